Context: an optimization exercise on an open-source flow, tuned for small area. The choices shown serve that exercise and are no tape-out recipe.
Function was checked by simulation only, so behaviour that the tests miss may differ from the original.
Order is by start time. A run may have started before the one above it ended, and the first run may already hold edits.
Some runs may be left out. An edit can pass the tests and still lose a function that they never use.
Power figures rest on the tool's default switching activity, not on a simulated workload.

==> flow/design.v <==
module mux # (parameter SIZE = 8) (
	input logic [SIZE - 1 : 0] in_0, in_1, in_2, in_3, in_4, in_5, in_6, in_7, in_8, in_9,
	input logic [2:0] sel,
	output logic [SIZE - 1 : 0] out1, out2
);
	always_comb
	begin
		unique case (sel)
			0 : begin
				out1 = in_0;
				out2 = in_1;
			end
			1: begin
				out1 = in_2;
				out2 = in_3;	
			end
			2: begin
				out1 = in_4;
				out2 = in_5;
			end
			3: begin
				out1 = in_6;
				out2 = in_7;
			end
			4: begin
				out1 = in_8;
				out2 = in_9;
			end
			default: begin
				out1 = 0;
				out2 = 0;
			end
		endcase
	end
endmodule
module ADD_LOOKAHEAD # (
	parameter SIZE = 8
) (
	input wire [SIZE - 1 : 0] A,
	input wire [SIZE - 1 : 0] B,
	output logic [SIZE - 1 : 0] S
);
	wire [SIZE : 0] carries;
	logic [SIZE - 1 : 0] p_and;
	logic [SIZE - 1 : 0] p_xor;
	assign p_and = A & B;
	assign p_xor = A ^ B;
	assign carries[0] = 0;
	genvar i;
	generate
		for(i = 1; i < SIZE + 1; i++)
		begin
			assign carries[i] = p_and[i - 1] || (p_xor[i - 1] && carries[i - 1]);
		end 
	endgenerate
	assign S = p_xor ^ carries[SIZE - 1 : 0];
endmodule
module MULT_LOOKAHEAD # (
	parameter SIZE = 8
) (
	input wire [SIZE - 1 : 0] A,
	input wire [SIZE - 1 : 0] B,
	output logic [SIZE * 2 - 1 : 0] S,
	input wire clk,
	input wire resetn
);
	logic [SIZE - 1 : 0] register [SIZE : 0];
	logic [SIZE - 1 : 0] register_pipe [SIZE * 2: SIZE];
	logic [SIZE - 1 : 0] S_pipe;
	logic [SIZE - 1 : 0] A_pipe;
	logic B_pipe;
	assign register[0] = {SIZE {1'b0}};
	always @(posedge clk, negedge resetn)
	begin
		if(~resetn)
		begin
			register_pipe[SIZE] <= 0;
			A_pipe <= 0;
			B_pipe <= 0;
			S[SIZE - 1 : 0] <= 0;
		end
		else
		begin
			register_pipe[SIZE] <= register[SIZE];
			S[SIZE - 1 : 0] <= S_pipe[SIZE - 1 : 0];
			A_pipe <= A;
			B_pipe <= B[SIZE - 1];
		end
	end
	genvar i;
	generate
		for(i = 0; i < SIZE; i++)
		begin
			ADD_LOOKAHEAD # (.SIZE(SIZE + 1)) adder (
				.A({A[SIZE - 1], A[SIZE - 1 : 0]} & (B[i] ? {SIZE + 1 {1'b1}} : {SIZE{1'b0}})),
				.B({register[i][SIZE - 1], register[i][SIZE - 1 : 0]}),
				.S({register[i + 1][SIZE - 1 : 0], S_pipe[i]})
			);
		end		
		for(i = SIZE; i < SIZE * 2; i++)
		begin
			ADD_LOOKAHEAD # (.SIZE(SIZE + 1)) adder (
				.A({A_pipe[SIZE - 1], A_pipe[SIZE - 1 : 0]} & (B_pipe ? {SIZE + 1 {1'b1}} : {SIZE{1'b0}})),
				.B({register_pipe[i][SIZE - 1], register_pipe[i][SIZE - 1 : 0]}),
				.S({register_pipe[i + 1][SIZE - 1 : 0], S[i]})
			);
		end
	endgenerate
endmodule
module fsm (
  input  logic       clk,                
  input  logic       resetn,              
  output logic signed [1:0] cosine_out,        
  output logic signed [1:0] sine_out
);
logic [2:0] counter;
typedef enum  {
  INIT, ONE, TWO, THREE, FOUR
   } fsm_t;
  fsm_t current_state, next_state;
always_ff @(posedge clk, negedge resetn)
begin
     if(~resetn) begin
	current_state <= INIT;
	counter <= 0;
     end
     else if (counter==4) begin
	current_state <= next_state;
	counter <= 0;
	end
     else
	counter <= counter + 1;
end
always_comb
	begin
	     unique case(current_state)
		INIT:
		     begin
			sine_out = 0;
			cosine_out = 1;
			next_state = ONE;
			end
		ONE:
		     begin
			cosine_out = 0;
			sine_out = 1;
			next_state = TWO;
			end
		TWO:
		     begin
			cosine_out = -1;
			sine_out = 0;
			next_state = THREE;
		     end
		THREE:
		     begin
			cosine_out = 0;
			sine_out = -1;
			next_state = FOUR;
		     end
		FOUR:
		     begin
			cosine_out = 1;
			sine_out = 0;
			next_state = ONE;
		     end
		default :
			begin
			sine_out = 0;
			cosine_out = 1;
			next_state = INIT;
			end
		endcase
	end
endmodule
module shift_register_20 (
  input  logic                       clk,            
  input  logic                       reset,          
  input  logic                [4:0] data_in,        
  input  logic                       data_shift_en,  
  output  logic                 [2:0] cpt_shift,  
  output logic                 [4:0] data_out0, data_out1,  data_out2,  data_out3,  data_out4,  data_out5,  data_out6,  data_out7,  data_out8,  data_out9, data_out10, data_out11,  data_out12,  data_out13,  data_out14,  data_out15,  data_out16,  data_out17,  data_out18,  data_out19         
);
always_ff @(posedge clk, negedge reset) begin  
  if      (~reset)         begin  
                            data_out19<=10'b0;
			    data_out18<=10'b0;
                            data_out17<=10'b0;
			    data_out16<=10'b0;
                            data_out15<=10'b0;
			    data_out14<=10'b0;
                            data_out13<=10'b0;
			    data_out12<=10'b0;
                            data_out11<=10'b0;
			    data_out10<=10'b0;
                            data_out9<=10'b0;
			    data_out8<=10'b0;
                            data_out7<=10'b0;
			    data_out6<=10'b0;
                            data_out5<=10'b0;
			    data_out4<=10'b0;
                            data_out3<=10'b0;
			    data_out2<=10'b0;
                            data_out1<=10'b0;
			    data_out0<=10'b0;
			    cpt_shift<=3'b0;
			  end  
  else if ((data_shift_en) && ((cpt_shift == 3'b100))) begin  
		       data_out19<=data_out18;
		       data_out18<=data_out17;
		       data_out17<=data_out16;
		       data_out16<=data_out15;
		       data_out15<=data_out14;
		       data_out14<=data_out13;
		       data_out13<=data_out12;
	   	       data_out12<=data_out11;
		       data_out11<=data_out10;
		       data_out10<=data_out9;
		       data_out9<=data_out8;
		       data_out8<=data_out7;
		       data_out7<=data_out6;
		       data_out6<=data_out5;
		       data_out5<=data_out4;
		       data_out4<=data_out3;
		       data_out3<=data_out2;
	   	       data_out2<=data_out1;
		       data_out1<=data_out0;
		       data_out0<=data_in;
		       cpt_shift<=3'b0;
		         	     		    end 
 else cpt_shift<=cpt_shift+1;			   
end  
endmodule
module enable
	(input logic clk,
	input logic resetn,
	input logic ADC_rdy,
	output logic demod_rdy);
typedef enum {IDLE,S_ENABLE,WAIT}fsm_valid;
fsm_valid next_state_valid, current_state_valid;
always_ff @(posedge clk, negedge resetn)
	begin
		if(~resetn) begin
			current_state_valid <= IDLE;
		end
		else
		begin
			current_state_valid <= next_state_valid;
		end
	end  
always_comb
	begin
	unique case(current_state_valid)
		IDLE: 
			begin
				if (~ADC_rdy)
					next_state_valid <= IDLE;
				else 
					next_state_valid <= S_ENABLE;
			end
		S_ENABLE: 
		     	begin
				next_state_valid <= WAIT; 
			end
		WAIT: 
		     	begin
				if (ADC_rdy)
 					next_state_valid <= WAIT; 
				else
					next_state_valid <= IDLE; 
			end
		default:
			begin
				next_state_valid <= IDLE;
			end
		endcase
	end  
	assign demod_rdy = (current_state_valid == S_ENABLE) ? 1 : 0;
endmodule
module filter_20 (
	input logic clk,
	input logic resetn,
	input bit in_valid,
	input logic signed [4:0] data_in,
	output logic signed [4:0] data_out,
	output bit out_valid
);
logic signed [4:0] data_1_1, data_2_1, data_1_2, data_2_2;
logic signed [4:0] data_1_1_req, data_2_1_req, data_1_2_req, data_2_2_req;
logic signed [8:0] out_factor1, out_factor2;
logic signed [8:0] out_factor1_req, out_factor2_req;
logic signed [17:0] mult1,mult2;
logic signed [15:0] tot;
logic signed [17:0] temp, n_temp;
logic signed [5:0] sum1, sum2;
logic [2:0] sel;
logic signed [4:0] shift_reg0, shift_reg1, shift_reg2, shift_reg3, shift_reg4, shift_reg5, shift_reg6, shift_reg7, shift_reg8, shift_reg9,shift_reg10, shift_reg11, shift_reg12, shift_reg13, shift_reg14, shift_reg15, shift_reg16, shift_reg17, shift_reg18, shift_reg19;
logic [2:0] shift_count;
always @(posedge clk, negedge resetn)
begin
	if(~resetn)
	begin
		data_1_1 <= 0;
		data_2_1 <= 0;
		data_1_2 <= 0;
		data_2_2 <= 0;
		out_factor1 <= 0;
		out_factor2 <= 0;
	end
	else
	begin
		data_1_1 <= data_1_1_req;
		data_2_1 <= data_2_1_req;
		data_1_2 <= data_1_2_req;
		data_2_2 <= data_2_2_req;
		out_factor1 <= out_factor1_req;
		out_factor2 <= out_factor2_req;
	end
end
mux # (.SIZE(5)) data_reg1 (.in_0(shift_reg0),
	    .in_1(shift_reg1),
	    .in_2(shift_reg2),
	    .in_3(shift_reg3),
	    .in_4(shift_reg4),
	    .in_5(shift_reg5),
	    .in_6(shift_reg6),
	    .in_7(shift_reg7),
	    .in_8(shift_reg8),
	    .in_9(shift_reg9),
	    .sel(sel),
	    .out1(data_1_1_req),
	    .out2(data_2_1_req)
);
mux # (.SIZE(5)) data_reg2 (.in_0(shift_reg19),
	    .in_1(shift_reg18),
	    .in_2(shift_reg17),
	    .in_3(shift_reg16),
	    .in_4(shift_reg15),
	    .in_5(shift_reg14),
	    .in_6(shift_reg13),
	    .in_7(shift_reg12),
	    .in_8(shift_reg11),
	    .in_9(shift_reg10),
	    .sel(sel),
	    .out1(data_1_2_req),
	    .out2(data_2_2_req)
);
mux # (.SIZE(9)) factor (
	    .in_0(9'h001),
	    .in_1(9'h1F7),
	    .in_2(9'h1FE),
	    .in_3(9'h00D),
	    .in_4(9'h00E),
	    .in_5(9'h1F2),
	    .in_6(9'h1D9),
	    .in_7(9'h1FD),
	    .in_8(9'h063),
	    .in_9(9'h0C1),
	    .sel(sel),
	    .out1(out_factor1_req),
	    .out2(out_factor2_req)
);
shift_register_20 shift_r (.clk(clk),
			.reset(resetn),
			.data_in(data_in),
			.data_shift_en(in_valid),
			.data_out0(shift_reg0),
			.data_out1(shift_reg1),
			.data_out2(shift_reg2),
			.data_out3(shift_reg3),
			.data_out4(shift_reg4),
			.data_out5(shift_reg5),
			.data_out6(shift_reg6),
			.data_out7(shift_reg7),
			.data_out8(shift_reg8),
			.data_out9(shift_reg9),
			.data_out10(shift_reg10),
			.data_out11(shift_reg11),
			.data_out12(shift_reg12),
			.data_out13(shift_reg13),
			.data_out14(shift_reg14),
			.data_out15(shift_reg15),
			.data_out16(shift_reg16),
			.data_out17(shift_reg17),
			.data_out18(shift_reg18),
			.data_out19(shift_reg19),
			.cpt_shift(shift_count)
);
typedef enum  {
  INIT, ZERO, ONE, TWO, THREE, FOUR
   } fsm_t;
fsm_t current_state, next_state;
 always_ff @(posedge clk, negedge resetn)
	begin
	     if(~resetn) begin
		current_state <= INIT;
		out_valid <= 0;
		data_out <= 'b0;
		temp <= 'b0;
	     end
	     else 
		begin
			if (shift_count == 3'b010) begin 
				data_out <= temp[13:9];
				temp <= tot;
				out_valid <= 1'b1;
			end
			else begin
				temp <= n_temp;
				out_valid <= 1'b0;
			end
		current_state <= next_state;
		end
	end 
ADD_LOOKAHEAD #(.SIZE(18)) temp_adder (
		.A(temp),
		.B({tot[15] ? 2'b11 : 2'b00, tot}),
		.S(n_temp)
	);
always_comb
	begin
	     case(current_state)
		INIT:
		    begin
			sel = 3'b000;
			next_state = ZERO;
		    end
		ZERO:
		     begin
			sel = 3'b000;
			next_state = ONE;
			end
		ONE:
		     begin
			sel = 3'b001;
			next_state = TWO;			
			end
		TWO:
		     begin
			sel = 3'b010;
			next_state = THREE;		
			end
		THREE:
		     begin
			sel = 3'b011;
			next_state = FOUR;
			end
		FOUR:
		     begin
			sel = 3'b100;
			next_state = ZERO;
			end
		default:
			begin
			sel = 3'b100;
			next_state = ZERO;
			end
		endcase
	end
	ADD_LOOKAHEAD #(.SIZE(6)) sum1_adder (
		.A({data_1_1[4], data_1_1}),
		.B({data_2_1[4], data_2_1}),
		.S(sum1[5:0])
	);
	ADD_LOOKAHEAD #(.SIZE(6)) sum2_adder (
		.A({data_1_2[4], data_1_2}),
		.B({data_2_2[4], data_2_2}),
		.S(sum2[5:0])
	);
	MULT_LOOKAHEAD #(.SIZE(9)) mult1_multiplier (
		.A(out_factor1),
		.B({sum1[5] ? 3'b111 : 3'b000, sum1}),
		.S(mult1[17:0]),
		.clk(clk),
		.resetn(resetn)
	);
	MULT_LOOKAHEAD #(.SIZE(9)) mult2_multiplier (
		.A(out_factor2),
		.B({sum2[5] ? 3'b111 : 3'b000, sum2}),
		.S(mult2[17:0]),
		.clk(clk),
		.resetn(resetn)
	);
	ADD_LOOKAHEAD #(.SIZE(16)) tot_adder (
		.A({mult1[14], mult1[14:0]}),
		.B({mult2[14], mult2[14:0]}),
		.S(tot[15:0])
	);
endmodule
module demodulation(
	input logic clk,
	input logic resetn,
	input bit ADC_rdy,
	input logic signed [4:0] I_IF,
	input logic signed [4:0] Q_IF,
	input logic signed [1:0] sine_in,
	input logic signed [1:0] cosine_in,
	output logic signed [4:0] I_BB, 
	output logic signed [4:0] Q_BB,
	output bit demod_rdy
);
	logic signed [6:0] I_BB_f;
	logic signed [6:0] Q_BB_f;
	logic signed [6:0] IS;
	logic signed [6:0] IC;
	logic signed [6:0] QS;
	logic signed [6:0] QC;
	enable validation(	.clk(clk),
				.resetn(resetn),
				.ADC_rdy(ADC_rdy),
				.demod_rdy(demod_rdy)
	);
	always_comb
	begin
		unique case (sine_in)
			-2:
			begin
				IS <= 0;
				QS <= 0;
			end
			-1:
			begin
				IS <= -I_IF;
				QS <= -Q_IF;
			end
			0:
			begin
				IS <= 0;
				QS <= 0;
			end
			1:
			begin
				IS <= I_IF;
				QS <= Q_IF;
			end
			default:
			begin
				IS <= 0;
				QS <= 0;
			end
		endcase
		unique case (cosine_in)
			-2:
			begin
				IC <= 0;
				QC <= 0;
			end
			-1:
			begin
				IC <= -I_IF;
				QC <= -Q_IF;
			end
			0:
			begin
				IC <= 0;
				QC <= 0;
			end
			1:
			begin
				IC <= I_IF;
				QC <= Q_IF;
			end
			default:
			begin
				IC <= 0;
				QC <= 0;
			end
		endcase
	end  
	assign I_BB_f = (IC + QS) * -1;
	assign Q_BB_f = (QC - IS) * -1;
	assign I_BB[4:0] = I_BB_f[4:0];  
	assign Q_BB[4:0] = Q_BB_f[4:0];
endmodule
module top_iq_demod(
	input logic clk,
	input logic resetn,
	input bit ADC_rdy_i,  
	input logic signed [4:0] I_IF,
	input logic signed [4:0] Q_IF,
	output bit demod_iq_valid,  
	output logic signed [4:0] I_BB,
	output logic signed [4:0] Q_BB
);
logic signed [4:0] I_BB_IN, Q_BB_IN;
logic signed [1:0] sine_IN, cosine_IN; 
bit  filter_en, valid_out_I, valid_out_Q;  
demodulation demod(
	.clk(clk),
	.resetn(resetn),
	.ADC_rdy(ADC_rdy_i),
	.I_IF(I_IF),
	.Q_IF(Q_IF),
	.sine_in(sine_IN),
	.cosine_in(cosine_IN),
	.I_BB(I_BB_IN),
	.Q_BB(Q_BB_IN),
	.demod_rdy(filter_en)
);
filter_20 filtre_I (
	.clk(clk),
	.resetn(resetn),
	.in_valid(filter_en),
	.data_in(I_BB_IN),
	.data_out(I_BB),
	.out_valid(valid_out_I)
);
filter_20 filtre_Q (
	.clk(clk),
	.resetn(resetn),
	.in_valid(filter_en),
	.data_in(Q_BB_IN),
	.data_out(Q_BB),
	.out_valid(valid_out_Q)
);
fsm gen_sin(
	.clk(clk),                
  	.resetn(resetn),              
	.cosine_out(cosine_IN),        
  	.sine_out(sine_IN)
	);
always_comb
begin
	if (valid_out_I && valid_out_Q) begin
	for (integer i = 0; i < 100; i++)begin  
	demod_iq_valid = 1;
	end
	end 
	else demod_iq_valid = 0;
end
endmodule
==> flow/run.sh <==
#!/bin/bash
# synth_recipe.tcl (not shown) runs the flow's synth.tcl, then flattens the netlist and writes it again
# the make line also repeats each setting of config.mk as NAME=value (left out here)
make -C /OpenROAD-flow-scripts/flow DESIGN_CONFIG=/design/flow/config.mk WORK_HOME=/design/flow/orfs CLKGATE_MAP_FILE= SYNTH_SCRIPT=/design/flow/synth_recipe.tcl finish
==> flow/config.mk <==
export PLATFORM = sky130hd
export DESIGN_NAME = top_iq_demod
export DESIGN_NICKNAME = top_iq_demod
export VERILOG_FILES = /design/flow/design.v
export SDC_FILE = /design/flow/constraint.sdc
export NUM_CORES = 4
export LEC_CHECK = 0
export ABC_AREA = 1
export CAP_MARGIN = 20
export CORE_MARGIN = 2
export CORE_UTILIZATION = 40
export SLEW_MARGIN = 20
==> flow/constraint.sdc <==
create_clock -name core_clock -period 13.0 [get_ports {clk}]
set_input_delay 2.6000 -clock core_clock [delete_from_list [all_inputs] [get_ports {clk}]]
set_output_delay 2.6000 -clock core_clock [all_outputs]
set_load 0.01 [all_outputs]
==> results_dict.tcl, run 1 <==
set metrics [dict create \
    core_area_sq_um 61710 \
    dieArea_sq_um 64550 \
    numCtsBuffers 44 \
    maxSlewHeadroom_pct 37.96 \
    slew_violations 0 \
    die_x_um 254.1 \
    hold_end "filtre_I.shift_r.cpt_shift[0]$_DFF_PN0_" \
    nNetsFinal 2994 \
    clkLatencyLatePin_ns 0.59 \
    cp.arrival_ns 10.52 \
    multi_input_area_sq_um 12350 \
    grt_pass1_wl_um 79120 \
    r2r_setup_slack_ns 2.96 \
    path_max_fanout 6 \
    syn-num-nets 2981 \
    status "timing/DRC/antenna clean" \
    htreeDepth 2 \
    die_h_um 254.1 \
    syn_inst 2583 \
    initial_utilization_pct 40.53 \
    synth_seq_cells 402 \
    final_cell_mix "inv_1, nand2_1, dfrtp_1" \
    postCtsHoldBufs 0 \
    irDropWorstVdd_uv 86.55 \
    area_growth_pct 10.78 \
    avgSynthCellArea_sq_um 9.684 \
    endpoint_kind "flop" \
    r2r_end "filtre_I.mult2_multiplier.register_pipe[9][4]$_DFF_PN0_" \
    reg2regPathDepth 35 \
    yosysWarnings 11 \
    syn-cell-area_sq_um 25010 \
    clock.fmax_mhz 99.58 \
    fillers 5856 \
    report.final.hold_viol_count 0 \
    synth_area_leaders "dfrtp_1, fa_1, inv_1, nand2_1, o21ai_0" \
    cts_setup_buffers 0 \
    ant_nets 0 \
    min_path_cells 1 \
    gp_congestion 0.8052 \
    clock_sinks 402 \
    synthArstFlopShare_pct 100.0 \
    required_ns 13.48 \
    power_density_nw_per_um2 149.8 \
    cap_violations 0 \
    worstHoldStart "filtre_I.shift_r.cpt_shift[0]$_DFF_PN0_" \
    crit_top_cell "fa_1" \
    final-seq-area_sq_um 10060 \
    final_common_cell "inv_1" \
    p_leak_nw 13.25 \
    cp_slowest_cell "fa_1" \
    clk_pin_slew_ns 0.06 \
    yosysTopAreaCell "dfrtp_1" \
    wl_um 44730 \
    ctsRootBufferMaster "clkbuf_16" \
    worst_pin_slew_ns 0.9305 \
    synth_cell_types 33 \
    via_count 16010 \
    first_pass_iters 6 \
    timing.final.crit_share_pct 77.25 \
    startpoint_type "flop" \
    synth-edff-count 0 \
    finalSetupTns_ns 0 \
    min_period_ns 10.04 \
    io_pins 24 \
    clock_path_buffers 3 \
    place_ws_ns 2.917 \
    drt_iter0_markers 1032 \
    viasPerCell 4.617 \
    grt_usage_pct 14.91 \
    drive_above_1_share_pct 4.105 \
    post-route-drc-count 0 \
    rsz0062_at_grt "no" \
    r2r_start "filtre_I.data_2_2[0]$_DFF_PN0_" \
    num_rows 91 \
    synth_top_area_share_pct 40.22 \
    fin_skew_ns 0.02944 \
    ys_seq_area_share_pct 40.22 \
    antenna_cells 0 \
    grt_start_max_net_pins 137 \
    ctsResizeCount 0 \
    hpwl_um 32610 \
    wl_per_cell_um 12.90 \
    first_global_vias 16800 \
    portBuffers 23 \
    finalWorstSetupSlack_ns 2.958 \
    cts_tree "done" \
    critPathKind "flop to flop" \
    overflow 0 \
    hold_path.class "flop to flop" \
    finalSetupViolCount 0 \
    ys_dominant_reg_cell "dfrtp_1" \
    antenna_found_initial 0 \
    critical_path.max_stage_delay_ns 0.59 \
]
[sequential cells by signal, summed over array words and instances (netlist names), 6 cells and up]
| signal | cells |
|---|---|
| filtre_I.out_factor1 | 6 |
| filtre_Q.mult2_multiplier.S | 9 |
| filtre_I.temp | 14 |
| filtre_Q.mult1_multiplier.S | 9 |
| filtre_Q.out_factor2 | 6 |
| filtre_I.out_factor2 | 6 |
| filtre_I.mult2_multiplier.S | 9 |
| filtre_Q.out_factor1 | 6 |
| filtre_I.mult1_multiplier.S | 9 |
| filtre_Q.temp | 14 |
[synth_stat cells (7+ instances only)]
cell type	instances
nand2_1	598
fa_1	308
o22ai_1	43
buf_2	25
o221ai_1	14
a21oi_1	40
a221oi_1	7
mux2i_1	22
xor2_1	21
clkbuf_1	36
inv_1	615
nor2_1	59
o21ai_0	195
nand3_1	55
dfrtp_1	402
xnor2_1	22
ha_1	77
[kinds of logic after synthesis]
kind of cell,count (synthesis),synth area share (%)
simple gates,733,11.56
buf+inv,689,10.54
flops,402,40.22
compound gates,309,6.793
mux,22,0.8804
fa+ha+maj,385,28.50
xor+xnor,43,1.506
[through the flow]
stage | util [%] | cell area [sq um] | cells | hold WS (ns) | power, mW
global route | 44.90 | 27710 | 3468 | 0.4939 | 4.515
floorplan | - | 25010 | 2583 | 0.3721 | 2.549
CTS | 44.84 | 27670 | 3467 | 0.4619 | 4.239
finish | 44.90 | 27710 | 3468 | 0.4634 | 4.150
global placement | 42.30 | 26110 | 3386 | 0.4432 | 2.821
detailed placement | 42.30 | 26110 | 3386 | 0.4536 | 2.893
[where the power goes]
group | total (mW) | internal (mW) | switching (mW)
clock network | 1.32 | 0.796 | 0.523
logic | 1.28 | 0.521 | 0.756
registers | 1.55 | 1.46 | 0.0932
total | 4.15 | 2.78 | 1.37
[critical path, delay by kind of cell (launching register included)]
family / cells / cell delay, ns
XOR/XNOR: 3 / 0.55
adder cells (fa/ha/maj): 21 / 8.26
buffers and inverters: 10 / 0.63
flip-flops: 1 / 0.36
AND/OR/NAND/NOR: 1 / 0.11
[worst max-delay path by stage]
stage                                              start                                                      end  slack, ns  cells after the start
after floorplan           filtre_Q.data_2_1[0]$_DFF_PN0_  filtre_Q.mult1_multiplier.register_pipe[9][4]$_DFF_PN0_       3.32                     35
after global placement    filtre_I.data_2_2[0]$_DFF_PN0_  filtre_I.mult2_multiplier.register_pipe[9][4]$_DFF_PN0_       3.05                     33
after detailed placement  filtre_I.data_2_2[0]$_DFF_PN0_  filtre_I.mult2_multiplier.register_pipe[9][4]$_DFF_PN0_       2.92                     35
after CTS                 filtre_I.data_2_2[0]$_DFF_PN0_  filtre_I.mult2_multiplier.register_pipe[9][4]$_DFF_PN0_       2.88                     35
after global routing      filtre_I.data_2_2[0]$_DFF_PN0_  filtre_I.mult2_multiplier.register_pipe[9][4]$_DFF_PN0_       2.41                     35
final                     filtre_I.data_2_2[0]$_DFF_PN0_  filtre_I.mult2_multiplier.register_pipe[9][4]$_DFF_PN0_       2.96                     35
[per-layer routing]
layer / GRT usage, % / vias up / wire length (um) / part of all wire, %
met5: 0 / - / 0 / 0
met4: 3.832 / 0 / 892 / 2.0
met3: 2.499 / 68 / 1788 / 4.0
met2: 25.25 / 246 / 21880 / 49
met1: 19.95 / 7953 / 20170 / 45
li1: - / 7744 / - / -
[cell type report]
cell class,instances,area share (%)
timing repair buffer,34,1.278
clock buffer,60,4.624
tap,837,3.779
inverter,622,8.426
clock inverter,21,1.030
multi-input combinational,1492,44.56
sequential,402,36.30
==> run 2, diff against run 1 <==
==> flow/design.v (replaced) <==
module fa_cell (input logic a, b, ci, output logic s, co);
	assign s = a ^ b ^ ci;
	assign co = (a & b) | (a & ci) | (b & ci);
endmodule
module ha_cell (input logic a, b, output logic s, co);
	assign s = a ^ b;
	assign co = a & b;
endmodule
module fir_mac (
	input logic [4:0] sel,
	input logic [4:0] a, b, c, d,
	input logic start,
	input logic [13:0] acc,
	output logic [13:0] nacc
);
	wire hs1, hc1;
	ha_cell u1 (.a(a[0]), .b(b[0]), .s(hs1), .co(hc1));
	wire fs2, fc2;
	fa_cell u2 (.a(a[1]), .b(b[1]), .ci(hc1), .s(fs2), .co(fc2));
	wire fs3, fc3;
	fa_cell u3 (.a(a[2]), .b(b[2]), .ci(fc2), .s(fs3), .co(fc3));
	wire fs4, fc4;
	fa_cell u4 (.a(a[3]), .b(b[3]), .ci(fc3), .s(fs4), .co(fc4));
	wire fs5, fc5;
	fa_cell u5 (.a(a[4]), .b(b[4]), .ci(fc4), .s(fs5), .co(fc5));
	wire t6 = a[4] ^ b[4] ^ fc5;
	wire hs7, hc7;
	ha_cell u7 (.a(c[0]), .b(d[0]), .s(hs7), .co(hc7));
	wire fs8, fc8;
	fa_cell u8 (.a(c[1]), .b(d[1]), .ci(hc7), .s(fs8), .co(fc8));
	wire fs9, fc9;
	fa_cell u9 (.a(c[2]), .b(d[2]), .ci(fc8), .s(fs9), .co(fc9));
	wire fs10, fc10;
	fa_cell u10 (.a(c[3]), .b(d[3]), .ci(fc9), .s(fs10), .co(fc10));
	wire fs11, fc11;
	fa_cell u11 (.a(c[4]), .b(d[4]), .ci(fc10), .s(fs11), .co(fc11));
	wire t12 = c[4] ^ d[4] ^ fc11;
	wire hs13, hc13;
	ha_cell u13 (.a(hs1), .b(hs7), .s(hs13), .co(hc13));
	wire fs14, fc14;
	fa_cell u14 (.a(fs2), .b(fs8), .ci(hc13), .s(fs14), .co(fc14));
	wire fs15, fc15;
	fa_cell u15 (.a(fs3), .b(fs9), .ci(fc14), .s(fs15), .co(fc15));
	wire fs16, fc16;
	fa_cell u16 (.a(fs4), .b(fs10), .ci(fc15), .s(fs16), .co(fc16));
	wire fs17, fc17;
	fa_cell u17 (.a(fs5), .b(fs11), .ci(fc16), .s(fs17), .co(fc17));
	wire fs18, fc18;
	fa_cell u18 (.a(t6), .b(t12), .ci(fc17), .s(fs18), .co(fc18));
	wire t19 = t6 ^ t12 ^ fc18;
	wire hs20, hc20;
	ha_cell u20 (.a(hs13), .b(hs7), .s(hs20), .co(hc20));
	wire fs21, fc21;
	fa_cell u21 (.a(fs14), .b(fs8), .ci(hc20), .s(fs21), .co(fc21));
	wire fs22, fc22;
	fa_cell u22 (.a(fs15), .b(fs9), .ci(fc21), .s(fs22), .co(fc22));
	wire fs23, fc23;
	fa_cell u23 (.a(fs16), .b(fs10), .ci(fc22), .s(fs23), .co(fc23));
	wire fs24, fc24;
	fa_cell u24 (.a(fs17), .b(fs11), .ci(fc23), .s(fs24), .co(fc24));
	wire fs25, fc25;
	fa_cell u25 (.a(fs18), .b(t12), .ci(fc24), .s(fs25), .co(fc25));
	wire fs26, fc26;
	fa_cell u26 (.a(t19), .b(t12), .ci(fc25), .s(fs26), .co(fc26));
	wire t27 = t19 ^ t12 ^ fc26;
	wire [5:0] S1 = {t6, fs5, fs4, fs3, fs2, hs1};
	wire [5:0] S2 = {t12, fs11, fs10, fs9, fs8, hs7};
	wire [6:0] T = {t19, fs18, fs17, fs16, fs15, fs14, hs13};
	wire [7:0] E = {t27, fs26, fs25, fs24, fs23, fs22, fs21, hs20};
	wire t28 = (~S2[0] & (sel[0])) | (~T[1] & (sel[1])) | (~S1[0] & (sel[2])) | (T[1] & (sel[3] | sel[4]));
	wire t29 = (~S2[1] & (sel[0])) | (~T[2] & (sel[1])) | (~S1[1] & (sel[2])) | (T[2] & (sel[3] | sel[4]));
	wire t30 = (~S2[2] & (sel[0])) | (~T[3] & (sel[1])) | (~S1[2] & (sel[2])) | (T[3] & (sel[3] | sel[4]));
	wire t31 = (~S2[3] & (sel[0])) | (~T[4] & (sel[1])) | (~S1[3] & (sel[2])) | (T[4] & (sel[3] | sel[4]));
	wire t32 = (~S2[4] & (sel[0])) | (~T[5] & (sel[1])) | (~S1[4] & (sel[2])) | (T[5] & (sel[3] | sel[4]));
	wire t33 = (S2[5] & (sel[0])) | (T[6] & (sel[1])) | (S1[5] & (sel[2])) | (~T[6] & (sel[3] | sel[4]));
	wire t34 = (~T[0] & (sel[1])) | (T[0] & (sel[3] | sel[4]));
	wire t35 = (~S2[0] & (sel[0])) | (~T[0] & (sel[3]));
	wire t36 = (~S2[1] & (sel[0])) | (S2[0] & (sel[1])) | (S1[0] & (sel[2])) | (~T[1] & (sel[3]));
	wire t37 = (~S2[2] & (sel[0])) | (S2[1] & (sel[1])) | (S1[1] & (sel[2])) | (~T[2] & (sel[3]));
	wire t38 = (~S2[3] & (sel[0])) | (S2[2] & (sel[1])) | (S1[2] & (sel[2])) | (~T[3] & (sel[3]));
	wire t39 = (~S2[4] & (sel[0])) | (S2[3] & (sel[1])) | (S1[3] & (sel[2])) | (~T[4] & (sel[3])) | (E[0] & (sel[4]));
	wire t40 = (S2[5] & (sel[0])) | (S2[4] & (sel[1])) | (S1[4] & (sel[2])) | (~T[5] & (sel[3])) | (E[1] & (sel[4]));
	wire t41 = (~S2[5] & (sel[1])) | (~S1[5] & (sel[2])) | (T[6] & (sel[3])) | (E[2] & (sel[4]));
	wire t42 = (E[3] & (sel[4]));
	wire t43 = (E[4] & (sel[4]));
	wire t44 = (E[5] & (sel[4]));
	wire t45 = (E[6] & (sel[4]));
	wire t46 = (T[0] & (sel[0])) | (~E[0] & (sel[1]));
	wire t47 = (T[1] & (sel[0])) | (~E[1] & (sel[1])) | (S2[0] & (sel[2])) | (S1[0] & (sel[4]));
	wire t48 = (T[2] & (sel[0])) | (~E[2] & (sel[1])) | (S2[1] & (sel[2])) | (S2[0] & (sel[3])) | (S1[1] & (sel[4]));
	wire t49 = (T[3] & (sel[0])) | (~E[3] & (sel[1])) | (S2[2] & (sel[2])) | (S2[1] & (sel[3])) | (S1[2] & (sel[4]));
	wire t50 = (T[4] & (sel[0])) | (~E[4] & (sel[1])) | (S2[3] & (sel[2])) | (S2[2] & (sel[3])) | (S1[3] & (sel[4]));
	wire t51 = (T[5] & (sel[0])) | (~E[5] & (sel[1])) | (S2[4] & (sel[2])) | (S2[3] & (sel[3])) | (S1[4] & (sel[4]));
	wire t52 = (~T[6] & (sel[0])) | (~E[6] & (sel[1])) | (~S2[5] & (sel[2])) | (S2[4] & (sel[3])) | (~S1[5] & (sel[4]));
	wire t53 = (E[7] & (sel[1])) | (~S2[5] & (sel[3]));
	wire t54 = (~S2[0] & (sel[2]));
	wire t55 = (~S2[1] & (sel[2])) | (~S1[0] & (sel[3])) | (~E[0] & (sel[4]));
	wire t56 = (~S2[2] & (sel[2])) | (~S1[1] & (sel[3])) | (~E[1] & (sel[4]));
	wire t57 = (~S2[3] & (sel[2])) | (~S1[2] & (sel[3])) | (~E[2] & (sel[4]));
	wire t58 = (~S2[4] & (sel[2])) | (~S1[3] & (sel[3])) | (~E[3] & (sel[4]));
	wire t59 = (S2[5] & (sel[2])) | (~S1[4] & (sel[3])) | (~E[4] & (sel[4]));
	wire t60 = (S1[5] & (sel[3])) | (~E[5] & (sel[4]));
	wire t61 = (~E[6] & (sel[4]));
	wire t62 = (E[7] & (sel[4]));
	wire t63 = sel[0] | sel[1] | sel[2];
	wire t64 = sel[0] | sel[3];
	wire t65 = sel[2];
	wire t66 = sel[3] | sel[4];
	wire t67 = sel[1] | sel[3];
	wire t68 = sel[0] | sel[2] | sel[4];
	wire t69 = sel[1] | sel[2] | sel[3] | sel[4];
	wire t70 = sel[0] | sel[2] | sel[4];
	wire t71 = sel[0] | sel[1] | sel[4];
	wire t72 = sel[0] | sel[1] | sel[2] | sel[3];
	wire t73 = acc[0] & ~start;
	wire t74 = acc[1] & ~start;
	wire t75 = acc[2] & ~start;
	wire t76 = acc[3] & ~start;
	wire t77 = acc[4] & ~start;
	wire t78 = acc[5] & ~start;
	wire t79 = acc[6] & ~start;
	wire t80 = acc[7] & ~start;
	wire t81 = acc[8] & ~start;
	wire t82 = acc[9] & ~start;
	wire t83 = acc[10] & ~start;
	wire t84 = acc[11] & ~start;
	wire t85 = acc[12] & ~start;
	wire t86 = acc[13] & ~start;
	wire hs87, hc87;
	wire fs88, fc88;
	wire hs89, hc89;
	wire fs90, fc90;
	wire fs91, fc91;
	wire fs92, fc92;
	wire fs93, fc93;
	wire fs94, fc94;
	wire hs95, hc95;
	wire fs96, fc96;
	wire hs97, hc97;
	wire hs98, hc98;
	wire t99 = ~t84;
	wire hs100, hc100;
	wire hs101, hc101;
	wire hs102, hc102;
	wire fs103, fc103;
	wire fs104, fc104;
	wire fs105, fc105;
	wire fs106, fc106;
	wire fs107, fc107;
	wire fs108, fc108;
	wire fs109, fc109;
	wire fs110, fc110;
	wire fs111, fc111;
	wire fs112, fc112;
	wire t113 = ~(t86 ^ hc100);
	wire t114 = t86 | hc100;
	wire hs115, hc115;
	wire fs116, fc116;
	wire fs117, fc117;
	wire fs118, fc118;
	wire fs119, fc119;
	wire fs120, fc120;
	wire fs121, fc121;
	wire fs122, fc122;
	wire fs123, fc123;
	wire fs124, fc124;
	wire fs125, fc125;
	wire fs126, fc126;
	wire fs127, fc127;
	wire fs128, fc128;
	wire hs129, hc129;
	wire fs130, fc130;
	wire fs131, fc131;
	wire fs132, fc132;
	wire fs133, fc133;
	wire fs134, fc134;
	wire fs135, fc135;
	wire fs136, fc136;
	wire fs137, fc137;
	wire fs138, fc138;
	wire fs139, fc139;
	wire fs140, fc140;
	wire fs141, fc141;
	wire fs142, fc142;
	ha_cell u87 (.a(t76), .b(t64), .s(hs87), .co(hc87));
	fa_cell u88 (.a(t77), .b(t65), .ci(t54), .s(fs88), .co(fc88));
	ha_cell u89 (.a(t50), .b(t36), .s(hs89), .co(hc89));
	fa_cell u90 (.a(t78), .b(t66), .ci(t55), .s(fs90), .co(fc90));
	fa_cell u91 (.a(t51), .b(t37), .ci(t32), .s(fs91), .co(fc91));
	fa_cell u92 (.a(t79), .b(t67), .ci(t56), .s(fs92), .co(fc92));
	fa_cell u93 (.a(t52), .b(t38), .ci(t33), .s(fs93), .co(fc93));
	fa_cell u94 (.a(t80), .b(t68), .ci(t57), .s(fs94), .co(fc94));
	ha_cell u95 (.a(t53), .b(t39), .s(hs95), .co(hc95));
	fa_cell u96 (.a(t81), .b(t69), .ci(t58), .s(fs96), .co(fc96));
	ha_cell u97 (.a(t82), .b(t70), .s(hs97), .co(hc97));
	ha_cell u98 (.a(t83), .b(t71), .s(hs98), .co(hc98));
	ha_cell u100 (.a(t85), .b(t72), .s(hs100), .co(hc100));
	ha_cell u101 (.a(t74), .b(t63), .s(hs101), .co(hc101));
	ha_cell u102 (.a(t75), .b(t48), .s(hs102), .co(hc102));
	fa_cell u103 (.a(hs87), .b(t49), .ci(t35), .s(fs103), .co(fc103));
	fa_cell u104 (.a(hc87), .b(hs89), .ci(fs88), .s(fs104), .co(fc104));
	fa_cell u105 (.a(hc89), .b(fc88), .ci(fs91), .s(fs105), .co(fc105));
	fa_cell u106 (.a(fc91), .b(fc90), .ci(fs93), .s(fs106), .co(fc106));
	fa_cell u107 (.a(fc93), .b(fc92), .ci(hs95), .s(fs107), .co(fc107));
	fa_cell u108 (.a(hc95), .b(fc94), .ci(fs96), .s(fs108), .co(fc108));
	fa_cell u109 (.a(fc96), .b(hs97), .ci(t59), .s(fs109), .co(fc109));
	fa_cell u110 (.a(hc97), .b(hs98), .ci(t60), .s(fs110), .co(fc110));
	fa_cell u111 (.a(hc98), .b(t99), .ci(t61), .s(fs111), .co(fc111));
	fa_cell u112 (.a(t84), .b(hs100), .ci(t62), .s(fs112), .co(fc112));
	ha_cell u115 (.a(t73), .b(t46), .s(hs115), .co(hc115));
	fa_cell u116 (.a(hs101), .b(t47), .ci(t28), .s(fs116), .co(fc116));
	fa_cell u117 (.a(hc101), .b(hs102), .ci(t29), .s(fs117), .co(fc117));
	fa_cell u118 (.a(hc102), .b(fs103), .ci(t30), .s(fs118), .co(fc118));
	fa_cell u119 (.a(fc103), .b(fs104), .ci(t31), .s(fs119), .co(fc119));
	fa_cell u120 (.a(fc104), .b(fs105), .ci(fs90), .s(fs120), .co(fc120));
	fa_cell u121 (.a(fc105), .b(fs106), .ci(fs92), .s(fs121), .co(fc121));
	fa_cell u122 (.a(fc106), .b(fs107), .ci(fs94), .s(fs122), .co(fc122));
	fa_cell u123 (.a(fc107), .b(fs108), .ci(t40), .s(fs123), .co(fc123));
	fa_cell u124 (.a(fc108), .b(fs109), .ci(t41), .s(fs124), .co(fc124));
	fa_cell u125 (.a(fc109), .b(fs110), .ci(t42), .s(fs125), .co(fc125));
	fa_cell u126 (.a(fc110), .b(fs111), .ci(t43), .s(fs126), .co(fc126));
	fa_cell u127 (.a(fc111), .b(fs112), .ci(t44), .s(fs127), .co(fc127));
	fa_cell u128 (.a(fc112), .b(t113), .ci(t45), .s(fs128), .co(fc128));
	ha_cell u129 (.a(t34), .b(hs115), .s(hs129), .co(hc129));
	fa_cell u130 (.a(fs116), .b(hc115), .ci(hc129), .s(fs130), .co(fc130));
	fa_cell u131 (.a(fs117), .b(fc116), .ci(fc130), .s(fs131), .co(fc131));
	fa_cell u132 (.a(fs118), .b(fc117), .ci(fc131), .s(fs132), .co(fc132));
	fa_cell u133 (.a(fs119), .b(fc118), .ci(fc132), .s(fs133), .co(fc133));
	fa_cell u134 (.a(fs120), .b(fc119), .ci(fc133), .s(fs134), .co(fc134));
	fa_cell u135 (.a(fs121), .b(fc120), .ci(fc134), .s(fs135), .co(fc135));
	fa_cell u136 (.a(fs122), .b(fc121), .ci(fc135), .s(fs136), .co(fc136));
	fa_cell u137 (.a(fs123), .b(fc122), .ci(fc136), .s(fs137), .co(fc137));
	fa_cell u138 (.a(fs124), .b(fc123), .ci(fc137), .s(fs138), .co(fc138));
	fa_cell u139 (.a(fs125), .b(fc124), .ci(fc138), .s(fs139), .co(fc139));
	fa_cell u140 (.a(fs126), .b(fc125), .ci(fc139), .s(fs140), .co(fc140));
	fa_cell u141 (.a(fs127), .b(fc126), .ci(fc140), .s(fs141), .co(fc141));
	fa_cell u142 (.a(fs128), .b(fc127), .ci(fc141), .s(fs142), .co(fc142));
	assign nacc = {fs142, fs141, fs140, fs139, fs138, fs137, fs136, fs135, fs134, fs133, fs132, fs131, fs130, hs129};
endmodule
module top_iq_demod(
	input logic clk,
	input logic resetn,
	input bit ADC_rdy_i,
	input logic signed [4:0] I_IF,
	input logic signed [4:0] Q_IF,
	output bit demod_iq_valid,
	output logic signed [4:0] I_BB,
	output logic signed [4:0] Q_BB
);
logic [2:0] cnt;
logic [1:0] ph;
logic [2:0] cpt;
logic e, w;
logic [4:0] n;
wire shift = e & (cpt == 3'd4);
always_ff @(posedge clk, negedge resetn)
	if (~resetn) begin
		cnt <= 0; ph <= 0; cpt <= 0; e <= 0; w <= 0; n <= 0;
	end else begin
		cnt <= (cnt == 3'd4) ? 3'd0 : cnt + 3'd1;
		if (cnt == 3'd4) ph <= ph + 2'd1;
		cpt <= shift ? 3'd0 : cpt + 3'd1;
		e <= ~e & ~w & ADC_rdy_i;
		w <= e | (w & ADC_rdy_i);
		if (shift && n != 5'd20) n <= n + 5'd1;
	end
wire [4:0] sel = {cnt == 3'd0, cnt == 3'd4, cnt == 3'd3, cnt == 3'd2, cnt == 3'd1};
wire [4:0] xi = ph[0] ? Q_IF : I_IF;
wire [4:0] xq = ph[0] ? I_IF : Q_IF;
wire [4:0] in_i = ph[1] ? xi : -xi;
wire [4:0] in_q = (ph[0] ^ ph[1]) ? xq : -xq;
logic [4:0] sr_i [0:19];
logic [4:0] sr_q [0:19];
always_ff @(posedge clk)
	if (shift) begin
		sr_i[0] <= in_i; sr_q[0] <= in_q;
		for (int k = 1; k < 20; k++) begin sr_i[k] <= sr_i[k-1]; sr_q[k] <= sr_q[k-1]; end
	end
logic [4:0] ga, gb, gc, gd;
always_comb
	for (int s = 0; s < 5; s++) begin
		ga[s] = sel[s] & (n > 2*s);
		gb[s] = sel[s] & (n > 2*s+1);
		gc[s] = sel[s] & (n > 18-2*s);
		gd[s] = sel[s] & (n > 19-2*s);
	end
logic [4:0] ai, bi, ci, di, aq, bq, cq, dq;
always_comb begin
	ai = 0; bi = 0; ci = 0; di = 0; aq = 0; bq = 0; cq = 0; dq = 0;
	for (int s = 0; s < 5; s++) begin
		ai = ai | ({5{ga[s]}} & sr_i[2*s]);
		bi = bi | ({5{gb[s]}} & sr_i[2*s+1]);
		ci = ci | ({5{gc[s]}} & sr_i[18-2*s]);
		di = di | ({5{gd[s]}} & sr_i[19-2*s]);
		aq = aq | ({5{ga[s]}} & sr_q[2*s]);
		bq = bq | ({5{gb[s]}} & sr_q[2*s+1]);
		cq = cq | ({5{gc[s]}} & sr_q[18-2*s]);
		dq = dq | ({5{gd[s]}} & sr_q[19-2*s]);
	end
end
logic [13:9] acc_i_h, acc_q_h;
logic [8:0] acc_i_l, acc_q_l;
logic [4:0] h_i, h_q;
wire start = (cpt == 3'd0);
wire [13:0] acc_i = {acc_i_h, acc_i_l};
wire [13:0] acc_q = {acc_q_h, acc_q_l};
wire [13:0] nacc_i, nacc_q;
fir_mac mac_i (.sel(sel), .a(ai), .b(bi), .c(ci), .d(di), .start(start), .acc(acc_i), .nacc(nacc_i));
fir_mac mac_q (.sel(sel), .a(aq), .b(bq), .c(cq), .d(dq), .start(start), .acc(acc_q), .nacc(nacc_q));
always_ff @(posedge clk, negedge resetn)
	if (~resetn) begin
		acc_i_h <= 0; acc_q_h <= 0; I_BB <= 0; Q_BB <= 0;
	end else begin
		acc_i_h <= nacc_i[13:9];
		acc_q_h <= nacc_q[13:9];
		if (cpt == 3'd2) begin I_BB <= h_i; Q_BB <= h_q; end
	end
always_ff @(posedge clk) begin
	acc_i_l <= nacc_i[8:0];
	acc_q_l <= nacc_q[8:0];
	if (start) begin h_i <= acc_i[13:9]; h_q <= acc_q[13:9]; end
end
assign demod_iq_valid = (cpt == 3'd3);
endmodule
==> results_dict.tcl, run 2 <==
set metrics [dict create \
    r2r_setup_slack_ns 1.65 \
    startpoint_type "flop" \
    synth_seq_cells 263 \
    final_cell_mix "nand2_1, inv_1, edfxtp_1" \
    intPower_mw 2.247 \
    drive_above_1_share_pct 7.342 \
    clock.fmax_mhz 88.12 \
    largestRegisters "sr_i (100), sr_q (100)" \
    worstHoldStart "w$_DFF_PN0_" \
    r2r_start "cnt[0]$_DFF_PN0_" \
    area_growth_pct 11.96 \
    final_common_cell "nand2_1" \
    numCtsBuffers 30 \
    place_ws_ns 1.686 \
    antenna_cells 0 \
    clkLatencyLatePin_ns 0.59 \
    core_area_sq_um 37490 \
    synth_area_leaders "edfxtp_1, fa_1, nand2_1, inv_1, dfrtp_1" \
    syn-num-nets 1594 \
    ys_seq_area_share_pct 49.67 \
    postCtsHoldBufs 0 \
    num_rows 71 \
    slew_violations 0 \
    first_global_vias 10410 \
    finalSetupViolCount 0 \
    power_density_nw_per_um2 208.4 \
    switching_share_pct 36.60 \
    report.final.hold_viol_count 0 \
    crit_top_cell "fa_1" \
    yosysWarnings 3 \
    power.share.sequential_pct 32.8 \
    post-synth-top-count-cell "nand2_1" \
    gp_congestion 0.8877 \
    reg2regPathDepth 38 \
    antenna_found_initial 0 \
    endpoint_kind "flop" \
    drt_iter0_markers 941 \
    critPathLaunch "cnt[0]$_DFF_PN0_" \
    yosysTopAreaCell "edfxtp_1" \
    status "timing/DRC/antenna clean" \
    synth_top_area_share_pct 41.53 \
    ant_nets 0 \
    required_ns 13.44 \
    htreeDepth 1 \
    min_period_ns 11.35 \
    hold_end "e$_DFF_PN0_" \
    min_path_cells 1 \
    irDropWorstVdd_uv 157.0 \
    worst_pin_slew_ns 1.143 \
    rsz0062_at_grt "no" \
    clk_pin_slew_ns 0.07 \
    ys_dominant_reg_cell "edfxtp_1" \
    overflow 0 \
    wl_per_cell_um 18.04 \
    cp.arrival_ns 11.79 \
    cts_setup_buffers 0 \
    synthArstFlopShare_pct 13.31 \
    finalWorstSetupSlack_ns 1.652 \
    finalSetupTns_ns 0 \
    clock_sinks 263 \
    critPathKind "flop to flop" \
    post-route-drc-count 0 \
    combinationalPowerShare_pct 43.3 \
    hold_path.class "flop to flop" \
    synth_cell_types 50 \
    initial_utilization_pct 40.51 \
    critical_path.max_stage_delay_ns 0.68 \
    avgSynthCellArea_sq_um 10.73 \
    p_leak_nw 6.987 \
    cp_slowest_cell "ha_1" \
    grt_usage_pct 18.80 \
    r2r_end "acc_i_h[12]$_DFF_PN0_" \
    grt_pass1_wl_um 57620 \
    die_h_um 198.8 \
    portBuffers 23 \
    grt_start_max_net_pins 202 \
    synth-edff-count 210 \
    io_pins 24 \
    viasPerCell 5.198 \
    ctsRootBufferMaster "clkbuf_16" \
    total_power_mw 3.544 \
    syn_inst 1415 \
    maxSlewHeadroom_pct 23.82 \
    power_switching_mw 1.297 \
    path_max_fanout 16 \
    wl_um 35750 \
    syn-cell-area_sq_um 15190 \
    die_x_um 198.8 \
    ctsResizeCount 0 \
    ys_top_cells_by_count "nand2_1, inv_1, edfxtp_1" \
    cts_tree "done" \
    timing.final.crit_share_pct 87.29 \
    clock_path_buffers 3 \
    fin_skew_ns 0.02874 \
    via_count 10300 \
    power.share.clock_pct 23.9 \
    dieArea_sq_um 39540 \
    cap_violations 0 \
    hpwl_um 24980 \
    first_pass_iters 7 \
    nNetsFinal 1626 \
]
run 2: cell types whose count changed in the layout (fill, tap and decap cells not counted), sizes merged, moves of 18 or more:
cell	delta
o22ai	-23
dfrtp	-367
edfxtp	+210
fa	-208
mux2i	-22
clkbuf	-23
o21ai	-142
dfxtp	+18
nand3	+28
nand2	-327
inv	-357
run 2: cell type report:
type	count	area, sq um
inverters	268	1008
clock buffers	37	777.0
clock inverters	19	221.5
repair buffers	30	290.3
multi-input cells	854	6524
flip-flops and latches	263	7542
fillers	3575	20490
well taps	511	639.4
run 2: worst max path at each step:
stage	end	slack, ns	cells after the start
6_report	acc_i_h[12]$_DFF_PN0_	1.65	38
5_1_grt	acc_i_h[12]$_DFF_PN0_	1.11	39
4_1_cts	acc_i_h[12]$_DFF_PN0_	1.68	38
3_5_place_dp	acc_i_h[12]$_DFF_PN0_	1.69	38
3_3_place_gp	acc_i_h[12]$_DFF_PN0_	2.02	38
2_1_floorplan	n[3]$_DFFE_PN0P_	2.61	7
run 2: layer usage:
metal | wire (um) | up-vias | global-route usage (%)
met5 | 0 | - | 0
met4 | 991 | 0 | 5.694
met2 | 16610 | 334 | 30.46
li1 | - | 4789 | -
met1 | 16150 | 5109 | 26.52
met3 | 1995 | 71 | 2.323
run 2: power by group through the flow:
stage / Sequential, mW / Clock [mW] / Combinational [mW]
final: 1.16 / 0.847 / 1.53
after global routing: 1.18 / 0.896 / 1.82
after CTS: 1.16 / 0.866 / 1.59
after detailed placement: 1.18 / 0 / 1.57
after global placement: 1.17 / 0 / 1.52
after floorplan: 1.17 / 0 / 1.15
run 2: cells by family (layout without fill, tap and decap cells):
family,Yosys count,after routing,share of synthesized area [%]
AND/OR/NAND/NOR,442,442,12.46
buffers and inverters,298,354,7.498
flip-flops,263,263,49.67
AO/OA/AOI/OAI,203,203,9.113
adder cells (fa/ha/maj),166,166,18.62
XOR/XNOR,33,33,1.903
multiplexers,10,10,0.7415
run 2: critical path, delay by kind of cell, from the launching register on:
kind	cells	cell delay [ns]
DFF	1	0.42
AOI/OAI and AO/OA	6	1.46
buffers and inverters	7	1.10
adders and majority gates	18	7.31
and+or+nand+nor	7	0.90
run 2: stage by stage:
stage / area (sq um) / hold WS, ns / std cells / util [%]
floorplan: 15190 / 0.4000 / 1415 / -
global placement: 16000 / 0.4053 / 1926 / 42.69
detailed placement: 16000 / 0.4231 / 1926 / 42.69
CTS: 17000 / 0.4296 / 1982 / 45.35
global route: 17000 / 0.4520 / 1982 / 45.35
finish: 17000 / 0.4293 / 1982 / 45.35
==> run 3, diff against run 2 <==
--- a/flow/config.mk
+++ b/flow/config.mk
@@ -9,4 +9,5 @@
 export CAP_MARGIN = 20
 export CORE_MARGIN = 2
-export CORE_UTILIZATION = 40
+export CORE_UTILIZATION = 60
+export CTS_BUF_LIST = sky130_fd_sc_hd__clkbuf_4
 export SLEW_MARGIN = 20
==> results_dict.tcl, run 3 <==
set metrics [dict create \
    clk_pin_slew_ns 0.06 \
    cts_tree "done" \
    first_pass_iters 7 \
    synth-edff-count 210 \
    synth_top_area_share_pct 41.53 \
    endpoint "acc_i_h[12]$_DFF_PN0_" \
    die_h_um 163.1 \
    syn-num-nets 1594 \
    status "timing/DRC/antenna clean" \
    clkLatencyLatePin_ns 0.67 \
    ys_dominant_reg_cell "edfxtp_1" \
    syn-cell-area_sq_um 15190 \
    finalSetupViolCount 0 \
    grt_pass1_wl_um 58110 \
    cp_slowest_cell "fa_1" \
    cp.buffers_inverters 10 \
    reg2regPathDepth 41 \
    min_period_ns 10.86 \
    synth_area_leaders "edfxtp_1, fa_1, nand2_1, inv_1, dfrtp_1" \
    slew_violations 0 \
    startpoint_type "flop" \
    maxSlewHeadroom_pct 20.98 \
    r2r_setup_slack_ns 2.14 \
    first_global_vias 10640 \
    fin_skew_ns 0.07085 \
    ys_top_cells_by_count "nand2_1, inv_1, edfxtp_1" \
    via_count 10490 \
    io_pins 24 \
    die_x_um 163.1 \
    finalSetupTns_ns 0 \
    postCtsHoldBufs 0 \
    yosysWarnings 3 \
    hold_path.class "flop to flop" \
    largestRegisters "sr_i (100), sr_q (100)" \
    required_ns 13.51 \
    post-synth-top-count-cell "nand2_1" \
    ant_nets 0 \
    rsz0062_at_grt "no" \
    num_rows 58 \
    area_growth_pct 9.500 \
    cts_setup_buffers 0 \
    path_max_fanout 13 \
    avgSynthCellArea_sq_um 10.73 \
    critPathKind "flop to flop" \
    r2r_start "cnt[0]$_DFF_PN0_" \
    wl_per_cell_um 19.35 \
    cp.arrival_ns 11.37 \
    ctsRootBufferMaster "clkbuf_4" \
    syn_inst 1415 \
    critical_path.max_stage_delay_ns 0.68 \
    synthArstFlopShare_pct 13.31 \
    nNetsFinal 1668 \
    wl_um 36060 \
    whs_ns 0.4081 \
    synth_cell_types 50 \
    crit_cells 41 \
    clock_sinks 263 \
    timing.final.crit_share_pct 83.52 \
    critPathLaunch "cnt[0]$_DFF_PN0_" \
    synth_seq_cells 263 \
    gp_congestion 0.9389 \
    irDropWorstVdd_uv 196.1 \
    worstHoldStart "sr_i[14][3]$_DFFE_PP_" \
    dieArea_sq_um 26600 \
    crit_top_cell "fa_1" \
    antenna_found_initial 1 \
    r2r_end "acc_i_h[12]$_DFF_PN0_" \
    report.final.hold_viol_count 0 \
    core_area_sq_um 25040 \
    hpwl_um 25310 \
    power_density_nw_per_um2 207.6 \
    final_cell_mix "nand2_1, inv_1, edfxtp_1" \
    p_leak_nw 7.017 \
    drt_iter0_markers 1085 \
    post-route-drc-count 0 \
    ctsResizeCount 0 \
    endpoint_kind "flop" \
    numCtsBuffers 70 \
    grt_usage_pct 28.79 \
    clock.fmax_mhz 92.10 \
    ys_seq_area_share_pct 49.67 \
    drive_above_1_share_pct 11.09 \
    htreeDepth 3 \
    grt_start_max_net_pins 204 \
    worst_pin_slew_ns 1.185 \
    final_common_cell "nand2_1" \
    yosysTopAreaCell "edfxtp_1" \
    cap_violations 0 \
    clock_path_buffers 3 \
    initial_utilization_pct 60.65 \
    overflow 0 \
    portBuffers 23 \
    critPathTopFamily "adder cells" \
    viasPerCell 5.628 \
]
run 3: changes by cell type in the layout (fill, tap and decap cells not counted), sizes merged:
cell      before  now
diode          0    1
buf            8   10
inv          263  265
clkbuf        37  100
bufinv         3    0
clkinvlp       4    2
run 3: cell type report:
type	count	area, sq um
Sequential cell	263	7542
Multi-Input combinational cell	854	6519
Clock buffer	100	750.7
Inverter	268	1008
Tap cell	330	412.9
Timing Repair Buffer	32	305.3
Fill cell	2000	8408
Clock inverter	16	87.58
Antenna cell	1	2.502
run 3: worst min path at each step:
stage	to	slack [ns]	depth (start not counted)
final	sr_i[15][3]$_DFFE_PP_	0.41	0
after global routing	sr_q[8][3]$_DFFE_PP_	0.42	0
after CTS	sr_i[17][4]$_DFFE_PP_	0.40	0
after detailed placement	e$_DFF_PN0_	0.41	1
after global placement	e$_DFF_PN0_	0.41	1
after floorplan	e$_DFF_PN0_	0.40	1
run 3: cells by family (layout without fill, tap and decap cells):
kind of cell             count (synthesis)  after routing  share of synthesized area (%)
AO/OA/AOI/OAI                          203            203                          9.113
XOR/XNOR                                33             33                          1.903
adder cells (fa/ha/maj)                166            166                          18.62
buffers and inverters                  298            416                          7.498
flip-flops                             263            263                          49.67
multiplexers                            10             10                         0.7415
other                                    0              1                              0
AND/OR/NAND/NOR                        442            442                          12.46
run 3: stage by stage:
stage | setup WS (ns) | area (sq um) | power, mW | cells | utilization [%]
finish | 2.143 | 16630 | 3.452 | 1864 | 66.42
global route | 1.551 | 16630 | 3.787 | 1864 | 66.42
CTS | 2.131 | 16630 | 3.519 | 1863 | 66.41
detailed placement | 2.143 | 15790 | 2.778 | 1747 | 63.06
global placement | 2.420 | 15790 | 2.721 | 1747 | 63.06
floorplan | 2.609 | 15190 | 2.322 | 1415 | -
run 3: layer usage:
layer / vias to the layer above / wire length (um) / GRT usage (%)
met4: 0 / 882 / 9.895
met3: 70 / 3047 / 6.247
li1: 4922 / - / -
met5: - / 0 / 0
met1: 5019 / 15940 / 41.88
met2: 479 / 16200 / 43.43
run 3: power breakdown:
group	total (mW)	internal, mW	switching (mW)
sequential	1.16	1.10	0.0648
clock	0.695	0.356	0.339
combinational	1.60	0.681	0.915
==> run 4, diff against run 3 <==
--- a/flow/design.v
+++ b/flow/design.v
@@ -252,16 +252,15 @@
 logic [2:0] cpt;
 logic e, w;
-logic [4:0] n;
+logic first;
 wire shift = e & (cpt == 3'd4);
 always_ff @(posedge clk, negedge resetn)
 	if (~resetn) begin
-		cnt <= 0; ph <= 0; cpt <= 0; e <= 0; w <= 0; n <= 0;
+		cnt <= 0; ph <= 0; cpt <= 0; e <= 0; w <= 0; first <= 1;
 	end else begin
 		cnt <= (cnt == 3'd4) ? 3'd0 : cnt + 3'd1;
-		if (cnt == 3'd4) ph <= ph + 2'd1;
+		if (cnt == 3'd4) begin ph <= ph + 2'd1; first <= 0; end
 		cpt <= shift ? 3'd0 : cpt + 3'd1;
 		e <= ~e & ~w & ADC_rdy_i;
 		w <= e | (w & ADC_rdy_i);
-		if (shift && n != 5'd20) n <= n + 5'd1;
 	end
 wire [4:0] sel = {cnt == 3'd0, cnt == 3'd4, cnt == 3'd3, cnt == 3'd2, cnt == 3'd1};
@@ -270,33 +269,37 @@
 wire [4:0] in_i = ph[1] ? xi : -xi;
 wire [4:0] in_q = (ph[0] ^ ph[1]) ? xq : -xq;
-logic [4:0] sr_i [0:19];
-logic [4:0] sr_q [0:19];
-always_ff @(posedge clk)
-	if (shift) begin
-		sr_i[0] <= in_i; sr_q[0] <= in_q;
-		for (int k = 1; k < 20; k++) begin sr_i[k] <= sr_i[k-1]; sr_q[k] <= sr_q[k-1]; end
-	end
-logic [4:0] ga, gb, gc, gd;
+wire [4:0] z = {sel[0], sel[1], sel[2], sel[3], sel[4]};
+wire [4:0] f = {sel[4], sel[0], sel[1], sel[2], sel[3]};
+logic [4:0] ra_i [0:4], rb_i [0:4], rc_i [0:4], rd_i [0:4];
+logic [4:0] ra_q [0:4], rb_q [0:4], rc_q [0:4], rd_q [0:4];
+logic [4:0] pa_i [0:4], pb_i [0:4], pc_i [0:4], pd_i [0:4];
+logic [4:0] pa_q [0:4], pb_q [0:4], pc_q [0:4], pd_q [0:4];
 always_comb
-	for (int s = 0; s < 5; s++) begin
-		ga[s] = sel[s] & (n > 2*s);
-		gb[s] = sel[s] & (n > 2*s+1);
-		gc[s] = sel[s] & (n > 18-2*s);
-		gd[s] = sel[s] & (n > 19-2*s);
+	for (int j = 0; j < 5; j++) begin
+		pa_i[j] = ra_i[j]; pb_i[j] = rb_i[j]; pc_i[j] = rc_i[j]; pd_i[j] = rd_i[j];
+		pa_q[j] = ra_q[j]; pb_q[j] = rb_q[j]; pc_q[j] = rc_q[j]; pd_q[j] = rd_q[j];
+		if (j == 0 && first) begin
+			pa_i[j] = 0; pb_i[j] = 0; pc_i[j] = 0; pd_i[j] = 0;
+			pa_q[j] = 0; pb_q[j] = 0; pc_q[j] = 0; pd_q[j] = 0;
+		end
 	end
-logic [4:0] ai, bi, ci, di, aq, bq, cq, dq;
-always_comb begin
-	ai = 0; bi = 0; ci = 0; di = 0; aq = 0; bq = 0; cq = 0; dq = 0;
-	for (int s = 0; s < 5; s++) begin
-		ai = ai | ({5{ga[s]}} & sr_i[2*s]);
-		bi = bi | ({5{gb[s]}} & sr_i[2*s+1]);
-		ci = ci | ({5{gc[s]}} & sr_i[18-2*s]);
-		di = di | ({5{gd[s]}} & sr_i[19-2*s]);
-		aq = aq | ({5{ga[s]}} & sr_q[2*s]);
-		bq = bq | ({5{gb[s]}} & sr_q[2*s+1]);
-		cq = cq | ({5{gc[s]}} & sr_q[18-2*s]);
-		dq = dq | ({5{gd[s]}} & sr_q[19-2*s]);
+always_ff @(posedge clk)
+	for (int j = 0; j < 5; j++) begin
+		if (shift) begin
+			ra_i[j] <= z[j] ? in_i : pb_i[j];
+			rb_i[j] <= pa_i[(j+1)%5];
+			rc_i[j] <= f[j] ? pb_i[(j+1)%5] : pd_i[(j+2)%5];
+			rd_i[j] <= pc_i[(j+1)%5];
+			ra_q[j] <= z[j] ? in_q : pb_q[j];
+			rb_q[j] <= pa_q[(j+1)%5];
+			rc_q[j] <= f[j] ? pb_q[(j+1)%5] : pd_q[(j+2)%5];
+			rd_q[j] <= pc_q[(j+1)%5];
+		end else begin
+			ra_i[j] <= pa_i[(j+1)%5]; rb_i[j] <= pb_i[(j+1)%5];
+			rc_i[j] <= pc_i[(j+1)%5]; rd_i[j] <= pd_i[(j+1)%5];
+			ra_q[j] <= pa_q[(j+1)%5]; rb_q[j] <= pb_q[(j+1)%5];
+			rc_q[j] <= pc_q[(j+1)%5]; rd_q[j] <= pd_q[(j+1)%5];
+		end
 	end
-end
 logic [13:9] acc_i_h, acc_q_h;
 logic [8:0] acc_i_l, acc_q_l;
@@ -306,6 +309,6 @@
 wire [13:0] acc_q = {acc_q_h, acc_q_l};
 wire [13:0] nacc_i, nacc_q;
-fir_mac mac_i (.sel(sel), .a(ai), .b(bi), .c(ci), .d(di), .start(start), .acc(acc_i), .nacc(nacc_i));
-fir_mac mac_q (.sel(sel), .a(aq), .b(bq), .c(cq), .d(dq), .start(start), .acc(acc_q), .nacc(nacc_q));
+fir_mac mac_i (.sel(sel), .a(pa_i[0]), .b(pb_i[0]), .c(pc_i[0]), .d(pd_i[0]), .start(start), .acc(acc_i), .nacc(nacc_i));
+fir_mac mac_q (.sel(sel), .a(pa_q[0]), .b(pb_q[0]), .c(pc_q[0]), .d(pd_q[0]), .start(start), .acc(acc_q), .nacc(nacc_q));
 always_ff @(posedge clk, negedge resetn)
 	if (~resetn) begin
--- a/flow/config.mk
+++ b/flow/config.mk
@@ -10,4 +10,6 @@
 export CORE_MARGIN = 2
 export CORE_UTILIZATION = 60
-export CTS_BUF_LIST = sky130_fd_sc_hd__clkbuf_4
+export CTS_BUF_LIST = sky130_fd_sc_hd__clkbuf_8
+export CTS_CLUSTER_DIAMETER = 50
+export CTS_CLUSTER_SIZE = 20
 export SLEW_MARGIN = 20
==> results_dict.tcl, run 4 <==
set metrics [dict create \
    core_area_sq_um 24250 \
    cp.arrival_ns 9.94 \
    finalNonFillerCells 2145 \
    portBuffers 23 \
    overflow 0 \
    final_cell_area_sq_um 15810 \
    worst_pin_slew_ns 1.057 \
    crit_top_cell "fa_1" \
    synth-edff-count 10 \
    place_inst 2093 \
    wl_um 34840 \
    yosysTopAreaCell "dfxtp_1" \
    ys_seq_area_share_pct 36.80 \
    first_global_vias 11330 \
    rsz0062_at_grt "no" \
    clock.fmax_mhz 105.6 \
    maxSlewHeadroom_pct 29.55 \
    endpoint_kind "flop" \
    wl_per_cell_um 16.24 \
    htreeDepth 1 \
    ctsRootBufferMaster "clkbuf_8" \
    io_pins 24 \
    area_growth_pct 6.947 \
    multi_input_area_sq_um 7805 \
    startpoint_type "flop" \
    slew_violations 0 \
    postCtsHoldBufs 0 \
    antenna_cells 0 \
    final_cell_mix "nand2_1, inv_1, o21ai_0" \
    clock_sinks 259 \
    grt_pass1_wl_um 57290 \
    grt_start_max_net_pins 210 \
    synth_area_leaders "dfxtp_1, fa_1, nand2_1, o21ai_0, inv_1" \
    finalSetupViolCount 0 \
    gp_congestion 0.9035 \
    syn_inst 1832 \
    die_h_um 161.0 \
    synthArstFlopShare_pct 11.97 \
    die_x_um 161.0 \
    clock_path_buffers 3 \
    yosys.area_share.simple_pct 15.28 \
    hold_path.class "flop to flop" \
    min_period_ns 9.469 \
    timing.final.crit_share_pct 72.84 \
    numCtsBuffers 28 \
    antenna_found_initial 0 \
    cts_tree "done" \
    synth_top_area_share_pct 29.51 \
    whs_ns 0.4260 \
    report.final.hold_viol_count 0 \
    clkLatencyLatePin_ns 0.61 \
    via_count 11620 \
    synth_mux_area_share_pct 0.9477 \
    num_rows 57 \
    post-route-drc-count 0 \
    fin_skew_ns 0.03054 \
    drive_above_1_share_pct 7.798 \
    status "timing/DRC/antenna clean" \
    dieArea_sq_um 25920 \
    ys_dominant_reg_cell "dfxtp_1" \
    cts_setup_buffers 0 \
    fillers 2104 \
    final-seq-area_sq_um 5441 \
    hpwl_um 23150 \
    viasPerCell 5.415 \
    first_pass_iters 5 \
    final_common_cell "nand2_1" \
    cap_violations 0 \
    ys_top_cells_by_count "nand2_1, inv_1, o21ai_0" \
    synth_adder_area_share_pct 18.53 \
    syn-cell-area_sq_um 14790 \
    required_ns 13.47 \
    nNetsFinal 1971 \
    initial_utilization_pct 60.98 \
    synth_compound_area_share_pct 15.96 \
    synth_cell_types 45 \
    ant_nets 0 \
    grt_usage_pct 27.43 \
    synth_xor_xnor_area_share_pct 1.929 \
    ctsResizeCount 0 \
    synth_top_family_by_area "adder cells" \
    critical_path.max_stage_delay_ns 0.66 \
    synth_seq_cells 259 \
    clk_pin_slew_ns 0.10 \
    path_max_fanout 55 \
    place_area_sq_um 15130 \
    cp_slowest_cell "inv_2" \
    yosysWarnings 33 \
    post-synth-top-count-cell "nand2_1" \
    syn-num-nets 2004 \
    finalSetupTns_ns 0 \
    drt_iter0_markers 834 \
    avgSynthCellArea_sq_um 8.071 \
    critPathKind "flop to flop" \
]
[run 4: changes by cell type after synthesis, moves of 36 or more]
cell	previous run	this run
inv_1	246	295
nand3_1	80	44
nand2_1	269	352
clkbuf_1	22	68
nor2_1	61	104
o21ai_0	53	238
edfxtp_1	210	10
dfxtp_1	18	218
[run 4: critical path: cells and delay by family, from the launching register on]
family	cells	cell delay [ns]
AO/OA/AOI/OAI	4	0.65
flip-flops	1	0.38
adder cells (fa/ha/maj)	18	6.54
AND/OR/NAND/NOR	4	0.51
buffers and inverters	8	1.26
[run 4: stage by stage]
stage          worst slack [ns]  utilization (%)
2_1_floorplan             4.357                -
3_3_place_gp              3.744            62.40
3_5_place_dp              3.568            62.40
4_1_cts                   3.537            65.22
5_1_grt                   2.943            65.22
6_report                  3.531            65.22
[run 4: cell families after synthesis]
| kind of cell | Yosys count |
|---|---|
| buffers and inverters | 404 |
| XOR/XNOR | 30 |
| flip-flops | 259 |
| AO/OA/AOI/OAI | 424 |
| AND/OR/NAND/NOR | 544 |
| adder cells (fa/ha/maj) | 159 |
| multiplexers | 12 |
[run 4: layout make-up]
class | count | share of cell area, %
multi-input cells | 1169 | 49.36
flip-flops and latches | 259 | 34.41
inverters | 306 | 7.279
well taps | 324 | 2.563
clock buffers | 29 | 2.524
repair buffers | 35 | 2.073
clock inverters | 23 | 1.796
[run 4: path summary, 6_finish.rpt]
| kind | start | end | slack [ns] | depth (start not counted) |
|---|---|---|---|---|
| max | first$_DFFE_PN1P_ | acc_i_h[12]$_DFF_PN0_ | 3.53 | 34 |
| min | w$_DFF_PN0_ | e$_DFF_PN0_ | 0.43 | 1 |
| max reg2reg | first$_DFFE_PN1P_ | acc_i_h[12]$_DFF_PN0_ | 3.53 | 34 |
| min reg2reg | w$_DFF_PN0_ | e$_DFF_PN0_ | 0.43 | 1 |
| max in group asynchronous | resetn | acc_i_h[12]$_DFF_PN0_ | 10.30 | 1 |
| min in group asynchronous | resetn | ph[1]$_DFFE_PN0P_ | 2.09 | 1 |
[run 4: per-layer routing]
layer | wire (um) | vias up | GRT usage (%)
li1 | - | 5751 | -
met1 | 15520 | 5505 | 36.79
met2 | 16780 | 295 | 47.23
met3 | 1689 | 65 | 3.775
met4 | 852 | 0 | 7.021
met5 | 0 | - | 0
Power of run 4 is left out: the tool's default activity adds up to more than one toggle a clock period on the data nets, which glitch-free logic cannot reach.
==> run 5, diff against run 4 <==
--- a/flow/config.mk
+++ b/flow/config.mk
@@ -10,6 +10,6 @@
 export CORE_MARGIN = 2
 export CORE_UTILIZATION = 60
-export CTS_BUF_LIST = sky130_fd_sc_hd__clkbuf_8
-export CTS_CLUSTER_DIAMETER = 50
-export CTS_CLUSTER_SIZE = 20
+export CTS_BUF_LIST = sky130_fd_sc_hd__clkbuf_8 sky130_fd_sc_hd__clkbuf_16
+export CTS_CLUSTER_DIAMETER = 60
+export CTS_CLUSTER_SIZE = 25
 export SLEW_MARGIN = 20
==> results_dict.tcl, run 5 <==
set metrics [dict create \
    nNetsFinal 1965 \
    ctsResizeCount 0 \
    initial_utilization_pct 60.98 \
    finalSetupViolCount 0 \
    antenna_found_initial 0 \
    first_global_vias 11380 \
    syn-cell-area_sq_um 14790 \
    min_period_ns 9.480 \
    cp_slowest_cell "inv_2" \
    ys_dominant_reg_cell "dfxtp_1" \
    syn-num-nets 2004 \
    fin_skew_ns 0.03094 \
    path_max_fanout 55 \
    drive_above_1_share_pct 7.186 \
    critPathKind "flop to flop" \
    ant_nets 0 \
    hpwl_um 23150 \
    wl_per_cell_um 16.34 \
    postCtsHoldBufs 0 \
    first_pass_iters 8 \
    endpoint_kind "flop" \
    synth_mux_area_share_pct 0.9477 \
    clock.fmax_mhz 105.5 \
    clock_path_buffers 3 \
    critical_path.max_stage_delay_ns 0.66 \
    ys_top_cells_by_count "nand2_1, inv_1, o21ai_0" \
    yosysTopAreaCell "dfxtp_1" \
    grt_usage_pct 27.52 \
    synth_area_leaders "dfxtp_1, fa_1, nand2_1, o21ai_0, inv_1" \
    synthArstFlopShare_pct 11.97 \
    viasPerCell 5.449 \
    synth_compound_area_share_pct 15.96 \
    report.final.hold_viol_count 0 \
    synth_top_family_by_area "adder cells" \
    num_rows 57 \
    synth_xor_xnor_area_share_pct 1.929 \
    die_x_um 161.0 \
    drt_iter0_markers 932 \
    cap_violations 0 \
    post-route-drc-count 0 \
    numCtsBuffers 22 \
    gr-usage-met3_pct 4.006 \
    worst_pin_slew_ns 1.060 \
    finalSetupTns_ns 0 \
    synth_cell_types 45 \
    grtUsageMet2_pct 47.44 \
    grt_pass1_wl_um 57440 \
    ys_seq_area_share_pct 36.80 \
    die_h_um 161.0 \
    status "timing/DRC/antenna clean" \
    post-synth-top-count-cell "nand2_1" \
    ctsRootBufferMaster "clkbuf_16" \
    synth_adder_area_share_pct 18.53 \
    startpoint_type "flop" \
    hold_path.class "flop to flop" \
    clkLatencyLatePin_ns 0.54 \
    core_area_sq_um 24250 \
    rsz0062_at_grt "no" \
    via_count 11620 \
    syn_inst 1832 \
    cp.arrival_ns 9.88 \
    overflow 0 \
    cts_tree "done" \
    crit_top_cell "fa_1" \
    synth_seq_cells 259 \
    avgSynthCellArea_sq_um 8.071 \
    fillers 2068 \
    portBuffers 23 \
    yosysWarnings 33 \
    antenna_cells 0 \
    cts_setup_buffers 0 \
    synth-edff-count 10 \
    slew_violations 0 \
    clk_pin_slew_ns 0.08 \
    synth_top_area_share_pct 29.51 \
    required_ns 13.40 \
    timing.final.crit_share_pct 72.93 \
    top_usage_layer "met2" \
    dieArea_sq_um 25920 \
    wl_um 34850 \
    final_cell_mix "nand2_1, inv_1, o21ai_0" \
    use_met1_pct 36.83 \
    area_growth_pct 7.717 \
    gp_congestion 0.9035 \
    final_common_cell "nand2_1" \
    clock_sinks 259 \
    io_pins 24 \
    grt_start_max_net_pins 210 \
    htreeDepth 1 \
    maxSlewHeadroom_pct 29.33 \
    yosys.area_share.simple_pct 15.28 \
]
## run 5: cell counts after synthesis
No cell type changed its count.
## run 5: layer usage
metal  up-vias  share of wire, %
li1       5749                 -
met1      5509                44
met2       308                49
met3        56               5.5
met4         0               2.1
met5         -                 0
## run 5: critical path, delay by kind of cell (launching register included)
family | cells | cell delay (ns)
AND/OR/NAND/NOR | 4 | 0.50
AO/OA/AOI/OAI | 4 | 0.66
adder cells (fa/ha/maj) | 18 | 6.51
buffers and inverters | 8 | 1.28
flip-flops | 1 | 0.37
## run 5: path summary, 6_finish.rpt
path / slack, ns / start / cells past startpoint / end
max in group asynchronous: 10.22 / resetn / 1 / cnt[2]$_DFF_PN0_
worst max-delay path: 3.52 / first$_DFFE_PN1P_ / 34 / acc_i_h[12]$_DFF_PN0_
worst min-delay path: 0.42 / w$_DFF_PN0_ / 1 / e$_DFF_PN0_
min in group asynchronous: 2.17 / resetn / 1 / ph[1]$_DFFE_PN0P_
worst max register to register: 3.52 / first$_DFFE_PN1P_ / 34 / acc_i_h[12]$_DFF_PN0_
worst min register to register: 0.42 / w$_DFF_PN0_ / 1 / e$_DFF_PN0_
## run 5: kinds of logic after synthesis
| logic type | after synthesis |
|---|---|
| mux | 12 |
| simple gates | 544 |
| buf+inv | 404 |
| fa+ha+maj | 159 |
| flops | 259 |
| xor+xnor | 30 |
| compound gates | 424 |
## run 5: layout make-up
type	count	area, sq um	share of cell area (%)
Clock buffer	24	589.3	3.700
Clock inverter	16	207.7	1.304
Inverter	306	1151	7.227
Multi-Input combinational cell	1169	7805	49.00
Sequential cell	259	5441	34.16
Tap cell	324	405.4	2.545
Timing Repair Buffer	35	327.8	2.058
## run 5: stage by stage
step                area, sq um  util, %  worst slack [ns]  hold WS (ns)  std cells
global placement          15130    62.40             3.744        0.4040       2093
global route              15930    65.69             2.954        0.4462       2133
floorplan                 14790        -             4.357        0.4005       1832
finish                    15930    65.69             3.520        0.4230       2133
detailed placement        15130    62.40             3.568        0.4188       2093
CTS                       15930    65.69             3.533        0.4289       2133
Power of run 5 is left out for the same reason.
==> run 6, diff against run 5 <==
--- a/flow/config.mk
+++ b/flow/config.mk
@@ -10,6 +10,6 @@
 export CORE_MARGIN = 2
 export CORE_UTILIZATION = 60
-export CTS_BUF_LIST = sky130_fd_sc_hd__clkbuf_8 sky130_fd_sc_hd__clkbuf_16
-export CTS_CLUSTER_DIAMETER = 60
-export CTS_CLUSTER_SIZE = 25
+export CTS_BUF_LIST = sky130_fd_sc_hd__clkbuf_16
+export CTS_CLUSTER_DIAMETER = 80
+export CTS_CLUSTER_SIZE = 35
 export SLEW_MARGIN = 20
==> results_dict.tcl, run 6 <==
set metrics [dict create \
    core_area_sq_um 24250 \
    ant_nets 0 \
    place_inst 2093 \
    crit_top_cell "fa_1" \
    fillers 2091 \
    avgSynthCellArea_sq_um 8.071 \
    finalSetupTns_ns 0 \
    required_ns 13.40 \
    syn-cell-area_sq_um 14790 \
    critPathKind "flop to flop" \
    final_common_cell "nand2_1" \
    finalSetupViolCount 0 \
    die_x_um 161.0 \
    path_max_fanout 55 \
    ys_top_cells_by_count "nand2_1, inv_1, o21ai_0" \
    synthArstFlopShare_pct 11.97 \
    post-synth-top-count-cell "nand2_1" \
    report.final.hold_viol_count 0 \
    clkLatencyLatePin_ns 0.53 \
    startpoint_type "flop" \
    final_cell_area_sq_um 15690 \
    ctsResizeCount 0 \
    post-route-drc-count 0 \
    place_area_sq_um 15130 \
    first_pass_iters 5 \
    die_h_um 161.0 \
    yosysTopAreaCell "dfxtp_1" \
    hpwl_um 23150 \
    fin_skew_ns 0.03180 \
    multi_input_area_sq_um 7805 \
    syn-num-nets 2004 \
    numCtsBuffers 15 \
    grt_start_max_net_pins 210 \
    clock_sinks 259 \
    io_pins 24 \
    area_growth_pct 6.092 \
    grt_pass1_wl_um 57100 \
    r2r_setup_slack_ns 3.52 \
    drt_iter0_markers 814 \
    cap_violations 0 \
    slew_violations 0 \
    critPathTopFamily "adder cells" \
    first_global_vias 11280 \
    clk_pin_slew_ns 0.11 \
    synth_area_leaders "dfxtp_1, fa_1, nand2_1, o21ai_0, inv_1" \
    maxSlewHeadroom_pct 29.13 \
    synth_seq_cells 259 \
    dieArea_sq_um 25920 \
    via_count 11550 \
    initial_utilization_pct 60.98 \
    hold_path.class "flop to flop" \
    grt_usage_pct 27.35 \
    rsz0062_at_grt "no" \
    clock.fmax_mhz 105.5 \
    ys_dominant_reg_cell "dfxtp_1" \
    drive_above_1_share_pct 6.518 \
    synth-edff-count 10 \
    htreeDepth 1 \
    ys_seq_area_share_pct 36.80 \
    cp.buffers_inverters 8 \
    worst_pin_slew_ns 1.063 \
    endpoint_kind "flop" \
    clock_path_buffers 3 \
    yosysWarnings 33 \
    wl_um 34600 \
    critical_path.max_stage_delay_ns 0.66 \
    synth_cell_types 45 \
    antenna_found_initial 0 \
    cts_tree "done" \
    timing.final.crit_share_pct 72.93 \
    wl_per_cell_um 16.33 \
    postCtsHoldBufs 0 \
    nNetsFinal 1958 \
    antenna_cells 0 \
    portBuffers 23 \
    cp.arrival_ns 9.88 \
    finalNonFillerCells 2119 \
    cts_setup_buffers 0 \
    synth_top_area_share_pct 29.51 \
    overflow 0 \
    min_period_ns 9.481 \
    gp_congestion 0.9035 \
    final-seq-area_sq_um 5441 \
    ctsRootBufferMaster "clkbuf_16" \
    syn_inst 1832 \
    status "timing/DRC/antenna clean" \
    viasPerCell 5.450 \
    final_cell_mix "nand2_1, inv_1, o21ai_0" \
    cp_slowest_cell "inv_2" \
    num_rows 57 \
]
run 6: final cells by class:
type,count,share of cell area (%)
clock buffer,15,2.393
clock inverter,11,1.156
inverter,306,7.338
multi-input combinational,1169,49.75
sequential,259,34.69
tap,324,2.584
timing repair buffer,35,2.090
run 6: per-stage QoR:
| step | setup WS, ns | util [%] | hold slack, ns |
|---|---|---|---|
| finish | 3.519 | 64.70 | 0.3988 |
| global route | 2.945 | 64.70 | 0.4187 |
| CTS | 3.543 | 64.70 | 0.4057 |
| detailed placement | 3.568 | 62.40 | 0.4188 |
| global placement | 3.744 | 62.40 | 0.4040 |
| floorplan | 4.357 | - | 0.4005 |
run 6: cell families (layout without fill, tap and decap cells):
| logic type | count (synthesis) | in the layout | share of synthesized area, % |
|---|---|---|---|
| simple gates | 544 | 544 | 15.28 |
| compound gates | 424 | 424 | 15.96 |
| buf+inv | 404 | 367 | 10.55 |
| flops | 259 | 259 | 36.80 |
| fa+ha+maj | 159 | 159 | 18.53 |
| xor+xnor | 30 | 30 | 1.929 |
| mux | 12 | 12 | 0.9477 |
run 6: metal layers:
metal	wire length (um)	share of wire, %	global-route usage (%)	vias up
met3	1726	5.0	3.287	64
met2	16780	48	47.05	293
li1	-	-	-	5723
met1	15170	44	36.80	5468
met5	0	0	0	-
met4	929	2.7	7.508	0
run 6: worst paths after layout:
check | start | cells after the start | endpoint
worst max-delay path | first$_DFFE_PN1P_ | 34 | acc_i_h[12]$_DFF_PN0_
worst min-delay path | w$_DFF_PN0_ | 1 | e$_DFF_PN0_
worst max register to register | first$_DFFE_PN1P_ | 34 | acc_i_h[12]$_DFF_PN0_
worst min register to register | w$_DFF_PN0_ | 1 | e$_DFF_PN0_
max in group asynchronous | resetn | 1 | w$_DFF_PN0_
min in group asynchronous | resetn | 1 | ph[0]$_DFFE_PN0P_
Power of run 6 is left out for the same reason.
==> run 7, diff against run 6 <==
==> flow/flow/run.sh (new file) <==
#!/bin/bash
# Layout flow: the standard ORFS flow (standard.sh) with two changes in how the
# layout is made:
#  - synthesis maps the combinational logic with an area-oriented ABC script
#    (abc_area.script in this folder) instead of ORFS's default one; registers are
#    mapped by the unchanged standard synthesis (ABC never touches them);
#  - the port buffers are the smallest buffer, sky130_fd_sc_hd__buf_1.
# Every tool's full output goes to the ORFS logs (orfs/logs/...) and to flow.log here.
set -euo pipefail
here=$(pwd)
rm -rf "$here/scripts"
cp -r "$FLOW_HOME/scripts" "$here/scripts"
cp "$here/flow/abc_area.script" "$here/scripts/abc_area.script"
bash standard.sh "SCRIPTS_DIR=$here/scripts" "BUFFER_PORTS_ARGS=-buffer_cell sky130_fd_sc_hd__buf_1" finish > "$here/flow.log" 2>&1
==> flow/flow/abc_area.script (new file) <==
strash
dc2
dch
amap -F 3 -A 8
topo
==> flow/standard.sh (new file) <==
#!/bin/bash
# synth_recipe.tcl (not shown) runs the flow's synth.tcl, then flattens the netlist and writes it again
# the make line also repeats each setting of config.mk as NAME=value (left out here)
make -C /OpenROAD-flow-scripts/flow DESIGN_CONFIG=/design/flow/config.mk WORK_HOME=/design/flow/orfs CLKGATE_MAP_FILE= SYNTH_SCRIPT=/design/flow/synth_recipe.tcl "${@:-finish}"
--- a/flow/config.mk
+++ b/flow/config.mk
@@ -10,6 +10,6 @@
 export CORE_MARGIN = 2
 export CORE_UTILIZATION = 60
-export CTS_BUF_LIST = sky130_fd_sc_hd__clkbuf_16
-export CTS_CLUSTER_DIAMETER = 80
-export CTS_CLUSTER_SIZE = 35
+export CTS_BUF_LIST = sky130_fd_sc_hd__clkbuf_8
+export CTS_CLUSTER_DIAMETER = 50
+export CTS_CLUSTER_SIZE = 20
 export SLEW_MARGIN = 20
removed: flow/run.sh
==> results_dict.tcl, run 7 <==
set metrics [dict create \
    overflow 0 \
    syn-num-nets 1594 \
    fin_skew_ns 0.02708 \
    crit_top_cell "fa_1" \
    cp_slowest_cell "o21ai_0" \
    syn_inst 1422 \
    numCtsBuffers 30 \
    finalSetupViolCount 0 \
    cp.arrival_ns 9.96 \
    finalWorstSetupSlack_ns 3.511 \
    startpoint_type "flop" \
    synth_mux_area_share_pct 0 \
    critPathTopFamily "adder cells" \
    fillers 1829 \
    final_common_cell "dfxtp_1" \
    rsz0062_at_grt "no" \
    grt_pass1_wl_um 53130 \
    ant_nets 0 \
    clock_path_buffers 3 \
    wl_per_cell_um 18.10 \
    final_cell_mix "dfxtp_1, clkinv_1, nor2_1" \
    synth_top_area_share_pct 32.71 \
    synth_xor_xnor_area_share_pct 0 \
    yosys.area_share.simple_pct 8.937 \
    required_ns 13.48 \
    synth-edff-count 10 \
    slew_violations 0 \
    finalSetupTns_ns 0 \
    num_rows 54 \
    die_x_um 153.1 \
    synth_adder_area_share_pct 20.54 \
    place_ws_ns 3.584 \
    syn-cell-area_sq_um 13340 \
    yosysTopAreaCell "dfxtp_1" \
    grt_start_max_net_pins 204 \
    synth_seq_cells 259 \
    core_area_sq_um 21820 \
    ys_dominant_reg_cell "dfxtp_1" \
    critPathKind "flop to flop" \
    synth_compound_area_share_pct 23.58 \
    whs_ns 0.4202 \
    hold_path.class "flop to flop" \
    htreeDepth 1 \
    viasPerCell 5.973 \
    die_h_um 153.1 \
    ys_seq_area_share_pct 40.78 \
    maxSlewHeadroom_pct 37.28 \
    cts_tree "done" \
    area_growth_pct 10.12 \
    first_global_vias 10300 \
    grt_usage_pct 27.96 \
    post-route-drc-count 0 \
    yosysWarnings 33 \
    synth_top_family_by_area "compound AO/OA/AOI/OAI gates" \
    timing.final.crit_share_pct 73.00 \
    cp.buffers_inverters 6 \
    first_pass_iters 5 \
    worst_pin_slew_ns 0.9408 \
    via_count 10720 \
    min_period_ns 9.489 \
    initial_utilization_pct 61.14 \
    portBuffers 23 \
    gp_congestion 0.8639 \
    drt_iter0_markers 1052 \
    critical_path.max_stage_delay_ns 0.55 \
    hpwl_um 21220 \
    synth_cell_types 30 \
    clk_pin_slew_ns 0.10 \
    status "timing/DRC/antenna clean" \
    ctsResizeCount 0 \
    cap_violations 0 \
    endpoint_kind "flop" \
    ctsRootBufferMaster "clkbuf_8" \
    clkLatencyLatePin_ns 0.62 \
    nNetsFinal 1662 \
    drive_above_1_share_pct 5.218 \
    antenna_found_initial 0 \
    dieArea_sq_um 23450 \
    report.final.hold_viol_count 0 \
    io_pins 24 \
    postCtsHoldBufs 0 \
    synthArstFlopShare_pct 11.97 \
    wl_um 32470 \
    antenna_cells 0 \
    avgSynthCellArea_sq_um 9.383 \
    path_max_fanout 20 \
    cts_setup_buffers 0 \
    ys_top_cells_by_count "clkinv_1, dfxtp_1, nor2_1" \
    clock.fmax_mhz 105.4 \
    clock_sinks 259 \
    synth_area_leaders "dfxtp_1, fa_1, clkinv_1, dfrtp_1, ha_1" \
]
-- run 7: cell count changes after synthesis, sizes merged, moves of 61 or more --
cell | previous run | this run
clkbuf | 68 | 0
nand2 | 386 | 107
clkinv | 1 | 218
o21ai | 257 | 115
o221ai | 6 | 67
inv | 305 | 0
-- run 7: stage by stage --
stage | instance area, sq um | utilization (%) | std cells
final | 14690 | 67.33 | 1794
after CTS | 14690 | 67.31 | 1794
after global placement | 13920 | 63.78 | 1738
after global routing | 14690 | 67.33 | 1794
after floorplan | 13340 | - | 1422
after detailed placement | 13920 | 63.78 | 1738
-- run 7: kinds of logic after synthesis --
kind of cell	count (synthesis)
AOI/OAI and AO/OA	489
and+or+nand+nor	296
DFF	259
buffers and inverters	219
adders and majority gates	159
-- run 7: area by class of cell --
class	instances	area, sq um	share of cell area (%)
clock buffer	32	440.4	2.998
clock inverter	24	329.1	2.240
inverter	218	825.8	5.620
multi-input combinational	944	7109	48.39
sequential	259	5441	37.03
tap	280	350.3	2.384
timing repair buffer	37	196.4	1.337
-- run 7: path summary, 6_finish.rpt --
check / to / startpoint / slack (ns) / cells after the start
min in group asynchronous: ph[0]$_DFFE_PN0P_ / resetn / 2.11 / 1
max: acc_q_h[12]$_DFF_PN0_ / first$_DFFE_PN1P_ / 3.51 / 29
min: rb_i[0][3]$_DFF_P_ / ra_i[1][3]$_DFF_P_ / 0.42 / 2
max in group asynchronous: cnt[1]$_DFF_PN0_ / resetn / 10.31 / 1
max reg2reg: acc_q_h[12]$_DFF_PN0_ / first$_DFFE_PN1P_ / 3.51 / 29
min reg2reg: rb_i[0][3]$_DFF_P_ / ra_i[1][3]$_DFF_P_ / 0.42 / 2
-- run 7: worst min-delay path, cell delays in order (launching register included) --
cell and delay (ns):
dfxtp_1 0.31, clkinv_1 0.04, a21oi_1 0.05
-- run 7: per-layer routing --
layer  vias up  wire [um]  GRT usage, %
met5         -          0             0
met4         0        764         7.892
met3        57       2215         3.799
met2       381      14130         43.60
met1      5065      15360         41.13
li1       5212          -             -
Power of run 7 is left out for the same reason.
==> run 8, diff against run 7 <==
==> flow/flow/run.sh (replaced) <==
#!/bin/bash
# Layout flow: the standard ORFS flow (standard.sh) with these changes in how the
# layout is made:
#  - synthesis maps the combinational logic with an area-oriented ABC script
#    (abc_area.script in this folder) instead of ORFS's default one; registers are
#    mapped by the unchanged standard synthesis (ABC never touches them);
#  - the port buffers are the smallest buffer, sky130_fd_sc_hd__buf_1;
#  - clock tree synthesis inserts no dummy loads.
# Every tool's full output goes to the ORFS logs (orfs/logs/...) and to flow.log here.
set -euo pipefail
here=$(pwd)
rm -rf "$here/scripts"
cp -r "$FLOW_HOME/scripts" "$here/scripts"
cp "$here/flow/abc_area.script" "$here/scripts/abc_area.script"
bash standard.sh "SCRIPTS_DIR=$here/scripts" \
	"BUFFER_PORTS_ARGS=-buffer_cell sky130_fd_sc_hd__buf_1" \
	"CTS_ARGS=-sink_clustering_enable -repair_clock_nets -buf_list sky130_fd_sc_hd__clkbuf_8 -sink_clustering_size 20 -sink_clustering_max_diameter 50 -dont_use_dummy_load" \
	finish > "$here/flow.log" 2>&1
==> flow/flow/abc_area.script (replaced) <==
strash
dc2
&get -n
&deepsyn -T 60 -S 7
&put
dch
amap -F 3 -A 8
topo
==> results_dict.tcl, run 8 <==
set metrics [dict create \
    synth_cell_types 30 \
    yosysTopAreaCell "dfxtp_1" \
    maxSlewHeadroom_pct 23.04 \
    syn-cell-area_sq_um 13200 \
    synth_seq_cells 259 \
    post-synth-top-count-cell "clkinv_1" \
    ctsResizeCount 0 \
    drt_iter0_markers 1270 \
    wl_um 32780 \
    grt_start_max_net_pins 114 \
    viasPerCell 6.114 \
    worstHoldStart "rc_i[1][4]$_DFF_P_" \
    ys_dominant_reg_cell "dfxtp_1" \
    syn-num-nets 1530 \
    grt_usage_pct 28.42 \
    grt_pass1_wl_um 53740 \
    cp.buffers_inverters 7 \
    portBuffers 23 \
    final_cell_mix "clkinv_1, dfxtp_1, nand2_1" \
    timing.final.crit_share_pct 78.39 \
    clock.fmax_mhz 98.13 \
    wl_per_cell_um 19.19 \
    yosysWarnings 33 \
    area_growth_pct 7.486 \
    ys_seq_area_share_pct 41.21 \
    hold_end "rc_i[0][4]$_DFF_P_" \
    dieArea_sq_um 23210 \
    report.final.hold_viol_count 0 \
    clkLatencyLatePin_ns 0.59 \
    synth_area_leaders "dfxtp_1, fa_1, clkinv_1, a222oi_1, dfrtp_1" \
    cp_slowest_cell "fa_1" \
    avgSynthCellArea_sq_um 9.723 \
    overflow 0 \
    slew_violations 0 \
    worst_pin_slew_ns 1.153 \
    synthArstFlopShare_pct 11.97 \
    clk_pin_slew_ns 0.10 \
    path_max_fanout 46 \
    drive_above_1_share_pct 4.135 \
    ant_nets 0 \
    nNetsFinal 1601 \
    first_global_vias 10230 \
    ctsRootBufferMaster "clkbuf_8" \
    critPathKind "flop to flop" \
    io_pins 24 \
    numCtsBuffers 25 \
    r2r_end "acc_q_h[13]$_DFF_PN0_" \
    num_rows 54 \
    critical_path.max_stage_delay_ns 0.54 \
    synth_top_area_share_pct 33.05 \
    ys_top_cells_by_count "clkinv_1, dfxtp_1, nand2_1" \
    die_h_um 152.3 \
    min_period_ns 10.19 \
    crit_top_cell "fa_1" \
    cp.arrival_ns 10.64 \
    cts_tree "done" \
    postCtsHoldBufs 0 \
    post-route-drc-count 0 \
    startpoint_type "flop" \
    finalSetupTns_ns 0 \
    min_path_cells 2 \
    via_count 10440 \
    reg2regPathDepth 35 \
    syn_inst 1358 \
    hpwl_um 22060 \
    die_x_um 152.3 \
    clock_path_buffers 3 \
    r2r_setup_slack_ns 2.81 \
    gp_congestion 0.9022 \
    critPathTopFamily "adder cells" \
    clock_sinks 259 \
    synth-edff-count 10 \
    first_pass_iters 6 \
    status "timing/DRC/antenna clean" \
    finalSetupViolCount 0 \
    antenna_found_initial 1 \
    cts_setup_buffers 0 \
    final_common_cell "clkinv_1" \
    initial_utilization_pct 60.88 \
    hold_path.class "flop to flop" \
    htreeDepth 1 \
    fin_skew_ns 0.09568 \
    core_area_sq_um 21690 \
    endpoint_kind "flop" \
    cap_violations 0 \
    required_ns 13.45 \
    r2r_start "first$_DFFE_PN1P_" \
    rsz0062_at_grt "no" \
]
run 8: cell count changes in the layout (fill, tap and decap cells not counted), moves of 8 or more:
cell / change
a21oi_1: -73
a222oi_1: +84
a22oi_1: +11
a31oi_1: -11
a32oi_1: +8
buf_4: +8
clkinv_1: +77
nor2_1: -81
o21ai_0: -12
o221ai_1: -60
o22a_1: -15
run 8: through the flow:
stage	setup WS (ns)	util, %	instance area, sq um	cells	hold WS [ns]
finish	2.810	65.44	14190	1708	0.3812
global route	2.119	65.43	14190	1707	0.4071
CTS	2.927	65.39	14180	1707	0.4069
detailed placement	3.030	63.80	13840	1682	0.4249
global placement	3.321	63.80	13840	1682	0.4209
floorplan	3.683	-	13200	1358	0.4171
run 8: final cells by class:
cell class	count	area [sq um]
well taps	280	350.3
multi-input cells	803	6689
inverters	295	1109
fillers	1848	7496
clock buffers	25	344.1
diodes	1	2.502
flip-flops and latches	259	5441
repair buffers	45	256.5
run 8: worst max-delay path by stage:
stage | startpoint | endpoint | slack (ns) | depth (start not counted)
floorplan | first$_DFFE_PN1P_ | acc_q_h[13]$_DFF_PN0_ | 3.68 | 39
global placement | first$_DFFE_PN1P_ | acc_q_h[13]$_DFF_PN0_ | 3.32 | 34
detailed placement | first$_DFFE_PN1P_ | acc_q_h[13]$_DFF_PN0_ | 3.03 | 35
CTS | first$_DFFE_PN1P_ | acc_q_h[13]$_DFF_PN0_ | 2.93 | 35
global route | first$_DFFE_PN1P_ | acc_q_h[13]$_DFF_PN0_ | 2.12 | 40
finish | first$_DFFE_PN1P_ | acc_q_h[13]$_DFF_PN0_ | 2.81 | 35
run 8: worst register-to-register path, delay by kind of cell (launching register included):
family,cells,cell delay [ns]
xor gates and xnor gates,1,0.20
adders and majority gates,19,7.00
buffers and inverters,7,0.83
AOI/OAI and AO/OA,5,1.34
and+or+nand+nor,3,0.30
DFF,1,0.40
run 8: kinds of logic (layout without fill, tap and decap cells):
group | Yosys count | count (layout) | share of synthesized area [%]
adder cells (fa/ha/maj) | 159 | 159 | 20.75
AO/OA/AOI/OAI | 417 | 417 | 22.46
other | 0 | 1 | 0
buffers and inverters | 296 | 365 | 8.415
XOR/XNOR | 2 | 2 | 0.1327
AND/OR/NAND/NOR | 225 | 225 | 7.031
flip-flops | 259 | 259 | 41.21
run 8: routing by layer:
metal | vias up | wire length [um] | global-route usage, %
met5 | - | 0 | 0
met3 | 65 | 2678 | 4.778
met1 | 4939 | 14820 | 41.29
met4 | 0 | 889 | 8.144
li1 | 4977 | - | -
met2 | 462 | 14390 | 44.32
Power of run 8 is left out for the same reason.
==> run 9, diff against run 8 <==
--- a/flow/flow/run.sh
+++ b/flow/flow/run.sh
@@ -15,4 +15,4 @@
 bash standard.sh "SCRIPTS_DIR=$here/scripts" \
 	"BUFFER_PORTS_ARGS=-buffer_cell sky130_fd_sc_hd__buf_1" \
-	"CTS_ARGS=-sink_clustering_enable -repair_clock_nets -buf_list sky130_fd_sc_hd__clkbuf_8 -sink_clustering_size 20 -sink_clustering_max_diameter 50 -dont_use_dummy_load" \
+	"CTS_ARGS=-sink_clustering_enable -repair_clock_nets -buf_list sky130_fd_sc_hd__clkbuf_16 -sink_clustering_size 30 -sink_clustering_max_diameter 80 -dont_use_dummy_load" \
 	finish > "$here/flow.log" 2>&1
==> flow/config.mk (replaced) <==
export PLATFORM = sky130hd
export DESIGN_NAME = top_iq_demod
export DESIGN_NICKNAME = top_iq_demod
export VERILOG_FILES = /design/flow/design.v
export SDC_FILE = /design/flow/constraint.sdc
export NUM_CORES = 4
export LEC_CHECK = 0
export ABC_AREA = 1
export CAP_MARGIN = 0
export CORE_MARGIN = 2
export CORE_UTILIZATION = 60
export SLEW_MARGIN = 0
==> results_dict.tcl, run 9 <==
set metrics [dict create \
    status "timing/DRC/antenna clean" \
    report.final.hold_viol_count 0 \
    crit_top_cell "fa_1" \
    drive_above_1_share_pct 3.458 \
    clock_sinks 259 \
    avgSynthCellArea_sq_um 9.723 \
    final_cell_mix "clkinv_1, dfxtp_1, nand2_1" \
    drt_iter0_markers 1253 \
    clkLatencyLatePin_ns 0.50 \
    numCtsBuffers 15 \
    maxSlewHeadroom_pct 22.94 \
    initial_utilization_pct 60.88 \
    ys_top_cells_by_count "clkinv_1, dfxtp_1, nand2_1" \
    via_count 10400 \
    cp.buffers_inverters 7 \
    first_pass_iters 10 \
    slew_violations 0 \
    hold_path.class "flop to flop" \
    die_x_um 152.3 \
    crit_cells 35 \
    die_h_um 152.3 \
    endpoint_kind "flop" \
    yosysWarnings 33 \
    r2r_end "acc_q_h[13]$_DFF_PN0_" \
    core_area_sq_um 21690 \
    reg2regPathDepth 35 \
    yosysTopAreaCell "dfxtp_1" \
    post-route-drc-count 0 \
    overflow 0 \
    ant_nets 0 \
    cts_tree "done" \
    htreeDepth 1 \
    first_global_vias 10140 \
    rsz0062_at_grt "no" \
    synth-edff-count 10 \
    clk_pin_slew_ns 0.11 \
    area_growth_pct 7.638 \
    gp_congestion 0.9022 \
    required_ns 13.40 \
    grt_usage_pct 28.36 \
    postCtsHoldBufs 0 \
    io_pins 24 \
    dieArea_sq_um 23210 \
    grt_start_max_net_pins 114 \
    grt_pass1_wl_um 53680 \
    synth_area_leaders "dfxtp_1, fa_1, clkinv_1, a222oi_1, dfrtp_1" \
    worst_pin_slew_ns 1.155 \
    cp_slowest_cell "fa_1" \
    syn-cell-area_sq_um 13200 \
    worstHoldStart "rd_q[4][1]$_DFF_P_" \
    synth_seq_cells 259 \
    startpoint_type "flop" \
    portBuffers 23 \
    finalSetupTns_ns 0 \
    ys_seq_area_share_pct 41.21 \
    multi_input_area_sq_um 6684 \
    synth_cell_types 30 \
    ctsRootBufferMaster "clkbuf_16" \
    path_max_fanout 46 \
    timing.final.crit_share_pct 78.36 \
    min_path_cells 2 \
    cp.arrival_ns 10.59 \
    finalWorstSetupSlack_ns 2.814 \
    clock_path_buffers 3 \
    syn-num-nets 1530 \
    antenna_found_initial 0 \
    post-synth-top-count-cell "clkinv_1" \
    critPathTopFamily "adder cells" \
    nNetsFinal 1591 \
    r2r_start "first$_DFFE_PN1P_" \
    place_inst 1682 \
    num_rows 54 \
    synth_top_area_share_pct 33.05 \
    fillers 1834 \
    place_ws_ns 3.030 \
    cap_violations 0 \
    cts_setup_buffers 0 \
    hpwl_um 22060 \
    finalSetupViolCount 0 \
    hold_end "rc_q[2][1]$_DFF_P_" \
    wl_per_cell_um 19.23 \
    synthArstFlopShare_pct 11.97 \
    fin_skew_ns 0.05574 \
    ys_dominant_reg_cell "dfxtp_1" \
    r2r_setup_slack_ns 2.81 \
    syn_inst 1358 \
    clock.fmax_mhz 98.17 \
    wl_um 32640 \
    viasPerCell 6.130 \
    finalNonFillerCells 1697 \
    critical_path.max_stage_delay_ns 0.54 \
    final_common_cell "clkinv_1" \
    min_period_ns 10.19 \
    ctsResizeCount 0 \
    final-seq-area_sq_um 5441 \
    antenna_cells 0 \
    critPathKind "flop to flop" \
]
-- run 9: cell counts after synthesis --
Identical to the previous run, type by type.
-- run 9: routing by layer --
| metal | track usage [%] | up-vias | part of all wire, % |
|---|---|---|---|
| li1 | - | 4969 | - |
| met5 | 0 | - | 0 |
| met2 | 44.72 | 400 | 45 |
| met1 | 41.86 | 4975 | 45 |
| met4 | 7.833 | 0 | 2.4 |
| met3 | 3.299 | 58 | 7.5 |
-- run 9: layout make-up --
| cell class | count | share of cell area [%] |
|---|---|---|
| sequential | 259 | 38.29 |
| multi-input combinational | 803 | 47.03 |
| tap | 280 | 2.465 |
| inverter | 295 | 7.800 |
| timing repair buffer | 45 | 1.778 |
| clock buffer | 15 | 2.641 |
-- run 9: cells by family (layout without fill, tap and decap cells) --
logic type      Yosys count  count (layout)  share of synthesized area, %
xor+xnor                  2               2                        0.1327
buf+inv                 296             355                         8.415
simple gates            225             225                         7.031
compound gates          417             417                         22.46
flops                   259             259                         41.21
fa+ha+maj               159             159                         20.75
-- run 9: worst max-delay path by stage --
| stage | from | end | slack [ns] |
|---|---|---|---|
| 2_1_floorplan | first$_DFFE_PN1P_ | acc_q_h[13]$_DFF_PN0_ | 3.68 |
| 3_3_place_gp | first$_DFFE_PN1P_ | acc_q_h[13]$_DFF_PN0_ | 3.32 |
| 3_5_place_dp | first$_DFFE_PN1P_ | acc_q_h[13]$_DFF_PN0_ | 3.03 |
| 4_1_cts | first$_DFFE_PN1P_ | acc_q_h[13]$_DFF_PN0_ | 2.94 |
| 5_1_grt | first$_DFFE_PN1P_ | acc_q_h[13]$_DFF_PN0_ | 2.13 |
| 6_report | first$_DFFE_PN1P_ | acc_q_h[13]$_DFF_PN0_ | 2.81 |
-- run 9: worst min-delay path, stage by stage (launching register included) --
cell	delay, ns
dfxtp_1	0.31
clkinv_1	0.05
a222oi_1	0.06
-- run 9: metrics by stage --
stage | utilization, % | area [sq um] | hold WS, ns
floorplan | - | 13200 | 0.4171
global placement | 63.80 | 13840 | 0.4209
detailed placement | 63.80 | 13840 | 0.4249
CTS | 65.53 | 14210 | 0.4221
global route | 65.53 | 14210 | 0.4365
finish | 65.53 | 14210 | 0.4241
Power of run 9 is left out for the same reason.
==> run 10, diff against run 9 <==
==> flow/design.v (replaced) <==
module fir_mac (
	input logic [4:0] sel,
	input logic [4:0] a, b, c, d,
	input logic start,
	input logic [13:0] acc,
	output logic [13:0] nacc
);
	wire t1 = a[0] ^ b[0];
	wire t2 = a[0] & b[0];
	wire t3 = a[1] ^ b[1] ^ t2;
	wire t4 = (a[1] & b[1]) | (a[1] & t2) | (b[1] & t2);
	wire t5 = a[2] ^ b[2] ^ t4;
	wire t6 = (a[2] & b[2]) | (a[2] & t4) | (b[2] & t4);
	wire t7 = a[3] ^ b[3] ^ t6;
	wire t8 = (a[3] & b[3]) | (a[3] & t6) | (b[3] & t6);
	wire t9 = a[4] ^ b[4] ^ t8;
	wire t10 = (a[4] & b[4]) | (a[4] & t8) | (b[4] & t8);
	wire t11 = a[4] ^ b[4] ^ t10;
	wire t12 = c[0] ^ d[0];
	wire t13 = c[0] & d[0];
	wire t14 = c[1] ^ d[1] ^ t13;
	wire t15 = (c[1] & d[1]) | (c[1] & t13) | (d[1] & t13);
	wire t16 = c[2] ^ d[2] ^ t15;
	wire t17 = (c[2] & d[2]) | (c[2] & t15) | (d[2] & t15);
	wire t18 = c[3] ^ d[3] ^ t17;
	wire t19 = (c[3] & d[3]) | (c[3] & t17) | (d[3] & t17);
	wire t20 = c[4] ^ d[4] ^ t19;
	wire t21 = (c[4] & d[4]) | (c[4] & t19) | (d[4] & t19);
	wire t22 = c[4] ^ d[4] ^ t21;
	wire t23 = t1 ^ t12;
	wire t24 = t1 & t12;
	wire t25 = t3 ^ t14 ^ t24;
	wire t26 = (t3 & t14) | (t3 & t24) | (t14 & t24);
	wire t27 = t5 ^ t16 ^ t26;
	wire t28 = (t5 & t16) | (t5 & t26) | (t16 & t26);
	wire t29 = t7 ^ t18 ^ t28;
	wire t30 = (t7 & t18) | (t7 & t28) | (t18 & t28);
	wire t31 = t9 ^ t20 ^ t30;
	wire t32 = (t9 & t20) | (t9 & t30) | (t20 & t30);
	wire t33 = t11 ^ t22 ^ t32;
	wire t34 = (t11 & t22) | (t11 & t32) | (t22 & t32);
	wire t35 = t11 ^ t22 ^ t34;
	wire t36 = t23 ^ t12;
	wire t37 = t23 & t12;
	wire t38 = t25 ^ t14 ^ t37;
	wire t39 = (t25 & t14) | (t25 & t37) | (t14 & t37);
	wire t40 = t27 ^ t16 ^ t39;
	wire t41 = (t27 & t16) | (t27 & t39) | (t16 & t39);
	wire t42 = t29 ^ t18 ^ t41;
	wire t43 = (t29 & t18) | (t29 & t41) | (t18 & t41);
	wire t44 = t31 ^ t20 ^ t43;
	wire t45 = (t31 & t20) | (t31 & t43) | (t20 & t43);
	wire t46 = t33 ^ t22 ^ t45;
	wire t47 = (t33 & t22) | (t33 & t45) | (t22 & t45);
	wire t48 = t35 ^ t22 ^ t47;
	wire t49 = (t35 & t22) | (t35 & t47) | (t22 & t47);
	wire t50 = t35 ^ t22 ^ t49;
	wire [5:0] S1 = {t11, t9, t7, t5, t3, t1};
	wire [5:0] S2 = {t22, t20, t18, t16, t14, t12};
	wire [6:0] T = {t35, t33, t31, t29, t27, t25, t23};
	wire [7:0] E = {t50, t48, t46, t44, t42, t40, t38, t36};
	wire t51 = (~S2[0] & (sel[0])) | (~S2[1] & (sel[1])) | (S2[0] & (sel[2])) | (T[1] & (sel[3] | sel[4]));
	wire t52 = (~S2[1] & (sel[0])) | (~S2[2] & (sel[1])) | (S2[1] & (sel[2])) | (T[2] & (sel[3] | sel[4]));
	wire t53 = (~S2[2] & (sel[0])) | (~S2[3] & (sel[1])) | (S2[2] & (sel[2])) | (T[3] & (sel[3] | sel[4]));
	wire t54 = (~S2[3] & (sel[0])) | (~S2[4] & (sel[1])) | (S2[3] & (sel[2])) | (T[4] & (sel[3] | sel[4]));
	wire t55 = (~S2[4] & (sel[0])) | (S2[5] & (sel[1])) | (S2[4] & (sel[2])) | (T[5] & (sel[3] | sel[4]));
	wire t56 = (S2[5] & (sel[0])) | (~S2[5] & (sel[2])) | (~T[6] & (sel[3] | sel[4])) | (sel[1]);
	wire t57 = (~S2[0] & (sel[1])) | (T[0] & (sel[3] | sel[4]));
	wire t58 = (~S2[0] & (sel[0])) | (~S1[2] & (sel[2])) | (~T[0] & (sel[3])) | (S1[2] & (sel[4]));
	wire t59 = (~S2[1] & (sel[0])) | (S2[0] & (sel[1])) | (~S1[3] & (sel[2])) | (~T[1] & (sel[3])) | (S1[3] & (sel[4]));
	wire t60 = (~S2[2] & (sel[0])) | (S2[1] & (sel[1])) | (~S1[4] & (sel[2])) | (~T[2] & (sel[3])) | (S1[4] & (sel[4]));
	wire t61 = (~S2[3] & (sel[0])) | (S2[2] & (sel[1])) | (S1[5] & (sel[2])) | (~T[3] & (sel[3])) | (~S1[5] & (sel[4]));
	wire t62 = (~S2[4] & (sel[0])) | (S2[3] & (sel[1])) | (~T[4] & (sel[3])) | (sel[2] | sel[4]);
	wire t63 = (S2[5] & (sel[0])) | (S2[4] & (sel[1])) | (~T[5] & (sel[3])) | (sel[2] | sel[4]);
	wire t64 = (~S2[5] & (sel[1])) | (T[6] & (sel[3])) | (sel[0] | sel[2] | sel[4]);
	wire t65 = (~S1[0] & (sel[2])) | (S1[0] & (sel[4])) | (sel[0] | sel[1]);
	wire t66 = (~S1[1] & (sel[2])) | (S1[1] & (sel[4]));
	wire t67 = (T[0] & (sel[0])) | (sel[1]);
	wire t68 = (T[1] & (sel[0])) | (~T[0] & (sel[1])) | (sel[2]);
	wire t69 = (T[2] & (sel[0])) | (~T[1] & (sel[1])) | (S2[0] & (sel[3]));
	wire t70 = (T[3] & (sel[0])) | (~T[2] & (sel[1])) | (S2[1] & (sel[3]));
	wire t71 = (T[4] & (sel[0])) | (~T[3] & (sel[1])) | (T[0] & (sel[2])) | (S2[2] & (sel[3]));
	wire t72 = (T[5] & (sel[0])) | (~T[4] & (sel[1])) | (T[1] & (sel[2])) | (S2[3] & (sel[3])) | (E[0] & (sel[4]));
	wire t73 = (~T[6] & (sel[0])) | (~T[5] & (sel[1])) | (T[2] & (sel[2])) | (S2[4] & (sel[3])) | (E[1] & (sel[4]));
	wire t74 = (T[6] & (sel[1])) | (T[3] & (sel[2])) | (~S2[5] & (sel[3])) | (E[2] & (sel[4])) | (sel[0]);
	wire t75 = (T[4] & (sel[2])) | (E[3] & (sel[4])) | (sel[1] | sel[3]);
	wire t76 = (T[5] & (sel[2])) | (E[4] & (sel[4]));
	wire t77 = (~T[6] & (sel[2])) | (E[5] & (sel[4])) | (sel[0] | sel[1]);
	wire t78 = (E[6] & (sel[4])) | (sel[0] | sel[1] | sel[3]);
	wire t79 = (~E[7] & (sel[4])) | (sel[0] | sel[1] | sel[2] | sel[3]);
	wire t80 = (~S2[0] & (sel[2])) | (~S1[0] & (sel[3])) | (sel[1]);
	wire t81 = (~S2[1] & (sel[2])) | (~S1[1] & (sel[3])) | (E[0] & (sel[4]));
	wire t82 = (~S2[2] & (sel[2])) | (~S1[2] & (sel[3])) | (E[1] & (sel[4]));
	wire t83 = (~S2[3] & (sel[2])) | (~S1[3] & (sel[3])) | (E[2] & (sel[4]));
	wire t84 = (~S2[4] & (sel[2])) | (~S1[4] & (sel[3])) | (E[3] & (sel[4]));
	wire t85 = (S2[5] & (sel[2])) | (S1[5] & (sel[3])) | (E[4] & (sel[4]));
	wire t86 = (E[5] & (sel[4]));
	wire t87 = (E[6] & (sel[4]));
	wire t88 = (~E[7] & (sel[4])) | (sel[0] | sel[1] | sel[2] | sel[3]);
	wire t89 = sel[0] | sel[3];
	wire t90 = sel[2] | sel[3];
	wire t91 = sel[3];
	wire t92 = sel[2] | sel[4];
	wire t93 = sel[4];
	wire t94 = acc[0] & ~start;
	wire t95 = acc[1] & ~start;
	wire t96 = acc[2] & ~start;
	wire t97 = acc[3] & ~start;
	wire t98 = acc[4] & ~start;
	wire t99 = acc[5] & ~start;
	wire t100 = acc[6] & ~start;
	wire t101 = acc[7] & ~start;
	wire t102 = acc[8] & ~start;
	wire t103 = acc[9] & ~start;
	wire t104 = acc[10] & ~start;
	wire t105 = acc[11] & ~start;
	wire t106 = acc[12] & ~start;
	wire t107 = acc[13] & ~start;
	wire t108 = t97 ^ t89;
	wire t109 = t97 & t89;
	wire t110 = t98 ^ t71;
	wire t111 = t98 & t71;
	wire t112 = t99 ^ t90 ^ t80;
	wire t113 = (t99 & t90) | (t99 & t80) | (t90 & t80);
	wire t114 = t72 ^ t60;
	wire t115 = t72 & t60;
	wire t116 = t100 ^ t91 ^ t81;
	wire t117 = (t100 & t91) | (t100 & t81) | (t91 & t81);
	wire t118 = t73 ^ t61 ^ t56;
	wire t119 = (t73 & t61) | (t73 & t56) | (t61 & t56);
	wire t120 = t101 ^ t82 ^ t74;
	wire t121 = (t101 & t82) | (t101 & t74) | (t82 & t74);
	wire t122 = t102 ^ t83;
	wire t123 = t102 & t83;
	wire t124 = t103 ^ t84;
	wire t125 = t103 & t84;
	wire t126 = t104 ^ t92;
	wire t127 = t104 & t92;
	wire t128 = t105 ^ t93;
	wire t129 = t105 & t93;
	wire t130 = t95 ^ t68;
	wire t131 = t95 & t68;
	wire t132 = t96 ^ t69 ^ t66;
	wire t133 = (t96 & t69) | (t96 & t66) | (t69 & t66);
	wire t134 = t108 ^ t70 ^ t58;
	wire t135 = (t108 & t70) | (t108 & t58) | (t70 & t58);
	wire t136 = t109 ^ t110 ^ t59;
	wire t137 = (t109 & t110) | (t109 & t59) | (t110 & t59);
	wire t138 = t111 ^ t114 ^ t112;
	wire t139 = (t111 & t114) | (t111 & t112) | (t114 & t112);
	wire t140 = t115 ^ t113 ^ t118;
	wire t141 = (t115 & t113) | (t115 & t118) | (t113 & t118);
	wire t142 = t119 ^ t117 ^ t120;
	wire t143 = (t119 & t117) | (t119 & t120) | (t117 & t120);
	wire t144 = t121 ^ t122 ^ t75;
	wire t145 = (t121 & t122) | (t121 & t75) | (t122 & t75);
	wire t146 = t123 ^ t124 ^ t76;
	wire t147 = (t123 & t124) | (t123 & t76) | (t124 & t76);
	wire t148 = t125 ^ t126 ^ t85;
	wire t149 = (t125 & t126) | (t125 & t85) | (t126 & t85);
	wire t150 = t127 ^ t128 ^ t86;
	wire t151 = (t127 & t128) | (t127 & t86) | (t128 & t86);
	wire t152 = t129 ^ t106 ^ t87;
	wire t153 = (t129 & t106) | (t129 & t87) | (t106 & t87);
	wire t154 = t94 ^ t67;
	wire t155 = t94 & t67;
	wire t156 = t130 ^ t65 ^ t51;
	wire t157 = (t130 & t65) | (t130 & t51) | (t65 & t51);
	wire t158 = t131 ^ t132 ^ t52;
	wire t159 = (t131 & t132) | (t131 & t52) | (t132 & t52);
	wire t160 = t133 ^ t134 ^ t53;
	wire t161 = (t133 & t134) | (t133 & t53) | (t134 & t53);
	wire t162 = t135 ^ t136 ^ t54;
	wire t163 = (t135 & t136) | (t135 & t54) | (t136 & t54);
	wire t164 = t137 ^ t138 ^ t55;
	wire t165 = (t137 & t138) | (t137 & t55) | (t138 & t55);
	wire t166 = t139 ^ t140 ^ t116;
	wire t167 = (t139 & t140) | (t139 & t116) | (t140 & t116);
	wire t168 = t141 ^ t142 ^ t62;
	wire t169 = (t141 & t142) | (t141 & t62) | (t142 & t62);
	wire t170 = t143 ^ t144 ^ t63;
	wire t171 = (t143 & t144) | (t143 & t63) | (t144 & t63);
	wire t172 = t145 ^ t146 ^ t64;
	wire t173 = (t145 & t146) | (t145 & t64) | (t146 & t64);
	wire t174 = t147 ^ t148 ^ t77;
	wire t175 = (t147 & t148) | (t147 & t77) | (t148 & t77);
	wire t176 = t149 ^ t150 ^ t78;
	wire t177 = (t149 & t150) | (t149 & t78) | (t150 & t78);
	wire t178 = t151 ^ t152 ^ t79;
	wire t179 = (t151 & t152) | (t151 & t79) | (t152 & t79);
	wire t180 = t153 ^ t107 ^ t88;
	wire t181 = (t153 & t107) | (t153 & t88) | (t107 & t88);
	wire t182 = t57 ^ t154;
	wire t183 = t57 & t154;
	wire t184 = t156 ^ t155 ^ t183;
	wire t185 = (t156 & t155) | (t156 & t183) | (t155 & t183);
	wire t186 = t158 ^ t157 ^ t185;
	wire t187 = (t158 & t157) | (t158 & t185) | (t157 & t185);
	wire t188 = t160 ^ t159 ^ t187;
	wire t189 = (t160 & t159) | (t160 & t187) | (t159 & t187);
	wire t190 = t162 ^ t161 ^ t189;
	wire t191 = (t162 & t161) | (t162 & t189) | (t161 & t189);
	wire t192 = t164 ^ t163 ^ t191;
	wire t193 = (t164 & t163) | (t164 & t191) | (t163 & t191);
	wire t194 = t166 ^ t165 ^ t193;
	wire t195 = (t166 & t165) | (t166 & t193) | (t165 & t193);
	wire t196 = t168 ^ t167 ^ t195;
	wire t197 = (t168 & t167) | (t168 & t195) | (t167 & t195);
	wire t198 = t170 ^ t169 ^ t197;
	wire t199 = (t170 & t169) | (t170 & t197) | (t169 & t197);
	wire t200 = t172 ^ t171 ^ t199;
	wire t201 = (t172 & t171) | (t172 & t199) | (t171 & t199);
	wire t202 = t174 ^ t173 ^ t201;
	wire t203 = (t174 & t173) | (t174 & t201) | (t173 & t201);
	wire t204 = t176 ^ t175 ^ t203;
	wire t205 = (t176 & t175) | (t176 & t203) | (t175 & t203);
	wire t206 = t178 ^ t177 ^ t205;
	wire t207 = (t178 & t177) | (t178 & t205) | (t177 & t205);
	wire t208 = t180 ^ t179 ^ t207;
	wire t209 = (t180 & t179) | (t180 & t207) | (t179 & t207);
	assign nacc = {t208, t206, t204, t202, t200, t198, t196, t194, t192, t190, t188, t186, t184, t182};
endmodule
module top_iq_demod(
	input logic clk,
	input logic resetn,
	input bit ADC_rdy_i,
	input logic signed [4:0] I_IF,
	input logic signed [4:0] Q_IF,
	output bit demod_iq_valid,
	output logic signed [4:0] I_BB,
	output logic signed [4:0] Q_BB
);
logic [2:0] cnt;
logic [1:0] ph;
logic [2:0] cpt;
logic e, w;
logic first;
wire shift = e & (cpt == 3'd4);
always_ff @(posedge clk, negedge resetn)
	if (~resetn) begin
		cnt <= 0; ph <= 0; cpt <= 0; e <= 0; w <= 0; first <= 1;
	end else begin
		cnt <= (cnt == 3'd4) ? 3'd0 : cnt + 3'd1;
		if (cnt == 3'd4) begin ph <= ph + 2'd1; first <= 0; end
		cpt <= shift ? 3'd0 : cpt + 3'd1;
		e <= ~e & ~w & ADC_rdy_i;
		w <= e | (w & ADC_rdy_i);
	end
wire [4:0] sel = {cnt == 3'd0, cnt == 3'd4, cnt == 3'd3, cnt == 3'd2, cnt == 3'd1};
wire [4:0] xi = ph[0] ? Q_IF : I_IF;
wire [4:0] xq = ph[0] ? I_IF : Q_IF;
wire [4:0] in_i = ph[1] ? xi : -xi;
wire [4:0] in_q = (ph[0] ^ ph[1]) ? xq : -xq;
wire [4:0] z = {sel[0], sel[1], sel[2], sel[3], sel[4]};
wire [4:0] f = {sel[4], sel[0], sel[1], sel[2], sel[3]};
logic [4:0] ra_i [0:4], rb_i [0:4], rc_i [0:4], rd_i [0:4];
logic [4:0] ra_q [0:4], rb_q [0:4], rc_q [0:4], rd_q [0:4];
logic [4:0] pa_i [0:4], pb_i [0:4], pc_i [0:4], pd_i [0:4];
logic [4:0] pa_q [0:4], pb_q [0:4], pc_q [0:4], pd_q [0:4];
always_comb
	for (int j = 0; j < 5; j++) begin
		pa_i[j] = ra_i[j]; pb_i[j] = rb_i[j]; pc_i[j] = rc_i[j]; pd_i[j] = rd_i[j];
		pa_q[j] = ra_q[j]; pb_q[j] = rb_q[j]; pc_q[j] = rc_q[j]; pd_q[j] = rd_q[j];
		if (j == 0 && first) begin
			pa_i[j] = 0; pb_i[j] = 0; pc_i[j] = 0; pd_i[j] = 0;
			pa_q[j] = 0; pb_q[j] = 0; pc_q[j] = 0; pd_q[j] = 0;
		end
	end
always_ff @(posedge clk)
	for (int j = 0; j < 5; j++) begin
		if (shift) begin
			ra_i[j] <= z[j] ? in_i : pb_i[j];
			rb_i[j] <= pa_i[(j+1)%5];
			rc_i[j] <= f[j] ? pb_i[(j+1)%5] : pd_i[(j+2)%5];
			rd_i[j] <= pc_i[(j+1)%5];
			ra_q[j] <= z[j] ? in_q : pb_q[j];
			rb_q[j] <= pa_q[(j+1)%5];
			rc_q[j] <= f[j] ? pb_q[(j+1)%5] : pd_q[(j+2)%5];
			rd_q[j] <= pc_q[(j+1)%5];
		end else begin
			ra_i[j] <= pa_i[(j+1)%5]; rb_i[j] <= pb_i[(j+1)%5];
			rc_i[j] <= pc_i[(j+1)%5]; rd_i[j] <= pd_i[(j+1)%5];
			ra_q[j] <= pa_q[(j+1)%5]; rb_q[j] <= pb_q[(j+1)%5];
			rc_q[j] <= pc_q[(j+1)%5]; rd_q[j] <= pd_q[(j+1)%5];
		end
	end
logic [13:9] acc_i_h, acc_q_h;
logic [8:0] acc_i_l, acc_q_l;
logic [4:0] h_i, h_q;
wire start = (cpt == 3'd0);
wire [13:0] acc_i = {acc_i_h, acc_i_l};
wire [13:0] acc_q = {acc_q_h, acc_q_l};
wire [13:0] nacc_i, nacc_q;
fir_mac mac_i (.sel(sel), .a(pa_i[0]), .b(pb_i[0]), .c(pc_i[0]), .d(pd_i[0]), .start(start), .acc(acc_i), .nacc(nacc_i));
fir_mac mac_q (.sel(sel), .a(pa_q[0]), .b(pb_q[0]), .c(pc_q[0]), .d(pd_q[0]), .start(start), .acc(acc_q), .nacc(nacc_q));
always_ff @(posedge clk, negedge resetn)
	if (~resetn) begin
		acc_i_h <= 0; acc_q_h <= 0; I_BB <= 0; Q_BB <= 0;
	end else begin
		acc_i_h <= nacc_i[13:9];
		acc_q_h <= nacc_q[13:9];
		if (cpt == 3'd2) begin I_BB <= h_i; Q_BB <= h_q; end
	end
always_ff @(posedge clk) begin
	acc_i_l <= nacc_i[8:0];
	acc_q_l <= nacc_q[8:0];
	if (start) begin h_i <= acc_i[13:9]; h_q <= acc_q[13:9]; end
end
assign demod_iq_valid = (cpt == 3'd3);
endmodule
--- a/flow/flow/run.sh
+++ b/flow/flow/run.sh
@@ -15,4 +15,4 @@
 bash standard.sh "SCRIPTS_DIR=$here/scripts" \
 	"BUFFER_PORTS_ARGS=-buffer_cell sky130_fd_sc_hd__buf_1" \
-	"CTS_ARGS=-sink_clustering_enable -repair_clock_nets -buf_list sky130_fd_sc_hd__clkbuf_16 -sink_clustering_size 30 -sink_clustering_max_diameter 80 -dont_use_dummy_load" \
+	"CTS_ARGS=-sink_clustering_enable -repair_clock_nets -buf_list {sky130_fd_sc_hd__clkbuf_4 sky130_fd_sc_hd__clkbuf_8} -sink_clustering_size 12 -sink_clustering_max_diameter 40 -dont_use_dummy_load" \
 	finish > "$here/flow.log" 2>&1
--- a/flow/config.mk
+++ b/flow/config.mk
@@ -7,6 +7,9 @@
 export LEC_CHECK = 0
 export ABC_AREA = 1
-export CAP_MARGIN = 0
+export CAP_MARGIN = 20
 export CORE_MARGIN = 2
 export CORE_UTILIZATION = 60
-export SLEW_MARGIN = 0
+export CTS_BUF_LIST = sky130_fd_sc_hd__clkbuf_8
+export CTS_CLUSTER_DIAMETER = 50
+export CTS_CLUSTER_SIZE = 20
+export SLEW_MARGIN = 20
==> results_dict.tcl, run 10 <==
set metrics [dict create \
    status "timing/DRC/antenna clean" \
    dieArea_sq_um 22720 \
    r2r_setup_slack_ns 3.91 \
    wl_um 32230 \
    clk_pin_slew_ns 0.08 \
    r2r_start "first$_DFFE_PN1P_" \
    gp_congestion 0.9599 \
    min_path_cells 2 \
    ys_seq_area_share_pct 42.13 \
    ys_top_cells_by_count "clkinv_1, dfxtp_1, o22ai_1" \
    hpwl_um 22240 \
    grt_pass1_wl_um 52190 \
    synth_seq_cells 259 \
    report.final.hold_viol_count 0 \
    postCtsHoldBufs 0 \
    endpoint "acc_q_h[13]$_DFF_PN0_" \
    startpoint_type "flop" \
    cts_setup_buffers 0 \
    antenna_found_initial 0 \
    ys_dominant_reg_cell "dfxtp_1" \
    multi_input_area_sq_um 6310 \
    numCtsBuffers 35 \
    finalSetupTns_ns 0 \
    avgSynthCellArea_sq_um 10.05 \
    num_rows 53 \
    r2r_end "acc_q_h[13]$_DFF_PN0_" \
    synth_cell_types 28 \
    htreeDepth 2 \
    cap_violations 0 \
    post-route-drc-count 0 \
    crit_top_cell "fa_1" \
    final-seq-area_sq_um 5441 \
    drt_iter0_markers 1408 \
    overflow 0 \
    ctsResizeCount 0 \
    path_max_fanout 30 \
    post-synth-top-count-cell "clkinv_1" \
    synth_area_leaders "dfxtp_1, fa_1, clkinv_1, a222oi_1, dfrtp_1" \
    cts_tree "done" \
    finalSetupViolCount 0 \
    viasPerCell 6.158 \
    die_x_um 150.7 \
    timing.final.crit_share_pct 69.95 \
    ctsRootBufferMaster "clkbuf_8" \
    via_count 10100 \
    syn-num-nets 1453 \
    synth_top_area_share_pct 33.79 \
    grt_usage_pct 29.58 \
    core_area_sq_um 21090 \
    worst_pin_slew_ns 1.092 \
    portBuffers 23 \
    drive_above_1_share_pct 4.908 \
    io_pins 24 \
    endpoint_kind "flop" \
    min_period_ns 9.093 \
    clock_path_buffers 3 \
    final_common_cell "clkinv_1" \
    syn_inst 1285 \
    die_h_um 150.7 \
    slew_violations 0 \
    area_growth_pct 8.651 \
    grt_start_max_net_pins 87 \
    yosysTopAreaCell "dfxtp_1" \
    final_cell_mix "clkinv_1, dfxtp_1, o22ai_1" \
    cp.arrival_ns 9.47 \
    critPathLaunch "first$_DFFE_PN1P_" \
    critPathKind "flop to flop" \
    hold_path.class "flop to flop" \
    required_ns 13.38 \
    reg2regPathDepth 30 \
    ant_nets 0 \
    initial_utilization_pct 61.24 \
    clock_sinks 259 \
    whs_ns 0.4114 \
    yosysWarnings 33 \
    synth-edff-count 10 \
    synthArstFlopShare_pct 11.97 \
    cp_slowest_cell "dfstp_2" \
    wl_per_cell_um 19.65 \
    nNetsFinal 1535 \
    first_pass_iters 9 \
    antenna_cells 0 \
    fillers 1707 \
    clock.fmax_mhz 110.0 \
    first_global_vias 9742 \
    fin_skew_ns 0.06419 \
    syn-cell-area_sq_um 12910 \
    rsz0062_at_grt "no" \
    critical_path.max_stage_delay_ns 0.55 \
    clkLatencyLatePin_ns 0.54 \
    maxSlewHeadroom_pct 27.13 \
]
run 10: cells by family after synthesis:
| family | share of synthesized area (%) |
|---|---|
| simple gates | 5.551 |
| buf+inv | 9.301 |
| compound gates | 21.72 |
| flops | 42.13 |
| fa+ha+maj | 21.29 |
run 10: worst min-delay path by stage:
stage                                    end                   from
after floorplan             h_i[0]$_DFFE_PP_   acc_i_h[9]$_DFF_PN0_
after global placement      h_i[2]$_DFFE_PP_  acc_i_h[11]$_DFF_PN0_
after detailed placement    h_i[3]$_DFFE_PP_  acc_i_h[12]$_DFF_PN0_
after CTS                 ra_i[1][3]$_DFF_P_     ra_i[2][3]$_DFF_P_
after global routing      rb_i[2][0]$_DFF_P_     ra_i[3][0]$_DFF_P_
final                     ra_i[1][3]$_DFF_P_     ra_i[2][3]$_DFF_P_
run 10: through the flow:
step | instances | setup WS, ns | utilization [%] | area [sq um]
after floorplan | 1285 | 4.210 | - | 12910
after global placement | 1605 | 4.140 | 64.21 | 13540
after detailed placement | 1605 | 3.966 | 64.26 | 13550
after CTS | 1640 | 3.940 | 66.54 | 14030
after global routing | 1640 | 3.321 | 66.54 | 14030
final | 1640 | 3.907 | 66.54 | 14030
run 10: layer usage:
layer	vias to the layer above	share of wire [%]	global-route usage, %
met4	0	2.3	8.458
met5	-	0	0
met3	57	8.4	5.970
met1	4827	44	42.86
met2	467	45	45.27
li1	4748	-	-
run 10: cell type report:
type / count / share of cell area [%]
multi-input combinational: 706 / 44.97
sequential: 259 / 38.78
inverter: 320 / 8.569
clock buffer: 35 / 3.433
tap: 275 / 2.452
timing repair buffer: 45 / 1.801
run 10: worst max-delay path, delay by kind of cell (launching register included):
kind	cells	cell delay (ns)
AND/OR/NAND/NOR	2	0.19
AO/OA/AOI/OAI	4	1.08
buffers and inverters	7	1.12
adder cells (fa/ha/maj)	17	6.00
flip-flops	1	0.55
Power of run 10 is left out for the same reason.
==> run 11, diff against run 10 <==
--- a/flow/flow/run.sh
+++ b/flow/flow/run.sh
@@ -15,4 +15,4 @@
 bash standard.sh "SCRIPTS_DIR=$here/scripts" \
 	"BUFFER_PORTS_ARGS=-buffer_cell sky130_fd_sc_hd__buf_1" \
-	"CTS_ARGS=-sink_clustering_enable -repair_clock_nets -buf_list {sky130_fd_sc_hd__clkbuf_4 sky130_fd_sc_hd__clkbuf_8} -sink_clustering_size 12 -sink_clustering_max_diameter 40 -dont_use_dummy_load" \
+	"CTS_ARGS=-sink_clustering_enable -repair_clock_nets -buf_list sky130_fd_sc_hd__clkbuf_8 -sink_clustering_size 20 -sink_clustering_max_diameter 50 -dont_use_dummy_load" \
 	finish > "$here/flow.log" 2>&1
==> results_dict.tcl, run 11 <==
set metrics [dict create \
    hpwl_um 22240 \
    ys_top_cells_by_count "clkinv_1, dfxtp_1, o22ai_1" \
    path_max_fanout 30 \
    clock_sinks 259 \
    critPathKind "flop to flop" \
    final_cell_area_sq_um 13890 \
    initial_utilization_pct 61.24 \
    syn-num-nets 1453 \
    dieArea_sq_um 22720 \
    gp_congestion 0.9599 \
    fillers 1717 \
    status "timing/DRC/antenna clean" \
    report.final.hold_viol_count 0 \
    slew_violations 0 \
    nNetsFinal 1525 \
    min_period_ns 9.098 \
    ctsResizeCount 0 \
    finalSetupTns_ns 0 \
    clock_path_buffers 3 \
    synth-edff-count 10 \
    yosysWarnings 33 \
    post-route-drc-count 0 \
    portBuffers 23 \
    ctsRootBufferMaster "clkbuf_8" \
    antenna_found_initial 0 \
    synth_area_leaders "dfxtp_1, fa_1, clkinv_1, a222oi_1, dfrtp_1" \
    wl_per_cell_um 19.60 \
    yosysTopAreaCell "dfxtp_1" \
    clk_pin_slew_ns 0.09 \
    ys_seq_area_share_pct 42.13 \
    r2r_end "acc_q_h[13]$_DFF_PN0_" \
    top_usage_layer "met2" \
    place_area_sq_um 13550 \
    cp.arrival_ns 9.53 \
    clkLatencyLatePin_ns 0.60 \
    maxSlewHeadroom_pct 28.92 \
    cp_slowest_cell "dfstp_2" \
    core_area_sq_um 21090 \
    htreeDepth 1 \
    gr-usage-met3_pct 4.606 \
    io_pins 24 \
    startpoint_type "flop" \
    fin_skew_ns 0.08639 \
    whs_ns 0.4137 \
    critPathTopFamily "adder cells" \
    overflow 0 \
    cts_tree "done" \
    antenna_cells 0 \
    ant_nets 0 \
    viasPerCell 6.169 \
    synthArstFlopShare_pct 11.97 \
    num_rows 53 \
    min_path_cells 2 \
    syn_inst 1285 \
    reg2regPathDepth 30 \
    clock.fmax_mhz 109.9 \
    drive_above_1_share_pct 4.207 \
    worstHoldStart "rc_i[3][4]$_DFF_P_" \
    numCtsBuffers 25 \
    area_growth_pct 7.586 \
    grt_start_max_net_pins 87 \
    postCtsHoldBufs 0 \
    cts_setup_buffers 0 \
    endpoint_kind "flop" \
    crit_top_cell "fa_1" \
    final_cell_mix "clkinv_1, dfxtp_1, o22ai_1" \
    required_ns 13.43 \
    use_met1_pct 42.36 \
    r2r_start "first$_DFFE_PN1P_" \
    via_count 10060 \
    avgSynthCellArea_sq_um 10.05 \
    wl_um 31950 \
    first_global_vias 9641 \
    grt_pass1_wl_um 51740 \
    timing.final.crit_share_pct 69.99 \
    drt_iter0_markers 1465 \
    rsz0062_at_grt "no" \
    synth_seq_cells 259 \
    r2r_setup_slack_ns 3.90 \
    cp.buffers_inverters 7 \
    worst_pin_slew_ns 1.065 \
    hold_end "rc_i[2][4]$_DFF_P_" \
    first_pass_iters 10 \
    finalSetupViolCount 0 \
    syn-cell-area_sq_um 12910 \
    critical_path.max_stage_delay_ns 0.56 \
    cap_violations 0 \
    grtUsageMet2_pct 46.14 \
    place_ws_ns 3.966 \
    final_common_cell "clkinv_1" \
    die_h_um 150.7 \
    hold_path.class "flop to flop" \
    post-synth-top-count-cell "clkinv_1" \
    die_x_um 150.7 \
    grt_usage_pct 29.19 \
    ys_dominant_reg_cell "dfxtp_1" \
    finalWorstSetupSlack_ns 3.902 \
    synth_cell_types 28 \
    synth_top_area_share_pct 33.79 \
]
==> run 11: how the worst max path moves through the flow <==
| stage | depth (start not counted) | end | from | slack (ns) |
|---|---|---|---|---|
| floorplan | 31 | acc_i_h[13]$_DFF_PN0_ | first$_DFFE_PN1P_ | 4.21 |
| global placement | 30 | acc_i_h[13]$_DFF_PN0_ | first$_DFFE_PN1P_ | 4.14 |
| detailed placement | 30 | acc_q_h[13]$_DFF_PN0_ | first$_DFFE_PN1P_ | 3.97 |
| CTS | 30 | acc_q_h[13]$_DFF_PN0_ | first$_DFFE_PN1P_ | 3.95 |
| global route | 33 | acc_i_h[13]$_DFF_PN0_ | first$_DFFE_PN1P_ | 3.34 |
| finish | 30 | acc_q_h[13]$_DFF_PN0_ | first$_DFFE_PN1P_ | 3.90 |
==> run 11: kinds of logic after synthesis <==
logic type      Yosys count  share of synthesized area, %
flops                   259                         42.13
buf+inv                 320                         9.301
compound gates          380                         21.72
simple gates            171                         5.551
fa+ha+maj               155                         21.29
==> run 11: final cells by class <==
| cell class | count | area [sq um] | area share (%) |
|---|---|---|---|
| multi-input cells | 706 | 6310 | 45.41 |
| inverters | 320 | 1202 | 8.654 |
| clock buffers | 25 | 344.1 | 2.476 |
| repair buffers | 45 | 252.7 | 1.819 |
| flip-flops and latches | 259 | 5441 | 39.16 |
| well taps | 275 | 344.1 | 2.476 |
==> run 11: through the flow <==
stage / util, % / cells
final: 65.89 / 1630
after global placement: 64.21 / 1605
after floorplan: - / 1285
after global routing: 65.89 / 1630
after detailed placement: 64.26 / 1605
after CTS: 65.89 / 1630
==> run 11: worst reg2reg max path: cells and delay by family, from the launching register on <==
family	cells	cell delay, ns
AND/OR/NAND/NOR	2	0.20
adder cells (fa/ha/maj)	17	6.01
flip-flops	1	0.56
buffers and inverters	7	1.12
AO/OA/AOI/OAI	4	1.08
==> run 11: layer usage <==
| layer | routed length (um) | vias up |
|---|---|---|
| met4 | 642 | 0 |
| met2 | 14690 | 456 |
| li1 | - | 4729 |
| met5 | 0 | - |
| met3 | 2459 | 41 |
| met1 | 14150 | 4829 |
Power of run 11 is left out for the same reason.
==> run 12, diff against run 11 <==
--- a/flow/flow/run.sh
+++ b/flow/flow/run.sh
@@ -2,7 +2,9 @@
 # Layout flow: the standard ORFS flow (standard.sh) with these changes in how the
 # layout is made:
-#  - synthesis maps the combinational logic with an area-oriented ABC script
-#    (abc_area.script in this folder) instead of ORFS's default one; registers are
-#    mapped by the unchanged standard synthesis (ABC never touches them);
+#  - synthesis: Yosys's coarse "synth -run fine:" step runs without its quick ABC pass
+#    (-noabc), so that the full adders the RTL spells out are extracted as written, and
+#    the final ABC mapping of the combinational logic uses an area-oriented script
+#    (abc_area.script in this folder) instead of ORFS's default one. Registers are
+#    mapped by the unchanged standard synthesis steps (ABC never touches them);
 #  - the port buffers are the smallest buffer, sky130_fd_sc_hd__buf_1;
 #  - clock tree synthesis inserts no dummy loads.
@@ -13,4 +15,6 @@
 cp -r "$FLOW_HOME/scripts" "$here/scripts"
 cp "$here/flow/abc_area.script" "$here/scripts/abc_area.script"
+sed -i 's/^  synth -top $::env(DESIGN_NAME) -run fine: {\*}$synth_full_args$/  synth -top $::env(DESIGN_NAME) -run fine: -noabc {*}$synth_full_args/' "$here/scripts/synth.tcl"
+grep -q -- '-run fine: -noabc' "$here/scripts/synth.tcl"
 bash standard.sh "SCRIPTS_DIR=$here/scripts" \
 	"BUFFER_PORTS_ARGS=-buffer_cell sky130_fd_sc_hd__buf_1" \
==> results_dict.tcl, run 12 <==
set metrics [dict create \
    status "timing/DRC/antenna clean" \
    final_cell_mix "dfxtp_1, clkinv_1, fa_1" \
    postCtsHoldBufs 0 \
    io_pins 24 \
    clock.fmax_mhz 88.00 \
    fin_skew_ns 0.08480 \
    clk_pin_slew_ns 0.07 \
    drive_above_1_share_pct 4.327 \
    clock_sinks 259 \
    overflow 0 \
    timing.final.crit_share_pct 87.41 \
    crit_top_cell "fa_1" \
    endpoint_kind "flop" \
    place_area_sq_um 13340 \
    cts_tree "done" \
    clock_path_buffers 3 \
    r2r_setup_slack_ns 1.64 \
    fillers 1723 \
    r2r_end "acc_q_h[13]$_DFF_PN0_" \
    final_cell_area_sq_um 13690 \
    min_period_ns 11.36 \
    required_ns 13.44 \
    grt_pass1_wl_um 50770 \
    die_h_um 149.7 \
    synthArstFlopShare_pct 11.97 \
    final_common_cell "dfxtp_1" \
    synth_cell_types 26 \
    ctsResizeCount 0 \
    ys_seq_area_share_pct 42.70 \
    nNetsFinal 1443 \
    cp.arrival_ns 11.80 \
    yosysWarnings 33 \
    antenna_found_initial 0 \
    hold_path.class "flop to flop" \
    critPathLaunch "first$_DFFE_PN1N_" \
    ys_dominant_reg_cell "dfxtp_1" \
    viasPerCell 6.173 \
    synth_top_area_share_pct 34.25 \
    cp_slowest_cell "dfstp_2" \
    place_ws_ns 1.625 \
    drt_iter0_markers 1290 \
    synth-edff-count 10 \
    ctsRootBufferMaster "clkbuf_8" \
    startpoint_type "flop" \
    post-route-drc-count 0 \
    area_growth_pct 7.414 \
    clkLatencyLatePin_ns 0.59 \
    portBuffers 23 \
    htreeDepth 1 \
    critical_path.max_stage_delay_ns 0.73 \
    synth_seq_cells 259 \
    post-synth-top-count-cell "dfxtp_1" \
    report.final.hold_viol_count 0 \
    reg2regPathDepth 35 \
    rsz0062_at_grt "no" \
    dieArea_sq_um 22420 \
    hpwl_um 22210 \
    cap_violations 0 \
    synth_area_leaders "dfxtp_1, fa_1, a222oi_1, clkinv_1, dfrtp_1" \
    endpoint "acc_q_h[13]$_DFF_PN0_" \
    avgSynthCellArea_sq_um 10.57 \
    syn_inst 1205 \
    finalWorstSetupSlack_ns 1.637 \
    grt_usage_pct 29.11 \
    wl_per_cell_um 20.39 \
    antenna_cells 0 \
    path_max_fanout 17 \
    ys_top_cells_by_count "dfxtp_1, clkinv_1, fa_1" \
    finalSetupViolCount 0 \
    gp_congestion 0.9356 \
    first_global_vias 9369 \
    maxSlewHeadroom_pct 23.15 \
    core_area_sq_um 20960 \
    slew_violations 0 \
    via_count 9544 \
    grt_start_max_net_pins 97 \
    first_pass_iters 9 \
    yosysTopAreaCell "dfxtp_1" \
    die_x_um 149.7 \
    worst_pin_slew_ns 1.141 \
    ant_nets 0 \
    r2r_start "first$_DFFE_PN1N_" \
    syn-num-nets 1375 \
    syn-cell-area_sq_um 12740 \
    critPathKind "flop to flop" \
    initial_utilization_pct 60.81 \
    cts_setup_buffers 0 \
    wl_um 31530 \
    finalSetupTns_ns 0 \
    numCtsBuffers 25 \
    num_rows 53 \
]
==> run 12: cell types whose count changed in the layout (fill, tap and decap cells not counted), moves of 15 or more <==
cell,delta
nor2b_1,+25
o21ai_0,+29
o22ai_1,-73
a22o_1,+34
a222oi_1,-15
clkinv_1,-104
a221oi_1,-16
a22oi_1,+21
==> run 12: critical path: cells and delay by family (launching register included) <==
kind,cells,cell delay [ns]
adders and majority gates,18,7.81
buffers and inverters,7,1.38
AOI/OAI and AO/OA,6,1.00
DFF,1,0.73
and+or+nand+nor,4,0.31
==> run 12: layout make-up <==
cell class,instances,area (sq um),share of cell area (%)
multi-input cells,730,6523,47.66
flip-flops and latches,259,5441,39.76
inverters,216,812.0,5.933
clock buffers,25,344.1,2.514
well taps,275,344.1,2.514
repair buffers,41,222.7,1.627
==> run 12: cell families (layout without fill, tap and decap cells) <==
family          Yosys count  after routing  synth area share, %
compound gates          374            374                21.88
fa+ha+maj               157            157                22.25
simple gates            199            199                6.805
flops                   259            259                42.70
buf+inv                 216            282                6.363
==> run 12: metrics by stage <==
stage	hold slack, ns	std cells	utilization (%)
after floorplan	0.4171	1205	-
after global placement	0.4232	1521	63.67
after detailed placement	0.4234	1521	63.67
after CTS	0.4117	1546	65.32
after global routing	0.4196	1546	65.32
final	0.4188	1546	65.32
==> run 12: routing by layer <==
| metal | part of all wire, % | track usage [%] |
|---|---|---|
| met1 | 45 | 43.32 |
| met2 | 45 | 44.01 |
| met3 | 6.8 | 4.268 |
| met4 | 3.3 | 9.670 |
| met5 | 0 | 0 |
==> run 12: worst min path at each step <==
stage,start,endpoint,slack [ns],cells past startpoint
floorplan,acc_i_h[9]$_DFF_PN0_,h_i[0]$_DFFE_PN_,0.42,0
global placement,acc_i_h[10]$_DFF_PN0_,h_i[1]$_DFFE_PN_,0.42,0
detailed placement,acc_i_h[10]$_DFF_PN0_,h_i[1]$_DFFE_PN_,0.42,0
CTS,rd_q[3][4]$_DFF_P_,rc_q[1][4]$_DFF_P_,0.41,2
global route,rc_q[4][4]$_DFF_P_,rc_q[3][4]$_DFF_P_,0.42,2
finish,rc_q[4][4]$_DFF_P_,rc_q[3][4]$_DFF_P_,0.42,2
Power of run 12 is left out for the same reason.
==> run 13, diff against run 12 <==
--- a/flow/flow/run.sh
+++ b/flow/flow/run.sh
@@ -19,4 +19,4 @@
 bash standard.sh "SCRIPTS_DIR=$here/scripts" \
 	"BUFFER_PORTS_ARGS=-buffer_cell sky130_fd_sc_hd__buf_1" \
-	"CTS_ARGS=-sink_clustering_enable -repair_clock_nets -buf_list sky130_fd_sc_hd__clkbuf_8 -sink_clustering_size 20 -sink_clustering_max_diameter 50 -dont_use_dummy_load" \
+	"CTS_ARGS=-sink_clustering_enable -repair_clock_nets -buf_list sky130_fd_sc_hd__clkbuf_8 -sink_clustering_size 20 -sink_clustering_max_diameter 70 -dont_use_dummy_load" \
 	finish > "$here/flow.log" 2>&1
==> results_dict.tcl, run 13 <==
set metrics [dict create \
    status "timing/DRC/antenna clean" \
    clock_sinks 259 \
    synth_compound_area_share_pct 21.88 \
    place_ws_ns 1.625 \
    ys_dominant_reg_cell "dfxtp_1" \
    overflow 0 \
    worst_pin_slew_ns 1.099 \
    cp_slowest_cell "dfstp_2" \
    cts_setup_buffers 0 \
    required_ns 13.42 \
    post-synth-top-count-cell "dfxtp_1" \
    ctsRootBufferMaster "clkbuf_8" \
    cp.arrival_ns 11.83 \
    avgSynthCellArea_sq_um 10.57 \
    synth_xor_xnor_area_share_pct 0 \
    report.final.hold_viol_count 0 \
    final_common_cell "dfxtp_1" \
    drt_iter0_markers 1301 \
    place_inst 1521 \
    min_period_ns 11.41 \
    synth_top_family_by_area "adder cells" \
    clk_pin_slew_ns 0.12 \
    wl_um 31580 \
    viasPerCell 6.251 \
    crit_top_cell "fa_1" \
    die_x_um 149.7 \
    synth_seq_cells 259 \
    syn_inst 1205 \
    rsz0062_at_grt "no" \
    yosysWarnings 33 \
    core_area_sq_um 20960 \
    maxSlewHeadroom_pct 26.68 \
    wl_met2_um 14140 \
    wl_met1_um 14270 \
    nNetsFinal 1436 \
    num_rows 53 \
    io_pins 24 \
    grt_usage_pct 29.08 \
    synthArstFlopShare_pct 11.97 \
    gp_congestion 0.9356 \
    final_cell_mix "dfxtp_1, clkinv_1, fa_1" \
    htreeDepth 1 \
    antenna_found_initial 0 \
    finalSetupViolCount 0 \
    ant_nets 0 \
    syn-cell-area_sq_um 12740 \
    numCtsBuffers 18 \
    finalWorstSetupSlack_ns 1.593 \
    first_global_vias 9342 \
    cap_violations 0 \
    drive_above_1_share_pct 3.797 \
    synth-edff-count 10 \
    critPathKind "flop to flop" \
    die_h_um 149.7 \
    post-route-drc-count 0 \
    synth_cell_types 26 \
    ys_top_cells_by_count "dfxtp_1, clkinv_1, fa_1" \
    clock_path_buffers 3 \
    dieArea_sq_um 22420 \
    initial_utilization_pct 60.81 \
    cts_tree "done" \
    postCtsHoldBufs 0 \
    wl_per_cell_um 20.52 \
    clkLatencyLatePin_ns 0.57 \
    timing.final.crit_share_pct 87.75 \
    slew_violations 0 \
    first_pass_iters 8 \
    fin_util_pct 64.86 \
    area_growth_pct 6.657 \
    hold_path.class "flop to flop" \
    syn-num-nets 1375 \
    critical_path.max_stage_delay_ns 0.75 \
    ctsResizeCount 0 \
    ys_seq_area_share_pct 42.70 \
    synth_area_leaders "dfxtp_1, fa_1, a222oi_1, clkinv_1, dfrtp_1" \
    synth_top_area_share_pct 34.25 \
    endpoint_kind "flop" \
    fin_skew_ns 0.1132 \
    via_count 9621 \
    startpoint_type "flop" \
    finalSetupTns_ns 0 \
    grt_start_max_net_pins 97 \
    portBuffers 23 \
    yosys.area_share.simple_pct 6.805 \
    grt_pass1_wl_um 50830 \
    dr_wl_met3_um 2346 \
    antenna_cells 0 \
    clock.fmax_mhz 87.66 \
    synth_mux_area_share_pct 0 \
    highest_layer "met4" \
    hpwl_um 22210 \
    finalNonFillerCells 1539 \
    synth_adder_area_share_pct 22.25 \
    yosysTopAreaCell "dfxtp_1" \
    path_max_fanout 17 \
]
-- run 13: cell counts after synthesis --
No cell type changed its count.
-- run 13: kinds of logic (layout without fill, tap and decap cells) --
| group | Yosys count | after routing |
|---|---|---|
| and+or+nand+nor | 199 | 199 |
| DFF | 259 | 259 |
| adders and majority gates | 157 | 157 |
| AOI/OAI and AO/OA | 374 | 374 |
| buffers and inverters | 216 | 275 |
-- run 13: final cells by class --
type / count / area [sq um]
Fill cell: 1731 / 7365
Tap cell: 275 / 344.1
Multi-Input combinational cell: 730 / 6523
Clock buffer: 18 / 247.7
Timing Repair Buffer: 41 / 222.7
Sequential cell: 259 / 5441
Inverter: 216 / 812.0
-- run 13: stage by stage --
stage	hold slack, ns	area (sq um)
2_1_floorplan	0.4171	12740
3_3_place_gp	0.4232	13340
3_5_place_dp	0.4234	13340
4_1_cts	0.3813	13590
5_1_grt	0.3960	13590
6_report	0.3811	13590
-- run 13: worst paths after layout --
path	startpoint	endpoint	slack, ns	cells after the start
min in group asynchronous	resetn	cnt[1]$_DFF_PN0_	2.15	1
max reg2reg	first$_DFFE_PN1N_	acc_q_h[13]$_DFF_PN0_	1.59	35
max in group asynchronous	resetn	Q_BB[0]$_DFFE_PN0N_	10.21	1
min	rd_q[2][4]$_DFF_P_	rd_q[1][4]$_DFF_P_	0.38	1
min reg2reg	rd_q[2][4]$_DFF_P_	rd_q[1][4]$_DFF_P_	0.38	1
max	first$_DFFE_PN1N_	acc_q_h[13]$_DFF_PN0_	1.59	35
-- run 13: worst max-delay path: cells and delay by family (launching register included) --
family | cells | cell delay (ns)
AO/OA/AOI/OAI | 6 | 1.00
AND/OR/NAND/NOR | 4 | 0.31
adder cells (fa/ha/maj) | 18 | 7.81
buffers and inverters | 7 | 1.40
flip-flops | 1 | 0.75
-- run 13: routing by layer --
metal	GRT usage, %	up-vias
li1	-	4471
met1	43.62	4678
met2	44.40	405
met3	3.780	67
met4	8.679	0
met5	0	-
Power of run 13 is left out for the same reason.
==> run 14, diff against run 13 <==
==> flow/design.v (replaced) <==
module fir_mac (
	input logic [4:0] sel,
	input logic [4:0] a, b, c, d,
	input logic start,
	input logic [13:0] acc,
	output logic [13:0] nacc
);
	wire t1 = a[0] ^ b[0];
	wire t2 = a[0] & b[0];
	wire t3 = a[1] ^ b[1] ^ t2;
	wire t4 = (a[1] & b[1]) | (a[1] & t2) | (b[1] & t2);
	wire t5 = a[2] ^ b[2] ^ t4;
	wire t6 = (a[2] & b[2]) | (a[2] & t4) | (b[2] & t4);
	wire t7 = a[3] ^ b[3] ^ t6;
	wire t8 = (a[3] & b[3]) | (a[3] & t6) | (b[3] & t6);
	wire t9 = a[4] ^ b[4] ^ t8;
	wire t10 = (a[4] & b[4]) | (a[4] & t8) | (b[4] & t8);
	wire t11 = a[4] ^ b[4] ^ t10;
	wire t12 = c[0] ^ d[0];
	wire t13 = c[0] & d[0];
	wire t14 = c[1] ^ d[1] ^ t13;
	wire t15 = (c[1] & d[1]) | (c[1] & t13) | (d[1] & t13);
	wire t16 = c[2] ^ d[2] ^ t15;
	wire t17 = (c[2] & d[2]) | (c[2] & t15) | (d[2] & t15);
	wire t18 = c[3] ^ d[3] ^ t17;
	wire t19 = (c[3] & d[3]) | (c[3] & t17) | (d[3] & t17);
	wire t20 = c[4] ^ d[4] ^ t19;
	wire t21 = (c[4] & d[4]) | (c[4] & t19) | (d[4] & t19);
	wire t22 = c[4] ^ d[4] ^ t21;
	wire t23 = t1 ^ t12;
	wire t24 = t1 & t12;
	wire t25 = t3 ^ t14 ^ t24;
	wire t26 = (t3 & t14) | (t3 & t24) | (t14 & t24);
	wire t27 = t5 ^ t16 ^ t26;
	wire t28 = (t5 & t16) | (t5 & t26) | (t16 & t26);
	wire t29 = t7 ^ t18 ^ t28;
	wire t30 = (t7 & t18) | (t7 & t28) | (t18 & t28);
	wire t31 = t9 ^ t20 ^ t30;
	wire t32 = (t9 & t20) | (t9 & t30) | (t20 & t30);
	wire t33 = t11 ^ t22 ^ t32;
	wire t34 = (t11 & t22) | (t11 & t32) | (t22 & t32);
	wire t35 = t11 ^ t22 ^ t34;
	wire t36 = t3 ^ t12;
	wire t37 = t3 & t12;
	wire t38 = t5 ^ t14 ^ t37;
	wire t39 = (t5 & t14) | (t5 & t37) | (t14 & t37);
	wire t40 = t7 ^ t16 ^ t39;
	wire t41 = (t7 & t16) | (t7 & t39) | (t16 & t39);
	wire t42 = t9 ^ t18 ^ t41;
	wire t43 = (t9 & t18) | (t9 & t41) | (t18 & t41);
	wire t44 = t11 ^ t20 ^ t43;
	wire t45 = (t11 & t20) | (t11 & t43) | (t20 & t43);
	wire t46 = t11 ^ t22 ^ t45;
	wire t47 = (t11 & t22) | (t11 & t45) | (t22 & t45);
	wire t48 = t11 ^ t22 ^ t47;
	wire [5:0] S1 = {t11, t9, t7, t5, t3, t1};
	wire [5:0] S2 = {t22, t20, t18, t16, t14, t12};
	wire [6:0] T = {t35, t33, t31, t29, t27, t25, t23};
	wire [7:0] E = {t48, t46, t44, t42, t40, t38, t36, t1};
	wire t49 = (~S2[0] & (sel[0])) | (~S2[1] & (sel[1])) | (S2[0] & (sel[2])) | (T[1] & (sel[3] | sel[4]));
	wire t50 = (~S2[1] & (sel[0])) | (~S2[2] & (sel[1])) | (S2[1] & (sel[2])) | (T[2] & (sel[3] | sel[4]));
	wire t51 = (~S2[2] & (sel[0])) | (~S2[3] & (sel[1])) | (S2[2] & (sel[2])) | (T[3] & (sel[3] | sel[4]));
	wire t52 = (~S2[3] & (sel[0])) | (~S2[4] & (sel[1])) | (S2[3] & (sel[2])) | (T[4] & (sel[3] | sel[4]));
	wire t53 = (~S2[4] & (sel[0])) | (S2[5] & (sel[1])) | (S2[4] & (sel[2])) | (T[5] & (sel[3] | sel[4]));
	wire t54 = (S2[5] & (sel[0])) | (~S2[5] & (sel[2])) | (~T[6] & (sel[3] | sel[4])) | (sel[1]);
	wire t55 = (~S2[0] & (sel[1])) | (T[0] & (sel[3] | sel[4]));
	wire t56 = (~S2[0] & (sel[0])) | (~S1[2] & (sel[2])) | (~T[0] & (sel[3])) | (S1[2] & (sel[4]));
	wire t57 = (~S2[1] & (sel[0])) | (S2[0] & (sel[1])) | (~S1[3] & (sel[2])) | (~T[1] & (sel[3])) | (S1[3] & (sel[4]));
	wire t58 = (~S2[2] & (sel[0])) | (S2[1] & (sel[1])) | (~S1[4] & (sel[2])) | (~T[2] & (sel[3])) | (S1[4] & (sel[4]));
	wire t59 = (~S2[3] & (sel[0])) | (S2[2] & (sel[1])) | (S1[5] & (sel[2])) | (~T[3] & (sel[3])) | (~S1[5] & (sel[4]));
	wire t60 = (~S2[4] & (sel[0])) | (S2[3] & (sel[1])) | (~T[4] & (sel[3])) | (sel[2] | sel[4]);
	wire t61 = (S2[5] & (sel[0])) | (S2[4] & (sel[1])) | (~T[5] & (sel[3])) | (sel[2] | sel[4]);
	wire t62 = (~S2[5] & (sel[1])) | (T[6] & (sel[3])) | (sel[0] | sel[2] | sel[4]);
	wire t63 = (~S1[0] & (sel[2])) | (S1[0] & (sel[4])) | (sel[0] | sel[1]);
	wire t64 = (~S1[1] & (sel[2])) | (S1[1] & (sel[4]));
	wire t65 = (T[0] & (sel[0])) | (sel[1]);
	wire t66 = (T[1] & (sel[0])) | (~T[0] & (sel[1])) | (sel[2]);
	wire t67 = (T[2] & (sel[0])) | (~T[1] & (sel[1])) | (S2[0] & (sel[3]));
	wire t68 = (T[3] & (sel[0])) | (~T[2] & (sel[1])) | (S2[1] & (sel[3]));
	wire t69 = (T[4] & (sel[0])) | (~T[3] & (sel[1])) | (T[0] & (sel[2])) | (S2[2] & (sel[3]));
	wire t70 = (T[5] & (sel[0])) | (~T[4] & (sel[1])) | (T[1] & (sel[2])) | (S2[3] & (sel[3])) | (E[0] & (sel[4]));
	wire t71 = (~T[6] & (sel[0])) | (~T[5] & (sel[1])) | (T[2] & (sel[2])) | (S2[4] & (sel[3])) | (E[1] & (sel[4]));
	wire t72 = (T[6] & (sel[1])) | (T[3] & (sel[2])) | (~S2[5] & (sel[3])) | (E[2] & (sel[4])) | (sel[0]);
	wire t73 = (T[4] & (sel[2])) | (E[3] & (sel[4])) | (sel[1] | sel[3]);
	wire t74 = (T[5] & (sel[2])) | (E[4] & (sel[4]));
	wire t75 = (~T[6] & (sel[2])) | (E[5] & (sel[4])) | (sel[0] | sel[1]);
	wire t76 = (E[6] & (sel[4])) | (sel[0] | sel[1] | sel[3]);
	wire t77 = (~E[7] & (sel[4])) | (sel[0] | sel[1] | sel[2] | sel[3]);
	wire t78 = (~S2[0] & (sel[2])) | (~S1[0] & (sel[3])) | (sel[1]);
	wire t79 = (~S2[1] & (sel[2])) | (~S1[1] & (sel[3])) | (E[0] & (sel[4]));
	wire t80 = (~S2[2] & (sel[2])) | (~S1[2] & (sel[3])) | (E[1] & (sel[4]));
	wire t81 = (~S2[3] & (sel[2])) | (~S1[3] & (sel[3])) | (E[2] & (sel[4]));
	wire t82 = (~S2[4] & (sel[2])) | (~S1[4] & (sel[3])) | (E[3] & (sel[4]));
	wire t83 = (S2[5] & (sel[2])) | (S1[5] & (sel[3])) | (E[4] & (sel[4]));
	wire t84 = (E[5] & (sel[4]));
	wire t85 = (E[6] & (sel[4]));
	wire t86 = (~E[7] & (sel[4])) | (sel[0] | sel[1] | sel[2] | sel[3]);
	wire t87 = sel[0] | sel[3];
	wire t88 = sel[2] | sel[3];
	wire t89 = sel[3];
	wire t90 = sel[2] | sel[4];
	wire t91 = sel[4];
	wire t92 = acc[0] & ~start;
	wire t93 = acc[1] & ~start;
	wire t94 = acc[2] & ~start;
	wire t95 = acc[3] & ~start;
	wire t96 = acc[4] & ~start;
	wire t97 = acc[5] & ~start;
	wire t98 = acc[6] & ~start;
	wire t99 = acc[7] & ~start;
	wire t100 = acc[8] & ~start;
	wire t101 = acc[9] & ~start;
	wire t102 = acc[10] & ~start;
	wire t103 = acc[11] & ~start;
	wire t104 = acc[12] & ~start;
	wire t105 = acc[13] & ~start;
	wire t106 = t95 ^ t87;
	wire t107 = t95 & t87;
	wire t108 = t96 ^ t69;
	wire t109 = t96 & t69;
	wire t110 = t97 ^ t88 ^ t78;
	wire t111 = (t97 & t88) | (t97 & t78) | (t88 & t78);
	wire t112 = t70 ^ t58;
	wire t113 = t70 & t58;
	wire t114 = t98 ^ t89 ^ t79;
	wire t115 = (t98 & t89) | (t98 & t79) | (t89 & t79);
	wire t116 = t71 ^ t59 ^ t54;
	wire t117 = (t71 & t59) | (t71 & t54) | (t59 & t54);
	wire t118 = t99 ^ t80 ^ t72;
	wire t119 = (t99 & t80) | (t99 & t72) | (t80 & t72);
	wire t120 = t100 ^ t81;
	wire t121 = t100 & t81;
	wire t122 = t101 ^ t82;
	wire t123 = t101 & t82;
	wire t124 = t102 ^ t90;
	wire t125 = t102 & t90;
	wire t126 = t103 ^ t91;
	wire t127 = t103 & t91;
	wire t128 = t93 ^ t66;
	wire t129 = t93 & t66;
	wire t130 = t94 ^ t67 ^ t64;
	wire t131 = (t94 & t67) | (t94 & t64) | (t67 & t64);
	wire t132 = t106 ^ t68 ^ t56;
	wire t133 = (t106 & t68) | (t106 & t56) | (t68 & t56);
	wire t134 = t107 ^ t108 ^ t57;
	wire t135 = (t107 & t108) | (t107 & t57) | (t108 & t57);
	wire t136 = t109 ^ t112 ^ t110;
	wire t137 = (t109 & t112) | (t109 & t110) | (t112 & t110);
	wire t138 = t113 ^ t111 ^ t116;
	wire t139 = (t113 & t111) | (t113 & t116) | (t111 & t116);
	wire t140 = t117 ^ t115 ^ t118;
	wire t141 = (t117 & t115) | (t117 & t118) | (t115 & t118);
	wire t142 = t119 ^ t120 ^ t73;
	wire t143 = (t119 & t120) | (t119 & t73) | (t120 & t73);
	wire t144 = t121 ^ t122 ^ t74;
	wire t145 = (t121 & t122) | (t121 & t74) | (t122 & t74);
	wire t146 = t123 ^ t124 ^ t83;
	wire t147 = (t123 & t124) | (t123 & t83) | (t124 & t83);
	wire t148 = t125 ^ t126 ^ t84;
	wire t149 = (t125 & t126) | (t125 & t84) | (t126 & t84);
	wire t150 = t127 ^ t104 ^ t85;
	wire t151 = (t127 & t104) | (t127 & t85) | (t104 & t85);
	wire t152 = t92 ^ t65;
	wire t153 = t92 & t65;
	wire t154 = t128 ^ t63 ^ t49;
	wire t155 = (t128 & t63) | (t128 & t49) | (t63 & t49);
	wire t156 = t129 ^ t130 ^ t50;
	wire t157 = (t129 & t130) | (t129 & t50) | (t130 & t50);
	wire t158 = t131 ^ t132 ^ t51;
	wire t159 = (t131 & t132) | (t131 & t51) | (t132 & t51);
	wire t160 = t133 ^ t134 ^ t52;
	wire t161 = (t133 & t134) | (t133 & t52) | (t134 & t52);
	wire t162 = t135 ^ t136 ^ t53;
	wire t163 = (t135 & t136) | (t135 & t53) | (t136 & t53);
	wire t164 = t137 ^ t138 ^ t114;
	wire t165 = (t137 & t138) | (t137 & t114) | (t138 & t114);
	wire t166 = t139 ^ t140 ^ t60;
	wire t167 = (t139 & t140) | (t139 & t60) | (t140 & t60);
	wire t168 = t141 ^ t142 ^ t61;
	wire t169 = (t141 & t142) | (t141 & t61) | (t142 & t61);
	wire t170 = t143 ^ t144 ^ t62;
	wire t171 = (t143 & t144) | (t143 & t62) | (t144 & t62);
	wire t172 = t145 ^ t146 ^ t75;
	wire t173 = (t145 & t146) | (t145 & t75) | (t146 & t75);
	wire t174 = t147 ^ t148 ^ t76;
	wire t175 = (t147 & t148) | (t147 & t76) | (t148 & t76);
	wire t176 = t149 ^ t150 ^ t77;
	wire t177 = (t149 & t150) | (t149 & t77) | (t150 & t77);
	wire t178 = t151 ^ t105 ^ t86;
	wire t179 = (t151 & t105) | (t151 & t86) | (t105 & t86);
	wire t180 = t55 ^ t152;
	wire t181 = t55 & t152;
	wire t182 = t154 ^ t153 ^ t181;
	wire t183 = (t154 & t153) | (t154 & t181) | (t153 & t181);
	wire t184 = t156 ^ t155 ^ t183;
	wire t185 = (t156 & t155) | (t156 & t183) | (t155 & t183);
	wire t186 = t158 ^ t157 ^ t185;
	wire t187 = (t158 & t157) | (t158 & t185) | (t157 & t185);
	wire t188 = t160 ^ t159 ^ t187;
	wire t189 = (t160 & t159) | (t160 & t187) | (t159 & t187);
	wire t190 = t162 ^ t161 ^ t189;
	wire t191 = (t162 & t161) | (t162 & t189) | (t161 & t189);
	wire t192 = t164 ^ t163 ^ t191;
	wire t193 = (t164 & t163) | (t164 & t191) | (t163 & t191);
	wire t194 = t166 ^ t165 ^ t193;
	wire t195 = (t166 & t165) | (t166 & t193) | (t165 & t193);
	wire t196 = t168 ^ t167 ^ t195;
	wire t197 = (t168 & t167) | (t168 & t195) | (t167 & t195);
	wire t198 = t170 ^ t169 ^ t197;
	wire t199 = (t170 & t169) | (t170 & t197) | (t169 & t197);
	wire t200 = t172 ^ t171 ^ t199;
	wire t201 = (t172 & t171) | (t172 & t199) | (t171 & t199);
	wire t202 = t174 ^ t173 ^ t201;
	wire t203 = (t174 & t173) | (t174 & t201) | (t173 & t201);
	wire t204 = t176 ^ t175 ^ t203;
	wire t205 = (t176 & t175) | (t176 & t203) | (t175 & t203);
	wire t206 = t178 ^ t177 ^ t205;
	wire t207 = (t178 & t177) | (t178 & t205) | (t177 & t205);
	assign nacc = {t206, t204, t202, t200, t198, t196, t194, t192, t190, t188, t186, t184, t182, t180};
endmodule
module top_iq_demod(
	input logic clk,
	input logic resetn,
	input bit ADC_rdy_i,
	input logic signed [4:0] I_IF,
	input logic signed [4:0] Q_IF,
	output bit demod_iq_valid,
	output logic signed [4:0] I_BB,
	output logic signed [4:0] Q_BB
);
logic [2:0] cnt;
logic [1:0] ph;
logic [2:0] cpt;
logic e, w;
logic first;
wire shift = e & (cpt == 3'd4);
always_ff @(posedge clk, negedge resetn)
	if (~resetn) begin
		cnt <= 0; ph <= 0; cpt <= 0; e <= 0; w <= 0; first <= 1;
	end else begin
		cnt <= (cnt == 3'd4) ? 3'd0 : cnt + 3'd1;
		if (cnt == 3'd4) begin ph <= ph + 2'd1; first <= 0; end
		cpt <= shift ? 3'd0 : cpt + 3'd1;
		e <= ~e & ~w & ADC_rdy_i;
		w <= e | (w & ADC_rdy_i);
	end
wire [4:0] sel = {cnt == 3'd0, cnt == 3'd4, cnt == 3'd3, cnt == 3'd2, cnt == 3'd1};
wire [4:0] xi = ph[0] ? Q_IF : I_IF;
wire [4:0] xq = ph[0] ? I_IF : Q_IF;
wire [4:0] in_i = ph[1] ? xi : -xi;
wire [4:0] in_q = (ph[0] ^ ph[1]) ? xq : -xq;
wire [4:0] z = {sel[0], sel[1], sel[2], sel[3], sel[4]};
wire [4:0] f = {sel[4], sel[0], sel[1], sel[2], sel[3]};
logic [4:0] ra_i [0:4], rb_i [0:4], rc_i [0:4], rd_i [0:4];
logic [4:0] ra_q [0:4], rb_q [0:4], rc_q [0:4], rd_q [0:4];
logic [4:0] pa_i [0:4], pb_i [0:4], pc_i [0:4], pd_i [0:4];
logic [4:0] pa_q [0:4], pb_q [0:4], pc_q [0:4], pd_q [0:4];
always_comb
	for (int j = 0; j < 5; j++) begin
		pa_i[j] = ra_i[j]; pb_i[j] = rb_i[j]; pc_i[j] = rc_i[j]; pd_i[j] = rd_i[j];
		pa_q[j] = ra_q[j]; pb_q[j] = rb_q[j]; pc_q[j] = rc_q[j]; pd_q[j] = rd_q[j];
		if (j == 0 && first) begin
			pa_i[j] = 0; pb_i[j] = 0; pc_i[j] = 0; pd_i[j] = 0;
			pa_q[j] = 0; pb_q[j] = 0; pc_q[j] = 0; pd_q[j] = 0;
		end
	end
always_ff @(posedge clk)
	for (int j = 0; j < 5; j++) begin
		if (shift) begin
			ra_i[j] <= z[j] ? in_i : pb_i[j];
			rb_i[j] <= pa_i[(j+1)%5];
			rc_i[j] <= f[j] ? pb_i[(j+1)%5] : pd_i[(j+2)%5];
			rd_i[j] <= pc_i[(j+1)%5];
			ra_q[j] <= z[j] ? in_q : pb_q[j];
			rb_q[j] <= pa_q[(j+1)%5];
			rc_q[j] <= f[j] ? pb_q[(j+1)%5] : pd_q[(j+2)%5];
			rd_q[j] <= pc_q[(j+1)%5];
		end else begin
			ra_i[j] <= pa_i[(j+1)%5]; rb_i[j] <= pb_i[(j+1)%5];
			rc_i[j] <= pc_i[(j+1)%5]; rd_i[j] <= pd_i[(j+1)%5];
			ra_q[j] <= pa_q[(j+1)%5]; rb_q[j] <= pb_q[(j+1)%5];
			rc_q[j] <= pc_q[(j+1)%5]; rd_q[j] <= pd_q[(j+1)%5];
		end
	end
logic [13:9] acc_i_h, acc_q_h;
logic [8:0] acc_i_l, acc_q_l;
logic [4:0] h_i, h_q;
wire start = (cpt == 3'd0);
wire [13:0] acc_i = {acc_i_h, acc_i_l};
wire [13:0] acc_q = {acc_q_h, acc_q_l};
wire [13:0] nacc_i, nacc_q;
fir_mac mac_i (.sel(sel), .a(pa_i[0]), .b(pb_i[0]), .c(pc_i[0]), .d(pd_i[0]), .start(start), .acc(acc_i), .nacc(nacc_i));
fir_mac mac_q (.sel(sel), .a(pa_q[0]), .b(pb_q[0]), .c(pc_q[0]), .d(pd_q[0]), .start(start), .acc(acc_q), .nacc(nacc_q));
always_ff @(posedge clk, negedge resetn)
	if (~resetn) begin
		acc_i_h <= 0; acc_q_h <= 0; I_BB <= 0; Q_BB <= 0;
	end else begin
		acc_i_h <= nacc_i[13:9];
		acc_q_h <= nacc_q[13:9];
		if (cpt == 3'd2) begin I_BB <= h_i; Q_BB <= h_q; end
	end
always_ff @(posedge clk) begin
	acc_i_l <= nacc_i[8:0];
	acc_q_l <= nacc_q[8:0];
	if (start) begin h_i <= acc_i[13:9]; h_q <= acc_q[13:9]; end
end
assign demod_iq_valid = (cpt == 3'd3);
endmodule
--- a/flow/flow/run.sh
+++ b/flow/flow/run.sh
@@ -19,4 +19,4 @@
 bash standard.sh "SCRIPTS_DIR=$here/scripts" \
 	"BUFFER_PORTS_ARGS=-buffer_cell sky130_fd_sc_hd__buf_1" \
-	"CTS_ARGS=-sink_clustering_enable -repair_clock_nets -buf_list sky130_fd_sc_hd__clkbuf_8 -sink_clustering_size 20 -sink_clustering_max_diameter 70 -dont_use_dummy_load" \
+	"CTS_ARGS=-sink_clustering_enable -repair_clock_nets -buf_list sky130_fd_sc_hd__clkbuf_8 -sink_clustering_size 20 -sink_clustering_max_diameter 50 -dont_use_dummy_load" \
 	finish > "$here/flow.log" 2>&1
==> results_dict.tcl, run 14 <==
set metrics [dict create \
    initial_utilization_pct 60.74 \
    synth_top_area_share_pct 34.40 \
    die_h_um 149.4 \
    required_ns 13.50 \
    cts_tree "done" \
    antenna_cells 0 \
    synth_area_leaders "dfxtp_1, fa_1, a222oi_1, clkinv_1, dfrtp_1" \
    syn-num-nets 1384 \
    post-synth-top-count-cell "clkinv_1" \
    finalWorstSetupSlack_ns 1.366 \
    nNetsFinal 1453 \
    path_max_fanout 24 \
    ys_seq_area_share_pct 42.89 \
    place_area_sq_um 13290 \
    cp_slowest_cell "clkinv_1" \
    synth-edff-count 10 \
    place_ws_ns 1.467 \
    dieArea_sq_um 22330 \
    io_pins 24 \
    slew_violations 0 \
    finalSetupTns_ns 0 \
    status "timing/DRC/antenna clean" \
    wl_um 31710 \
    fillers 1746 \
    final_common_cell "clkinv_1" \
    wl_per_cell_um 20.33 \
    yosysTopAreaCell "dfxtp_1" \
    antenna_found_initial 0 \
    startpoint_type "flop" \
    via_count 9628 \
    numCtsBuffers 25 \
    synth_seq_cells 259 \
    ant_nets 0 \
    core_area_sq_um 20890 \
    critPathKind "flop to flop" \
    endpoint_kind "flop" \
    overflow 0 \
    drt_iter0_markers 1256 \
    cp.arrival_ns 12.13 \
    clkLatencyLatePin_ns 0.57 \
    first_pass_iters 6 \
    hold_path.class "flop to flop" \
    synthArstFlopShare_pct 11.97 \
    postCtsHoldBufs 0 \
    crit_top_cell "fa_1" \
    yosysWarnings 33 \
    num_rows 53 \
    clock_path_buffers 3 \
    clk_pin_slew_ns 0.09 \
    min_period_ns 11.63 \
    final_cell_area_sq_um 13630 \
    ys_dominant_reg_cell "dfxtp_1" \
    critPathTopFamily "adder cells" \
    grt_usage_pct 28.78 \
    area_growth_pct 7.415 \
    rsz0062_at_grt "no" \
    avgSynthCellArea_sq_um 10.42 \
    timing.final.crit_share_pct 89.49 \
    finalSetupViolCount 0 \
    maxSlewHeadroom_pct 25.88 \
    ctsRootBufferMaster "clkbuf_8" \
    final_cell_mix "clkinv_1, dfxtp_1, fa_1" \
    synth_cell_types 33 \
    cts_setup_buffers 0 \
    htreeDepth 1 \
    report.final.hold_viol_count 0 \
    final-seq-area_sq_um 5441 \
    clock_sinks 259 \
    grt_pass1_wl_um 50130 \
    grt_start_max_net_pins 83 \
    worst_pin_slew_ns 1.111 \
    post-route-drc-count 0 \
    first_global_vias 9167 \
    viasPerCell 6.172 \
    hpwl_um 21810 \
    gp_congestion 0.8903 \
    syn-cell-area_sq_um 12690 \
    die_x_um 149.4 \
    critical_path.max_stage_delay_ns 0.81 \
    ctsResizeCount 0 \
    multi_input_area_sq_um 6331 \
    clock.fmax_mhz 85.96 \
    cp.buffers_inverters 2 \
    fin_skew_ns 0.05638 \
    cap_violations 0 \
    portBuffers 23 \
    drive_above_1_share_pct 4.047 \
    ys_top_cells_by_count "clkinv_1, dfxtp_1, fa_1" \
    syn_inst 1218 \
]
==> run 14: cell count changes in the layout (fill, tap and decap cells not counted), moves of 13 or more <==
cell and change:
a22o_1 -33, a22oi_1 -13, clkinv_1 +34, o21ai_0 -23
o22ai_1 +36
==> run 14: cell families after synthesis <==
kind of cell | share of synthesized area [%]
xor+xnor | 0.1381
flops | 42.89
compound gates | 20.89
fa+ha+maj | 21.83
simple gates | 6.863
buf+inv | 7.396
==> run 14: worst paths after layout <==
| check | slack, ns | endpoint | startpoint | cells after the start |
|---|---|---|---|---|
| setup / recovery | 1.37 | acc_i_h[13]$_DFF_PN0_ | first$_DFFE_PN1N_ | 27 |
| hold / removal | 0.41 | h_i[3]$_DFFE_PN_ | acc_i_h[12]$_DFF_PN0_ | 0 |
| setup reg to reg | 1.37 | acc_i_h[13]$_DFF_PN0_ | first$_DFFE_PN1N_ | 27 |
| hold reg to reg | 0.41 | h_i[3]$_DFFE_PN_ | acc_i_h[12]$_DFF_PN0_ | 0 |
| max in group asynchronous | 10.27 | acc_i_h[10]$_DFF_PN0_ | resetn | 1 |
| min in group asynchronous | 2.14 | Q_BB[4]$_DFFE_PN0N_ | resetn | 1 |
==> run 14: final cells by class <==
| cell class | count | share of cell area, % |
|---|---|---|
| Clock buffer | 25 | 2.525 |
| Inverter | 250 | 6.885 |
| Multi-Input combinational cell | 709 | 46.45 |
| Sequential cell | 259 | 39.92 |
| Tap cell | 275 | 2.525 |
| Timing Repair Buffer | 42 | 1.689 |
==> run 14: worst reg2reg max path: stages, from the launching register on <==
cell,delay [ns]
dfstp_2,0.79
clkinv_1,0.82
nand2_1,0.37
clkinv_1,0.11
ha_1,0.22
fa_1,0.45
fa_1,0.47
fa_1,0.64
fa_1,0.49
fa_1,0.58
a222oi_1,0.38
o21ai_0,0.18
ha_1,0.32
fa_1,0.52
fa_1,0.52
fa_1,0.45
fa_1,0.47
fa_1,0.47
fa_1,0.47
fa_1,0.46
fa_1,0.47
fa_1,0.47
fa_1,0.46
fa_1,0.44
o21ai_0,0.20
xnor2_1,0.16
nor2_1,0.06
a21oi_1,0.13
==> run 14: routing by layer <==
layer  up-vias  global-route usage (%)  routed length, um
met5         -                       0                  0
met4         0                   7.000                589
met3        50                   3.720               2410
met2       413                   44.11              14090
met1      4643                   43.69              14630
li1       4522                       -                  -
==> run 14: metrics by stage <==
stage | util [%] | instances | hold WS (ns)
6_report | 65.25 | 1560 | 0.4054
5_1_grt | 65.25 | 1560 | 0.4057
4_1_cts | 65.25 | 1560 | 0.4049
3_5_place_dp | 63.60 | 1535 | 0.4250
3_3_place_gp | 63.60 | 1535 | 0.4227
2_1_floorplan | - | 1218 | 0.4171
Power of run 14 is left out for the same reason.
==> run 15, diff against run 14 <==
--- a/flow/flow/run.sh
+++ b/flow/flow/run.sh
@@ -19,4 +19,4 @@
 bash standard.sh "SCRIPTS_DIR=$here/scripts" \
 	"BUFFER_PORTS_ARGS=-buffer_cell sky130_fd_sc_hd__buf_1" \
-	"CTS_ARGS=-sink_clustering_enable -repair_clock_nets -buf_list sky130_fd_sc_hd__clkbuf_8 -sink_clustering_size 20 -sink_clustering_max_diameter 50 -dont_use_dummy_load" \
+	"CTS_ARGS=-sink_clustering_enable -repair_clock_nets -buf_list sky130_fd_sc_hd__clkbuf_8 -sink_clustering_size 20 -sink_clustering_max_diameter 60 -dont_use_dummy_load" \
 	finish > "$here/flow.log" 2>&1
==> results_dict.tcl, run 15 <==
set metrics [dict create \
    min_path_cells 2 \
    die_h_um 149.4 \
    synth_compound_area_share_pct 20.89 \
    post-synth-top-count-cell "clkinv_1" \
    critPathTopFamily "adder cells" \
    crit_cells 27 \
    clkLatencyLatePin_ns 0.60 \
    hpwl_um 21810 \
    r2r_setup_slack_ns 1.51 \
    antenna_found_initial 0 \
    cts_tree "done" \
    grt_start_max_net_pins 83 \
    grt_usage_pct 28.85 \
    drt_iter0_markers 1333 \
    synth-edff-count 10 \
    ys_dominant_reg_cell "dfxtp_1" \
    yosysWarnings 33 \
    via_count 9624 \
    num_rows 53 \
    area_growth_pct 7.199 \
    htreeDepth 1 \
    first_global_vias 9095 \
    yosys.area_share.simple_pct 6.863 \
    wl_per_cell_um 20.32 \
    gp_congestion 0.8903 \
    antenna_cells 0 \
    synth_top_area_share_pct 34.40 \
    synth_seq_cells 259 \
    viasPerCell 6.177 \
    finalSetupTns_ns 0 \
    ys_seq_area_share_pct 42.89 \
    startpoint_type "flop" \
    drive_above_1_share_pct 3.897 \
    clock.fmax_mhz 87.04 \
    postCtsHoldBufs 0 \
    avgSynthCellArea_sq_um 10.42 \
    required_ns 13.47 \
    synth_area_leaders "dfxtp_1, fa_1, a222oi_1, clkinv_1, dfrtp_1" \
    ys_top_cells_by_count "clkinv_1, dfxtp_1, fa_1" \
    wl_um 31660 \
    report.final.hold_viol_count 0 \
    critPathKind "flop to flop" \
    clock_sinks 259 \
    grt_pass1_wl_um 50280 \
    portBuffers 23 \
    cp_slowest_cell "dfstp_2" \
    min_period_ns 11.49 \
    whs_ns 0.3580 \
    endpoint_kind "flop" \
    finalSetupViolCount 0 \
    first_pass_iters 8 \
    final_cell_mix "clkinv_1, dfxtp_1, fa_1" \
    rsz0062_at_grt "no" \
    clk_pin_slew_ns 0.12 \
    synth_cell_types 33 \
    final_common_cell "clkinv_1" \
    status "timing/DRC/antenna clean" \
    reg2regPathDepth 27 \
    fin_skew_ns 0.1095 \
    ctsRootBufferMaster "clkbuf_8" \
    cp.buffers_inverters 2 \
    fillers 1735 \
    io_pins 24 \
    cap_violations 0 \
    dieArea_sq_um 22330 \
    slew_violations 0 \
    timing.final.crit_share_pct 88.38 \
    clock_path_buffers 3 \
    syn-cell-area_sq_um 12690 \
    synth_adder_area_share_pct 21.83 \
    multi_input_area_sq_um 6331 \
    critical_path.max_stage_delay_ns 0.78 \
    die_x_um 149.4 \
    numCtsBuffers 23 \
    crit_top_cell "fa_1" \
    synthArstFlopShare_pct 11.97 \
    synth_top_family_by_area "adder cells" \
    syn-num-nets 1384 \
    syn_inst 1218 \
    maxSlewHeadroom_pct 25.62 \
    nNetsFinal 1451 \
    cts_setup_buffers 0 \
    synth_xor_xnor_area_share_pct 0.1381 \
    path_max_fanout 24 \
    worst_pin_slew_ns 1.115 \
    core_area_sq_um 20890 \
    synth_mux_area_share_pct 0 \
    post-route-drc-count 0 \
    yosysTopAreaCell "dfxtp_1" \
    final-seq-area_sq_um 5441 \
    cp.arrival_ns 11.96 \
    initial_utilization_pct 60.74 \
    ctsResizeCount 0 \
    overflow 0 \
    ant_nets 0 \
    hold_path.class "flop to flop" \
]
run 15: cell count changes in the layout (fill, tap and decap cells not counted), sizes merged:
cell    change
clkbuf      -2
run 15: worst paths after layout:
check,to,from
worst min register to register,rd_q[2][4]$_DFF_P_,rd_q[3][4]$_DFF_P_
worst max register to register,acc_i_h[13]$_DFF_PN0_,first$_DFFE_PN1N_
worst max-delay path,acc_i_h[13]$_DFF_PN0_,first$_DFFE_PN1N_
max in group asynchronous,w$_DFF_PN0_,resetn
worst min-delay path,rd_q[2][4]$_DFF_P_,rd_q[3][4]$_DFF_P_
min in group asynchronous,ph[1]$_DFFE_PN0N_,resetn
run 15: cell type report:
type | count | area share (%)
Clock buffer | 23 | 2.327
Inverter | 250 | 6.899
Multi-Input combinational cell | 709 | 46.55
Sequential cell | 259 | 40.01
Tap cell | 275 | 2.530
Timing Repair Buffer | 42 | 1.693
run 15: logic make-up after synthesis:
kind of cell	after synthesis
fa+ha+maj	153
simple gates	197
flops	259
compound gates	357
buf+inv	250
xor+xnor	2
run 15: worst reg2reg max path, cell delays in order, from the launching register on:
cell      delay [ns]
dfstp_2         0.78
clkinv_1        0.77
nand2_1         0.37
clkinv_1        0.11
ha_1            0.22
fa_1            0.45
fa_1            0.47
fa_1            0.65
fa_1            0.49
fa_1            0.58
a222oi_1        0.33
o21ai_0         0.17
ha_1            0.32
fa_1            0.52
fa_1            0.52
fa_1            0.45
fa_1            0.47
fa_1            0.47
fa_1            0.47
fa_1            0.46
fa_1            0.47
fa_1            0.47
fa_1            0.46
fa_1            0.44
o21ai_0         0.20
xnor2_1         0.16
nor2_1          0.06
a21oi_1         0.13
run 15: layer usage:
layer | wire length, um | track usage (%) | share of wire, %
met5 | 0 | 0 | 0
met4 | 805 | 7.429 | 2.5
met3 | 2526 | 3.720 | 8.0
met2 | 13880 | 44.11 | 44
met1 | 14450 | 43.71 | 46
run 15: stage by stage:
step | utilization (%) | instances | instance area (sq um) | setup slack [ns]
after floorplan | - | 1218 | 12690 | 2.555
after global placement | 63.60 | 1535 | 13290 | 1.720
final | 65.12 | 1558 | 13600 | 1.511
after CTS | 65.12 | 1558 | 13600 | 1.445
after detailed placement | 63.60 | 1535 | 13290 | 1.467
after global routing | 65.12 | 1558 | 13600 | 0.8925
Power of run 15 is left out for the same reason.
==> run 16, diff against run 15 <==
--- a/flow/design.v
+++ b/flow/design.v
@@ -258,6 +258,6 @@
 always_comb
 	for (int j = 0; j < 5; j++) begin
-		pa_i[j] = ra_i[j]; pb_i[j] = rb_i[j]; pc_i[j] = rc_i[j]; pd_i[j] = rd_i[j];
-		pa_q[j] = ra_q[j]; pb_q[j] = rb_q[j]; pc_q[j] = rc_q[j]; pd_q[j] = rd_q[j];
+		pa_i[j] = ~ra_i[j]; pb_i[j] = rb_i[j]; pc_i[j] = ~rc_i[j]; pd_i[j] = rd_i[j];
+		pa_q[j] = ~ra_q[j]; pb_q[j] = rb_q[j]; pc_q[j] = ~rc_q[j]; pd_q[j] = rd_q[j];
 		if (j == 0 && first) begin
 			pa_i[j] = 0; pb_i[j] = 0; pc_i[j] = 0; pd_i[j] = 0;
@@ -268,17 +268,17 @@
 	for (int j = 0; j < 5; j++) begin
 		if (shift) begin
-			ra_i[j] <= z[j] ? in_i : pb_i[j];
+			ra_i[j] <= ~(z[j] ? in_i : pb_i[j]);
 			rb_i[j] <= pa_i[(j+1)%5];
-			rc_i[j] <= f[j] ? pb_i[(j+1)%5] : pd_i[(j+2)%5];
+			rc_i[j] <= ~(f[j] ? pb_i[(j+1)%5] : pd_i[(j+2)%5]);
 			rd_i[j] <= pc_i[(j+1)%5];
-			ra_q[j] <= z[j] ? in_q : pb_q[j];
+			ra_q[j] <= ~(z[j] ? in_q : pb_q[j]);
 			rb_q[j] <= pa_q[(j+1)%5];
-			rc_q[j] <= f[j] ? pb_q[(j+1)%5] : pd_q[(j+2)%5];
+			rc_q[j] <= ~(f[j] ? pb_q[(j+1)%5] : pd_q[(j+2)%5]);
 			rd_q[j] <= pc_q[(j+1)%5];
 		end else begin
-			ra_i[j] <= pa_i[(j+1)%5]; rb_i[j] <= pb_i[(j+1)%5];
-			rc_i[j] <= pc_i[(j+1)%5]; rd_i[j] <= pd_i[(j+1)%5];
-			ra_q[j] <= pa_q[(j+1)%5]; rb_q[j] <= pb_q[(j+1)%5];
-			rc_q[j] <= pc_q[(j+1)%5]; rd_q[j] <= pd_q[(j+1)%5];
+			ra_i[j] <= ~(pa_i[(j+1)%5]); rb_i[j] <= pb_i[(j+1)%5];
+			rc_i[j] <= ~(pc_i[(j+1)%5]); rd_i[j] <= pd_i[(j+1)%5];
+			ra_q[j] <= ~(pa_q[(j+1)%5]); rb_q[j] <= pb_q[(j+1)%5];
+			rc_q[j] <= ~(pc_q[(j+1)%5]); rd_q[j] <= pd_q[(j+1)%5];
 		end
 	end
--- a/flow/flow/run.sh
+++ b/flow/flow/run.sh
@@ -19,4 +19,4 @@
 bash standard.sh "SCRIPTS_DIR=$here/scripts" \
 	"BUFFER_PORTS_ARGS=-buffer_cell sky130_fd_sc_hd__buf_1" \
-	"CTS_ARGS=-sink_clustering_enable -repair_clock_nets -buf_list sky130_fd_sc_hd__clkbuf_8 -sink_clustering_size 20 -sink_clustering_max_diameter 60 -dont_use_dummy_load" \
+	"CTS_ARGS=-sink_clustering_enable -repair_clock_nets -buf_list sky130_fd_sc_hd__clkbuf_8 -sink_clustering_size 20 -sink_clustering_max_diameter 50 -dont_use_dummy_load" \
 	finish > "$here/flow.log" 2>&1
==> results_dict.tcl, run 16 <==
set metrics [dict create \
    status "timing/DRC/antenna clean" \
    fin_skew_ns 0.08805 \
    slew_violations 0 \
    synth_compound_area_share_pct 21.38 \
    timing.final.crit_share_pct 86.00 \
    hold_path.class "flop to flop" \
    synth_adder_area_share_pct 22.02 \
    fillers 1661 \
    path_max_fanout 21 \
    gp_congestion 0.9264 \
    worstHoldStart "acc_i_h[13]$_DFF_PN0_" \
    ys_top_cells_by_count "clkinv_1, dfxtp_1, fa_1" \
    portBuffers 23 \
    required_ns 13.40 \
    critical_path.max_stage_delay_ns 0.84 \
    syn-cell-area_sq_um 12580 \
    synth_xor_xnor_area_share_pct 0.1393 \
    antenna_cells 0 \
    clkLatencyLatePin_ns 0.60 \
    dieArea_sq_um 22140 \
    reg2regPathDepth 31 \
    place_inst 1507 \
    syn_inst 1194 \
    rsz0062_at_grt "no" \
    die_x_um 148.8 \
    ant_nets 0 \
    r2r_setup_slack_ns 1.82 \
    avgSynthCellArea_sq_um 10.53 \
    wl_per_cell_um 20.30 \
    min_path_cells 0 \
    cts_tree "done" \
    cap_violations 0 \
    syn-num-nets 1360 \
    synth-edff-count 10 \
    ys_dominant_reg_cell "dfxtp_1" \
    crit_top_cell "fa_1" \
    maxSlewHeadroom_pct 38.92 \
    drt_iter0_markers 1454 \
    finalWorstSetupSlack_ns 1.821 \
    critPathKind "flop to flop" \
    synth_top_area_share_pct 34.70 \
    place_ws_ns 1.926 \
    clock_path_buffers 3 \
    clk_pin_slew_ns 0.11 \
    ctsResizeCount 0 \
    yosysTopAreaCell "dfxtp_1" \
    hpwl_um 21660 \
    startpoint_type "flop" \
    die_h_um 148.8 \
    clock_sinks 259 \
    endpoint_kind "flop" \
    clock.fmax_mhz 89.45 \
    grt_start_max_net_pins 91 \
    cp_slowest_cell "dfstp_2" \
    synth_mux_area_share_pct 0 \
    area_growth_pct 7.610 \
    initial_utilization_pct 61.57 \
    r2r_start "first$_DFFE_PN1N_" \
    antenna_found_initial 0 \
    finalSetupViolCount 0 \
    nNetsFinal 1430 \
    synthArstFlopShare_pct 11.97 \
    post-route-drc-count 0 \
    wl_um 31110 \
    first_global_vias 9260 \
    finalNonFillerCells 1532 \
    grt_usage_pct 29.22 \
    yosys.area_share.simple_pct 6.128 \
    overflow 0 \
    postCtsHoldBufs 0 \
    htreeDepth 1 \
    synth_cell_types 27 \
    worst_pin_slew_ns 0.9128 \
    synth_top_family_by_area "adder cells" \
    synth_seq_cells 259 \
    ys_seq_area_share_pct 43.26 \
    core_area_sq_um 20430 \
    final_cell_mix "clkinv_1, dfxtp_1, fa_1" \
    io_pins 24 \
    report.final.hold_viol_count 0 \
    r2r_end "acc_q_h[13]$_DFF_PN0_" \
    num_rows 52 \
    numCtsBuffers 25 \
    final_common_cell "clkinv_1" \
    grt_pass1_wl_um 50580 \
    first_pass_iters 10 \
    drive_above_1_share_pct 4.358 \
    min_period_ns 11.18 \
    post-synth-top-count-cell "clkinv_1" \
    ctsRootBufferMaster "clkbuf_8" \
    viasPerCell 6.271 \
    finalSetupTns_ns 0 \
    yosysWarnings 33 \
    cp.arrival_ns 11.58 \
    hold_end "h_i[4]$_DFFE_PN_" \
    via_count 9607 \
    cts_setup_buffers 0 \
    synth_area_leaders "dfxtp_1, fa_1, a222oi_1, clkinv_1, dfrtp_1" \
]
run 16: logic make-up (layout without fill, tap and decap cells):
logic type | after synthesis | in the layout
and+or+nand+nor | 182 | 182
buffers and inverters | 237 | 305
DFF | 259 | 259
AOI/OAI and AO/OA | 361 | 361
xor gates and xnor gates | 2 | 2
adders and majority gates | 153 | 153
run 16: cell type report:
cell class	count	area, sq um	area share, %
well taps	270	337.8	2.496
flip-flops and latches	259	5441	40.20
inverters	237	890.9	6.582
multi-input cells	698	6280	46.39
repair buffers	43	241.5	1.784
clock buffers	25	344.1	2.542
run 16: per-stage QoR:
step	hold slack, ns	utilization [%]	area [sq um]
2_1_floorplan	0.4171	-	12580
3_3_place_gp	0.4219	64.49	13180
3_5_place_dp	0.4276	64.57	13190
4_1_cts	0.4253	66.25	13540
5_1_grt	0.4376	66.25	13540
6_report	0.4305	66.25	13540
run 16: per-layer routing:
| metal | vias up | part of all wire [%] | GRT usage [%] |
|---|---|---|---|
| li1 | 4458 | - | - |
| met1 | 4679 | 43 | 43.76 |
| met2 | 410 | 46 | 44.88 |
| met3 | 60 | 8.6 | 4.404 |
| met4 | 0 | 2.5 | 7.762 |
| met5 | - | 0 | 0 |
run 16: worst max-delay path by stage:
stage               depth (start not counted)                     to              start  slack, ns
floorplan                                  30  acc_q_h[13]$_DFF_PN0_  first$_DFFE_PN1N_       2.63
global placement                           31  acc_q_h[13]$_DFF_PN0_  first$_DFFE_PN1N_       2.12
detailed placement                         31  acc_q_h[13]$_DFF_PN0_  first$_DFFE_PN1N_       1.93
CTS                                        32  acc_q_h[13]$_DFF_PN0_  first$_DFFE_PN1N_       1.84
global route                               31  acc_q_h[13]$_DFF_PN0_  first$_DFFE_PN1N_       1.30
finish                                     31  acc_q_h[13]$_DFF_PN0_  first$_DFFE_PN1N_       1.82
run 16: critical path: cells and delay by family (launching register included):
kind	cells	cell delay, ns
buffers and inverters	7	1.13
AO/OA/AOI/OAI	4	0.89
flip-flops	1	0.84
AND/OR/NAND/NOR	1	0.14
adder cells (fa/ha/maj)	18	7.82
XOR/XNOR	1	0.16
Power of run 16 is left out for the same reason.
==> run 17, diff against run 16 <==
==> flow/design.v (replaced) <==
module fir_mac (
	input logic [4:0] sel,
	input logic [4:0] a, b, c, d,
	input logic start,
	input logic [13:0] acc,
	output logic [13:0] nacc
);
	wire t1 = a[0] ^ b[0];
	wire t2 = a[0] & b[0];
	wire t3 = a[1] ^ b[1] ^ t2;
	wire t4 = (a[1] & b[1]) | (a[1] & t2) | (b[1] & t2);
	wire t5 = a[2] ^ b[2] ^ t4;
	wire t6 = (a[2] & b[2]) | (a[2] & t4) | (b[2] & t4);
	wire t7 = a[3] ^ b[3] ^ t6;
	wire t8 = (a[3] & b[3]) | (a[3] & t6) | (b[3] & t6);
	wire t9 = a[4] ^ b[4] ^ t8;
	wire t10 = (a[4] & b[4]) | (a[4] & t8) | (b[4] & t8);
	wire t11 = a[4] ^ b[4] ^ t10;
	wire t12 = c[0] ^ d[0];
	wire t13 = c[0] & d[0];
	wire t14 = c[1] ^ d[1] ^ t13;
	wire t15 = (c[1] & d[1]) | (c[1] & t13) | (d[1] & t13);
	wire t16 = c[2] ^ d[2] ^ t15;
	wire t17 = (c[2] & d[2]) | (c[2] & t15) | (d[2] & t15);
	wire t18 = c[3] ^ d[3] ^ t17;
	wire t19 = (c[3] & d[3]) | (c[3] & t17) | (d[3] & t17);
	wire t20 = c[4] ^ d[4] ^ t19;
	wire t21 = (c[4] & d[4]) | (c[4] & t19) | (d[4] & t19);
	wire t22 = c[4] ^ d[4] ^ t21;
	wire t23 = t1 ^ t12;
	wire t24 = t1 & t12;
	wire t25 = t3 ^ t14 ^ t24;
	wire t26 = (t3 & t14) | (t3 & t24) | (t14 & t24);
	wire t27 = t5 ^ t16 ^ t26;
	wire t28 = (t5 & t16) | (t5 & t26) | (t16 & t26);
	wire t29 = t7 ^ t18 ^ t28;
	wire t30 = (t7 & t18) | (t7 & t28) | (t18 & t28);
	wire t31 = t9 ^ t20 ^ t30;
	wire t32 = (t9 & t20) | (t9 & t30) | (t20 & t30);
	wire t33 = t11 ^ t22 ^ t32;
	wire t34 = (t11 & t22) | (t11 & t32) | (t22 & t32);
	wire t35 = t11 ^ t22 ^ t34;
	wire t36 = t3 ^ t12;
	wire t37 = t3 & t12;
	wire t38 = t5 ^ t14 ^ t37;
	wire t39 = (t5 & t14) | (t5 & t37) | (t14 & t37);
	wire t40 = t7 ^ t16 ^ t39;
	wire t41 = (t7 & t16) | (t7 & t39) | (t16 & t39);
	wire t42 = t9 ^ t18 ^ t41;
	wire t43 = (t9 & t18) | (t9 & t41) | (t18 & t41);
	wire t44 = t11 ^ t20 ^ t43;
	wire t45 = (t11 & t20) | (t11 & t43) | (t20 & t43);
	wire t46 = t11 ^ t22 ^ t45;
	wire t47 = (t11 & t22) | (t11 & t45) | (t22 & t45);
	wire t48 = t11 ^ t22 ^ t47;
	wire [5:0] S1 = {t11, t9, t7, t5, t3, t1};
	wire [5:0] S2 = {t22, t20, t18, t16, t14, t12};
	wire [6:0] T = {t35, t33, t31, t29, t27, t25, t23};
	wire [7:0] E = {t48, t46, t44, t42, t40, t38, t36, t1};
	wire t49 = (~S2[0] & (sel[0])) | (sel[1] | sel[2]);
	wire t50 = (~S2[1] & (sel[0])) | (S2[0] & (sel[3])) | (sel[2]);
	wire t51 = (~S2[2] & (sel[0])) | (S2[1] & (sel[3])) | (sel[2]);
	wire t52 = (~S2[3] & (sel[0])) | (S1[0] & (sel[2])) | (S2[2] & (sel[3]));
	wire t53 = (~S2[4] & (sel[0])) | (S1[1] & (sel[2])) | (S2[3] & (sel[3])) | (E[0] & (sel[4])) | (sel[1]);
	wire t54 = (S2[5] & (sel[0])) | (S1[2] & (sel[2])) | (S2[4] & (sel[3])) | (E[1] & (sel[4])) | (sel[1]);
	wire t55 = (S1[3] & (sel[2])) | (~S2[5] & (sel[3])) | (E[2] & (sel[4])) | (sel[0] | sel[1]);
	wire t56 = (S1[4] & (sel[2])) | (E[3] & (sel[4])) | (sel[3]);
	wire t57 = (~S1[5] & (sel[2])) | (E[4] & (sel[4])) | (sel[0]);
	wire t58 = (E[5] & (sel[4])) | (sel[0] | sel[1] | sel[2]);
	wire t59 = (E[6] & (sel[4])) | (sel[0] | sel[1] | sel[2] | sel[3]);
	wire t60 = (~E[7] & (sel[4])) | (sel[0] | sel[1] | sel[2] | sel[3]);
	wire t61 = (~S2[0] & (sel[0])) | (~E[2] & (sel[1])) | (~S2[1] & (sel[2])) | (S1[2] & (sel[4])) | (sel[3]);
	wire t62 = (~S2[1] & (sel[0])) | (~E[3] & (sel[1])) | (~S2[2] & (sel[2])) | (S1[3] & (sel[4]));
	wire t63 = (~S2[2] & (sel[0])) | (~E[4] & (sel[1])) | (~S2[3] & (sel[2])) | (~S1[0] & (sel[3])) | (S1[4] & (sel[4]));
	wire t64 = (~S2[3] & (sel[0])) | (~E[5] & (sel[1])) | (~S2[4] & (sel[2])) | (~S1[1] & (sel[3])) | (~S1[5] & (sel[4]));
	wire t65 = (~S2[4] & (sel[0])) | (~E[6] & (sel[1])) | (S2[5] & (sel[2])) | (~S1[2] & (sel[3])) | (sel[4]);
	wire t66 = (S2[5] & (sel[0])) | (E[7] & (sel[1])) | (~S1[3] & (sel[3])) | (sel[4]);
	wire t67 = (~E[0] & (sel[1])) | (S1[0] & (sel[4])) | (sel[0]);
	wire t68 = (~E[1] & (sel[1])) | (~S2[0] & (sel[2])) | (S1[1] & (sel[4]));
	wire t69 = (~S1[4] & (sel[3])) | (sel[4]);
	wire t70 = (S1[5] & (sel[3])) | (sel[4]);
	wire t71 = (T[0] & (sel[0] | sel[3] | sel[4])) | (S2[0] & (sel[1]));
	wire t72 = (T[1] & (sel[0] | sel[3] | sel[4])) | (S2[1] & (sel[1])) | (~T[0] & (sel[2]));
	wire t73 = (T[2] & (sel[0] | sel[3] | sel[4])) | (S2[2] & (sel[1])) | (~T[1] & (sel[2]));
	wire t74 = (T[3] & (sel[0] | sel[3] | sel[4])) | (S2[3] & (sel[1])) | (~T[2] & (sel[2]));
	wire t75 = (T[4] & (sel[0] | sel[3] | sel[4])) | (S2[4] & (sel[1])) | (~T[3] & (sel[2]));
	wire t76 = (T[5] & (sel[0] | sel[3] | sel[4])) | (~S2[5] & (sel[1])) | (~T[4] & (sel[2]));
	wire t77 = (~T[6] & (sel[0] | sel[3] | sel[4])) | (~T[5] & (sel[2]));
	wire t78 = (T[6] & (sel[2]));
	wire t79 = (S2[0] & (sel[1])) | (~S2[1] & (sel[2])) | (~T[1] & (sel[3]));
	wire t80 = (S2[1] & (sel[1])) | (~S2[2] & (sel[2])) | (~T[2] & (sel[3]));
	wire t81 = (S2[2] & (sel[1])) | (~S2[3] & (sel[2])) | (~T[3] & (sel[3])) | (E[0] & (sel[4]));
	wire t82 = (S2[3] & (sel[1])) | (~S2[4] & (sel[2])) | (~T[4] & (sel[3])) | (E[1] & (sel[4]));
	wire t83 = (S2[4] & (sel[1])) | (S2[5] & (sel[2])) | (~T[5] & (sel[3])) | (E[2] & (sel[4]));
	wire t84 = (~S2[5] & (sel[1])) | (T[6] & (sel[3])) | (E[3] & (sel[4]));
	wire t85 = (~S2[0] & (sel[2])) | (~T[0] & (sel[3])) | (sel[0]);
	wire t86 = (E[4] & (sel[4]));
	wire t87 = (E[5] & (sel[4]));
	wire t88 = (E[6] & (sel[4]));
	wire t89 = (~E[7] & (sel[4])) | (sel[0] | sel[1] | sel[2] | sel[3]);
	wire t90 = sel[3];
	wire t91 = sel[3];
	wire t92 = sel[4];
	wire t93 = acc[0] & ~start;
	wire t94 = acc[1] & ~start;
	wire t95 = acc[2] & ~start;
	wire t96 = acc[3] & ~start;
	wire t97 = acc[4] & ~start;
	wire t98 = acc[5] & ~start;
	wire t99 = acc[6] & ~start;
	wire t100 = acc[7] & ~start;
	wire t101 = acc[8] & ~start;
	wire t102 = acc[9] & ~start;
	wire t103 = acc[10] & ~start;
	wire t104 = acc[11] & ~start;
	wire t105 = acc[12] & ~start;
	wire t106 = acc[13] & ~start;
	wire t107 = t96 ^ t85;
	wire t108 = t96 & t85;
	wire t109 = t97 ^ t79 ^ t75;
	wire t110 = (t97 & t79) | (t97 & t75) | (t79 & t75);
	wire t111 = t98 ^ t90 ^ t80;
	wire t112 = (t98 & t90) | (t98 & t80) | (t90 & t80);
	wire t113 = t76 ^ t63;
	wire t114 = t76 & t63;
	wire t115 = t99 ^ t91 ^ t81;
	wire t116 = (t99 & t91) | (t99 & t81) | (t91 & t81);
	wire t117 = t77 ^ t64 ^ t54;
	wire t118 = (t77 & t64) | (t77 & t54) | (t64 & t54);
	wire t119 = t100 ^ t82 ^ t78;
	wire t120 = (t100 & t82) | (t100 & t78) | (t82 & t78);
	wire t121 = t65 ^ t55;
	wire t122 = t65 & t55;
	wire t123 = t101 ^ t83 ^ t66;
	wire t124 = (t101 & t83) | (t101 & t66) | (t83 & t66);
	wire t125 = t102 ^ t84;
	wire t126 = t102 & t84;
	wire t127 = t103 ^ t86;
	wire t128 = t103 & t86;
	wire t129 = t104 ^ t92;
	wire t130 = t104 & t92;
	wire t131 = t94 ^ t72;
	wire t132 = t94 & t72;
	wire t133 = t95 ^ t73 ^ t68;
	wire t134 = (t95 & t73) | (t95 & t68) | (t73 & t68);
	wire t135 = t107 ^ t74 ^ t61;
	wire t136 = (t107 & t74) | (t107 & t61) | (t74 & t61);
	wire t137 = t108 ^ t109 ^ t62;
	wire t138 = (t108 & t109) | (t108 & t62) | (t109 & t62);
	wire t139 = t110 ^ t113 ^ t111;
	wire t140 = (t110 & t113) | (t110 & t111) | (t113 & t111);
	wire t141 = t114 ^ t112 ^ t117;
	wire t142 = (t114 & t112) | (t114 & t117) | (t112 & t117);
	wire t143 = t118 ^ t116 ^ t121;
	wire t144 = (t118 & t116) | (t118 & t121) | (t116 & t121);
	wire t145 = t122 ^ t120 ^ t123;
	wire t146 = (t122 & t120) | (t122 & t123) | (t120 & t123);
	wire t147 = t124 ^ t125 ^ t69;
	wire t148 = (t124 & t125) | (t124 & t69) | (t125 & t69);
	wire t149 = t126 ^ t127 ^ t70;
	wire t150 = (t126 & t127) | (t126 & t70) | (t127 & t70);
	wire t151 = t128 ^ t129 ^ t87;
	wire t152 = (t128 & t129) | (t128 & t87) | (t129 & t87);
	wire t153 = t130 ^ t105 ^ t88;
	wire t154 = (t130 & t105) | (t130 & t88) | (t105 & t88);
	wire t155 = t131 ^ t67;
	wire t156 = t131 & t67;
	wire t157 = t132 ^ t133 ^ t50;
	wire t158 = (t132 & t133) | (t132 & t50) | (t133 & t50);
	wire t159 = t134 ^ t135 ^ t51;
	wire t160 = (t134 & t135) | (t134 & t51) | (t135 & t51);
	wire t161 = t136 ^ t137 ^ t52;
	wire t162 = (t136 & t137) | (t136 & t52) | (t137 & t52);
	wire t163 = t138 ^ t139 ^ t53;
	wire t164 = (t138 & t139) | (t138 & t53) | (t139 & t53);
	wire t165 = t140 ^ t141 ^ t115;
	wire t166 = (t140 & t141) | (t140 & t115) | (t141 & t115);
	wire t167 = t142 ^ t143 ^ t119;
	wire t168 = (t142 & t143) | (t142 & t119) | (t143 & t119);
	wire t169 = t144 ^ t145 ^ t56;
	wire t170 = (t144 & t145) | (t144 & t56) | (t145 & t56);
	wire t171 = t146 ^ t147 ^ t57;
	wire t172 = (t146 & t147) | (t146 & t57) | (t147 & t57);
	wire t173 = t148 ^ t149 ^ t58;
	wire t174 = (t148 & t149) | (t148 & t58) | (t149 & t58);
	wire t175 = t150 ^ t151 ^ t59;
	wire t176 = (t150 & t151) | (t150 & t59) | (t151 & t59);
	wire t177 = t152 ^ t153 ^ t60;
	wire t178 = (t152 & t153) | (t152 & t60) | (t153 & t60);
	wire t179 = t154 ^ t106 ^ t89;
	wire t180 = (t154 & t106) | (t154 & t89) | (t106 & t89);
	wire t181 = t71 ^ t93;
	wire t182 = t71 & t93;
	wire t183 = t49 ^ t155 ^ t182;
	wire t184 = (t49 & t155) | (t49 & t182) | (t155 & t182);
	wire t185 = t157 ^ t156 ^ t184;
	wire t186 = (t157 & t156) | (t157 & t184) | (t156 & t184);
	wire t187 = t159 ^ t158 ^ t186;
	wire t188 = (t159 & t158) | (t159 & t186) | (t158 & t186);
	wire t189 = t161 ^ t160 ^ t188;
	wire t190 = (t161 & t160) | (t161 & t188) | (t160 & t188);
	wire t191 = t163 ^ t162 ^ t190;
	wire t192 = (t163 & t162) | (t163 & t190) | (t162 & t190);
	wire t193 = t165 ^ t164 ^ t192;
	wire t194 = (t165 & t164) | (t165 & t192) | (t164 & t192);
	wire t195 = t167 ^ t166 ^ t194;
	wire t196 = (t167 & t166) | (t167 & t194) | (t166 & t194);
	wire t197 = t169 ^ t168 ^ t196;
	wire t198 = (t169 & t168) | (t169 & t196) | (t168 & t196);
	wire t199 = t171 ^ t170 ^ t198;
	wire t200 = (t171 & t170) | (t171 & t198) | (t170 & t198);
	wire t201 = t173 ^ t172 ^ t200;
	wire t202 = (t173 & t172) | (t173 & t200) | (t172 & t200);
	wire t203 = t175 ^ t174 ^ t202;
	wire t204 = (t175 & t174) | (t175 & t202) | (t174 & t202);
	wire t205 = t177 ^ t176 ^ t204;
	wire t206 = (t177 & t176) | (t177 & t204) | (t176 & t204);
	wire t207 = t179 ^ t178 ^ t206;
	wire t208 = (t179 & t178) | (t179 & t206) | (t178 & t206);
	assign nacc = {t207, t205, t203, t201, t199, t197, t195, t193, t191, t189, t187, t185, t183, t181};
endmodule
module top_iq_demod(
	input logic clk,
	input logic resetn,
	input bit ADC_rdy_i,
	input logic signed [4:0] I_IF,
	input logic signed [4:0] Q_IF,
	output bit demod_iq_valid,
	output logic signed [4:0] I_BB,
	output logic signed [4:0] Q_BB
);
logic [2:0] cnt;
logic [1:0] ph;
logic [2:0] cpt;
logic e, w;
logic first;
wire shift = e & (cpt == 3'd4);
always_ff @(posedge clk, negedge resetn)
	if (~resetn) begin
		cnt <= 0; ph <= 0; cpt <= 0; e <= 0; w <= 0; first <= 1;
	end else begin
		cnt <= (cnt == 3'd4) ? 3'd0 : cnt + 3'd1;
		if (cnt == 3'd4) begin ph <= ph + 2'd1; first <= 0; end
		cpt <= shift ? 3'd0 : cpt + 3'd1;
		e <= ~e & ~w & ADC_rdy_i;
		w <= e | (w & ADC_rdy_i);
	end
wire [4:0] sel = {cnt == 3'd0, cnt == 3'd4, cnt == 3'd3, cnt == 3'd2, cnt == 3'd1};
wire [4:0] xi = ph[0] ? Q_IF : I_IF;
wire [4:0] xq = ph[0] ? I_IF : Q_IF;
wire [4:0] in_i = ph[1] ? xi : -xi;
wire [4:0] in_q = (ph[0] ^ ph[1]) ? xq : -xq;
wire [4:0] z = {sel[0], sel[1], sel[2], sel[3], sel[4]};
wire [4:0] f = {sel[4], sel[0], sel[1], sel[2], sel[3]};
logic [4:0] ra_i [0:4], rb_i [0:4], rc_i [0:4], rd_i [0:4];
logic [4:0] ra_q [0:4], rb_q [0:4], rc_q [0:4], rd_q [0:4];
logic [4:0] pa_i [0:4], pb_i [0:4], pc_i [0:4], pd_i [0:4];
logic [4:0] pa_q [0:4], pb_q [0:4], pc_q [0:4], pd_q [0:4];
always_comb
	for (int j = 0; j < 5; j++) begin
		pa_i[j] = ~ra_i[j]; pb_i[j] = rb_i[j]; pc_i[j] = ~rc_i[j]; pd_i[j] = rd_i[j];
		pa_q[j] = ~ra_q[j]; pb_q[j] = rb_q[j]; pc_q[j] = ~rc_q[j]; pd_q[j] = rd_q[j];
		if (j == 0 && first) begin
			pa_i[j] = 0; pb_i[j] = 0; pc_i[j] = 0; pd_i[j] = 0;
			pa_q[j] = 0; pb_q[j] = 0; pc_q[j] = 0; pd_q[j] = 0;
		end
	end
always_ff @(posedge clk)
	for (int j = 0; j < 5; j++) begin
		if (shift) begin
			ra_i[j] <= ~(z[j] ? in_i : pb_i[j]);
			rb_i[j] <= pa_i[(j+1)%5];
			rc_i[j] <= ~(f[j] ? pb_i[(j+1)%5] : pd_i[(j+2)%5]);
			rd_i[j] <= pc_i[(j+1)%5];
			ra_q[j] <= ~(z[j] ? in_q : pb_q[j]);
			rb_q[j] <= pa_q[(j+1)%5];
			rc_q[j] <= ~(f[j] ? pb_q[(j+1)%5] : pd_q[(j+2)%5]);
			rd_q[j] <= pc_q[(j+1)%5];
		end else begin
			ra_i[j] <= ~(pa_i[(j+1)%5]); rb_i[j] <= pb_i[(j+1)%5];
			rc_i[j] <= ~(pc_i[(j+1)%5]); rd_i[j] <= pd_i[(j+1)%5];
			ra_q[j] <= ~(pa_q[(j+1)%5]); rb_q[j] <= pb_q[(j+1)%5];
			rc_q[j] <= ~(pc_q[(j+1)%5]); rd_q[j] <= pd_q[(j+1)%5];
		end
	end
logic [13:9] acc_i_h, acc_q_h;
logic [8:0] acc_i_l, acc_q_l;
logic [4:0] h_i, h_q;
wire start = (cpt == 3'd0);
wire [13:0] acc_i = {acc_i_h, acc_i_l};
wire [13:0] acc_q = {acc_q_h, acc_q_l};
wire [13:0] nacc_i, nacc_q;
fir_mac mac_i (.sel(sel), .a(pa_i[0]), .b(pb_i[0]), .c(pc_i[0]), .d(pd_i[0]), .start(start), .acc(acc_i), .nacc(nacc_i));
fir_mac mac_q (.sel(sel), .a(pa_q[0]), .b(pb_q[0]), .c(pc_q[0]), .d(pd_q[0]), .start(start), .acc(acc_q), .nacc(nacc_q));
always_ff @(posedge clk, negedge resetn)
	if (~resetn) begin
		acc_i_h <= 0; acc_q_h <= 0; I_BB <= 0; Q_BB <= 0;
	end else begin
		acc_i_h <= nacc_i[13:9];
		acc_q_h <= nacc_q[13:9];
		if (cpt == 3'd2) begin I_BB <= h_i; Q_BB <= h_q; end
	end
always_ff @(posedge clk) begin
	acc_i_l <= nacc_i[8:0];
	acc_q_l <= nacc_q[8:0];
	if (start) begin h_i <= acc_i[13:9]; h_q <= acc_q[13:9]; end
end
assign demod_iq_valid = (cpt == 3'd3);
endmodule
==> results_dict.tcl, run 17 <==
set metrics [dict create \
    avgSynthCellArea_sq_um 10.66 \
    grtUsageMet2_pct 43.47 \
    min_period_ns 10.92 \
    final_cell_mix "dfxtp_1, nor2_1, o21ai_0, fa_1, nand2_1" \
    cap_violations 0 \
    synthArstFlopShare_pct 11.97 \
    ctsRootBufferMaster "clkbuf_8" \
    syn-num-nets 1327 \
    cts_setup_buffers 0 \
    grt_start_max_net_pins 89 \
    cp.arrival_ns 11.34 \
    fin_skew_ns 0.09966 \
    synth_area_leaders "dfxtp_1, fa_1, dfrtp_1, a221oi_1, o21ai_0" \
    first_global_vias 9038 \
    post-route-drc-count 0 \
    die_x_um 147.6 \
    yosysTopAreaCell "dfxtp_1" \
    grt_usage_pct 28.05 \
    io_pins 24 \
    reg2regPathDepth 26 \
    hpwl_um 21140 \
    startpoint_type "flop" \
    worstHoldStart "acc_i_h[12]$_DFF_PN0_" \
    critPathTopFamily "adder cells" \
    worst_pin_slew_ns 1.116 \
    hold_end "h_i[3]$_DFFE_PN_" \
    hold_path.class "flop to flop" \
    synth_top_area_share_pct 35.28 \
    maxSlewHeadroom_pct 25.55 \
    gr-usage-met3_pct 3.827 \
    critPathLaunch "first$_DFFE_PN1N_" \
    ys_top_cells_by_count "dfxtp_1, nor2_1, fa_1, o21ai_0, nand2_1" \
    drt_iter0_markers 972 \
    slew_violations 0 \
    nNetsFinal 1393 \
    crit_top_cell "fa_1" \
    critical_path.max_stage_delay_ns 1.04 \
    antenna_cells 0 \
    ys_dominant_reg_cell "dfxtp_1" \
    rsz0062_at_grt "no" \
    postCtsHoldBufs 0 \
    clock.fmax_mhz 91.57 \
    die_h_um 147.6 \
    portBuffers 23 \
    num_rows 52 \
    clock_path_buffers 3 \
    grt_pass1_wl_um 48360 \
    area_growth_pct 7.717 \
    ant_nets 0 \
    via_count 9294 \
    status "timing/DRC/antenna clean" \
    clock_sinks 259 \
    gp_congestion 0.9530 \
    final_common_cell "dfxtp_1" \
    core_area_sq_um 20230 \
    top_usage_layer "met2" \
    synth-edff-count 10 \
    dieArea_sq_um 21780 \
    ys_seq_area_share_pct 43.99 \
    wl_per_cell_um 19.98 \
    synth_cell_types 33 \
    wl_um 29880 \
    initial_utilization_pct 61.14 \
    synth_seq_cells 259 \
    syn_inst 1161 \
    use_met1_pct 41.42 \
    endpoint_kind "flop" \
    cp.buffers_inverters 1 \
    clkLatencyLatePin_ns 0.60 \
    critPathKind "flop to flop" \
    report.final.hold_viol_count 0 \
    htreeDepth 1 \
    min_path_cells 0 \
    viasPerCell 6.217 \
    post-synth-top-count-cell "dfxtp_1" \
    ctsResizeCount 0 \
    numCtsBuffers 26 \
    cp_slowest_cell "dfstp_2" \
    overflow 0 \
    r2r_start "first$_DFFE_PN1N_" \
    clk_pin_slew_ns 0.08 \
    required_ns 13.42 \
    antenna_found_initial 0 \
    first_pass_iters 8 \
    r2r_end "acc_i_h[13]$_DFF_PN0_" \
    yosysWarnings 33 \
    finalSetupViolCount 0 \
    syn-cell-area_sq_um 12370 \
    finalSetupTns_ns 0 \
    r2r_setup_slack_ns 2.08 \
    path_max_fanout 41 \
    cts_tree "done" \
    drive_above_1_share_pct 4.571 \
    timing.final.crit_share_pct 84.00 \
]
==> run 17: worst reg2reg max path: cells and delay by family, from the launching register on <==
kind | cells | cell delay (ns)
AO/OA/AOI/OAI | 4 | 0.67
buffers and inverters | 1 | 0.09
flip-flops | 1 | 1.04
adder cells (fa/ha/maj) | 18 | 8.59
XOR/XNOR | 1 | 0.14
AND/OR/NAND/NOR | 2 | 0.28
==> run 17: kinds of logic after synthesis <==
group | Yosys count | synth area share (%)
compound gates | 347 | 20.02
simple gates | 312 | 10.67
flops | 259 | 43.99
fa+ha+maj | 153 | 22.51
buf+inv | 88 | 2.670
xor+xnor | 2 | 0.1416
==> run 17: final cells by class <==
| class | instances | area (sq um) |
|---|---|---|
| flip-flops and latches | 259 | 5441 |
| multi-input cells | 814 | 6649 |
| clock buffers | 26 | 357.8 |
| well taps | 270 | 337.8 |
| repair buffers | 38 | 207.7 |
| inverters | 88 | 331.6 |
| fillers | 1654 | 6909 |
==> run 17: worst max path at each step <==
| stage | to | depth (start not counted) |
|---|---|---|
| after floorplan | acc_q_h[13]$_DFF_PN0_ | 26 |
| after global placement | acc_i_h[13]$_DFF_PN0_ | 28 |
| after detailed placement | acc_i_h[13]$_DFF_PN0_ | 26 |
| after CTS | acc_i_h[13]$_DFF_PN0_ | 26 |
| after global routing | acc_q_h[13]$_DFF_PN0_ | 26 |
| final | acc_i_h[13]$_DFF_PN0_ | 26 |
==> run 17: metal layers <==
metal | vias up | part of all wire [%]
li1 | 4336 | -
met1 | 4488 | 45
met2 | 392 | 44
met3 | 78 | 7.2
met4 | 0 | 3.1
met5 | - | 0
==> run 17: stage by stage <==
step           util [%]  instance area, sq um  std cells  worst slack (ns)  hold slack (ns)
6_report          65.85                 13330       1495             2.080           0.3700
5_1_grt           65.85                 13330       1495             1.552           0.3886
4_1_cts           65.81                 13320       1495             2.015           0.3771
3_5_place_dp      64.04                 12960       1469             2.019           0.4234
3_3_place_gp      63.96                 12940       1468             2.234           0.4220
2_1_floorplan         -                 12370       1161             2.782           0.4171
Power of run 17 is left out for the same reason.
==> run 18, diff against run 17 <==
--- a/flow/flow/run.sh
+++ b/flow/flow/run.sh
@@ -19,4 +19,4 @@
 bash standard.sh "SCRIPTS_DIR=$here/scripts" \
 	"BUFFER_PORTS_ARGS=-buffer_cell sky130_fd_sc_hd__buf_1" \
-	"CTS_ARGS=-sink_clustering_enable -repair_clock_nets -buf_list sky130_fd_sc_hd__clkbuf_8 -sink_clustering_size 20 -sink_clustering_max_diameter 50 -dont_use_dummy_load" \
+	"CTS_ARGS=-sink_clustering_enable -repair_clock_nets -buf_list sky130_fd_sc_hd__clkbuf_16 -sink_clustering_size 28 -sink_clustering_max_diameter 60 -dont_use_dummy_load" \
 	finish > "$here/flow.log" 2>&1
==> results_dict.tcl, run 18 <==
set metrics [dict create \
    status "timing/DRC/antenna clean" \
    final_cell_mix "dfxtp_1, nor2_1, o21ai_0, fa_1, nand2_1" \
    die_h_um 147.6 \
    antenna_cells 0 \
    post-synth-top-count-cell "dfxtp_1" \
    initial_utilization_pct 61.14 \
    postCtsHoldBufs 0 \
    drive_above_1_share_pct 4.102 \
    clk_pin_slew_ns 0.10 \
    required_ns 13.34 \
    wl_um 29880 \
    endpoint_kind "flop" \
    hpwl_um 21140 \
    startpoint_type "flop" \
    synth_top_area_share_pct 35.28 \
    critical_path.max_stage_delay_ns 1.06 \
    cts_tree "done" \
    numCtsBuffers 20 \
    die_x_um 147.6 \
    r2r_setup_slack_ns 2.00 \
    first_pass_iters 7 \
    cts_setup_buffers 0 \
    fin_util_pct 66.56 \
    wl_per_cell_um 20.07 \
    ant_nets 0 \
    reg2regPathDepth 26 \
    grt_usage_pct 28.12 \
    core_area_sq_um 20230 \
    yosysWarnings 33 \
    dieArea_sq_um 21780 \
    overflow 0 \
    min_path_cells 1 \
    num_rows 52 \
    finalNonFillerCells 1489 \
    ys_seq_area_share_pct 43.99 \
    first_global_vias 9063 \
    post-route-drc-count 0 \
    clock_path_buffers 3 \
    worst_pin_slew_ns 1.108 \
    synthArstFlopShare_pct 11.97 \
    via_count 9251 \
    io_pins 24 \
    portBuffers 23 \
    grt_pass1_wl_um 48380 \
    syn-cell-area_sq_um 12370 \
    final_common_cell "dfxtp_1" \
    timing.final.crit_share_pct 84.60 \
    hold_path.class "flop to flop" \
    synth_seq_cells 259 \
    finalSetupTns_ns 0 \
    synth_area_leaders "dfxtp_1, fa_1, dfrtp_1, a221oi_1, o21ai_0" \
    clock_sinks 259 \
    cap_violations 0 \
    r2r_start "first$_DFFE_PN1N_" \
    area_growth_pct 8.870 \
    clkLatencyLatePin_ns 0.53 \
    ys_dominant_reg_cell "dfxtp_1" \
    yosysTopAreaCell "dfxtp_1" \
    report.final.hold_viol_count 0 \
    use_met1_pct 41.64 \
    rsz0062_at_grt "no" \
    finalSetupViolCount 0 \
    path_max_fanout 41 \
    min_period_ns 11.00 \
    maxSlewHeadroom_pct 26.07 \
    r2r_end "acc_i_h[13]$_DFF_PN0_" \
    ctsResizeCount 0 \
    synth-edff-count 10 \
    antenna_found_initial 0 \
    hold_end "rc_i[0][2]$_DFF_P_" \
    ctsRootBufferMaster "clkbuf_16" \
    gr-usage-met3_pct 3.827 \
    syn_inst 1161 \
    nNetsFinal 1387 \
    grtUsageMet2_pct 43.26 \
    viasPerCell 6.213 \
    clock.fmax_mhz 90.93 \
    crit_top_cell "fa_1" \
    slew_violations 0 \
    htreeDepth 1 \
    gp_congestion 0.9530 \
    grt_start_max_net_pins 89 \
    synth_cell_types 33 \
    drt_iter0_markers 912 \
    ys_top_cells_by_count "dfxtp_1, nor2_1, fa_1, o21ai_0, nand2_1" \
    place_inst 1469 \
    worstHoldStart "rd_i[2][2]$_DFF_P_" \
    top_usage_layer "met2" \
    fin_skew_ns 0.05664 \
    cp.arrival_ns 11.34 \
    avgSynthCellArea_sq_um 10.66 \
    syn-num-nets 1327 \
    critPathKind "flop to flop" \
    cp_slowest_cell "dfstp_2" \
]
==> run 18: final cells by class <==
type | count | area (sq um)
multi-input cells | 814 | 6649
clock buffers | 20 | 500.5
inverters | 88 | 331.6
well taps | 270 | 337.8
flip-flops and latches | 259 | 5441
repair buffers | 38 | 207.7
fillers | 1647 | 6766
==> run 18: through the flow <==
stage               instance area (sq um)  setup slack (ns)  hold WS, ns
detailed placement                  12960             2.019       0.4234
global route                        13470             1.502       0.4162
CTS                                 13460             1.960       0.4012
global placement                    12940             2.234       0.4220
floorplan                           12370             2.782       0.4171
finish                              13470             2.002       0.3992
==> run 18: worst max-delay path by stage <==
stage | slack (ns) | cells after the start | startpoint | endpoint
floorplan | 2.78 | 26 | first$_DFFE_PN1N_ | acc_q_h[13]$_DFF_PN0_
global placement | 2.23 | 28 | first$_DFFE_PN1N_ | acc_i_h[13]$_DFF_PN0_
detailed placement | 2.02 | 26 | first$_DFFE_PN1N_ | acc_i_h[13]$_DFF_PN0_
CTS | 1.96 | 26 | first$_DFFE_PN1N_ | acc_i_h[13]$_DFF_PN0_
global route | 1.50 | 28 | first$_DFFE_PN1N_ | acc_i_h[13]$_DFF_PN0_
finish | 2.00 | 26 | first$_DFFE_PN1N_ | acc_i_h[13]$_DFF_PN0_
==> run 18: worst max-delay path, delay by kind of cell (launching register included) <==
| family | cells | cell delay [ns] |
|---|---|---|
| AO/OA/AOI/OAI | 4 | 0.68 |
| XOR/XNOR | 1 | 0.14 |
| adder cells (fa/ha/maj) | 18 | 8.60 |
| buffers and inverters | 1 | 0.09 |
| flip-flops | 1 | 1.06 |
| AND/OR/NAND/NOR | 2 | 0.26 |
==> run 18: layer usage <==
| layer | part of all wire [%] | wire (um) |
|---|---|---|
| met1 | 46 | 13700 |
| met2 | 44 | 13250 |
| met3 | 6.8 | 2044 |
| met4 | 3.0 | 885 |
| met5 | 0 | 0 |
==> run 18: kinds of logic after synthesis <==
| logic type | after synthesis | synth area share (%) |
|---|---|---|
| AOI/OAI and AO/OA | 347 | 20.02 |
| xor gates and xnor gates | 2 | 0.1416 |
| adders and majority gates | 153 | 22.51 |
| buffers and inverters | 88 | 2.670 |
| DFF | 259 | 43.99 |
| and+or+nand+nor | 312 | 10.67 |
Power of run 18 is left out for the same reason.
==> run 19, diff against run 18 <==
--- a/flow/flow/run.sh
+++ b/flow/flow/run.sh
@@ -19,4 +19,4 @@
 bash standard.sh "SCRIPTS_DIR=$here/scripts" \
 	"BUFFER_PORTS_ARGS=-buffer_cell sky130_fd_sc_hd__buf_1" \
-	"CTS_ARGS=-sink_clustering_enable -repair_clock_nets -buf_list sky130_fd_sc_hd__clkbuf_16 -sink_clustering_size 28 -sink_clustering_max_diameter 60 -dont_use_dummy_load" \
+	"CTS_ARGS=-sink_clustering_enable -repair_clock_nets -buf_list {sky130_fd_sc_hd__clkbuf_8 sky130_fd_sc_hd__clkbuf_16} -sink_clustering_size 24 -sink_clustering_max_diameter 60 -dont_use_dummy_load" \
 	finish > "$here/flow.log" 2>&1
==> results_dict.tcl, run 19 <==
set metrics [dict create \
    drt_iter0_markers 1081 \
    finalNonFillerCells 1490 \
    hold_end "rc_i[2][1]$_DFF_P_" \
    num_rows 52 \
    grt_start_max_net_pins 89 \
    wl_um 30040 \
    critical_path.max_stage_delay_ns 1.06 \
    cap_violations 0 \
    synth_cell_types 33 \
    place_inst 1469 \
    syn-cell-area_sq_um 12370 \
    wl_per_cell_um 20.16 \
    synth-edff-count 10 \
    endpoint_kind "flop" \
    drive_above_1_share_pct 4.180 \
    r2r_start "first$_DFFE_PN1N_" \
    cts_tree "done" \
    crit_top_cell "fa_1" \
    fin_skew_ns 0.04513 \
    clk_pin_slew_ns 0.09 \
    first_global_vias 9092 \
    initial_utilization_pct 61.14 \
    worst_pin_slew_ns 1.122 \
    cts_setup_buffers 0 \
    portBuffers 23 \
    io_pins 24 \
    first_pass_iters 6 \
    hold_path.class "flop to flop" \
    dieArea_sq_um 21780 \
    antenna_cells 0 \
    synth_top_area_share_pct 35.28 \
    ys_top_cells_by_count "dfxtp_1, nor2_1, fa_1, o21ai_0, nand2_1" \
    status "timing/DRC/antenna clean" \
    grt_pass1_wl_um 48620 \
    min_period_ns 10.99 \
    worstHoldStart "rd_i[4][1]$_DFF_P_" \
    ctsResizeCount 0 \
    syn-num-nets 1327 \
    synthArstFlopShare_pct 11.97 \
    post-synth-top-count-cell "dfxtp_1" \
    area_growth_pct 9.072 \
    clock_sinks 259 \
    avgSynthCellArea_sq_um 10.66 \
    min_path_cells 1 \
    numCtsBuffers 21 \
    synth_seq_cells 259 \
    r2r_setup_slack_ns 2.01 \
    critPathKind "flop to flop" \
    die_x_um 147.6 \
    final_cell_mix "dfxtp_1, nor2_1, o21ai_0, fa_1, nand2_1" \
    finalSetupTns_ns 0 \
    finalWorstSetupSlack_ns 2.013 \
    clock_path_buffers 3 \
    ant_nets 0 \
    grt_usage_pct 28.30 \
    clkLatencyLatePin_ns 0.52 \
    report.final.hold_viol_count 0 \
    required_ns 13.35 \
    via_count 9301 \
    slew_violations 0 \
    postCtsHoldBufs 0 \
    syn_inst 1161 \
    ctsRootBufferMaster "clkbuf_16" \
    nNetsFinal 1388 \
    timing.final.crit_share_pct 84.52 \
    finalSetupViolCount 0 \
    rsz0062_at_grt "no" \
    ys_seq_area_share_pct 43.99 \
    yosysWarnings 33 \
    synth_area_leaders "dfxtp_1, fa_1, dfrtp_1, a221oi_1, o21ai_0" \
    clock.fmax_mhz 91.01 \
    ys_dominant_reg_cell "dfxtp_1" \
    r2r_end "acc_i_h[13]$_DFF_PN0_" \
    maxSlewHeadroom_pct 25.12 \
    path_max_fanout 41 \
    gp_congestion 0.9530 \
    hpwl_um 21140 \
    cp.arrival_ns 11.33 \
    critPathTopFamily "adder cells" \
    yosysTopAreaCell "dfxtp_1" \
    antenna_found_initial 0 \
    core_area_sq_um 20230 \
    startpoint_type "flop" \
    reg2regPathDepth 26 \
    htreeDepth 1 \
    place_ws_ns 2.019 \
    overflow 0 \
    cp.buffers_inverters 1 \
    post-route-drc-count 0 \
    cp_slowest_cell "dfstp_2" \
    die_h_um 147.6 \
    final_common_cell "dfxtp_1" \
    viasPerCell 6.242 \
]
-- run 19: stage by stage --
step | util, % | hold slack [ns] | area [sq um]
after detailed placement | 64.04 | 0.4234 | 12960
after floorplan | - | 0.4171 | 12370
after global placement | 63.96 | 0.4220 | 12940
after CTS | 66.63 | 0.4141 | 13480
final | 66.68 | 0.4105 | 13490
after global routing | 66.68 | 0.4229 | 13490
-- run 19: worst reg2reg max path: stages, from the launching register on --
cell	delay, ns
dfstp_2	1.06
nor2b_1	0.20
ha_1	0.29
fa_1	0.46
fa_1	0.64
fa_1	0.48
fa_1	0.47
fa_1	0.59
clkinv_1	0.09
o221ai_1	0.26
fa_1	0.49
fa_1	0.53
fa_1	0.51
fa_1	0.43
fa_1	0.46
fa_1	0.46
fa_1	0.48
fa_1	0.46
fa_1	0.46
fa_1	0.47
fa_1	0.47
fa_1	0.45
a21oi_1	0.20
nand2_1	0.07
o21ai_0	0.09
o21ai_0	0.13
xnor2_1	0.14
-- run 19: per-layer routing --
metal | GRT usage (%) | routed length [um]
met1 | 42.19 | 13660
met2 | 43.44 | 13380
met3 | 3.580 | 2133
met4 | 9.087 | 864
met5 | 0 | 0
-- run 19: final cells by class --
cell class,count,area [sq um]
Fill cell,1640,6741
Multi-Input combinational cell,814,6649
Sequential cell,259,5441
Clock buffer,21,525.5
Tap cell,270,337.8
Inverter,88,331.6
Timing Repair Buffer,38,207.7
-- run 19: worst max-delay path by stage --
| stage | depth (start not counted) | endpoint | slack (ns) | from |
|---|---|---|---|---|
| after global routing | 28 | acc_i_h[13]$_DFF_PN0_ | 1.50 | first$_DFFE_PN1N_ |
| after floorplan | 26 | acc_q_h[13]$_DFF_PN0_ | 2.78 | first$_DFFE_PN1N_ |
| after global placement | 28 | acc_i_h[13]$_DFF_PN0_ | 2.23 | first$_DFFE_PN1N_ |
| after detailed placement | 26 | acc_i_h[13]$_DFF_PN0_ | 2.02 | first$_DFFE_PN1N_ |
| after CTS | 26 | acc_i_h[13]$_DFF_PN0_ | 1.96 | first$_DFFE_PN1N_ |
| final | 26 | acc_i_h[13]$_DFF_PN0_ | 2.01 | first$_DFFE_PN1N_ |
-- run 19: cell families (layout without fill, tap and decap cells) --
logic type                 Yosys count  count (layout)  synth area share [%]
xor gates and xnor gates             2               2                0.1416
adders and majority gates          153             153                 22.51
DFF                                259             259                 43.99
and+or+nand+nor                    312             312                 10.67
buffers and inverters               88             147                 2.670
AOI/OAI and AO/OA                  347             347                 20.02
Power of run 19 is left out for the same reason.
==> run 20, diff against run 19 <==
--- a/flow/flow/run.sh
+++ b/flow/flow/run.sh
@@ -19,4 +19,4 @@
 bash standard.sh "SCRIPTS_DIR=$here/scripts" \
 	"BUFFER_PORTS_ARGS=-buffer_cell sky130_fd_sc_hd__buf_1" \
-	"CTS_ARGS=-sink_clustering_enable -repair_clock_nets -buf_list {sky130_fd_sc_hd__clkbuf_8 sky130_fd_sc_hd__clkbuf_16} -sink_clustering_size 24 -sink_clustering_max_diameter 60 -dont_use_dummy_load" \
+	"CTS_ARGS=-sink_clustering_enable -repair_clock_nets -buf_list sky130_fd_sc_hd__clkbuf_8 -sink_clustering_size 20 -sink_clustering_max_diameter 50 -dont_use_dummy_load" \
 	finish > "$here/flow.log" 2>&1
--- a/flow/config.mk
+++ b/flow/config.mk
@@ -9,5 +9,5 @@
 export CAP_MARGIN = 20
 export CORE_MARGIN = 2
-export CORE_UTILIZATION = 60
+export CORE_UTILIZATION = 50
 export CTS_BUF_LIST = sky130_fd_sc_hd__clkbuf_8
 export CTS_CLUSTER_DIAMETER = 50
==> results_dict.tcl, run 20 <==
set metrics [dict create \
    status "timing/DRC/antenna clean" \
    post-synth-top-count-cell "dfxtp_1" \
    antenna_cells 0 \
    io_pins 24 \
    num_rows 57 \
    first_pass_iters 5 \
    startpoint_type "flop" \
    slew_violations 0 \
    fillers 2177 \
    timing.final.crit_share_pct 84.33 \
    nNetsFinal 1397 \
    min_period_ns 10.96 \
    numCtsBuffers 26 \
    synth-edff-count 10 \
    ctsResizeCount 0 \
    hold_path.class "flop to flop" \
    htreeDepth 1 \
    avgSynthCellArea_sq_um 10.66 \
    die_x_um 161.3 \
    area_growth_pct 8.435 \
    yosysWarnings 33 \
    cp_slowest_cell "dfstp_2" \
    fin_util_pct 55.16 \
    clock.fmax_mhz 91.22 \
    synth_seq_cells 259 \
    drive_above_1_share_pct 4.719 \
    post-route-drc-count 0 \
    syn-num-nets 1327 \
    synthArstFlopShare_pct 11.97 \
    cp.buffers_inverters 1 \
    critPathKind "flop to flop" \
    viasPerCell 5.919 \
    ys_seq_area_share_pct 43.99 \
    clkLatencyLatePin_ns 0.62 \
    clock_sinks 259 \
    yosysTopAreaCell "dfxtp_1" \
    critPathTopFamily "adder cells" \
    clk_pin_slew_ns 0.07 \
    worst_pin_slew_ns 0.9994 \
    overflow 0 \
    via_count 9192 \
    crit_top_cell "fa_1" \
    gp_congestion 0.9499 \
    first_global_vias 9006 \
    report.final.hold_viol_count 0 \
    maxSlewHeadroom_pct 32.67 \
    antenna_found_initial 0 \
    postCtsHoldBufs 0 \
    grt_pass1_wl_um 50330 \
    cts_tree "done" \
    r2r_setup_slack_ns 2.04 \
    synth_area_leaders "dfxtp_1, fa_1, dfrtp_1, a221oi_1, o21ai_0" \
    syn_inst 1161 \
    fin_skew_ns 0.1290 \
    initial_utilization_pct 50.87 \
    rsz0062_at_grt "no" \
    grt_start_max_net_pins 85 \
    cap_violations 0 \
    wl_um 31170 \
    grt_usage_pct 24.47 \
    syn-cell-area_sq_um 12370 \
    ant_nets 0 \
    drt_iter0_markers 925 \
    ctsRootBufferMaster "clkbuf_8" \
    final_common_cell "dfxtp_1" \
    ys_top_cells_by_count "dfxtp_1, nor2_1, fa_1, o21ai_0, nand2_1" \
    die_h_um 161.3 \
    core_area_sq_um 24320 \
    clock_path_buffers 3 \
    final_cell_mix "dfxtp_1, nor2_1, o21ai_0, fa_1, nand2_1" \
    cts_setup_buffers 0 \
    finalSetupViolCount 0 \
    endpoint_kind "flop" \
    synth_top_area_share_pct 35.28 \
    hpwl_um 21380 \
    portBuffers 23 \
    synth_cell_types 33 \
    finalSetupTns_ns 0 \
    critical_path.max_stage_delay_ns 1.05 \
    required_ns 13.39 \
    wl_per_cell_um 20.07 \
    cp.arrival_ns 11.35 \
    ys_dominant_reg_cell "dfxtp_1" \
    dieArea_sq_um 26020 \
    path_max_fanout 41 \
]
-- run 20: layer usage --
metal	vias up	routed length [um]	GRT usage, %
met5	-	0	0
met4	0	810	6.615
met3	45	1965	3.236
met2	341	13260	36.29
met1	4465	15140	37.80
li1	4341	-	-
-- run 20: area by class of cell --
type | instances | area, sq um | share of cell area [%]
tap | 324 | 405.4 | 3.022
clock buffer | 26 | 357.8 | 2.668
sequential | 259 | 5441 | 40.57
timing repair buffer | 42 | 234.0 | 1.744
multi-input combinational | 814 | 6644 | 49.53
inverter | 88 | 331.6 | 2.472
-- run 20: metrics by stage --
| stage | setup WS (ns) | instances | cell area, sq um | hold WS [ns] |
|---|---|---|---|---|
| after CTS | 2.026 | 1553 | 13400 | 0.3959 |
| after floorplan | 2.782 | 1161 | 12370 | 0.4171 |
| after global placement | 2.223 | 1526 | 13040 | 0.4223 |
| after global routing | 1.429 | 1553 | 13410 | 0.4232 |
| final | 2.037 | 1553 | 13410 | 0.3801 |
| after detailed placement | 2.098 | 1527 | 13050 | 0.4279 |
-- run 20: cell families (layout without fill, tap and decap cells) --
family	after synthesis	count (layout)	synth area share, %
AOI/OAI and AO/OA	347	347	20.02
xor gates and xnor gates	2	2	0.1416
adders and majority gates	153	153	22.51
buffers and inverters	88	156	2.670
DFF	259	259	43.99
and+or+nand+nor	312	312	10.67
-- run 20: worst paths after layout --
kind,startpoint,endpoint,cells past startpoint
setup / recovery,first$_DFFE_PN1N_,acc_i_h[13]$_DFF_PN0_,26
hold / removal,rd_q[4][0]$_DFF_P_,rc_q[2][0]$_DFF_P_,1
setup reg to reg,first$_DFFE_PN1N_,acc_i_h[13]$_DFF_PN0_,26
hold reg to reg,rd_q[4][0]$_DFF_P_,rc_q[2][0]$_DFF_P_,1
max in group asynchronous,resetn,cnt[2]$_DFF_PN0_,1
min in group asynchronous,resetn,ph[0]$_DFFE_PN0N_,1
Power of run 20 is left out for the same reason.
==> run 21, diff against run 20 <==
--- a/flow/config.mk
+++ b/flow/config.mk
@@ -9,5 +9,5 @@
 export CAP_MARGIN = 20
 export CORE_MARGIN = 2
-export CORE_UTILIZATION = 50
+export CORE_UTILIZATION = 70
 export CTS_BUF_LIST = sky130_fd_sc_hd__clkbuf_8
 export CTS_CLUSTER_DIAMETER = 50
==> results_dict.tcl, run 21 <==
set metrics [dict create \
    rsz0062_at_grt "no" \
    grt_pass1_wl_um 48440 \
    ctsRootBufferMaster "clkbuf_8" \
    antenna_cells 0 \
    io_pins 24 \
    dieArea_sq_um 18750 \
    overflow 0 \
    ys_top_cells_by_count "dfxtp_1, nor2_1, fa_1, o21ai_0, nand2_1" \
    avgSynthCellArea_sq_um 10.66 \
    htreeDepth 1 \
    drt_iter0_markers 1387 \
    ys_seq_area_share_pct 43.99 \
    grt_start_max_net_pins 113 \
    final-seq-area_sq_um 5441 \
    endpoint_kind "flop" \
    syn-num-nets 1327 \
    path_max_fanout 41 \
    postCtsHoldBufs 0 \
    cap_violations 0 \
    die_x_um 136.9 \
    cts_tree "done" \
    synth-edff-count 10 \
    clkLatencyLatePin_ns 0.58 \
    post-synth-top-count-cell "dfxtp_1" \
    status "timing/DRC/antenna clean" \
    wl_per_cell_um 20.87 \
    required_ns 13.43 \
    hold_path.class "flop to flop" \
    cp_slowest_cell "dfstp_2" \
    ctsResizeCount 0 \
    grt_usage_pct 33.43 \
    core_area_sq_um 17300 \
    num_rows 48 \
    first_pass_iters 8 \
    min_period_ns 11.06 \
    synthArstFlopShare_pct 11.97 \
    cp.arrival_ns 11.49 \
    die_h_um 136.9 \
    syn-cell-area_sq_um 12370 \
    clock_path_buffers 3 \
    finalSetupViolCount 0 \
    fillers 1212 \
    synth_area_leaders "dfxtp_1, fa_1, dfrtp_1, a221oi_1, o21ai_0" \
    final_cell_mix "dfxtp_1, nor2_1, o21ai_0, fa_1, nand2_1" \
    slew_violations 0 \
    post-route-drc-count 0 \
    area_growth_pct 7.050 \
    synth_cell_types 33 \
    cts_setup_buffers 0 \
    via_count 9545 \
    first_global_vias 9146 \
    yosysTopAreaCell "dfxtp_1" \
    final_common_cell "dfxtp_1" \
    numCtsBuffers 24 \
    whs_ns 0.4145 \
    clock.fmax_mhz 90.41 \
    finalSetupTns_ns 0 \
    maxSlewHeadroom_pct 25.04 \
    portBuffers 23 \
    critPathKind "flop to flop" \
    hpwl_um 20890 \
    startpoint_type "flop" \
    critical_path.max_stage_delay_ns 1.04 \
    synth_top_area_share_pct 35.28 \
    clk_pin_slew_ns 0.08 \
    viasPerCell 6.587 \
    initial_utilization_pct 71.52 \
    ys_dominant_reg_cell "dfxtp_1" \
    multi_input_area_sq_um 6639 \
    yosysWarnings 33 \
    gp_congestion 1.002 \
    worst_pin_slew_ns 1.123 \
    drive_above_1_share_pct 4.167 \
    wl_um 30250 \
    antenna_found_initial 0 \
    timing.final.crit_share_pct 85.09 \
    syn_inst 1161 \
    clock_sinks 259 \
    report.final.hold_viol_count 0 \
    synth_seq_cells 259 \
    ant_nets 0 \
    nNetsFinal 1392 \
    fin_skew_ns 0.07019 \
    crit_top_cell "fa_1" \
]
run 21: stage by stage:
step / std cells / utilization [%] / setup slack (ns) / cell area, sq um
4_1_cts: 1448 / 76.43 / 1.975 / 13220
6_report: 1449 / 76.56 / 1.939 / 13240
5_1_grt: 1449 / 76.56 / 1.427 / 13240
2_1_floorplan: 1161 / - / 2.782 / 12370
3_5_place_dp: 1424 / 74.52 / 2.030 / 12890
3_3_place_gp: 1424 / 74.49 / 2.289 / 12880
run 21: cell type report:
cell class	count	area share, %
multi-input combinational	814	50.13
inverter	88	2.504
timing repair buffer	39	1.653
clock buffer	24	2.494
sequential	259	41.09
tap	225	2.126
run 21: worst paths after layout:
path                       slack (ns)  cells past startpoint                     to                   from
hold reg to reg                  0.41                      0       h_i[4]$_DFFE_PN_  acc_i_h[13]$_DFF_PN0_
setup / recovery                 1.94                     27  acc_i_h[13]$_DFF_PN0_      first$_DFFE_PN1N_
setup reg to reg                 1.94                     27  acc_i_h[13]$_DFF_PN0_      first$_DFFE_PN1N_
min in group asynchronous        2.12                      1      ph[1]$_DFFE_PN0N_                 resetn
max in group asynchronous       10.28                      1  acc_q_h[13]$_DFF_PN0_                 resetn
hold / removal                   0.41                      0       h_i[4]$_DFFE_PN_  acc_i_h[13]$_DFF_PN0_
run 21: kinds of logic after synthesis:
logic type | count (synthesis) | synth area share, %
AOI/OAI and AO/OA | 347 | 20.02
xor gates and xnor gates | 2 | 0.1416
adders and majority gates | 153 | 22.51
buffers and inverters | 88 | 2.670
DFF | 259 | 43.99
and+or+nand+nor | 312 | 10.67
run 21: critical path: cells and delay by family (launching register included):
kind	cells	cell delay (ns)
AOI/OAI and AO/OA	4	0.69
and+or+nand+nor	3	0.37
buffers and inverters	1	0.09
adders and majority gates	18	8.59
DFF	1	1.04
xor gates and xnor gates	1	0.16
run 21: metal layers:
| layer | global-route usage [%] | vias to the layer above | wire length [um] | share of wire [%] |
|---|---|---|---|---|
| li1 | - | 4340 | - | - |
| met1 | 47.44 | 4676 | 12960 | 43 |
| met2 | 53.51 | 449 | 14080 | 47 |
| met3 | 6.148 | 80 | 2566 | 8.5 |
| met4 | 8.477 | 0 | 646 | 2.1 |
| met5 | 0 | - | 0 | 0 |
Power of run 21 is left out for the same reason.
==> run 22, diff against run 21 <==
--- a/flow/config.mk
+++ b/flow/config.mk
@@ -9,5 +9,5 @@
 export CAP_MARGIN = 20
 export CORE_MARGIN = 2
-export CORE_UTILIZATION = 70
+export CORE_UTILIZATION = 80
 export CTS_BUF_LIST = sky130_fd_sc_hd__clkbuf_8
 export CTS_CLUSTER_DIAMETER = 50
==> results_dict.tcl, run 22 <==
set metrics [dict create \
    status "timing/DRC/antenna clean" \
    synth_area_leaders "dfxtp_1, fa_1, dfrtp_1, a221oi_1, o21ai_0" \
    wl_met2_um 14540 \
    required_ns 13.49 \
    yosysWarnings 33 \
    core_area_sq_um 15150 \
    cap_violations 0 \
    final_common_cell "dfxtp_1" \
    critPathKind "flop to flop" \
    ys_seq_area_share_pct 43.99 \
    cts_setup_buffers 0 \
    grt_pass1_wl_um 50010 \
    fin_skew_ns 0.08095 \
    overflow 0 \
    path_max_fanout 41 \
    rsz0062_at_grt "no" \
    ctsResizeCount 0 \
    antenna_found_initial 0 \
    dieArea_sq_um 16470 \
    final_cell_mix "dfxtp_1, nor2_1, o21ai_0, fa_1, nand2_1" \
    min_period_ns 11.10 \
    synthArstFlopShare_pct 11.97 \
    fillers 772 \
    clock_sinks 259 \
    syn_inst 1161 \
    crit_top_cell "fa_1" \
    grt_usage_pct 39.02 \
    gp_congestion 1.039 \
    io_pins 24 \
    reg2regPathDepth 27 \
    syn-num-nets 1327 \
    postCtsHoldBufs 0 \
    dr_wl_met3_um 3351 \
    ctsRootBufferMaster "clkbuf_8" \
    ys_top_cells_by_count "dfxtp_1, nor2_1, fa_1, o21ai_0, nand2_1" \
    syn-cell-area_sq_um 12370 \
    via_count 9885 \
    post-synth-top-count-cell "dfxtp_1" \
    report.final.hold_viol_count 0 \
    yosysTopAreaCell "dfxtp_1" \
    synth_cell_types 33 \
    drive_above_1_share_pct 3.682 \
    hpwl_um 21280 \
    die_h_um 128.4 \
    drt_iter0_markers 1565 \
    cts_tree "done" \
    cp_slowest_cell "dfstp_2" \
    timing.final.crit_share_pct 85.38 \
    r2r_setup_slack_ns 1.90 \
    maxSlewHeadroom_pct 24.28 \
    slew_violations 0 \
    numCtsBuffers 22 \
    nNetsFinal 1390 \
    r2r_start "first$_DFFE_PN1N_" \
    avgSynthCellArea_sq_um 10.66 \
    wl_um 31380 \
    finalSetupTns_ns 0 \
    clock.fmax_mhz 90.09 \
    htreeDepth 1 \
    finalSetupViolCount 0 \
    first_pass_iters 9 \
    hold_path.class "flop to flop" \
    viasPerCell 7.011 \
    first_global_vias 9671 \
    synth_top_area_share_pct 35.28 \
    min_path_cells 0 \
    r2r_end "acc_i_h[13]$_DFF_PN0_" \
    synth_seq_cells 259 \
    portBuffers 23 \
    startpoint_type "flop" \
    num_rows 45 \
    hold_end "h_i[3]$_DFFE_PN_" \
    ys_dominant_reg_cell "dfxtp_1" \
    highest_layer "met4" \
    wl_met1_um 12230 \
    synth-edff-count 10 \
    grt_start_max_net_pins 109 \
    cp.arrival_ns 11.58 \
    initial_utilization_pct 81.68 \
    clkLatencyLatePin_ns 0.57 \
    die_x_um 128.4 \
    antenna_cells 0 \
    ant_nets 0 \
    clock_path_buffers 3 \
    whs_ns 0.3974 \
    worstHoldStart "acc_i_h[12]$_DFF_PN0_" \
    worst_pin_slew_ns 1.135 \
    critical_path.max_stage_delay_ns 1.06 \
    endpoint_kind "flop" \
    clk_pin_slew_ns 0.10 \
    area_growth_pct 6.240 \
    post-route-drc-count 0 \
    wl_per_cell_um 22.26 \
    fin_util_pct 86.77 \
]
## run 22: cell counts after synthesis
No cell type changed its count.
## run 22: cell families (layout without fill, tap and decap cells)
group | Yosys count | in the layout | synth area share, %
adders and majority gates | 153 | 153 | 22.51
and+or+nand+nor | 312 | 312 | 10.67
DFF | 259 | 259 | 43.99
buffers and inverters | 88 | 149 | 2.670
AOI/OAI and AO/OA | 347 | 347 | 20.02
xor gates and xnor gates | 2 | 2 | 0.1416
## run 22: worst max-delay path: cells and delay by family, from the launching register on
| family | cells | cell delay (ns) |
|---|---|---|
| xor+xnor | 1 | 0.14 |
| simple gates | 3 | 0.38 |
| compound gates | 4 | 0.64 |
| fa+ha+maj | 18 | 8.65 |
| flops | 1 | 1.06 |
| buf+inv | 1 | 0.12 |
## run 22: per-stage QoR
stage	worst slack, ns	std cells	cell area, sq um
6_report	1.901	1410	13140
3_3_place_gp	2.346	1388	12830
2_1_floorplan	2.782	1161	12370
4_1_cts	1.951	1410	13140
5_1_grt	1.448	1410	13140
3_5_place_dp	2.022	1388	12830
## run 22: cell type report
cell class	instances	area, sq um	area share (%)
Multi-Input combinational cell	814	6624	50.40
Tap cell	188	235.2	1.790
Sequential cell	259	5441	41.40
Clock buffer	22	302.8	2.304
Timing Repair Buffer	39	207.7	1.580
Inverter	88	331.6	2.523
## run 22: worst max-delay path by stage
stage | start | endpoint | slack, ns | cells after the start
after floorplan | first$_DFFE_PN1N_ | acc_q_h[13]$_DFF_PN0_ | 2.78 | 26
after global placement | first$_DFFE_PN1N_ | acc_i_h[13]$_DFF_PN0_ | 2.35 | 26
after detailed placement | first$_DFFE_PN1N_ | acc_i_h[13]$_DFF_PN0_ | 2.02 | 26
after CTS | first$_DFFE_PN1N_ | acc_i_h[13]$_DFF_PN0_ | 1.95 | 27
after global routing | first$_DFFE_PN1N_ | acc_i_h[13]$_DFF_PN0_ | 1.45 | 27
final | first$_DFFE_PN1N_ | acc_i_h[13]$_DFF_PN0_ | 1.90 | 27
## run 22: routing by layer
layer	track usage, %	vias to the layer above
li1	-	4335
met1	53.48	4750
met2	62.61	673
met3	7.443	127
met4	15.32	0
met5	0	-
Power of run 22 is left out for the same reason.

what the ideal ports hide:
The flow's constraints put no driver on any port. The routed layouts listed below were extracted and timed again, unchanged, in two steps.
Step 1: set_driving_cell puts a clkbuf_16 on clk and a buf_2 on each other input, an assumption about the parent block.
Step 2 moves the port delays by t, midway between the first and last clock arrival at a register: inputs arrive t later, outputs are due t later. That takes back most of the time a late clock gives input paths.
a / b / c = ideal / step 1 / step 2; a / b = the first two.
run	shift t [ns]	setup slack, ns	worst register clock-pin slew, ns	worst slew at a driven data input, ns	cell pins on the clock port's net
run 1	0.631	2.958 / 2.958 / 2.958	0.07 / 0.07	0.05	1
run 2	0.625	1.652 / 1.652 / 1.652	0.07 / 0.07	0.03	1
run 3	0.682	2.143 / 2.143 / 2.143	0.07 / 0.07	0.03	1
run 4	0.641	3.531 / 3.531 / 3.531	0.11 / 0.11	0.04	1
run 5	0.576	3.520 / 3.520 / 3.520	0.09 / 0.09	0.04	1
run 6	0.562	3.519 / 3.519 / 3.519	0.12 / 0.12	0.04	1
run 7	0.646	3.511 / 3.511 / 3.511	0.10 / 0.10	0.04	1
run 8	0.594	2.810 / 2.810 / 2.810	0.11 / 0.11	0.03	1
run 9	0.522	2.814 / 2.814 / 2.814	0.11 / 0.11	0.03	1
run 10	0.550	3.907 / 3.907 / 3.907	0.08 / 0.08	0.03	1
run 11	0.601	3.902 / 3.902 / 3.902	0.11 / 0.11	0.03	1
run 12	0.589	1.637 / 1.637 / 1.637	0.11 / 0.11	0.03	1
run 13	0.559	1.593 / 1.593 / 1.593	0.12 / 0.12	0.03	1
run 14	0.590	1.366 / 1.366 / 1.366	0.11 / 0.11	0.03	1
run 15	0.587	1.511 / 1.511 / 1.511	0.12 / 0.12	0.03	1
run 16	0.597	1.821 / 1.821 / 1.821	0.11 / 0.11	0.03	1
run 17	0.591	2.080 / 2.080 / 2.080	0.12 / 0.12	0.03	1
run 18	0.548	2.002 / 2.002 / 2.002	0.10 / 0.10	0.03	1
run 19	0.547	2.013 / 2.013 / 2.013	0.09 / 0.09	0.03	1
run 20	0.607	2.037 / 2.037 / 2.037	0.11 / 0.11	0.03	1
run 21	0.588	1.939 / 1.939 / 1.939	0.11 / 0.11	0.03	1
run 22	0.573	1.901 / 1.901 / 1.901	0.12 / 0.12	0.03	1
After both steps every run listed still meets setup and hold.
